Background: an optimization exercise with open tools, aiming at small area and a short achievable clock period. Do not read the settings as production practice. Only simulation tests tie the RTL to the original design; equivalence was not proved. The runs stand in the order in which they began. Some may have run side by side, so a run need not build on the results above it, and the first need not be the original design. The series may have gaps, and a smaller design here may also do less where the tests do not look.

==> run.sh <==
#!/bin/bash
# synth_recipe.tcl (not shown) runs the flow's synth.tcl, then flattens the netlist and writes it again
# the make line also repeats each setting of config.mk as NAME=value (left out here)
make -C /OpenROAD-flow-scripts/flow DESIGN_CONFIG=/design/flow/config.mk WORK_HOME=/design/flow/orfs CLKGATE_MAP_FILE= SYNTH_SCRIPT=/design/flow/synth_recipe.tcl finish
==> config.mk <==
export PLATFORM = sky130hd
export DESIGN_NAME = risc_v_superscalar
export DESIGN_NICKNAME = risc_v_superscalar
export VERILOG_FILES = /design/flow/design.v
export SDC_FILE = /design/flow/constraint.sdc
export NUM_CORES = 8
export LEC_CHECK = 0
export CAP_MARGIN = 20
export CORE_MARGIN = 2
export CORE_UTILIZATION = 35
export PLACE_DENSITY = 0.6
export SLEW_MARGIN = 20
==> constraint.sdc <==
create_clock -name core_clock -period 95.0 [get_ports {clk}]
set_input_delay 19.0000 -clock core_clock [delete_from_list [all_inputs] [get_ports {clk}]]
set_output_delay 19.0000 -clock core_clock [all_outputs]
set_load 0.01 [all_outputs]
==> design.v <==
package riscv_pkg;
typedef enum bit[6:0]{ 
    R_TYPE = 7'b0110011, 
    I_TYPE = 7'b0010011, 
    S_TYPE = 7'b0100011,
    B_TYPE = 7'b1100011, 
    J_TYPE = 7'b1101111, 
    U_TYPE = 7'b0010111, 
    JALR   = 7'b1100111,
    LW     = 7'b0000011,
    LUI    = 7'b0110111
} Opcode_enum;
typedef struct packed {
   logic [31:0] rs1_data;  
   logic [31:0] rs2_data;  
   logic rs1_data_valid;   
   logic rs2_data_valid;  
   logic [5:0] rs1_tag;    
   logic [5:0] rs2_tag;   
   logic [5:0] rd_tag;     
} queue_data;
typedef struct packed {
   queue_data common_data;
   logic [6:0] opcode;
   logic [2:0] func3;
   logic [6:0] func7;
} int_queue_data;
typedef struct packed {
	queue_data common_data;
	logic [31:0] imm;
	logic load_or_store_signal;
	logic [2:0] func3;
} lw_sw_queue_data;
typedef struct packed {
   logic [31:0]  cdb_data;
   logic [5:0]   cdb_tag;
   logic         cdb_valid;
   logic         cdb_branch;
   logic         cdb_branch_taken;
} cdb_bus;
typedef struct packed {
    logic          issueque_ready;
    logic [31:0]   issueque_rs_data;
    logic [31:0]   issueque_rt_data;
    logic [5:0]    issueque_rd_tag;
    logic [6:0]    issueque_opcode;
    logic [2:0]    func3;
    logic [6:0]    func7;
    logic          issueblk_done;     
} int_issue_data_exec_unit;
typedef struct packed {
    logic          issueque_ready;
    logic [31:0]   issueque_rs_data;
    logic [31:0]   issueque_rt_data;
    logic [5:0]    issueque_rd_tag;
    logic [2:0]    issueque_opcode;
    logic          issueblk_done;     
} int_data_exec_unit;
typedef struct packed {
   logic        valid;
   logic [2:0]  opcode;
   logic [5:0]  rd_tag;
   logic [5:0]  rs_tag;
   logic [31:0] rs_data;
   logic        rs_val;
   logic [5:0]  rt_tag;
   logic [31:0] rt_data;
   logic        rt_val;
} entry_issue_queue_t;
typedef struct packed {
   logic        valid;
   logic [6:0]  opcode;
   logic [2:0]  func3;
   logic [6:0]  func7;
   logic [5:0]  rd_tag;
   logic [5:0]  rs_tag;
   logic [31:0] rs_data;
   logic        rs_val;
   logic [5:0]  rt_tag;
   logic [31:0] rt_data;
   logic        rt_val;
} entry_int_issue_queue_t;
typedef struct packed {
   logic        valid;
   lw_sw_queue_data lw_sw_data;
} entry_issue_mem_queue_t;
typedef struct packed {
    logic          issueque_ready;
    logic [31:0]   issueque_rs_data;
    logic [31:0]   issueque_imm;
    logic [31:0]   issueque_rt_data;
    logic [5:0]    issueque_rd_tag;
    logic     		 issueque_opcode;
    logic          issueblk_done;     
} mem_data_exec_unit;
endpackage
module mux4_1 #(
    parameter int WIDTH = 32
)(
    input  logic [WIDTH-1:0] Data0,  
    input  logic [WIDTH-1:0] Data1,  
    input  logic [WIDTH-1:0] Data2,  
    input  logic [WIDTH-1:0] Data3,  
    input  logic [1:0]       sel,    
    output logic [WIDTH-1:0] Data_o  
);
    always_comb begin
        unique case (sel)
            2'b00:   Data_o = Data0;
            2'b01:   Data_o = Data1;
            2'b10:   Data_o = Data2;
            2'b11:   Data_o = Data3;
            default: Data_o = Data0;  
        endcase
    end
endmodule
module pc #(
    parameter int WIDTH = 32
)(
    input  logic              clk,
    input  logic              rst,
    input  logic              enable,
    input  logic [WIDTH-1:0]  Data_i,
    output logic [WIDTH-1:0]  Data_o
);
    always_ff @(posedge clk or posedge rst) begin
        if (rst)
            Data_o <= 32'h400_000;   
        else if (enable)
            Data_o <= Data_i;
		  else Data_o <= Data_o;
    end
endmodule
module fifo_ifq #(parameter CACHE_LINE_WIDTH=128, FIFO_DEPTH=4)(
input logic 								clk,
input logic 								rst,
input logic [CACHE_LINE_WIDTH-1:0] 	Data_in,
input logic									flush,
input logic [1:0]							Jmp_Branch_Bits_2_3,
input logic 								fifo_write_en,
input logic									read_instruction,
output logic								fifo_full,
output logic								fifo_empty,
output logic [CACHE_LINE_WIDTH-1:0] Data_out,
output logic [4:0]						wp,rp
);
logic [CACHE_LINE_WIDTH-1:0] fifo_mem[FIFO_DEPTH];
always_ff @(posedge clk or posedge rst) begin
   if (rst) begin
      wp <= 'b0;
      for (int i = 0; i < FIFO_DEPTH; i++)
         fifo_mem[i] <= '0;
   end 
	else if (flush) begin
      wp <= 'h4;
      fifo_mem[0] <= Data_in;
      for (int i = 1; i < FIFO_DEPTH; i++)
         fifo_mem[i] <= '0;
   end 
	else if (fifo_write_en && !fifo_full) begin
      fifo_mem[wp[3:2]] <= Data_in;
      wp <= wp + 'h4;
   end
end
always_ff @(posedge clk or posedge rst) begin
   if (rst) begin
		rp <= 'b0;
   end
	else if(flush) begin
		rp[4:2] <= 'b0;
		rp[1:0] <= Jmp_Branch_Bits_2_3;
	 end
	else if(rp[4:2] == 'b0)
		rp <= rp + 1'b1;
	else if (read_instruction && !fifo_empty)
		rp <= rp + 1'b1;
	else if (!read_instruction)
		rp <= rp;	
end
assign fifo_empty = (wp[4:2] == rp[4:2]);
always_comb begin
    if (flush)
        fifo_full = 1'b0;
	 else if (rst)
		  fifo_full = 1'b0;
    else
        fifo_full = (((wp[3:2] + 2'd1) & 2'd3) == rp[3:2]);
end 
assign Data_out = fifo_mem[rp[3:2]];
endmodule
module i_cache #(parameter DATA_WIDTH=32, CACHE_LINE_WIDTH=128, CACHE_DEPTH=64)(
input logic [DATA_WIDTH-1:0] 			PC_in,
input logic [CACHE_LINE_WIDTH-1:0]	line_in,
input logic 								rd_en,
input logic 								abort,
output logic [CACHE_LINE_WIDTH-1:0] D_out,
output logic								d_out_valid
);
always_comb begin
	if (rd_en && !abort)
	begin
		D_out  = line_in;		 
		d_out_valid = 1'b1;
	end
	else
	begin
		D_out = 'b0;
		d_out_valid = 1'b0;
	end
end
endmodule
module ifq #(parameter DATA_WIDTH=32, CACHE_LINE_WIDTH=128, FIFO_DEPTH=4)(
input logic 							clk,
input logic 							rst,
input logic [CACHE_LINE_WIDTH-1:0] 	    D_out,
input logic								d_out_valid,
input logic 							rd_en,
input logic [DATA_WIDTH-1:0]			Jmp_branch_address,
input logic 							jmp_branch_valid,
input logic                             branch_nt_next_inst,
input logic                             branch_signal,
output logic [DATA_WIDTH-1:0]			PC_in, 								
output logic [DATA_WIDTH-1:0]			PC_out, 		
output logic [DATA_WIDTH-1:0]			Instr,
output logic 							rd_en_o,
output logic							abort,
output logic 							empty 		
);
logic [CACHE_LINE_WIDTH-1:0] FIFO_out;		 
logic [4:0]   rp,wp;			 
logic [DATA_WIDTH-1:0] IFQ_mux_2_bypass_mux;  
logic [DATA_WIDTH-1:0] IFQ_mux_1st_instr;  
logic [DATA_WIDTH-1:0] IFQ_mux_1st_or_FIFO_inst; 
logic [DATA_WIDTH-1:0] PC_in_Plus_16;
logic [DATA_WIDTH-1:0] PC_in_reg;
logic 					  fifo_full;
logic [DATA_WIDTH-1:0] PC_out_i_w;
logic [DATA_WIDTH-1:0] IFQ_after_bnt;
logic [DATA_WIDTH-1:0] IFQ_bnt;
assign PC_in = jmp_branch_valid ? Jmp_branch_address : PC_in_reg;
assign PC_in_Plus_16 = PC_in + 'h10;
pc #(.WIDTH(DATA_WIDTH))program_counter_fetch(.clk(clk), .rst(rst), .enable(~fifo_full), .Data_i(PC_in_Plus_16), .Data_o(PC_in_reg));
assign PC_out_i_w = jmp_branch_valid ? Jmp_branch_address : (PC_out + 'h4);
pc #(.WIDTH(DATA_WIDTH))program_counter_out(.clk(clk), .rst(rst), .enable((rd_en | jmp_branch_valid)), .Data_i(PC_out_i_w), .Data_o(PC_out));
fifo_ifq #(.CACHE_LINE_WIDTH(CACHE_LINE_WIDTH), .FIFO_DEPTH(FIFO_DEPTH)) ifq_FIFO(
.clk(clk),
.rst(rst),
.Data_in(D_out),							 
.flush(jmp_branch_valid),
.Jmp_Branch_Bits_2_3(Jmp_branch_address[3:2]),
.fifo_write_en(d_out_valid && rd_en),
.read_instruction(rd_en),
.fifo_full(fifo_full),
.fifo_empty(empty),
.Data_out(FIFO_out),
.rp(rp), .wp(wp)
);
mux4_1 #(.WIDTH(32)) mux_ifq_output (
.Data0(FIFO_out[31:0]), 
.Data1(FIFO_out[63:32]), 
.Data2(FIFO_out[95:64]),
.Data3(FIFO_out[127:96]), 
.sel(rp[1:0]),  
.Data_o(IFQ_mux_2_bypass_mux) 
);
mux4_1 #(.WIDTH(32)) mux_1st_instr (
.Data0(D_out[31:0]), 
.Data1(D_out[63:32]), 
.Data2(D_out[95:64]),
.Data3(D_out[127:96]), 
.sel(rp[1:0]),  
.Data_o(IFQ_mux_1st_instr) 
);
mux4_1 #(.WIDTH(32)) mux_bnt_instr (
.Data0(FIFO_out[31:0]), 
.Data1(FIFO_out[63:32]), 
.Data2(FIFO_out[95:64]),
.Data3(FIFO_out[127:96]), 
.sel(rp[1:0] + 'h1),  
.Data_o(IFQ_bnt) 
);
always_comb begin 
    IFQ_mux_1st_or_FIFO_inst = 'b0;
    if(empty && d_out_valid)
        IFQ_mux_1st_or_FIFO_inst = IFQ_mux_1st_instr;
    else
        IFQ_mux_1st_or_FIFO_inst = IFQ_mux_2_bypass_mux;
end
always_comb begin 
    IFQ_after_bnt = 'b0;
    if(branch_nt_next_inst && jmp_branch_valid == 1'b1)
        IFQ_after_bnt = IFQ_bnt;
    else if(branch_nt_next_inst && jmp_branch_valid == 1'b0)
        IFQ_after_bnt = IFQ_mux_1st_or_FIFO_inst;
    else if(branch_nt_next_inst == 'b0 && jmp_branch_valid == 1'b1)
        IFQ_after_bnt = IFQ_bnt;
    else
        IFQ_after_bnt = IFQ_mux_1st_or_FIFO_inst;
end
assign Instr = IFQ_after_bnt;
assign rd_en_o = ~fifo_full;
assign abort = 1'b0;
endmodule
module decoder(
    input logic [31:0] Instruction,
    output logic [4:0] RS1,
    output logic [4:0] RS2,
    output logic [4:0] RD,
    output logic [6:0] Opcode,
    output logic [2:0] Func3,
    output logic [6:0] Func7,
	output logic rd_en
);
assign Opcode = Instruction[6:0];
assign RD = Instruction[11:7];
assign Func3 = Instruction[14:12];
assign RS1 = Instruction[19:15];
assign RS2 = Instruction[24:20];
assign Func7 = Instruction[31:25];
always_comb begin
	case(Opcode)
		riscv_pkg::R_TYPE, riscv_pkg::I_TYPE, riscv_pkg::U_TYPE, riscv_pkg::J_TYPE, riscv_pkg::LW: rd_en = (RD != 0) ? 1'b1:1'b0;
		default : rd_en = 1'b0;
	endcase
end
endmodule
module imm_gen (
    input  logic [31:0] Instruction_i,
    output logic [31:0] Imm_o
);
    always_comb begin
        unique case (Instruction_i[6:0])
            riscv_pkg::I_TYPE: Imm_o = {{20{Instruction_i[31]}}, Instruction_i[31:20]};
            riscv_pkg::B_TYPE: Imm_o = {{20{Instruction_i[31]}}, Instruction_i[7], Instruction_i[30:25], Instruction_i[11:8], 1'b0};
            riscv_pkg::S_TYPE: Imm_o = {{21{Instruction_i[31]}}, Instruction_i[30:25], Instruction_i[11:7]};
            riscv_pkg::J_TYPE: Imm_o = {{12{Instruction_i[31]}}, Instruction_i[19:12], Instruction_i[20], Instruction_i[30:21], 1'b0};
            riscv_pkg::U_TYPE: Imm_o = {Instruction_i[31:12], 12'b0};
            riscv_pkg::JALR :  Imm_o = {{20{Instruction_i[31]}}, Instruction_i[31:20]};
            riscv_pkg::LW   :  Imm_o = {{20{Instruction_i[31]}}, Instruction_i[31:20]};
            default: Imm_o = 32'h0;
        endcase
    end
endmodule
module addr_calc(
    input logic [31:0] PC,
	input logic [6:0] Opcode,
	input logic [31:0] Imm,
    output logic [31:0] Branch_jump_addr,
	output logic branch,
	output logic jump
);
always_comb begin
Branch_jump_addr = PC + Imm;
branch 			  = 1'b0;
jump 				  = 1'b0;
	case(Opcode)
		riscv_pkg::B_TYPE:
		begin
			branch 			  = 1'b1;
			jump 				  = 1'b0;
		end
		riscv_pkg::J_TYPE:
		begin
			branch 			  = 1'b0;
			jump 				  = 1'b1;
		end
		default:
		begin
			branch 			  = 1'b0;
			jump 				  = 1'b0;
		end
	endcase
end
endmodule
module tag_fifo #(parameter DEPTH=64, DATA_WIDTH=6)(
    input logic 								clk,
    input logic 								rst,
    input logic [DATA_WIDTH-1:0] 		cdb_tag_tf,
    input logic 								cdb_tag_tf_valid,
    input logic 								ren_tf,
    output logic [DATA_WIDTH-1:0] 		tagout_tf,
    output logic 								ff_tf,				 
    output logic 								ef_tf					 
);
logic [DATA_WIDTH-1:0] fifo[DEPTH];
logic [6:0] rp;
logic [6:0] wp;
always_ff @(posedge clk or posedge rst) begin
    if(rst) begin
        rp <= 7'b0000000;
        wp <= 7'b1000000;
        for (int i = 0; i < DEPTH; i++) begin
            fifo[i] <= i[DATA_WIDTH-1:0];
        end
    end
    else begin
        if (ren_tf)
            rp <= rp + 1'b1;
        if (!ff_tf && cdb_tag_tf_valid) begin
            fifo[wp[5:0]] <= cdb_tag_tf;
            wp <= wp + 1'b1;
        end
    end
end
assign tagout_tf = fifo[rp[5:0]];
assign ef_tf = (wp == rp);
assign ff_tf = ((wp[5:0] == rp[5:0]) & (wp[6] != rp[6]));
endmodule
module rst(
    input  logic                clk,
    input  logic                rst,
	 input logic [6:0]			  wdata0_rst,
     input logic [4:0]			  waddr0_rst,
	 input logic 				  wen0_rst,
	 input logic [6:0]			  wdata1_rst,
	 input logic [31:0] 		  wen1_rst,
	 input logic [4:0]			  rsaddr_rst,
	 output logic [5:0]			  rstag_rst,
	 output logic 				  rsvalid_rst,
	 input logic [4:0]			  rtaddr_rst,
	 output logic [5:0]			  rttag_rst,
	 output logic 				  rtvalid_rst,
	 input logic				  cdb_valid,
	 input logic [5:0] 			  cdb_tag_rst,
	 output logic [4:0] 		  rd_regfile_rst
);
logic [6:0] registers [0:31];
logic       cdb_hit;
always_comb begin
	rd_regfile_rst = 'b0;
	cdb_hit        = 1'b0;
	if(cdb_valid) begin
		for (int i = 1; i < 32; i++) begin
			if(registers[i][6] && registers[i][5:0] == cdb_tag_rst) begin
				rd_regfile_rst = i[4:0];
				cdb_hit        = 1'b1;
			end
		end
	end
end
always_ff @(posedge clk or posedge rst) begin
    if (rst) begin
        for (int i = 0; i < 32; i++)
            registers[i] <= 7'h0;
    end
	 else begin
        if (cdb_hit)
            registers[rd_regfile_rst] <= 7'h0;
        if (wen0_rst)
            registers[waddr0_rst] <= wdata0_rst;
    end
end
assign rstag_rst = registers[rsaddr_rst][5:0];
assign rsvalid_rst = registers[rsaddr_rst][6];
assign rttag_rst = registers[rtaddr_rst][5:0];
assign rtvalid_rst = registers[rtaddr_rst][6];
endmodule
module register_file #(
    parameter int ADDR  = 5,
    parameter int WIDTH = 32
)(
    input  logic                clk,
    input  logic                rst,
    input  logic [ADDR-1:0]     Read_reg1,
    input  logic [ADDR-1:0]     Read_reg2,
    input  logic [ADDR-1:0]     Write_reg,
    input  logic [WIDTH-1:0]    Write_Data,
    output logic [WIDTH-1:0]    Read_data1,
    output logic [WIDTH-1:0]    Read_data2
);
    logic [WIDTH-1:0] registers_out [0:(2**ADDR)-1];
    always_ff @(posedge clk or posedge rst) begin
        if (rst) begin
            integer i;
            for (i = 0; i < (2**ADDR); i++) begin
                registers_out[i] <= '0;
            end
            registers_out[2] <= 32'h7fffeffc;  
        end
        else if (Write_reg != 5'h0) begin
            registers_out[Write_reg] <= Write_Data;
        end
    end
assign Read_data1 = registers_out[Read_reg1];
assign Read_data2 = registers_out[Read_reg2];
endmodule
module pkg_dispatch(
    input logic [4:0]               	rs1_decoded, rs2_decoded,
	input logic [31:0]					rs1_data, rs2_data,
	input logic 						rs1_sel_cdb_or_regfile, rs2_sel_cdb_or_regfile,
	input logic [6:0]					Opcode,
	input logic [2:0]					Func3,
	input logic [6:0]					Func7,
	input logic [31:0]					Imm,
	input logic [6:0]					rs1_valid_plus_tag, rs2_valid_plus_tag,
	input logic [5:0]					rd_tag,
	input logic 						stall_branch,
	output riscv_pkg::int_queue_data 				dispatcher_2_int_queue,
	output riscv_pkg::lw_sw_queue_data 			dispatcher_2_lw_sw_queue,
	output riscv_pkg::queue_data					dispatcher_2_mult_or_div,
	output logic						en_div_dispatch,
	output logic 						en_mult_dispatch,
	output logic 						en_store_load_dispatch,
	output logic 					    en_int_dispatch
);
riscv_pkg::queue_data rsv_data_all;
always_comb begin
	rsv_data_all.rs1_data = rs1_data;
    rsv_data_all.rs2_data = rs2_data;
    rsv_data_all.rs1_tag = rs1_valid_plus_tag[5:0];
    rsv_data_all.rs2_tag = rs2_valid_plus_tag[5:0];
    rsv_data_all.rd_tag = rd_tag;
	if(rs1_decoded == 'b0)
		rsv_data_all.rs1_data_valid = 1'b1;
	else if (rs1_sel_cdb_or_regfile)
		rsv_data_all.rs1_data_valid = 1'b1;
	else
		rsv_data_all.rs1_data_valid = ~rs1_valid_plus_tag[6];
	if(rs2_decoded == 'b0)
		rsv_data_all.rs2_data_valid = 1'b1;
	else if (rs2_sel_cdb_or_regfile)
		rsv_data_all.rs2_data_valid = 1'b1;
	else
		rsv_data_all.rs2_data_valid = ~rs2_valid_plus_tag[6];
	if(!stall_branch) begin	
		case(Opcode)
			riscv_pkg::R_TYPE: begin
				if(Func3 == 'h4 && Func7 == 'h1)begin 
					en_div_dispatch 		= 1'b1;
					en_mult_dispatch 		= 1'b0;	 
					en_store_load_dispatch	= 1'b0;
					en_int_dispatch			= 1'b0;	
				end
				else if(Func3 == 'h0 && Func7 == 'h1)begin 
					en_div_dispatch 		= 1'b0;
					en_mult_dispatch 		= 1'b1;	 
					en_store_load_dispatch	= 1'b0;
					en_int_dispatch			= 1'b0;	
				end
				else begin 
					en_div_dispatch 		= 1'b0;
					en_mult_dispatch 		= 1'b0;	 
					en_store_load_dispatch	= 1'b0;
					en_int_dispatch			= 1'b1;	
				end			
			end
			riscv_pkg::I_TYPE, riscv_pkg::LUI: begin
				en_div_dispatch 		= 1'b0;
				en_mult_dispatch 		= 1'b0;	 
				en_store_load_dispatch	= 1'b0;
				en_int_dispatch			= 1'b1;	
				rsv_data_all.rs2_data_valid = 1'b1;
				rsv_data_all.rs2_data = Imm;
			end
			riscv_pkg::LW: begin
				en_div_dispatch 		= 1'b0;
				en_mult_dispatch 		= 1'b0;	 
				en_store_load_dispatch	= 1'b1;
				en_int_dispatch			= 1'b0;	
				rsv_data_all.rs2_data_valid = 1'b1;
			end
			riscv_pkg::S_TYPE: begin
				en_div_dispatch 		= 1'b0;
				en_mult_dispatch 		= 1'b0;	 
				en_store_load_dispatch	= 1'b1;
				en_int_dispatch			= 1'b0;	
			end
			riscv_pkg::J_TYPE: begin
				en_div_dispatch 		= 1'b0;
				en_mult_dispatch 		= 1'b0;	 
				en_store_load_dispatch	= 1'b0;
				en_int_dispatch			= 1'b0;	
			end
			riscv_pkg::JALR, riscv_pkg::B_TYPE, riscv_pkg::U_TYPE: begin    
				en_div_dispatch 		= 1'b0;
				en_mult_dispatch 		= 1'b0;	 
				en_store_load_dispatch	= 1'b0;
				en_int_dispatch			= 1'b1;	
			end
			default: begin   
				en_div_dispatch 		= 1'b0;
				en_mult_dispatch 		= 1'b0;	 
				en_store_load_dispatch	= 1'b0;
				en_int_dispatch			= 1'b0;	
			end
		endcase
	end
	else begin
		en_div_dispatch 		= 1'b0;
		en_mult_dispatch 		= 1'b0;	 
		en_store_load_dispatch	= 1'b0;
		en_int_dispatch			= 1'b0;	
	end
end
assign dispatcher_2_int_queue.common_data 	= rsv_data_all;
assign dispatcher_2_int_queue.opcode 		= Opcode;
assign dispatcher_2_int_queue.func3 		= Func3;
assign dispatcher_2_int_queue.func7		= Func7;
assign dispatcher_2_lw_sw_queue.common_data = rsv_data_all;
assign dispatcher_2_lw_sw_queue.func3		 = Func3;
assign dispatcher_2_lw_sw_queue.imm		 = Imm;
assign dispatcher_2_lw_sw_queue.load_or_store_signal = (Opcode == riscv_pkg::LW) ? 1'b0 : 1'b1;
assign dispatcher_2_mult_or_div = rsv_data_all;
endmodule
module dispatcher(
    input logic                		clk,
	 input logic 					rst,
	 input logic [31:0]			 	ifetch_pc_plus_four,
	 input logic [31:0]			 	ifetch_instruction,
	 input logic 					ifetch_empty_flag,
	 input logic [6:0]			    cdb_tag,
	 input logic 					cdb_valid,
	 input logic [31:0] 			cdb_data,
	 input logic 					cdb_branch,
	 input logic					cdb_branch_taken,  
	 output logic [31:0]			dispatch_jmp_branch_addr,
	 output logic 					dispatch_jump_branch,
	 output logic					dispatch_ren,	 
	 output logic					en_div_dispatch,
	 output logic 					en_mult_dispatch,
	 output logic 					en_store_load_dispatch,
	 output logic 					en_int_dispatch,
	 output riscv_pkg::int_queue_data 			dispatcher_2_int_queue,
	 output riscv_pkg::lw_sw_queue_data 		dispatcher_2_lw_sw_queue,
	 output riscv_pkg::queue_data				dispatcher_2_mult_or_div,
	 output logic 					branch_nt_next_inst,
	 output logic 					branch_signal,
	 input logic 					issueque_int_full,
	 input logic 					issueque_mem_full,
	 input logic 					issueque_mult_full,
	 input logic 					issueque_div_full
);
logic stall_branch;
logic [4:0]  instr_rs1_addr, instr_rs2_addr, instr_rd_addr;
logic [6:0]  instr_opcode;
logic [2:0]  instr_func3;
logic [6:0]  instr_func7;
logic 		 read_enable_w;		 
logic [31:0] Instruction_2_decode; 
logic [5:0]			rs1_tag_W;
logic 				rs1_valid_w;
logic [5:0]			rs2_tag_W;
logic 				rs2_valid_w;
logic [4:0]			rd_regfile_rst_w;
logic [31:0] Imm_o_w;
logic [31:0] Branch_jump_addr_w;
logic branch_signal_W, jump_signal_w;
logic [5:0] Tagout_tf_W;
logic ff_tf_w, et_tf_w;
logic sel_data_rs1, sel_data_rs2;
logic [31:0] rs1_data_dispatcher, rs2_data_dispatcher;
logic [31:0] RS1_regfile, RS2_regfile;
assign Instruction_2_decode = (ifetch_empty_flag || stall_branch) ? 32'b0 : ifetch_instruction;
decoder instruction_decode(
.Instruction(Instruction_2_decode),
.RS1(instr_rs1_addr), .RS2(instr_rs2_addr), .RD(instr_rd_addr),
.Opcode(instr_opcode), .Func3(instr_func3), .Func7(instr_func7),
.rd_en(read_enable_w)
);
imm_gen imm_gen_module (.Instruction_i(Instruction_2_decode), .Imm_o(Imm_o_w));
addr_calc jump_branch_calc(
.PC(ifetch_pc_plus_four), .Opcode(instr_opcode), .Imm(Imm_o_w),
.Branch_jump_addr(Branch_jump_addr_w), .branch(branch_signal_W), .jump(jump_signal_w) 
);
tag_fifo #(.DEPTH(64), .DATA_WIDTH(6))tag_fifo_module(
.clk(clk), .rst(rst),
.cdb_tag_tf(cdb_tag), .cdb_tag_tf_valid(cdb_valid),
.ren_tf(read_enable_w),
.tagout_tf(Tagout_tf_W),
.ff_tf(ff_tf_w), .ef_tf(et_tf_w)				
);
rst rst_module(
.clk(clk),
.rst(rst),
.wdata0_rst({1'b1,Tagout_tf_W}),  
.waddr0_rst(instr_rd_addr),		 
.wen0_rst(read_enable_w),
.wdata1_rst('b0),
.wen1_rst('b0),
.rsaddr_rst(instr_rs1_addr),		 
.rstag_rst(rs1_tag_W),
.rsvalid_rst(rs1_valid_w),
.rtaddr_rst(instr_rs2_addr),		 
.rttag_rst(rs2_tag_W),
.rtvalid_rst(rs2_valid_w),
.cdb_valid(cdb_valid),
.cdb_tag_rst(cdb_tag),
.rd_regfile_rst(rd_regfile_rst_w)
);
register_file #(.ADDR(5), .WIDTH(32))RegFile_module(
.clk(clk),
.rst(rst),
.Read_reg1(instr_rs1_addr),
.Read_reg2(instr_rs2_addr),
.Write_reg(rd_regfile_rst_w),
.Write_Data(cdb_data),
.Read_data1(RS1_regfile),
.Read_data2(RS2_regfile)
);
always_comb begin
    sel_data_rs1 = 1'b0;
    if (cdb_valid) begin
        if ((rs1_valid_w == 1'b1) && (rs1_tag_W == cdb_tag)) begin
            sel_data_rs1 = 1'b1;
        end
    end
end
assign rs1_data_dispatcher = sel_data_rs1 ? cdb_data : RS1_regfile;
always_comb begin
    sel_data_rs2 = 1'b0;
    if (cdb_valid) begin
        if ((rs2_valid_w == 1'b1) && (rs2_tag_W == cdb_tag)) begin
            sel_data_rs2 = 1'b1;
        end
    end
end
assign rs2_data_dispatcher = sel_data_rs2 ? cdb_data : RS2_regfile;
pkg_dispatch pkg_dispatch_module(
	.rs1_decoded(instr_rs1_addr), .rs2_decoded(instr_rs2_addr),
	.rs1_data(rs1_data_dispatcher), .rs2_data(rs2_data_dispatcher),
	.rs1_sel_cdb_or_regfile(sel_data_rs1), .rs2_sel_cdb_or_regfile(sel_data_rs2),
	.Opcode(instr_opcode), .Func3(instr_func3), .Func7(instr_func7), .Imm(Imm_o_w),
	.rs1_valid_plus_tag({rs1_valid_w,rs1_tag_W}), .rs2_valid_plus_tag({rs2_valid_w,rs2_tag_W}),
	.rd_tag(Tagout_tf_W),
	.stall_branch(stall_branch),
	.dispatcher_2_int_queue(dispatcher_2_int_queue),
	.dispatcher_2_lw_sw_queue(dispatcher_2_lw_sw_queue),
	.dispatcher_2_mult_or_div(dispatcher_2_mult_or_div),
	.en_div_dispatch(en_div_dispatch),
	.en_mult_dispatch(en_mult_dispatch),
	.en_store_load_dispatch(en_store_load_dispatch),
	.en_int_dispatch(en_int_dispatch)
);
always_ff @(posedge clk or posedge rst) begin
    if (rst) begin
        stall_branch <= 1'b0;
    end 
    else if (cdb_branch && dispatch_jump_branch) begin
        stall_branch <= 1'b0;
    end 
    else if (branch_signal_W) begin
        stall_branch <= 1'b1;
    end 
	else if (cdb_branch)
		stall_branch <= 1'b0;	
end
assign dispatch_ren = ~stall_branch | ~issueque_int_full | ~issueque_mem_full | ~issueque_mult_full | ~issueque_div_full;
logic [31:0] branch_target_q;
always_ff @(posedge clk or posedge rst) begin
	if(rst)
		branch_target_q <= 'b0;
	else if(branch_signal_W | jump_signal_w)
		branch_target_q <= Branch_jump_addr_w;
end
assign dispatch_jmp_branch_addr = branch_target_q;
always_ff @(posedge clk or posedge rst) begin
	if(rst)
		dispatch_jump_branch <= 1'b0;
	else if(jump_signal_w | cdb_branch_taken)
		dispatch_jump_branch <= 1'b1;
	else 
		dispatch_jump_branch <= 1'b0;
end
always_comb begin 
	branch_nt_next_inst = 'b0;
	if((cdb_branch == 1'b1) && (cdb_branch_taken == 1'b0))
		branch_nt_next_inst = 'b1;
	else 
		branch_nt_next_inst = 'b0;
end
assign branch_signal = branch_signal_W;
endmodule
module queue #(
    parameter DEPTH = 4
) (
    input  logic          clk,
    input  logic          reset,
    input  logic          dispatch_enable,   
    input  logic [31:0]   dispatch_rs_data,
    input  logic [5:0]    dispatch_rs_tag,
    input  logic          dispatch_rs_data_val,
    input  logic [31:0]   dispatch_rt_data,
    input  logic [5:0]    dispatch_rt_tag,
    input  logic          dispatch_rt_data_val,
    input  logic [3:0]    dispatch_opcode,
    input  logic [5:0]    dispatch_rd_tag,
    output logic          issueque_full,
    input  logic [5:0]    cdb_tag,
    input  logic [31:0]   cdb_data,
    input  logic          cdb_valid,
    output logic          issueque_ready,
    output logic [31:0]   issueque_rs_data,
    output logic [31:0]   issueque_rt_data,
    output logic [5:0]    issueque_rd_tag,
    output logic [2:0]    issueque_opcode,
    input  logic          issueblk_done     
);
riscv_pkg::entry_issue_queue_t new_entry;
localparam int EW = 88;     
logic [DEPTH-1:0][EW-1:0] slots;
logic [DEPTH-1:0][EW-1:0] queue_wake;
logic [DEPTH-1:0][EW-1:0] queue_pop;
logic [DEPTH-1:0][EW-1:0] queue_nxt;
riscv_pkg::entry_issue_queue_t wake_tmp;
riscv_pkg::entry_issue_queue_t tmp;
riscv_pkg::entry_issue_queue_t sel_tmp;
logic [DEPTH-1:0] instruction_ready;         
logic [DEPTH-1:0] slot_valid;
logic [2:0] shift_after_issue;
always_comb begin
	for (int i=0; i<DEPTH; i++) begin
		tmp = slots[i];
		slot_valid[i] = tmp.valid;
		instruction_ready[i] = tmp.valid && tmp.rs_val && tmp.rt_val;
	end
end
assign issueque_full = (&slot_valid) & !issueblk_done;
always_comb begin
	for (int i=0; i<DEPTH; i++) begin
		wake_tmp = slots[i];
		if (cdb_valid && wake_tmp.valid) begin    
			if (!wake_tmp.rs_val && wake_tmp.rs_tag == cdb_tag) begin   
				wake_tmp.rs_data = cdb_data;
				wake_tmp.rs_val  = 1'b1;
			end
			if (!wake_tmp.rt_val && wake_tmp.rt_tag == cdb_tag) begin  
				wake_tmp.rt_data = cdb_data;
				wake_tmp.rt_val  = 1'b1;
			end
		end
		queue_wake[i] = wake_tmp;
	end
	queue_pop = queue_wake;
	if (issueblk_done && issueque_ready) begin
		for (int i=0; i<DEPTH-1; i++) begin
			if (i >= shift_after_issue)
				queue_pop[i] = queue_wake[i+1];
		end
		queue_pop[DEPTH-1] = '0;
	end
	new_entry         = '0;
	new_entry.valid   = 1'b1;
	new_entry.rd_tag  = dispatch_rd_tag;
	new_entry.opcode  = dispatch_opcode[2:0];
	new_entry.rs_data = dispatch_rs_data;
	new_entry.rs_tag  = dispatch_rs_tag;
	new_entry.rs_val  = dispatch_rs_data_val;
	new_entry.rt_data = dispatch_rt_data;
	new_entry.rt_tag  = dispatch_rt_tag;
	new_entry.rt_val  = dispatch_rt_data_val;
	queue_nxt = queue_pop;
	if (dispatch_enable && !issueque_full) begin
		queue_nxt = {queue_pop[DEPTH-2:0], new_entry};
	end
end
always_ff @(posedge clk or posedge reset) begin
	if (reset)
		slots <= '0;
	else
		slots <= queue_nxt;
end
always_comb begin
	issueque_rs_data  = 'b0;
	issueque_rt_data  = 'b0;
	issueque_rd_tag   = 'b0;
	issueque_opcode   = 'b0;
	shift_after_issue = 'b0;
	for (int i=0; i<DEPTH; i++) begin
		sel_tmp = slots[i];
		if (instruction_ready[i]) begin
			issueque_rs_data  = sel_tmp.rs_data;
			issueque_rt_data  = sel_tmp.rt_data;
			issueque_rd_tag   = sel_tmp.rd_tag;
			issueque_opcode   = sel_tmp.opcode;
			shift_after_issue = i[2:0];
		end
	end
end
assign issueque_ready    = |instruction_ready;
endmodule
module integer_issue_queue #(
    parameter DEPTH = 4
) (
    input  logic          clk,
    input  logic          reset,
    input  logic          dispatch_enable,   
    input  logic [31:0]   dispatch_rs_data,
    input  logic [5:0]    dispatch_rs_tag,
    input  logic          dispatch_rs_data_val,
    input  logic [31:0]   dispatch_rt_data,
    input  logic [5:0]    dispatch_rt_tag,
    input  logic          dispatch_rt_data_val,
    input  logic [6:0]    dispatch_opcode,
    input  logic [2:0]    dispatch_func3,
    input  logic [6:0]    dispatch_func7,
    input  logic [5:0]    dispatch_rd_tag,
    output logic          issueque_full,
    input  logic [5:0]    cdb_tag,
    input  logic [31:0]   cdb_data,
    input  logic          cdb_valid,
    output logic          issueque_ready,
    output logic [31:0]   issueque_rs_data,
    output logic [31:0]   issueque_rt_data,
    output logic [5:0]    issueque_rd_tag,
    output logic [6:0]    issueque_opcode,
    output logic [2:0]    issueque_funct3,
    output logic [6:0]    issueque_funct7,
    input  logic          issueblk_done     
);
riscv_pkg::entry_int_issue_queue_t new_entry;
localparam int EW = 102;    
logic [DEPTH-1:0][EW-1:0] slots;
logic [DEPTH-1:0][EW-1:0] queue_wake;
logic [DEPTH-1:0][EW-1:0] queue_pop;
logic [DEPTH-1:0][EW-1:0] queue_nxt;
riscv_pkg::entry_int_issue_queue_t wake_tmp;
riscv_pkg::entry_int_issue_queue_t tmp;
riscv_pkg::entry_int_issue_queue_t sel_tmp;
logic [DEPTH-1:0] instruction_ready;         
logic [DEPTH-1:0] slot_valid;
logic [2:0] shift_after_issue;
always_comb begin
	for (int i=0; i<DEPTH; i++) begin
		tmp = slots[i];
		slot_valid[i] = tmp.valid;
		instruction_ready[i] = tmp.valid && tmp.rs_val && tmp.rt_val;
	end
end
assign issueque_full = (&slot_valid) & !issueblk_done;
always_comb begin
	for (int i=0; i<DEPTH; i++) begin
		wake_tmp = slots[i];
		if (cdb_valid && wake_tmp.valid) begin    
			if (!wake_tmp.rs_val && wake_tmp.rs_tag == cdb_tag) begin   
				wake_tmp.rs_data = cdb_data;
				wake_tmp.rs_val  = 1'b1;
			end
			if (!wake_tmp.rt_val && wake_tmp.rt_tag == cdb_tag) begin  
				wake_tmp.rt_data = cdb_data;
				wake_tmp.rt_val  = 1'b1;
			end
		end
		queue_wake[i] = wake_tmp;
	end
	queue_pop = queue_wake;
	if (issueblk_done && issueque_ready) begin
		for (int i=0; i<DEPTH-1; i++) begin
			if (i >= shift_after_issue)
				queue_pop[i] = queue_wake[i+1];
		end
		queue_pop[DEPTH-1] = '0;
	end
	new_entry         = '0;
	new_entry.valid   = 1'b1;
	new_entry.rd_tag  = dispatch_rd_tag;
	new_entry.opcode  = dispatch_opcode;
		new_entry.func3   = dispatch_func3;
		new_entry.func7   = dispatch_func7;
	new_entry.rs_data = dispatch_rs_data;
	new_entry.rs_tag  = dispatch_rs_tag;
	new_entry.rs_val  = dispatch_rs_data_val;
	new_entry.rt_data = dispatch_rt_data;
	new_entry.rt_tag  = dispatch_rt_tag;
	new_entry.rt_val  = dispatch_rt_data_val;
	queue_nxt = queue_pop;
	if (dispatch_enable && !issueque_full) begin
		queue_nxt = {queue_pop[DEPTH-2:0], new_entry};
	end
end
always_ff @(posedge clk or posedge reset) begin
	if (reset)
		slots <= '0;
	else
		slots <= queue_nxt;
end
always_comb begin
	issueque_rs_data  = 'b0;
	issueque_rt_data  = 'b0;
	issueque_rd_tag   = 'b0;
	issueque_opcode   = 'b0;
	issueque_funct3   = 'b0;
	issueque_funct7   = 'b0;
	shift_after_issue = 'b0;
	for (int i=0; i<DEPTH; i++) begin
		sel_tmp = slots[i];
		if (instruction_ready[i]) begin
			issueque_rs_data  = sel_tmp.rs_data;
			issueque_rt_data  = sel_tmp.rt_data;
			issueque_rd_tag   = sel_tmp.rd_tag;
			issueque_opcode   = sel_tmp.opcode;
			issueque_funct3   = sel_tmp.func3;
			issueque_funct7   = sel_tmp.func7;
			shift_after_issue = i[2:0];
		end
	end
end
assign issueque_ready    = |instruction_ready;
endmodule
module mem_issue_queue #(
    parameter DEPTH = 4
) (
    input  logic          clk,
    input  logic          reset,
	 input logic 				dispatch_enable,
	 input riscv_pkg::lw_sw_queue_data	  	  pkg_dispatch_lw_sw,
    output logic          issueque_full,
    input  logic [5:0]    cdb_tag,
    input  logic [31:0]   cdb_data,
    input  logic          cdb_valid,
    output logic          issueque_ready,
    output logic [31:0]   issueque_rs_data,
    output logic [31:0]   issueque_rt_data,
    output logic [31:0]   issueque_imm,
    output logic [5:0]    issueque_rd_tag,
    output logic 		  issueque_opcode,
    input  logic          issueblk_done
);
riscv_pkg::entry_issue_mem_queue_t new_entry;
localparam int EW = 121;    
logic [DEPTH-1:0][EW-1:0] slots;
logic [DEPTH-1:0][EW-1:0] queue_wake;
logic [DEPTH-1:0][EW-1:0] queue_nxt;
riscv_pkg::entry_issue_mem_queue_t oldest;
riscv_pkg::entry_issue_mem_queue_t wake_tmp;
riscv_pkg::entry_issue_mem_queue_t tmp;
logic [DEPTH-1:0] slot_valid;
logic [1:0] oldest_idx;      
always_comb begin
    oldest_idx = 'b0;
    for (int i = 0; i < DEPTH; i++) begin
        tmp = slots[i];
        slot_valid[i] = tmp.valid;
        if (tmp.valid)
            oldest_idx = i[1:0];
    end
end
assign oldest = slots[oldest_idx];
assign issueque_full = (&slot_valid) & !issueblk_done;
always_comb begin
    for (int i = 0; i < DEPTH; i++) begin
        wake_tmp = slots[i];
        if (cdb_valid && wake_tmp.valid) begin
            if (!wake_tmp.lw_sw_data.common_data.rs1_data_valid && wake_tmp.lw_sw_data.common_data.rs1_tag == cdb_tag) begin
                wake_tmp.lw_sw_data.common_data.rs1_data = cdb_data;
                wake_tmp.lw_sw_data.common_data.rs1_data_valid  = 1'b1;
            end
            if (!wake_tmp.lw_sw_data.common_data.rs2_data_valid && wake_tmp.lw_sw_data.common_data.rs2_tag == cdb_tag) begin
                wake_tmp.lw_sw_data.common_data.rs2_data = cdb_data;
                wake_tmp.lw_sw_data.common_data.rs2_data_valid  = 1'b1;
            end
        end
        if (issueblk_done && issueque_ready && i == oldest_idx)
            wake_tmp = '0;
        queue_wake[i] = wake_tmp;
    end
    new_entry.valid       = 1'b1;
    new_entry.lw_sw_data  = pkg_dispatch_lw_sw;
    queue_nxt = queue_wake;
    if (dispatch_enable && !issueque_full) begin
        queue_nxt = {queue_wake[DEPTH-2:0], new_entry};
    end
end
always_ff @(posedge clk or posedge reset) begin
    if (reset)
        slots <= '0;
    else
        slots <= queue_nxt;
end
assign issueque_ready    = oldest.valid && oldest.lw_sw_data.common_data.rs1_data_valid && oldest.lw_sw_data.common_data.rs2_data_valid;
assign issueque_rs_data  = oldest.lw_sw_data.common_data.rs1_data;
assign issueque_rt_data  = oldest.lw_sw_data.common_data.rs2_data;
assign issueque_rd_tag   = oldest.lw_sw_data.common_data.rd_tag;
assign issueque_opcode   = oldest.lw_sw_data.load_or_store_signal;
assign issueque_imm      = oldest.lw_sw_data.imm;
endmodule
module issue_unit(
	input logic clk,
	input logic rst,
    input logic ready_int,
    input logic ready_mult,
    input logic ready_div,
    input logic ready_mem,
    input logic div_exec_ready,
    output logic issue_int,
    output logic issue_mult,
    output logic issue_div,
    output logic issue_mem
);
logic lru;               
logic [6:0] CDB_reservation_reg;
always_ff @(posedge clk or posedge rst) begin
    if(rst)
        lru <= 1'b1;         
    else begin
        if(issue_int)
            lru <= 1'b0;
        else if (issue_mem)
            lru <= 1'b1;
    end
end
always_comb begin
    issue_int    = 1'b0;
    issue_mult  = 1'b0;
    issue_div    = 1'b0;
    issue_mem    = 1'b0;
    if(ready_div && div_exec_ready == 1'b0)
        issue_div = 1'b1;
    else if(ready_mult && !CDB_reservation_reg[4])
        issue_mult = 1'b1;
    else if((ready_int && ready_mem) && !CDB_reservation_reg[0]) begin
        if(lru)
            issue_int = 1'b1;
        else
            issue_mem = 1'b1;
    end
    else if(ready_int && !ready_mem && !CDB_reservation_reg[0])
        issue_int = 1'b1;
    else if(!ready_int && ready_mem && !CDB_reservation_reg[0])
        issue_mem = 1'b1;
end
always_ff @(posedge clk or posedge rst) begin
    if(rst)begin
        CDB_reservation_reg <= 'b0;
    end
    else begin
        CDB_reservation_reg <= {1'b0,CDB_reservation_reg[6:1]};
        if(issue_mult)
            CDB_reservation_reg[3] <= 1'b1;
        if(issue_div)
            CDB_reservation_reg[6] <= 1'b1;
    end
end
endmodule
module ALU #(
    parameter int LENGTH = 32
)(
    input  logic signed [LENGTH-1:0] A_i, 
    input  logic signed [LENGTH-1:0] B_i,
    input  logic [3:0]        ALU_Control,
    output logic              alu_zero,
    output logic signed [LENGTH-1:0] ALU_Result
);
    logic [LENGTH-1:0] temp_result;
    always_comb begin
        unique case (ALU_Control)
            4'h0 : temp_result = A_i + B_i;
            4'h1 : temp_result = A_i + (~B_i + 1'b1);
            4'h2 : temp_result = A_i * B_i;
            4'h3 : temp_result = A_i << B_i;
            4'h4 : temp_result = (A_i < B_i) ? {{LENGTH-1{1'b0}},1'b1} : {LENGTH{1'b0}};
            4'h5 : temp_result = A_i ^ B_i;
            4'h6 : temp_result = A_i >> B_i;
            4'h7 : temp_result = A_i | B_i;
            4'h8 : temp_result = A_i & B_i;
            4'h9 : temp_result = A_i << B_i[4:0];
            4'hA : temp_result = A_i >> B_i[4:0];
            default: temp_result = {LENGTH{1'b0}};
        endcase
    end
    assign alu_zero   = (temp_result == {LENGTH{1'b0}});
    assign ALU_Result = temp_result;
endmodule
module ALU_control (
    input  logic [6:0] Opcode, Funct7,
    input  logic [2:0] Funct3,
    output logic [3:0] ALU_op
);
always_comb begin
case (Opcode)
	riscv_pkg::R_TYPE: begin
	unique case ({Funct3, Funct7})
		 10'b000_0000000: ALU_op = 4'b0000;  
		 10'b000_0100000: ALU_op = 4'b0001;  
		 10'b000_0000001: ALU_op = 4'b0010;  
		 10'b001_0000000: ALU_op = 4'b0011;  
		 10'b010_0000000: ALU_op = 4'b0100;  
		 10'b011_0000000: ALU_op = 4'b0100;  
		 10'b100_0000000: ALU_op = 4'b0101;  
		 10'b101_0100000: ALU_op = 4'b0110;  
		 10'b101_0000000: ALU_op = 4'b0110;  
		 10'b110_0000000: ALU_op = 4'b0111;  
		 10'b111_0000000: ALU_op = 4'b1000;  
		 default:          ALU_op = 4'b0000;
	endcase
end
riscv_pkg::I_TYPE: begin
	unique case (Funct3)
		 3'b000: ALU_op = 4'b0000;  
		 3'b010: ALU_op = 4'b0100;  
		 3'b011: ALU_op = 4'b0100;  
		 3'b100: ALU_op = 4'b0101;  
		 3'b110: ALU_op = 4'b0111;  
		 3'b111: ALU_op = 4'b1000;  
		 3'b001: ALU_op = 4'b1001;  
		 3'b101: ALU_op = 4'b1010;  
		 default: ALU_op = 4'b0000;
	endcase
end
riscv_pkg::B_TYPE: begin
	unique case (Funct3)
		3'b000: ALU_op = 4'b0001;  
		3'b001: ALU_op = 4'b0001;  
		3'b100: ALU_op = 4'b0100;  
		3'b101: ALU_op = 4'b0100;   
		default: ALU_op = 4'b0000;
	endcase
end
default: ALU_op = 4'b0000;
endcase
end
endmodule
module int_exec_unit(
	input logic 		issue_int,
	input logic [6:0] 	Opcode,
	input logic [2:0] 	Funct3,
	input logic [6:0]   Funct7,
	input logic [31:0]	RS1, RS2,
	input logic [5:0]   RD_Tag,
	output riscv_pkg::cdb_bus		cdb_int_unit	
);
logic 			alu_zero_w;
logic [31:0]	ALU_Result_w; 
logic [3:0]		ALU_Opcode_w;
ALU_control alu_control_instance (
	.Opcode(Opcode), .Funct7(Funct7), .Funct3(Funct3),
   .ALU_op(ALU_Opcode_w)
);
ALU #(.LENGTH(32))alu_instance(
.A_i(RS1),	.B_i(RS2), .ALU_Control(ALU_Opcode_w),
.alu_zero(alu_zero_w),
.ALU_Result(ALU_Result_w)
);
always_comb begin
	cdb_int_unit.cdb_data = 'b0;
   	cdb_int_unit.cdb_tag = 'b0;
   	cdb_int_unit.cdb_valid = 'b0;
    cdb_int_unit.cdb_branch = 'b0;
    cdb_int_unit.cdb_branch_taken = 'b0;
	if(issue_int) begin
		cdb_int_unit.cdb_data	= ALU_Result_w;
		cdb_int_unit.cdb_tag	= RD_Tag;
		cdb_int_unit.cdb_valid	= 1'b1;
		cdb_int_unit.cdb_branch = 'b0;
		case (Opcode)
			riscv_pkg::B_TYPE: begin
				cdb_int_unit.cdb_branch = 1'b1;
				cdb_int_unit.cdb_valid	= 1'b0;
				cdb_int_unit.cdb_data	= 'b0;
				cdb_int_unit.cdb_tag	= 'b0;
				if(Funct3 == 'b0)
					cdb_int_unit.cdb_branch_taken = alu_zero_w ? 'b1 : 'b0;
				else if(Funct3 == 'b1)
					cdb_int_unit.cdb_branch_taken = alu_zero_w ? 'b0 : 'b1;
			end
			default: cdb_int_unit.cdb_branch = 'b0;
		endcase
	end
end
endmodule
module memory_master #(
    parameter int LENGTH = 32
)(
    input  logic [LENGTH-1:0] Address,
    input  logic [LENGTH-1:0] Write_Data,
    input  logic              write_en,
    input  logic [LENGTH-1:0] HRData1,
    input  logic [LENGTH-1:0] HRData2, 
    output logic [LENGTH-1:0] HWData,
    output logic [LENGTH-1:0] HAddress,
    output logic [LENGTH-1:0] Mem_Data,
    output logic              write_data_en
);
    logic [1:0] add_decoder, selector;
    always_comb begin
        if (Address >= 32'h10_010_000 && Address < 32'h10_040_000) begin
            if (Address >= 32'h10_010_020 && Address <= 32'h10_010_038) begin
                add_decoder = 2'b10;
            end
            else begin
                add_decoder = 2'b01;
            end
        end 
        else if (Address >= 32'h10_040_000 && Address < 32'h7fff_effc) begin
            add_decoder = 2'b11;
        end 
        else begin
            add_decoder = 2'b01;
        end
    end
    always_comb begin
        unique case (add_decoder)
            2'b01: begin   
                HAddress      = (Address + (~32'h10_010_000 + 1'b1)) >> 2'h2;
                HWData        = Write_Data;
                write_data_en = write_en;
                selector      = 2'b01;
            end	
            2'b10: begin   
                HAddress      = (Address + (~32'h10_010_020 + 1'b1)) >> 2'h2;
                HWData        = Write_Data;
                write_data_en = write_en;
                selector      = 2'b10;
            end	
            2'b11: begin   
                HAddress      = (Address - 32'h7fff_effc + 32'hD4) >> 2'h2; 
                HWData        = Write_Data;
                write_data_en = write_en;
                selector      = 2'b01;
            end			
            default: begin 
                HAddress      = Address;
                HWData        = Write_Data;
                write_data_en = 1'b0;
                selector      = 2'b00;
            end	
        endcase
    end		
    mux4_1 #(.WIDTH(LENGTH)) muxData (
        .Data0 (32'h0),
        .Data1 (HRData1),
        .Data2 (HRData2),      
        .Data3 (32'h0), 
        .sel   (selector),     
        .Data_o(Mem_Data)      
    );
endmodule
module single_port_ram #(
    parameter int DATA_WIDTH = 32,
    parameter int ADDR_WIDTH = 7
)(
    input  logic [DATA_WIDTH-1:0] data,
    input  logic [ADDR_WIDTH-1:0] addr,
    input  logic                  we,
    input  logic                  clk,
    input  logic                  rst,
    output logic [DATA_WIDTH-1:0] q
);
    logic [DATA_WIDTH-1:0] ram [2**ADDR_WIDTH-1:0];
    always_ff @(posedge clk or posedge rst) begin
        if (rst) begin
            for (int i = 0; i < 2**ADDR_WIDTH; i++)
                ram[i] <= '0;
        end
        else if (we) begin
            ram[addr] <= data;
        end
    end
    assign q = ram[addr];
endmodule
module mem_exec_unit(
    input riscv_pkg::mem_data_exec_unit  mem_data_exec_unit,
    input logic clk,
    input logic rst,
    output riscv_pkg::cdb_bus		cdb_mem_unit	
);
logic [31:0] Address_w;              
logic [31:0] Data_from_RAM;          
logic [31:0] HWData_w;               
logic [31:0] HAddress_w;             
logic [31:0] Mem_Data_w;
logic write_en_w;
assign Address_w = mem_data_exec_unit.issueque_rs_data + mem_data_exec_unit.issueque_imm;
memory_master #(.LENGTH(32)) memory_master_instance(
    .Address(Address_w),
    .Write_Data(mem_data_exec_unit.issueque_rt_data),
    .write_en(mem_data_exec_unit.issueque_opcode),  
    .HRData1(Data_from_RAM),
    .HRData2('b0),       
    .HWData(HWData_w),
    .HAddress(HAddress_w),
    .Mem_Data(Mem_Data_w),
    .write_data_en(write_en_w)
);
single_port_ram #(.DATA_WIDTH(32), .ADDR_WIDTH(5)) data_mem_instance (
.data(HWData_w), .addr(HAddress_w),
.we(write_en_w), .clk(clk), .rst(rst),
.q(Data_from_RAM) 
);
always_comb begin 
    cdb_mem_unit.cdb_data = 'b0;
   	cdb_mem_unit.cdb_tag = 'b0;
   	cdb_mem_unit.cdb_valid = 'b0;
    cdb_mem_unit.cdb_branch = 'b0;
    cdb_mem_unit.cdb_branch_taken = 'b0;
    if(mem_data_exec_unit.issueblk_done) begin
        if(mem_data_exec_unit.issueque_opcode == 1'b1) begin
            cdb_mem_unit.cdb_data = 'b0;
            cdb_mem_unit.cdb_tag = 'b0;
            cdb_mem_unit.cdb_valid = 'b0;
            cdb_mem_unit.cdb_branch = 'b0;
            cdb_mem_unit.cdb_branch_taken = 'b0;
        end
        else if(mem_data_exec_unit.issueque_opcode == 1'b0) begin
            cdb_mem_unit.cdb_data = Mem_Data_w;
            cdb_mem_unit.cdb_tag = mem_data_exec_unit.issueque_rd_tag;
            cdb_mem_unit.cdb_valid = 'b1;
            cdb_mem_unit.cdb_branch = 'b0;
            cdb_mem_unit.cdb_branch_taken = 'b0;
        end
    end
    else begin
        cdb_mem_unit.cdb_data = 'b0;
   	    cdb_mem_unit.cdb_tag = 'b0;
   	    cdb_mem_unit.cdb_valid = 'b0;
        cdb_mem_unit.cdb_branch = 'b0;
        cdb_mem_unit.cdb_branch_taken = 'b0;
    end
end
endmodule
module mult_exec_unit(
    input logic clk,
    input logic rst,
    input riscv_pkg::int_data_exec_unit    mult_data_exec_unit,
    output riscv_pkg::cdb_bus		cdb_mult_unit	 
);
riscv_pkg::cdb_bus cdb_mult_aux,cdb_mult_aux1,cdb_mult_aux2,cdb_mult_aux3;
always_comb begin 
    cdb_mult_aux.cdb_data = 'b0;
   	cdb_mult_aux.cdb_tag = 'b0;
   	cdb_mult_aux.cdb_valid = 'b0;
    cdb_mult_aux.cdb_branch = 'b0;
    cdb_mult_aux.cdb_branch_taken = 'b0;
    if(mult_data_exec_unit.issueblk_done) begin
        cdb_mult_aux.cdb_data = mult_data_exec_unit.issueque_rs_data * mult_data_exec_unit.issueque_rt_data;
        cdb_mult_aux.cdb_tag = mult_data_exec_unit.issueque_rd_tag;
        cdb_mult_aux.cdb_valid = 'b1;
        cdb_mult_aux.cdb_branch = 'b0;
        cdb_mult_aux.cdb_branch_taken = 'b0;
    end
    else begin
        cdb_mult_aux.cdb_data = 'b0;
        cdb_mult_aux.cdb_tag = 'b0;
        cdb_mult_aux.cdb_valid = 'b0;
        cdb_mult_aux.cdb_branch = 'b0;
        cdb_mult_aux.cdb_branch_taken = 'b0;
    end
end
always_ff @(posedge clk or posedge rst) begin
    if (rst)
        cdb_mult_aux1 <= 'b0;
    else
        cdb_mult_aux1 <= cdb_mult_aux;
end
always_ff @(posedge clk or posedge rst) begin
    if (rst)
        cdb_mult_aux2 <= 'b0;
    else
        cdb_mult_aux2 <= cdb_mult_aux1;
end
always_ff @(posedge clk or posedge rst) begin
    if (rst)
        cdb_mult_aux3 <= 'b0;
    else
        cdb_mult_aux3 <= cdb_mult_aux2;
end
always_ff @(posedge clk or posedge rst) begin
    if (rst)
        cdb_mult_unit <= 'b0;
    else
        cdb_mult_unit <= cdb_mult_aux3;
end
endmodule
module div_exec_unit(
    input logic clk,
    input logic rst,
    input riscv_pkg::int_data_exec_unit    div_data_exec_unit,
    output riscv_pkg::cdb_bus		cdb_div_unit,
    output logic        div_exec_unit_busy	 
);
riscv_pkg::cdb_bus cdb_div_aux,cdb_div_aux1,cdb_div_aux2,cdb_div_aux3, cdb_div_aux4, cdb_div_aux5, cdb_div_aux6;
logic busy_aux,busy_aux1,busy_aux2,busy_aux3,busy_aux4,busy_aux5,busy_aux6;
always_comb begin 
    cdb_div_aux.cdb_data = 'b0;
   	cdb_div_aux.cdb_tag = 'b0;
   	cdb_div_aux.cdb_valid = 'b0;
    cdb_div_aux.cdb_branch = 'b0;
    cdb_div_aux.cdb_branch_taken = 'b0;
    busy_aux = 1'b0;
    if(div_data_exec_unit.issueblk_done) begin
        cdb_div_aux.cdb_data = (div_data_exec_unit.issueque_rt_data == 32'd0) ? 32'hFFFF_FFFF :
                               div_data_exec_unit.issueque_rs_data / div_data_exec_unit.issueque_rt_data;
        cdb_div_aux.cdb_tag = div_data_exec_unit.issueque_rd_tag;
        cdb_div_aux.cdb_valid = 'b1;
        cdb_div_aux.cdb_branch = 'b0;
        cdb_div_aux.cdb_branch_taken = 'b0;
        busy_aux = 1'b1;
    end
    else begin
        cdb_div_aux.cdb_data = 'b0;
        cdb_div_aux.cdb_tag = 'b0;
        cdb_div_aux.cdb_valid = 'b0;
        cdb_div_aux.cdb_branch = 'b0;
        cdb_div_aux.cdb_branch_taken = 'b0;
        busy_aux = 1'b0;
    end
end
always_ff @(posedge clk or posedge rst) begin
    if (rst) begin
        cdb_div_aux1 <= 'b0;
        busy_aux1 <= 1'b0;
    end
    else begin
        cdb_div_aux1 <= cdb_div_aux;
        busy_aux1 <= busy_aux;
    end
end
always_ff @(posedge clk or posedge rst) begin
    if (rst) begin
        cdb_div_aux2 <= 'b0;
        busy_aux2 <= 1'b0;
    end
    else begin
        cdb_div_aux2 <= cdb_div_aux1;
        busy_aux2 <= busy_aux1;
    end
end
always_ff @(posedge clk or posedge rst) begin
    if (rst) begin
        cdb_div_aux3 <= 'b0;
        busy_aux3 <= 1'b0;
    end
    else begin
        cdb_div_aux3 <= cdb_div_aux2;
        busy_aux3 <= busy_aux2;
    end
end
always_ff @(posedge clk or posedge rst) begin
    if (rst)begin
        cdb_div_aux4 <= 'b0;
        busy_aux4 <= 1'b0;
    end
    else begin
        cdb_div_aux4 <= cdb_div_aux3;
        busy_aux4 <= busy_aux3;
    end
end
always_ff @(posedge clk or posedge rst) begin
    if (rst)begin
        cdb_div_aux5 <= 'b0;
        busy_aux5 <= 1'b0;
    end
    else begin
        cdb_div_aux5 <= cdb_div_aux4;
        busy_aux5 <= busy_aux4;
    end
end
always_ff @(posedge clk or posedge rst) begin
    if (rst)begin
        cdb_div_aux6 <= 'b0;
        busy_aux6 <= 1'b0;
    end
    else begin
        cdb_div_aux6 <= cdb_div_aux5;
        busy_aux6 <= busy_aux5;
    end
end
always_ff @(posedge clk or posedge rst) begin
    if (rst) begin
        cdb_div_unit <= 'b0;
        div_exec_unit_busy <= 1'b0;
    end
    else begin
        cdb_div_unit <= cdb_div_aux6;
        div_exec_unit_busy <= busy_aux6;
    end
end
endmodule
module cdb_logic(
	input logic clk,
	input logic rst,
    input logic issue_int,
    input logic issue_mem,
    input logic issue_div,
    input logic issue_mult,
    input riscv_pkg::cdb_bus     CDB_Int,
    input riscv_pkg::cdb_bus     CDB_Mem,
    input riscv_pkg::cdb_bus     CDB_Mult,
    input riscv_pkg::cdb_bus     CDB_Div,
    output riscv_pkg::cdb_bus    CDB_output  	
);
logic [2:0] cdb_rsv_inst_reg [6:0];
logic [2:0] cdb_sel;
always_ff @(posedge clk or posedge rst) begin
    if (rst) begin
        for (int i = 0; i < 7; i++) begin
            cdb_rsv_inst_reg[i] <= 3'b000;
        end
    end else begin
        for (int i = 0; i < 6; i++) begin
            cdb_rsv_inst_reg[i] <= cdb_rsv_inst_reg[i+1];
        end
        cdb_rsv_inst_reg[6] <= 3'b000;
        if(issue_mult)
            cdb_rsv_inst_reg[3] <= 'h3;
        if(issue_div)
            cdb_rsv_inst_reg[6] <= 'h4;
    end
end
always_comb begin
    if(issue_int)
        cdb_sel = 'h1;
    else if(issue_mem)
        cdb_sel = 'h2;
    else
        cdb_sel = cdb_rsv_inst_reg[0];
end
always_comb begin
    case(cdb_sel)
        'h1:
            CDB_output = CDB_Int;
        'h2:
            CDB_output = CDB_Mem;
        'h3:
            CDB_output = CDB_Mult;
        'h4:
            CDB_output = CDB_Div;
        default: CDB_output = '0;
    endcase
end
endmodule
module risc_v_superscalar(
	input logic clk,
	input logic rst,
	output logic [27:0]  imem_line_addr,	 
	input  logic [127:0] imem_line,		 
	output logic [31:0]  cdb_data,
	output logic [5:0]   cdb_tag,
	output logic         cdb_valid,
	output logic         cdb_branch,
	output logic         cdb_branch_taken
);
logic [31:0]       PC_in;			 
logic              rd_en_o;		 
logic 				 abort;			 
logic [127:0] 		 D_out;			 
logic              d_out_valid;	 
logic [31:0]       PC_out;			 
logic              rd_en;			 
logic [31:0]       Jmp_branch_address;		 
logic              jmp_branch_valid;		 
logic [31:0]       Instr;			 
logic              empty;			 
logic              branch_nt_next_inst;
logic              branch_signal;
logic					 en_div_dispatch;		 
logic 				 en_mult_dispatch;	 
logic 				 en_store_load_dispatch; 		 
logic 				 en_int_dispatch;		 
riscv_pkg::int_queue_data 	 dispatcher_2_int_queue;		 
riscv_pkg::lw_sw_queue_data 	 dispatcher_2_lw_sw_queue;		 
riscv_pkg::queue_data			 dispatcher_2_mult_or_div;		 
logic 				 int_queue_full;					 
logic 				 mult_queue_full;					 
logic 				 div_queue_full;	             
logic              mem_queue_full;               
riscv_pkg::cdb_bus 				CDB_Bus_w;		 
riscv_pkg::cdb_bus           CDB_Int_exec_w; 
riscv_pkg::cdb_bus           CDB_Mem_exec_w; 
riscv_pkg::cdb_bus           CDB_Mult_exec_w; 
riscv_pkg::cdb_bus           CDB_div_exec_w;  
logic [3:0]			ALU_Opcode;
riscv_pkg::int_issue_data_exec_unit int_data_queue_2_exec_unit;
riscv_pkg::int_data_exec_unit mult_data_queue_2_exec_unit;
riscv_pkg::int_data_exec_unit div_data_queue_2_exec_unit;
riscv_pkg::mem_data_exec_unit mem_data_queue_2_exec_unit;
logic             div_exec_unit_busy_w;
i_cache #(.DATA_WIDTH(32), .CACHE_LINE_WIDTH(128), .CACHE_DEPTH(64)) i_cache_instance (
	.PC_in({PC_in[31:4],4'b0}), 
   .line_in(imem_line),
   .rd_en(rd_en_o),
   .abort(abort),
   .D_out(D_out),
   .d_out_valid(d_out_valid)
);
ifq #(.DATA_WIDTH(32), .CACHE_LINE_WIDTH(128), .FIFO_DEPTH(4)) ifq_instance (
	.clk(clk),
   .rst(rst),
   .D_out(D_out),
   .d_out_valid(d_out_valid),
   .rd_en(rd_en),
   .Jmp_branch_address(Jmp_branch_address),
   .jmp_branch_valid(jmp_branch_valid),
   .branch_nt_next_inst(branch_nt_next_inst),
	.branch_signal(branch_signal),
   .PC_in(PC_in),
	.PC_out(PC_out),
   .Instr(Instr),
   .rd_en_o(rd_en_o),
   .abort(abort),
   .empty(empty)
);
dispatcher dispatcher_instance(
	.clk(clk),
	.rst(rst),
	.ifetch_pc_plus_four(PC_out),
	.ifetch_instruction(Instr),
	.ifetch_empty_flag(empty),
	.dispatch_jmp_branch_addr(Jmp_branch_address),
	.dispatch_jump_branch(jmp_branch_valid),
	.dispatch_ren(rd_en),	 
	.cdb_tag(CDB_Bus_w.cdb_tag),
	.cdb_valid(CDB_Bus_w.cdb_valid),
	.cdb_data(CDB_Bus_w.cdb_data),
	.cdb_branch(CDB_Bus_w.cdb_branch),
	.cdb_branch_taken(CDB_Bus_w.cdb_branch_taken),  
	.en_div_dispatch(en_div_dispatch),
	.en_mult_dispatch(en_mult_dispatch),
	.en_store_load_dispatch(en_store_load_dispatch),
	.en_int_dispatch(en_int_dispatch),
	.dispatcher_2_int_queue(dispatcher_2_int_queue),
	.dispatcher_2_lw_sw_queue(dispatcher_2_lw_sw_queue),
	.dispatcher_2_mult_or_div(dispatcher_2_mult_or_div),
   .branch_nt_next_inst(branch_nt_next_inst),	
   .branch_signal(branch_signal),
	.issueque_int_full(int_queue_full),
	.issueque_mem_full(mem_queue_full),
	.issueque_mult_full(mult_queue_full),
	.issueque_div_full(div_queue_full)
);
integer_issue_queue #(.DEPTH(4)) integer_queue_instance (
	.clk(clk),
	.reset(rst),
   .dispatch_enable(en_int_dispatch),   
   .dispatch_rs_data(dispatcher_2_int_queue.common_data.rs1_data),
   .dispatch_rs_tag(dispatcher_2_int_queue.common_data.rs1_tag),
   .dispatch_rs_data_val(dispatcher_2_int_queue.common_data.rs1_data_valid),
   .dispatch_rt_data(dispatcher_2_int_queue.common_data.rs2_data),
   .dispatch_rt_tag(dispatcher_2_int_queue.common_data.rs2_tag),
   .dispatch_rt_data_val(dispatcher_2_int_queue.common_data.rs2_data_valid),
   .dispatch_opcode(dispatcher_2_int_queue.opcode),
   .dispatch_func3(dispatcher_2_int_queue.func3),
   .dispatch_func7(dispatcher_2_int_queue.func7),
   .dispatch_rd_tag(dispatcher_2_int_queue.common_data.rd_tag),
   .issueque_full(int_queue_full),
   .cdb_tag(CDB_Bus_w.cdb_tag),
   .cdb_data(CDB_Bus_w.cdb_data),
   .cdb_valid(CDB_Bus_w.cdb_valid),
   .issueque_ready(int_data_queue_2_exec_unit.issueque_ready),
   .issueque_rs_data(int_data_queue_2_exec_unit.issueque_rs_data),
   .issueque_rt_data(int_data_queue_2_exec_unit.issueque_rt_data),
   .issueque_rd_tag(int_data_queue_2_exec_unit.issueque_rd_tag),
   .issueque_opcode(int_data_queue_2_exec_unit.issueque_opcode),
   .issueque_funct3(int_data_queue_2_exec_unit.func3),
   .issueque_funct7(int_data_queue_2_exec_unit.func7),
   .issueblk_done(int_data_queue_2_exec_unit.issueblk_done)     
);
queue #(.DEPTH(4)) mult_queue_instance (
	.clk(clk),
	.reset(rst),
   .dispatch_enable(en_mult_dispatch),   
   .dispatch_rs_data(dispatcher_2_mult_or_div.rs1_data),
   .dispatch_rs_tag(dispatcher_2_mult_or_div.rs1_tag),
   .dispatch_rs_data_val(dispatcher_2_mult_or_div.rs1_data_valid),
   .dispatch_rt_data(dispatcher_2_mult_or_div.rs2_data),
   .dispatch_rt_tag(dispatcher_2_mult_or_div.rs2_tag),
   .dispatch_rt_data_val(dispatcher_2_mult_or_div.rs2_data_valid),
   .dispatch_opcode('b0),
   .dispatch_rd_tag(dispatcher_2_mult_or_div.rd_tag),
   .issueque_full(mult_queue_full),
   .cdb_tag(CDB_Bus_w.cdb_tag),
   .cdb_data(CDB_Bus_w.cdb_data),
   .cdb_valid(CDB_Bus_w.cdb_valid),
   .issueque_ready(mult_data_queue_2_exec_unit.issueque_ready),
   .issueque_rs_data(mult_data_queue_2_exec_unit.issueque_rs_data),
   .issueque_rt_data(mult_data_queue_2_exec_unit.issueque_rt_data),
   .issueque_rd_tag(mult_data_queue_2_exec_unit.issueque_rd_tag),
   .issueque_opcode(mult_data_queue_2_exec_unit.issueque_opcode),
   .issueblk_done(mult_data_queue_2_exec_unit.issueblk_done)     
);
queue #(.DEPTH(4)) div_queue_instance (
	.clk(clk),
	.reset(rst),
   .dispatch_enable(en_div_dispatch),   
   .dispatch_rs_data(dispatcher_2_mult_or_div.rs1_data),
   .dispatch_rs_tag(dispatcher_2_mult_or_div.rs1_tag),
   .dispatch_rs_data_val(dispatcher_2_mult_or_div.rs1_data_valid),
   .dispatch_rt_data(dispatcher_2_mult_or_div.rs2_data),
   .dispatch_rt_tag(dispatcher_2_mult_or_div.rs2_tag),
   .dispatch_rt_data_val(dispatcher_2_mult_or_div.rs2_data_valid),
   .dispatch_opcode('b0),
   .dispatch_rd_tag(dispatcher_2_mult_or_div.rd_tag),
   .issueque_full(div_queue_full),
   .cdb_tag(CDB_Bus_w.cdb_tag),
   .cdb_data(CDB_Bus_w.cdb_data),
   .cdb_valid(CDB_Bus_w.cdb_valid),
   .issueque_ready(div_data_queue_2_exec_unit.issueque_ready),
   .issueque_rs_data(div_data_queue_2_exec_unit.issueque_rs_data),
   .issueque_rt_data(div_data_queue_2_exec_unit.issueque_rt_data),
   .issueque_rd_tag(div_data_queue_2_exec_unit.issueque_rd_tag),
   .issueque_opcode(div_data_queue_2_exec_unit.issueque_opcode),
   .issueblk_done(div_data_queue_2_exec_unit.issueblk_done)     
);
mem_issue_queue #(.DEPTH(4)) mem_queue_instance (
   .clk(clk),
   .reset(rst),
    .dispatch_enable(en_store_load_dispatch),
	 .pkg_dispatch_lw_sw(dispatcher_2_lw_sw_queue),
    .issueque_full(mem_queue_full),
   .cdb_tag(CDB_Bus_w.cdb_tag),
   .cdb_data(CDB_Bus_w.cdb_data),
   .cdb_valid(CDB_Bus_w.cdb_valid),
   .issueque_ready(mem_data_queue_2_exec_unit.issueque_ready),
   .issueque_rs_data(mem_data_queue_2_exec_unit.issueque_rs_data),
   .issueque_rt_data(mem_data_queue_2_exec_unit.issueque_rt_data),
   .issueque_imm(mem_data_queue_2_exec_unit.issueque_imm),
   .issueque_rd_tag(mem_data_queue_2_exec_unit.issueque_rd_tag),
   .issueque_opcode(mem_data_queue_2_exec_unit.issueque_opcode),
   .issueblk_done(mem_data_queue_2_exec_unit.issueblk_done)     
);
issue_unit issue_unit_instance(
   .clk(clk),
   .rst(rst),
    .ready_int(int_data_queue_2_exec_unit.issueque_ready),
    .ready_mult(mult_data_queue_2_exec_unit.issueque_ready),
    .ready_div(div_data_queue_2_exec_unit.issueque_ready),
    .ready_mem(mem_data_queue_2_exec_unit.issueque_ready),
    .div_exec_ready(div_exec_unit_busy_w),
    .issue_int(int_data_queue_2_exec_unit.issueblk_done),
    .issue_mult(mult_data_queue_2_exec_unit.issueblk_done),
    .issue_div(div_data_queue_2_exec_unit.issueblk_done),
    .issue_mem(mem_data_queue_2_exec_unit.issueblk_done)
);
int_exec_unit int_exec_unit_instance(
   .issue_int(int_data_queue_2_exec_unit.issueblk_done),
	.Opcode(int_data_queue_2_exec_unit.issueque_opcode),
	.Funct3(int_data_queue_2_exec_unit.func3),
   .Funct7(int_data_queue_2_exec_unit.func7),
	.RS1(int_data_queue_2_exec_unit.issueque_rs_data), 
   .RS2(int_data_queue_2_exec_unit.issueque_rt_data),
	.RD_Tag(int_data_queue_2_exec_unit.issueque_rd_tag),
	.cdb_int_unit(CDB_Int_exec_w)	
);	 
mem_exec_unit mem_exec_unit_instance(
   .mem_data_exec_unit(mem_data_queue_2_exec_unit),
   .clk(clk),
   .rst(rst),
   .cdb_mem_unit(CDB_Mem_exec_w)	
);
mult_exec_unit mult_exec_unit_instance(
   .clk(clk),
   .rst(rst),
   .mult_data_exec_unit(mult_data_queue_2_exec_unit),
   .cdb_mult_unit(CDB_Mult_exec_w)	 
);
div_exec_unit div_exec_unit_instance(
   .clk(clk),
   .rst(rst),
   .div_data_exec_unit(div_data_queue_2_exec_unit),
   .cdb_div_unit(CDB_div_exec_w),
   .div_exec_unit_busy(div_exec_unit_busy_w)	 
);
cdb_logic cdb_logic_feedback_instance(
   .clk(clk),
	.rst(rst),
   .issue_int(int_data_queue_2_exec_unit.issueblk_done),
   .issue_mult(mult_data_queue_2_exec_unit.issueblk_done),
   .issue_div(div_data_queue_2_exec_unit.issueblk_done),
   .issue_mem(mem_data_queue_2_exec_unit.issueblk_done),
   .CDB_Int(CDB_Int_exec_w),
   .CDB_Mem(CDB_Mem_exec_w),
   .CDB_Mult(CDB_Mult_exec_w),
   .CDB_Div(CDB_div_exec_w),
   .CDB_output(CDB_Bus_w)  	
);
assign imem_line_addr   = PC_in[31:4];
assign cdb_data         = CDB_Bus_w.cdb_data;
assign cdb_tag          = CDB_Bus_w.cdb_tag;
assign cdb_valid        = CDB_Bus_w.cdb_valid;
assign cdb_branch       = CDB_Bus_w.cdb_branch;
assign cdb_branch_taken = CDB_Bus_w.cdb_branch_taken;
endmodule
==> key figures, run 1 <==
Clocking
  • Clock latency on the worst-skew pair: 1.29 ns
  • Root buffer cell: clkbuf_16
  • Cts hold-fix bufs: 0
  • CTS tree: yes
  • H-tree depth: 6
  • Clock Path Buffers: 4
  • CTS Sinks: 5,250
  • Clock Pin Slew Worst Setup and Hold Paths: 0.06 ns
  • Total CTS buffers: 591

Critical path
  • Delay-heaviest family, CP: compound AO/OA/AOI/OAI gates
  • Arr. time, crit path: 88.86 ns
  • Crit-path max FO: 21
  • Crit path launch type: flip-flop
  • Setup crit end kind: flip-flop
  • Worst path bufs/invs: 21
  • Max incr delay on CP: 0.66 ns
  • Crit-path most repeated cell: o21a_1
  • Slowest CP cell: or4_1
  • Setup CP Type: flip-flop to flip-flop
  • Critical Path RT: 96.06 ns
  • Reg2reg setup slack: 7.20 ns

Cells and area
  • Largest register FFs: 1,024
  • Fin nets: 37,500
  • Layout cell share with drive strength beyond 1: 0.120
  • Area delta synth->final: 14.2%
  • Core Util, Final: 0.400
  • Largest Register: mem_exec_unit_instance.data_mem_instance.ram
  • Commonest non-fill, non-tap cell in the layout: dfrtp_1
  • Most frequent cells in the layout: dfrtp_1 (5,020), nand2_1 (4,536), nor2_1 (3,733)
  • Biggest regs: mem_exec_unit_instance.data_mem_instance.ram: 1024 flops, dispatcher_instance.RegFile_module.registers_out: 992 flops, ifq_instance.ifq_FIFO.fifo_mem: 512 flops

Die
  • Initial Util: 0.351
  • Die Area: 917,000 um^2
  • Num rows: 350
  • Core area: 907,000 um^2
  • Die width: 958 um
  • Die height: 958 um
  • # IOs: 199

Timing
  • Slew HR: 0.0737
  • Unrepaired setup endpoints after global routing: no
  • Final Hold Viols: 0
  • Slew @ Worst Pin: 1.38 ns
  • Layout Skew: 0.128 ns
  • Fin crit period: 87.80 ns
  • Final setup TNS: 0 ns
  • Final period util: 0.924
  • Final Max Tran Viols: 0
  • Final setup violation count: 0
  • Fmax: 11.4 MHz

Logic synthesis
  • Post-synthesis sequential area ratio: 0.414
  • YS warnings: 36
  • Top post-synthesis cells by area: dfrtp_1 (40%), nand2_1 (5.4%), o21ai_0 (5.2%)
  • Compound-Gate Fraction of Synth Area: 0.218
  • Syn Area/Cell: 8.86 um^2
  • Area share of the largest cell type after synthesis: 0.395
  • Synth area leader: dfrtp_1
  • Main combinational cell family by area after synthesis: compound AO/OA/AOI/OAI gates
  • Synthesized area: 318,000 um^2
  • Top_reg_cell synth: dfrtp_1
  • #FFs+latches synth: 5,250
  • Post-Synth XOR/XNOR Area: 0.0263
  • Mux contribution to synthesized area: 0.0389
  • Cells after synthesis: 35,900
  • Number of flops mapped to enable cells by yosys: 0
  • Post-synthesis adder-cell area fraction: 0.0903
  • Post-Synth Simple-Gate Area: 0.161
  • Post-synthesis async set-or-reset flop share: 1.00
  • Distinct cell type count after synthesis: 113
  • Net count after synthesis: 37,900

GRT
  • Met3 Use GR: 0.121
  • Number of global-route vias before repair: 292,000
  • GRT met2 Usage: 0.462
  • Initial antenna violation count: 193
  • Largest net degree at the start of global routing: 184
  • First-pass GRT wire length: 2,200,000 um
  • Global-route track usage on met1: 0.414
  • Grt total ovfl: 0
  • GR Util All Layers: 0.328
  • Gr busiest metal: met2

Routing
  • Via count: 306,000
  • DRT iter0 DRCs: 43,600
  • Drc violations: 0
  • Post-Route WL: 1,560,000 um
  • Detail Route Antenna Nets: 0
  • Via density per instance: 6.31
  • Drt wl/cell: 32.2 um
  • Drt first pass iters: 13

Place
  • GPL Wtd Cong: 0.999
  • Post-DP HPWL: 1,040,000 um
  • Port buffer count: 198

Run status
  • Outcome: complete, no violations

Hold path
  • HP Class: flip-flop to flip-flop

Job
  • Max-cap violations: 0
cells by family (layout without fill, tap and decap cells):
logic type	count (synthesis)	in the layout
AND/OR/NAND/NOR	11800	11800
multiplexers	1008	1008
flip-flops	5250	5250
XOR/XNOR	952	952
AO/OA/AOI/OAI	10800	10800
buffers and inverters	4289	4454
other	0	191
adder cells (fa/ha/maj)	1805	1805
layer usage:
layer	wire (um)	vias up
li1	-	127000
met1	585000	151000
met2	632000	20900
met3	206000	5760
met4	135000	135
met5	2130	-
worst register-to-register path: cells and delay by family (launching register included):
kind                     cells  cell delay, ns
adder cells (fa/ha/maj)     31            9.31
buffers and inverters       21            4.19
AND/OR/NAND/NOR             62           12.98
AO/OA/AOI/OAI              250           56.89
multiplexers                12            3.83
flip-flops                   1            0.39
cell type report:
type	instances	area, um^2
Fill cell	89800	544000
Multi-Input combinational cell	26400	175000
Sequential cell	5250	132000
Clock buffer	861	17300
Timing Repair Buffer	1940	15600
Tap cell	12100	15200
Inverter	1435	5390
Clock inverter	218	3140
Antenna cell	191	478
worst paths after layout:
check	from	end	cells after the start
worst max-delay path	div_queue_instance.slots[175]$_DFF_PP0_	div_exec_unit_instance.cdb_div_aux1[9]$_DFF_PP0_	376
worst min-delay path	mult_exec_unit_instance.cdb_mult_aux1[8]$_DFF_PP0_	mult_exec_unit_instance.cdb_mult_aux2[8]$_DFF_PP0_	0
worst max register to register	div_queue_instance.slots[175]$_DFF_PP0_	div_exec_unit_instance.cdb_div_aux1[9]$_DFF_PP0_	376
worst min register to register	mult_exec_unit_instance.cdb_mult_aux1[8]$_DFF_PP0_	mult_exec_unit_instance.cdb_mult_aux2[8]$_DFF_PP0_	0
max in group asynchronous	rst	mult_queue_instance.slots[333]$_DFF_PP0_	11
min in group asynchronous	rst	ifq_instance.ifq_FIFO.fifo_mem[2][20]$_DFFE_PP0P_	3
synthesized netlist by cell type (61+ instances only):
cell and number:
a31oi_1 169, mux2_2 501, and4_1 66, nor2b_1 158, a311oi_1 67, nor4_1 157
buf_1 319, and2_1 159, a2111oi_0 64, clkbuf_1 2259, o221ai_1 125, a211o_1 61
o211ai_1 124, a221o_1 112, nand3_1 992, a22o_1 601, fa_1 820, a221oi_1 541
and3_1 275, ha_1 985, a211oi_1 227, xor2_1 257, inv_1 1409, a21oi_1 2445
dfrtp_1 5026, nand2_1 4585, a222oi_1 278, mux4_2 131, o22ai_1 622, a22oi_1 853
dfstp_2 224, nand2b_1 131, or2_2 76, o21ai_0 3285, nor2_1 3856, xnor2_1 693
o31ai_1 115, or3_1 118, o21a_1 278, a21o_1 266, mux2i_1 373, nand4_1 439
nor3_1 565, buf_2 260
per-stage QoR:
stage	cells	instance area [um^2]	setup slack, ns	hold WS (ns)
after detailed placement	47100	342000	3.39	0.335
after floorplan	35900	318000	2.96	0.331
after global routing	48300	363000	0.0224	0.347
final	48400	363000	7.20	0.327
after global placement	47100	342000	3.31	0.331
after CTS	48200	362000	2.88	0.328
what timing repair did:
action,4_1_cts,5_1_grt
buffers inserted,0,1
resized for setup,0,34
endpoints found under the setup margin,0,2
Power of run 1 is not shown: the default activity estimate is doubtful for this run.
==> inputs of run 2 (changes only) <==
==> design.v (replaced) <==
package riscv_pkg;
typedef enum bit[6:0]{ 
    R_TYPE = 7'b0110011, 
    I_TYPE = 7'b0010011, 
    S_TYPE = 7'b0100011,
    B_TYPE = 7'b1100011, 
    J_TYPE = 7'b1101111, 
    U_TYPE = 7'b0010111, 
    JALR   = 7'b1100111,
    LW     = 7'b0000011,
    LUI    = 7'b0110111
} Opcode_enum;
typedef struct packed {
   logic [31:0] rs1_data;  
   logic [31:0] rs2_data;  
   logic rs1_data_valid;   
   logic rs2_data_valid;  
   logic [5:0] rs1_tag;    
   logic [5:0] rs2_tag;   
   logic [5:0] rd_tag;     
} queue_data;
typedef struct packed {
   queue_data common_data;
   logic [6:0] opcode;
   logic [2:0] func3;
   logic [6:0] func7;
} int_queue_data;
typedef struct packed {
	queue_data common_data;
	logic [31:0] imm;
	logic load_or_store_signal;
	logic [2:0] func3;
} lw_sw_queue_data;
typedef struct packed {
   logic [31:0]  cdb_data;
   logic [5:0]   cdb_tag;
   logic         cdb_valid;
   logic         cdb_branch;
   logic         cdb_branch_taken;
} cdb_bus;
typedef struct packed {
    logic          issueque_ready;
    logic [31:0]   issueque_rs_data;
    logic [31:0]   issueque_rt_data;
    logic [5:0]    issueque_rd_tag;
    logic [6:0]    issueque_opcode;
    logic [2:0]    func3;
    logic [6:0]    func7;
    logic          issueblk_done;     
} int_issue_data_exec_unit;
typedef struct packed {
    logic          issueque_ready;
    logic [31:0]   issueque_rs_data;
    logic [31:0]   issueque_rt_data;
    logic [5:0]    issueque_rd_tag;
    logic [2:0]    issueque_opcode;
    logic          issueblk_done;     
} int_data_exec_unit;
typedef struct packed {
   logic        valid;
   logic [2:0]  opcode;
   logic [5:0]  rd_tag;
   logic [5:0]  rs_tag;
   logic [31:0] rs_data;
   logic        rs_val;
   logic [5:0]  rt_tag;
   logic [31:0] rt_data;
   logic        rt_val;
} entry_issue_queue_t;
typedef struct packed {
   logic        valid;
   logic [6:0]  opcode;
   logic [2:0]  func3;
   logic [6:0]  func7;
   logic [5:0]  rd_tag;
   logic [5:0]  rs_tag;
   logic [31:0] rs_data;
   logic        rs_val;
   logic [5:0]  rt_tag;
   logic [31:0] rt_data;
   logic        rt_val;
} entry_int_issue_queue_t;
typedef struct packed {
   logic        valid;
   lw_sw_queue_data lw_sw_data;
} entry_issue_mem_queue_t;
typedef struct packed {
    logic          issueque_ready;
    logic [31:0]   issueque_rs_data;
    logic [31:0]   issueque_imm;
    logic [31:0]   issueque_rt_data;
    logic [5:0]    issueque_rd_tag;
    logic     		 issueque_opcode;
    logic          issueblk_done;     
} mem_data_exec_unit;
endpackage
module sq #(
    parameter int OPW = 4
) (
    input  logic           clk,
    input  logic           rst_q,       
    input  logic           ins,         
    input  logic [OPW-1:0] n_op,
    input  logic [5:0]     n_rd,
    input  logic           n_v1,
    input  logic [31:0]    n_d1,
    input  logic           n_v2,
    input  logic [31:0]    n_d2,
    input  logic           cdb_valid,
    input  logic [5:0]     cdb_tag,
    input  logic [31:0]    cdb_data,
    input  logic           issue,       
    output logic           ready_c,
    output logic           full,
    output logic           ready_n,
    output logic [OPW-1:0] op_n,
    output logic [5:0]     rd_n,
    output logic [31:0]    a_n,
    output logic [31:0]    b_n
);
logic [3:0]            v, ve, vw, vp, vn;
logic [3:0][OPW-1:0]   op, opp, opn;
logic [3:0][5:0]       rd, rdp, rdn;
logic [3:0]            v1, v2, v1w, v2w, v1p, v2p, v1n, v2n;
logic [3:0][31:0]      d1, d2, d1w, d2w, d1p, d2p, d1n, d2n;
logic [3:0]            rdy, rdyn;
logic [1:0]            sel, seln;
assign ve = rst_q ? 4'b0 : v;
always_comb begin
    for (int i = 0; i < 4; i++)
        rdy[i] = ve[i] & v1[i] & v2[i];
    sel = 2'd0;
    for (int i = 0; i < 4; i++)
        if (rdy[i]) sel = i[1:0];
end
assign ready_c = |rdy;
assign full    = (&ve) & ~issue;
always_comb begin
    for (int i = 0; i < 4; i++) begin
        v1w[i] = v1[i];
        d1w[i] = d1[i];
        v2w[i] = v2[i];
        d2w[i] = d2[i];
        if (cdb_valid && !v1[i] && d1[i][5:0] == cdb_tag) begin
            v1w[i] = 1'b1;
            d1w[i] = cdb_data;
        end
        if (cdb_valid && !v2[i] && d2[i][5:0] == cdb_tag) begin
            v2w[i] = 1'b1;
            d2w[i] = cdb_data;
        end
    end
    vw = ve;
    vp = vw; opp = op; rdp = rd; v1p = v1w; v2p = v2w; d1p = d1w; d2p = d2w;
    if (issue) begin
        for (int i = 0; i < 3; i++) begin
            if (i >= sel) begin
                vp[i] = vw[i+1]; opp[i] = op[i+1]; rdp[i] = rd[i+1];
                v1p[i] = v1w[i+1]; v2p[i] = v2w[i+1]; d1p[i] = d1w[i+1]; d2p[i] = d2w[i+1];
            end
        end
        vp[3] = 1'b0;
    end
    vn = vp; opn = opp; rdn = rdp; v1n = v1p; v2n = v2p; d1n = d1p; d2n = d2p;
    if (ins && !full) begin
        for (int i = 1; i < 4; i++) begin
            vn[i] = vp[i-1]; opn[i] = opp[i-1]; rdn[i] = rdp[i-1];
            v1n[i] = v1p[i-1]; v2n[i] = v2p[i-1]; d1n[i] = d1p[i-1]; d2n[i] = d2p[i-1];
        end
        vn[0] = 1'b1; opn[0] = n_op; rdn[0] = n_rd;
        v1n[0] = n_v1; v2n[0] = n_v2; d1n[0] = n_d1; d2n[0] = n_d2;
    end
end
always_ff @(posedge clk) begin
    v <= vn; op <= opn; rd <= rdn; v1 <= v1n; v2 <= v2n; d1 <= d1n; d2 <= d2n;
end
always_comb begin
    for (int i = 0; i < 4; i++)
        rdyn[i] = vn[i] & v1n[i] & v2n[i];
    seln = 2'd0;
    for (int i = 0; i < 4; i++)
        if (rdyn[i]) seln = i[1:0];
end
assign ready_n = |rdyn;
assign op_n    = opn[seln];
assign rd_n    = rdn[seln];
assign a_n     = d1n[seln];
assign b_n     = d2n[seln];
endmodule
module mq (
    input  logic        clk,
    input  logic        rst_q,
    input  logic        ins,
    input  logic        n_st,
    input  logic [5:0]  n_rd,
    input  logic        n_v1,
    input  logic [5:0]  n_t1,
    input  logic [31:0] n_d1,
    input  logic        n_v2,
    input  logic [5:0]  n_t2,
    input  logic [31:0] n_d2,
    input  logic [11:0] n_imm,
    input  logic        cdb_valid,
    input  logic [5:0]  cdb_tag,
    input  logic [31:0] cdb_data,
    input  logic        issue,
    output logic        ready_c,
    output logic        full,
    output logic        ready_n,
    output logic        valid_n,     
    output logic        st_n,
    output logic [5:0]  rd_n,
    output logic [31:0] rs_n,
    output logic [31:0] rt_n,
    output logic [11:0] imm_n
);
logic [3:0]        v, ve, vw, vn, st, stn;
logic [3:0][5:0]   rd, rdn, t1, t1n, t2, t2n;
logic [3:0]        v1, v2, v1w, v2w, v1n, v2n;
logic [3:0][31:0]  d1, d2, d1w, d2w, d1n, d2n;
logic [3:0][11:0]  imm, immn;
logic [1:0]        old, oldn;
assign ve = rst_q ? 4'b0 : v;
always_comb begin
    old = 2'd0;
    for (int i = 0; i < 4; i++)
        if (ve[i]) old = i[1:0];
end
assign ready_c = ve[old] & v1[old] & v2[old];
assign full    = (&ve) & ~issue;
always_comb begin
    for (int i = 0; i < 4; i++) begin
        v1w[i] = v1[i];
        d1w[i] = d1[i];
        v2w[i] = v2[i];
        d2w[i] = d2[i];
        if (cdb_valid && !v1[i] && t1[i] == cdb_tag) begin
            v1w[i] = 1'b1;
            d1w[i] = cdb_data;
        end
        if (cdb_valid && !v2[i] && t2[i] == cdb_tag) begin
            v2w[i] = 1'b1;
            d2w[i] = cdb_data;
        end
    end
    vw = ve;
    if (issue)
        vw[old] = 1'b0;
    vn = vw; stn = st; rdn = rd; t1n = t1; t2n = t2; v1n = v1w; v2n = v2w; d1n = d1w; d2n = d2w; immn = imm;
    if (ins && !full) begin
        for (int i = 1; i < 4; i++) begin
            vn[i] = vw[i-1]; stn[i] = st[i-1]; rdn[i] = rd[i-1]; t1n[i] = t1[i-1]; t2n[i] = t2[i-1];
            v1n[i] = v1w[i-1]; v2n[i] = v2w[i-1]; d1n[i] = d1w[i-1]; d2n[i] = d2w[i-1]; immn[i] = imm[i-1];
        end
        vn[0] = 1'b1; stn[0] = n_st; rdn[0] = n_rd; t1n[0] = n_t1; t2n[0] = n_t2;
        v1n[0] = n_v1; v2n[0] = n_v2; d1n[0] = n_d1; d2n[0] = n_d2; immn[0] = n_imm;
    end
end
always_ff @(posedge clk) begin
    v <= vn; st <= stn; rd <= rdn; t1 <= t1n; t2 <= t2n;
    v1 <= v1n; v2 <= v2n; d1 <= d1n; d2 <= d2n; imm <= immn;
end
always_comb begin
    oldn = 2'd0;
    for (int i = 0; i < 4; i++)
        if (vn[i]) oldn = i[1:0];
end
assign valid_n = |vn;
assign ready_n = vn[oldn] & v1n[oldn] & v2n[oldn];
assign st_n    = stn[oldn];
assign rd_n    = rdn[oldn];
assign rs_n    = d1n[oldn];
assign rt_n    = d2n[oldn];
assign imm_n   = immn[oldn];
endmodule
module mulp (
    input  logic        clk,
    input  logic [31:0] a,
    input  logic [31:0] b,
    input  logic [5:0]  tag,
    output logic [31:0] p,
    output logic [5:0]  pt
);
logic [31:0] ma, mb, p1, p2;
logic [5:0]  mt, t1, t2;
always_ff @(posedge clk) begin
    ma <= a;
    mb <= b;
    mt <= tag;
    p1 <= ma * mb;
    t1 <= mt;
    p2 <= p1;
    t2 <= t1;
    p  <= p2;
    pt <= t2;
end
endmodule
module divp #(
    parameter logic [31:0] BND = (32'd1 << 5) | (32'd1 << 10) | (32'd1 << 15) |
                                 (32'd1 << 19) | (32'd1 << 23) | (32'd1 << 27)
) (
    input  logic        clk,
    input  logic [31:0] a,       
    input  logic [31:0] b,       
    input  logic [5:0]  tag,
    output logic [31:0] q,
    output logic [5:0]  qt
);
logic [31:0] n0, d0;
logic [5:0]  t0;
always_ff @(posedge clk) begin
    n0 <= a;
    d0 <= b;
    t0 <= tag;
end
for (genvar j = 1; j <= 32; j++) begin : st
    logic [j-1:0] rc, ro;        
    logic [31:0]  nqc, nqo;      
    logic [31:0]  dd;            
    logic [31:0]  dout;
    logic [5:0]   tin, tout;
    logic [j-1:0] tt;
    logic         hz, ge;
    logic [31:0]  nqi;
    if (j == 1) begin : first
        assign nqi = n0;
        assign dd  = d0;
        assign tin = t0;
        assign tt  = nqi[31];
    end else begin : next
        assign nqi = st[j-1].nqo;
        assign dd  = st[j-1].dout;
        assign tin = st[j-1].tout;
        assign tt  = {st[j-1].ro, nqi[31]};
    end
    if (j < 32) begin : hzc
        assign hz = ~|dd[31:j];
    end else begin : hzl
        assign hz = 1'b1;
    end
    assign ge  = hz & (tt >= dd[j-1:0]);
    assign rc  = ge ? (tt - dd[j-1:0]) : tt;
    assign nqc = {nqi[30:0], ge};
    if (BND[j-1]) begin : rg
        always_ff @(posedge clk) begin
            ro   <= rc;
            nqo  <= nqc;
            dout <= dd;
            tout <= tin;
        end
    end else begin : cb
        assign ro   = rc;
        assign nqo  = nqc;
        assign dout = dd;
        assign tout = tin;
    end
end
assign q  = st[32].nqo;
assign qt = st[32].tout;
endmodule
module risc_v_superscalar(
	input logic clk,
	input logic rst,
	output logic [27:0]  imem_line_addr,	 
	input  logic [127:0] imem_line,		 
	output logic [31:0]  cdb_data,
	output logic [5:0]   cdb_tag,
	output logic         cdb_valid,
	output logic         cdb_branch,
	output logic         cdb_branch_taken
);
localparam logic [6:0] OP_R    = 7'b0110011;
localparam logic [6:0] OP_I    = 7'b0010011;
localparam logic [6:0] OP_S    = 7'b0100011;
localparam logic [6:0] OP_B    = 7'b1100011;
localparam logic [6:0] OP_J    = 7'b1101111;
localparam logic [6:0] OP_U    = 7'b0010111;
localparam logic [6:0] OP_JALR = 7'b1100111;
localparam logic [6:0] OP_LW   = 7'b0000011;
localparam logic [6:0] OP_LUI  = 7'b0110111;
localparam logic [3:0] A_ADD  = 4'd0;
localparam logic [3:0] A_SUB  = 4'd1;
localparam logic [3:0] A_SLT  = 4'd2;
localparam logic [3:0] A_XOR  = 4'd3;
localparam logic [3:0] A_OR   = 4'd4;
localparam logic [3:0] A_AND  = 4'd5;
localparam logic [3:0] A_SLL  = 4'd6;    
localparam logic [3:0] A_SRL  = 4'd7;
localparam logic [3:0] A_SLLI = 4'd8;    
localparam logic [3:0] A_SRLI = 4'd9;
localparam logic [3:0] A_BEQ  = 4'd10;
localparam logic [3:0] A_BNE  = 4'd11;
localparam logic [3:0] A_BNO  = 4'd12;   
logic rst_q;    
always_ff @(posedge clk)
	rst_q <= rst;
logic [31:0] cq_data, cn_data;
logic [5:0]  cq_tag, cn_tag;
logic        cq_valid, cn_valid, cq_branch, cn_branch, cq_taken, cn_taken;
logic [31:0] pcq, pcq_n;    
always_ff @(posedge clk or posedge rst) begin
	if (rst) begin
		cq_data  <= '0;
		cq_tag   <= '0;
		cq_valid <= 1'b0;
		cq_branch <= 1'b0;
		cq_taken <= 1'b0;
		pcq      <= 32'h400000;
	end else begin
		cq_data  <= cn_data;
		cq_tag   <= cn_tag;
		cq_valid <= cn_valid;
		cq_branch <= cn_branch;
		cq_taken <= cn_taken;
		pcq      <= pcq_n;
	end
end
assign imem_line_addr   = pcq[31:4];
assign cdb_data         = cq_data;
assign cdb_tag          = cq_tag;
assign cdb_valid        = cq_valid;
assign cdb_branch       = cq_branch;
assign cdb_branch_taken = cq_taken;
logic [31:0] pco, pco_e, pco_n;           
logic [2:0]  wpl, wpl_e, wpl_n;           
logic [4:0]  rp, rp_e, rp_n;              
logic [3:0]  fz, fz_e, fz_n;              
logic [3:0][127:0] fm;                    
logic        jmp, jmp_e, jmp_n;           
logic        stall, stall_e, stall_n;     
logic [31:0] tgt, tgt_n;                  
logic [6:0]  tf_rp, tf_rp_e, tf_rp_n, tf_wp, tf_wp_e, tf_wp_n;
logic        tf_aw, tf_aw_e, tf_aw_n;     
logic [63:0][5:0] tf_mem;
logic [31:1] rv, rv_e, rv_n;              
logic [31:1][5:0] rt;
logic [31:1] rfw, rfw_e, rfw_n;           
logic [31:1][31:0] rf;
logic        lru, lru_e, lru_n;
logic [4:1]  mv, mv_e, mv_n;              
logic [7:1]  dv, dv_e, dv_n;              
logic [31:0] ramw, ramw_e, ramw_n;        
logic [31:0][31:0] ram;
logic        we_q, we_e, we_n;            
logic [4:0]  wa_q, wa_n;
logic [31:0] wd_q, wd_n;
assign pco_e   = rst_q ? 32'h400000 : pco;
assign wpl_e   = rst_q ? 3'd0 : wpl;
assign rp_e    = rst_q ? 5'd0 : rp;
assign fz_e    = rst_q ? 4'hf : fz;
assign jmp_e   = ~rst_q & jmp;
assign stall_e = ~rst_q & stall;
assign tf_rp_e = rst_q ? 7'd0 : tf_rp;
assign tf_wp_e = rst_q ? 7'd64 : tf_wp;
assign tf_aw_e = ~rst_q & tf_aw;
assign rv_e    = rst_q ? '0 : rv;
assign rfw_e   = rst_q ? '0 : rfw;
assign lru_e   = rst_q | lru;
assign mv_e    = rst_q ? '0 : mv;
assign dv_e    = rst_q ? '0 : dv;
assign ramw_e  = rst_q ? '0 : ramw;
assign we_e    = ~rst_q & we_q;
always_ff @(posedge clk) begin
	pco   <= pco_n;
	wpl   <= wpl_n;
	rp    <= rp_n;
	fz    <= fz_n;
	jmp   <= jmp_n;
	stall <= stall_n;
	tgt   <= tgt_n;
	tf_rp <= tf_rp_n;
	tf_wp <= tf_wp_n;
	tf_aw <= tf_aw_n;
	rv    <= rv_n;
	rfw   <= rfw_n;
	lru   <= lru_n;
	mv    <= mv_n;
	dv    <= dv_n;
	ramw  <= ramw_n;
	we_q  <= we_n;
	wa_q  <= wa_n;
	wd_q  <= wd_n;
end
logic iq_ins, xq_ins, dq_ins, mq_ins;
logic iq_rc, xq_rc, dq_rc, mq_rc;        
logic iq_full, xq_full, dq_full, mq_full;
logic iq_rn, xq_rn, dq_rn, mq_rn;        
logic is_int, is_mem, is_mult, is_div;   
logic in_int, in_mem, in_mult, in_div;   
logic        full, empty, rd_en, wr;
logic [127:0] line;
logic [1:0]  widx;
logic [31:0] instr, i2d;
assign full  = jmp_e ? 1'b0 : ((wpl_e[1:0] + 2'd1) == rp_e[3:2]);
assign empty = (wpl_e == rp_e[4:2]);
assign rd_en = ~stall_e | ~iq_full | ~mq_full | ~xq_full | ~dq_full;
assign wr    = ~full & rd_en;
assign line  = fz_e[rp_e[3:2]] ? 128'b0 : fm[rp_e[3:2]];
assign widx  = jmp_e ? (rp_e[1:0] + 2'd1) : rp_e[1:0];
assign instr = line[widx*32 +: 32];
assign i2d   = (empty | stall_e) ? 32'b0 : instr;
always_comb begin
	wpl_n = wpl_e;
	fz_n  = fz_e;
	if (jmp_e) begin
		wpl_n = 3'd1;
		fz_n  = 4'b1110;
	end else if (wr) begin
		wpl_n = wpl_e + 3'd1;
		fz_n[wpl_e[1:0]] = 1'b0;
	end
	if (jmp_e)
		rp_n = {3'b000, tgt[3:2]};
	else if (rp_e[4:2] == 3'd0 || (rd_en && !empty))
		rp_n = rp_e + 5'd1;
	else
		rp_n = rp_e;
	pco_n = jmp_e ? tgt : (rd_en ? pco_e + 32'd4 : pco_e);
end
always_ff @(posedge clk) begin
	for (int k = 0; k < 4; k++)
		if (jmp_e ? (k == 0) : (wr && wpl_e[1:0] == k[1:0]))
			fm[k] <= imem_line;
end
logic [6:0]  opc, f7;
logic [4:0]  rd, rs1, rs2;
logic [2:0]  f3;
logic        o_r, o_i, o_s, o_b, o_j, o_u, o_jalr, o_lw, o_lui;
logic        rd_en_dec;
logic [31:0] imm, bj;
assign opc = i2d[6:0];
assign rd  = i2d[11:7];
assign f3  = i2d[14:12];
assign rs1 = i2d[19:15];
assign rs2 = i2d[24:20];
assign f7  = i2d[31:25];
assign o_r    = opc == OP_R;
assign o_i    = opc == OP_I;
assign o_s    = opc == OP_S;
assign o_b    = opc == OP_B;
assign o_j    = opc == OP_J;
assign o_u    = opc == OP_U;
assign o_jalr = opc == OP_JALR;
assign o_lw   = opc == OP_LW;
assign o_lui  = opc == OP_LUI;
assign rd_en_dec = (o_r | o_i | o_u | o_j | o_lw) & (rd != 5'd0);
always_comb begin
	if (o_i | o_jalr | o_lw) imm = {{20{i2d[31]}}, i2d[31:20]};
	else if (o_b)            imm = {{20{i2d[31]}}, i2d[7], i2d[30:25], i2d[11:8], 1'b0};
	else if (o_s)            imm = {{21{i2d[31]}}, i2d[30:25], i2d[11:7]};
	else if (o_j)            imm = {{12{i2d[31]}}, i2d[19:12], i2d[20], i2d[30:21], 1'b0};
	else if (o_u)            imm = {i2d[31:12], 12'b0};
	else                     imm = 32'b0;
end
assign bj = pco_e + imm;
assign jmp_n   = o_j | cq_taken;
assign tgt_n   = (o_b | o_j) ? bj : tgt;
always_comb begin
	if (cq_branch && jmp_e) stall_n = 1'b0;
	else if (o_b)           stall_n = 1'b1;
	else if (cq_branch)     stall_n = 1'b0;
	else                    stall_n = stall_e;
end
assign pcq_n = jmp_n ? tgt_n : (pcq + (full ? 32'd0 : 32'd16));
logic [5:0] tagout;
logic       tf_ow, tf_ff, tf_we;
assign tf_ow  = tf_aw_e | (tf_rp_e[5:0] < tf_wp_e[5:0]);
assign tagout = tf_ow ? tf_mem[tf_rp_e[5:0]] : tf_rp_e[5:0];
assign tf_ff  = (tf_wp_e[5:0] == tf_rp_e[5:0]) & (tf_wp_e[6] ^ tf_rp_e[6]);
assign tf_we  = ~tf_ff & cq_valid;
assign tf_rp_n = tf_rp_e + {6'd0, rd_en_dec};
assign tf_wp_n = tf_wp_e + {6'd0, tf_we};
assign tf_aw_n = tf_aw_e | (tf_we & (tf_wp_e[5:0] == 6'd63));
always_ff @(posedge clk)
	if (tf_we)
		tf_mem[tf_wp_e[5:0]] <= cq_tag;
logic [31:1] hit, hp;
logic        v1, v2;
logic [5:0]  t1, t2;
logic [31:0] r1, r2;
logic        sel1, sel2, val1, val2;
logic [31:0] d1, d2;
always_comb begin
	for (int i = 1; i < 32; i++)
		hit[i] = cq_valid & rv_e[i] & (rt[i] == cq_tag);
	hp = '0;
	for (int i = 1; i < 32; i++)
		if (hit[i]) hp = 31'd1 << (i - 1);
	for (int i = 1; i < 32; i++) begin
		rv_n[i]  = (rd_en_dec && rd == i[4:0]) | (rv_e[i] & ~hp[i]);
		rfw_n[i] = rfw_e[i] | hp[i];
	end
end
always_ff @(posedge clk) begin
	for (int i = 1; i < 32; i++) begin
		if (rd_en_dec && rd == i[4:0])
			rt[i] <= tagout;
		if (hp[i])
			rf[i] <= cq_data;
	end
end
logic [31:0]       rv_x, rfw_x;
logic [31:0][5:0]  rt_x;
logic [31:0][31:0] rf_x;
assign rv_x  = {rv_e, 1'b0};
assign rfw_x = {rfw_e, 1'b0};
assign rt_x  = {rt, 6'd0};
assign rf_x  = {rf, 32'd0};
assign v1 = rv_x[rs1];
assign v2 = rv_x[rs2];
assign t1 = rt_x[rs1];
assign t2 = rt_x[rs2];
assign r1 = rfw_x[rs1] ? rf_x[rs1] : ((rs1 == 5'd2) ? 32'h7fffeffc : 32'd0);
assign r2 = rfw_x[rs2] ? rf_x[rs2] : ((rs2 == 5'd2) ? 32'h7fffeffc : 32'd0);
assign sel1 = cq_valid & v1 & (t1 == cq_tag);
assign sel2 = cq_valid & v2 & (t2 == cq_tag);
assign d1   = sel1 ? cq_data : r1;
assign d2   = sel2 ? cq_data : r2;
assign val1 = ~v1 | sel1;
assign val2 = ~v2 | sel2;
logic [3:0]  aop;
logic [31:0] q1, q2;       
logic        iv2;
logic [31:0] id2;
always_comb begin
	aop = A_ADD;
	if (o_r) begin
		case ({f3, f7})
			10'b000_0100000: aop = A_SUB;
			10'b001_0000000: aop = A_SLL;
			10'b010_0000000: aop = A_SLT;
			10'b011_0000000: aop = A_SLT;
			10'b100_0000000: aop = A_XOR;
			10'b101_0100000: aop = A_SRL;
			10'b101_0000000: aop = A_SRL;
			10'b110_0000000: aop = A_OR;
			10'b111_0000000: aop = A_AND;
			default:         aop = A_ADD;
		endcase
	end else if (o_i) begin
		case (f3)
			3'b010, 3'b011: aop = A_SLT;
			3'b100:         aop = A_XOR;
			3'b110:         aop = A_OR;
			3'b111:         aop = A_AND;
			3'b001:         aop = A_SLLI;
			3'b101:         aop = A_SRLI;
			default:        aop = A_ADD;
		endcase
	end else if (o_b) begin
		case (f3)
			3'b000:  aop = A_BEQ;
			3'b001:  aop = A_BNE;
			default: aop = A_BNO;
		endcase
	end
end
assign q1  = val1 ? d1 : {26'd0, t1};
assign q2  = val2 ? d2 : {26'd0, t2};
assign iv2 = (o_i | o_lui) ? 1'b1 : val2;
assign id2 = (o_i | o_lui) ? imm : q2;
assign iq_ins = o_r ? !((f3 == 3'd4 || f3 == 3'd0) && f7 == 7'd1) : (o_i | o_lui | o_jalr | o_b | o_u);
assign xq_ins = o_r & (f3 == 3'd0) & (f7 == 7'd1);
assign dq_ins = o_r & (f3 == 3'd4) & (f7 == 7'd1);
assign mq_ins = o_lw | o_s;
logic [3:0]  iq_op;
logic [5:0]  iq_rd, xq_rd, dq_rd, mq_rd;
logic [31:0] iq_a, iq_b, xq_a, xq_b, dq_a, dq_b, mq_rs, mq_rt;
logic [11:0] mq_imm;
logic        mq_vn, mq_st;
logic        xq_op_unused, dq_op_unused;
sq #(.OPW(4)) int_q (
	.clk(clk), .rst_q(rst_q), .ins(iq_ins),
	.n_op(aop), .n_rd(tagout), .n_v1(val1), .n_d1(q1), .n_v2(iv2), .n_d2(id2),
	.cdb_valid(cq_valid), .cdb_tag(cq_tag), .cdb_data(cq_data),
	.issue(is_int), .ready_c(iq_rc), .full(iq_full),
	.ready_n(iq_rn), .op_n(iq_op), .rd_n(iq_rd), .a_n(iq_a), .b_n(iq_b)
);
sq #(.OPW(1)) mult_q (
	.clk(clk), .rst_q(rst_q), .ins(xq_ins),
	.n_op(1'b0), .n_rd(tagout), .n_v1(val1), .n_d1(q1), .n_v2(val2), .n_d2(q2),
	.cdb_valid(cq_valid), .cdb_tag(cq_tag), .cdb_data(cq_data),
	.issue(is_mult), .ready_c(xq_rc), .full(xq_full),
	.ready_n(xq_rn), .op_n(xq_op_unused), .rd_n(xq_rd), .a_n(xq_a), .b_n(xq_b)
);
sq #(.OPW(1)) div_queue (
	.clk(clk), .rst_q(rst_q), .ins(dq_ins),
	.n_op(1'b0), .n_rd(tagout), .n_v1(val1), .n_d1(q1), .n_v2(val2), .n_d2(q2),
	.cdb_valid(cq_valid), .cdb_tag(cq_tag), .cdb_data(cq_data),
	.issue(is_div), .ready_c(dq_rc), .full(dq_full),
	.ready_n(dq_rn), .op_n(dq_op_unused), .rd_n(dq_rd), .a_n(dq_a), .b_n(dq_b)
);
mq mem_q (
	.clk(clk), .rst_q(rst_q), .ins(mq_ins),
	.n_st(~o_lw), .n_rd(tagout), .n_v1(val1), .n_t1(t1), .n_d1(d1),
	.n_v2(o_lw | val2), .n_t2(t2), .n_d2(d2), .n_imm(imm[11:0]),
	.cdb_valid(cq_valid), .cdb_tag(cq_tag), .cdb_data(cq_data),
	.issue(is_mem), .ready_c(mq_rc), .full(mq_full),
	.ready_n(mq_rn), .valid_n(mq_vn), .st_n(mq_st), .rd_n(mq_rd),
	.rs_n(mq_rs), .rt_n(mq_rt), .imm_n(mq_imm)
);
always_comb begin
	is_int = 1'b0; is_mem = 1'b0; is_mult = 1'b0; is_div = 1'b0;
	if (dq_rc && !dv_e[7])
		is_div = 1'b1;
	else if (xq_rc && !dv_e[3])
		is_mult = 1'b1;
	else if (!(mv_e[4] | dv_e[7])) begin
		if (iq_rc && (lru_e || !mq_rc))
			is_int = 1'b1;
		else if (mq_rc)
			is_mem = 1'b1;
	end
end
assign lru_n = is_int ? 1'b0 : (is_mem ? 1'b1 : lru_e);
assign mv_n  = {mv_e[3:1], is_mult};
assign dv_n  = {dv_e[6:1], is_div};
always_comb begin
	in_int = 1'b0; in_mem = 1'b0; in_mult = 1'b0; in_div = 1'b0;
	if (dq_rn && !dv_e[6])
		in_div = 1'b1;
	else if (xq_rn && !dv_e[2])
		in_mult = 1'b1;
	else if (!(mv_e[3] | dv_e[6])) begin
		if (iq_rn && (lru_n || !mq_rn))
			in_int = 1'b1;
		else if (mq_rn)
			in_mem = 1'b1;
	end
end
logic [31:0] alu;
logic        beq, btaken;
always_comb begin
	case (iq_op)
		A_SUB:   alu = iq_a - iq_b;
		A_SLT:   alu = {31'd0, (iq_a[31] != iq_b[31]) ? iq_a[31] : (iq_a < iq_b)};
		A_XOR:   alu = iq_a ^ iq_b;
		A_OR:    alu = iq_a | iq_b;
		A_AND:   alu = iq_a & iq_b;
		A_SLL:   alu = (|iq_b[31:5]) ? 32'd0 : (iq_a << iq_b[4:0]);
		A_SRL:   alu = (|iq_b[31:5]) ? 32'd0 : (iq_a >> iq_b[4:0]);
		A_SLLI:  alu = iq_a << iq_b[4:0];
		A_SRLI:  alu = iq_a >> iq_b[4:0];
		default: alu = iq_a + iq_b;
	endcase
end
assign beq    = (iq_a == iq_b);
assign btaken = (iq_op == A_BEQ) ? beq : ((iq_op == A_BNE) ? ~beq : 1'b0);
wire   ibr    = (iq_op == A_BEQ) | (iq_op == A_BNE) | (iq_op == A_BNO);
logic [31:0] maddr;
logic        m_in1, m_gpio, m_stack;
logic [4:0]  ma;
logic [31:0] mdata;
assign maddr   = mq_rs + {{20{mq_imm[11]}}, mq_imm};
assign m_in1   = (maddr >= 32'h10010000) && (maddr < 32'h10040000);
assign m_gpio  = m_in1 && (maddr >= 32'h10010020) && (maddr <= 32'h10010038);
assign m_stack = !m_in1 && (maddr >= 32'h10040000) && (maddr < 32'h7fffeffc);
assign ma      = maddr[6:2] - (m_gpio ? 5'd8 : (m_stack ? 5'd10 : 5'd0));
always_ff @(posedge clk)
	if (we_e)
		ram[wa_q] <= wd_q;
always_comb begin
	ramw_n = ramw_e;
	if (we_e)
		ramw_n[wa_q] = 1'b1;
end
assign we_n = mq_vn & mq_st;
assign wa_n = ma;
assign wd_n = mq_rt;
always_comb begin
	if (we_e && wa_q == ma)
		mdata = wd_q;
	else if (ramw_e[ma])
		mdata = ram[ma];
	else
		mdata = 32'd0;
	if (m_gpio)
		mdata = 32'd0;
end
logic [31:0] mul_res, div_res;
logic [5:0]  mul_t, div_t;
mulp mul_unit (.clk(clk), .a(xq_a), .b(xq_b), .tag(xq_rd), .p(mul_res), .pt(mul_t));
divp div_unit (.clk(clk), .a(dq_a), .b(dq_b), .tag(dq_rd), .q(div_res), .qt(div_t));
always_comb begin
	cn_data = 32'd0; cn_tag = 6'd0; cn_valid = 1'b0; cn_branch = 1'b0; cn_taken = 1'b0;
	if (in_int) begin
		if (ibr) begin
			cn_branch = 1'b1;
			cn_taken  = btaken;
		end else begin
			cn_data  = alu;
			cn_tag   = iq_rd;
			cn_valid = 1'b1;
		end
	end else if (in_mem) begin
		if (!mq_st) begin
			cn_data  = mdata;
			cn_tag   = mq_rd;
			cn_valid = 1'b1;
		end
	end else if (mv_e[3]) begin
		cn_data  = mul_res;
		cn_tag   = mul_t;
		cn_valid = 1'b1;
	end else if (dv_e[6]) begin
		cn_data  = div_res;
		cn_tag   = div_t;
		cn_valid = 1'b1;
	end
end
endmodule
==> key figures, run 2 <==
GRT
  • First-pass GRT wire length: 1,860,000 um (-15%)
  • GR Util All Layers: 0.288 (-0.0397)
  • Largest net degree at the start of global routing: 197 (+7.1%)
  • Grt total ovfl: 0 (unchanged)
  • Number of global-route vias before repair: 248,000 (-15%)
  • Initial antenna violation count: 221 (+15%)

Critical path
  • CP Launch Point: cq_data[4]$_DFF_PP0_
  • Worst r2r dst: cq_data[0]$_DFF_PP0_
  • Crit-path max FO: 14 (-33%)
  • Setup crit end kind: output port
  • Reg2reg setup slack: 74.47 ns (+67.27 ns)
  • Setup CP Type: flip-flop to output port
  • Slowest CP cell: clkdlybuf4s50_1
  • Max incr delay on CP: 0.95 ns (+0.29 ns)
  • Cells along the critical path: buf_4 > clkdlybuf4s50_1
  • WP depth: 2 (-99%)
  • Length in cells of the worst reg-to-reg path: 78 (-79%)
  • Crit path launch type: flip-flop
  • Critical Path RT: 76.00 ns (-20.06 ns)
  • Arr. time, crit path: 3.18 ns (-85.68 ns)
  • Delay-heaviest family, CP: buffers and inverters
  • Worst path bufs/invs: 2 (-90%)
  • RR Startpoint: div_unit.st[28].dout[1]$_DFF_P_
  • Critical Path End: cdb_data[4]

Logic synthesis
  • YS warnings: 6 (-83%)
  • Distinct cell type count after synthesis: 149 (+32%)
  • Area share of the largest cell type after synthesis: 0.309 (-0.0863)
  • Synthesized area: 306,000 um^2 (-3.8%)
  • Syn Area/Cell: 10.3 um^2 (+16%)
  • Top post-synthesis cells by area: edfxtp_1 (31%), dfxtp_1 (15%), mux2_2 (5.3%)
  • Post-synthesis async set-or-reset flop share: 0.0126 (-0.987)
  • Cell with the most instances after synthesis: nand2_1
  • Top_reg_cell synth: edfxtp_1
  • Number of flops mapped to enable cells by yosys: 3,150 (+3,150)
  • #FFs+latches synth: 5,468 (+4.2%)
  • Net count after synthesis: 31,200 (-18%)
  • Post-synthesis sequential area ratio: 0.462 (+0.0479)
  • Cells after synthesis: 29,800 (-17%)
  • Synth area leader: edfxtp_1
  • Commonest cells in the netlist: nand2_1 (3,254), edfxtp_1 (3,150), dfxtp_1 (2,249)

Routing
  • Post-Route WL: 1,340,000 um (-14%)
  • Via density per instance: 6.30 (-0.21%)
  • Drc violations: 0 (unchanged)
  • DRT iter0 DRCs: 38,600 (-11%)
  • Via count: 262,000 (-14%)
  • Drt first pass iters: 10 (-3)
  • Drt wl/cell: 32.3 um (+0.26%)
  • Detail Route Antenna Nets: 0 (unchanged)

Timing
  • Layout Skew: 0.108 ns (-0.0200 ns)
  • Final Max Tran Viols: 0 (unchanged)
  • Final Hold Viols: 0 (unchanged)
  • Slew @ Worst Pin: 1.38 ns (+0.00726 ns)
  • Fin crit period: 22.18 ns (-65.62 ns)
  • Final setup TNS: 0 ns (unchanged)
  • Final period util: 0.233 (-0.691)
  • Final setup violation count: 0 (unchanged)
  • Slew HR: 0.0773 (+0.00362)
  • Unrepaired setup endpoints after global routing: no
  • Fmax: 45.1 MHz (+300%)

Clocking
  • Clock Pin Slew Worst Setup and Hold Paths: 0.06 ns (about the same)
  • CTS Sinks: 5,468 (+4.2%)
  • Clock Path Buffers: 4 (unchanged)
  • Cts hold-fix bufs: 0 (unchanged)
  • Total CTS buffers: 603 (+2.0%)
  • Root buffer cell: clkbuf_16
  • Clock latency on the worst-skew pair: 1.26 ns (-0.03 ns)
  • Post-CTS Setup Bufs: 0 (unchanged)
  • CTS-repair resized insts: 0 (unchanged)
  • CTS tree: yes
  • H-tree depth: 6 (unchanged)

Cells and area
  • Commonest non-fill, non-tap cell in the layout: nand2_1
  • Post-Layout Cell Count: 41,600 (-14%)
  • Fin nets: 30,700 (-18%)
  • Largest register FFs: 1,024 (unchanged)
  • Area delta synth->final: 12.1%
  • Cell area after layout: 343,000 um^2 (-5.5%)
  • Largest Register: ram
  • Most frequent cells in the layout: nand2_1 (3,218), edfxtp_1 (3,150), dfxtp_1 (2,219)
  • Biggest regs: ram: 1024 flops, rf: 992 flops, fm: 512 flops
  • Core Util, Final: 0.394 (-0.00674)
  • Layout cell share with drive strength beyond 1: 0.146 (+0.0263)

Die
  • Die width: 939 um (-1.9%)
  • Die height: 939 um (-1.9%)
  • # IOs: 199 (unchanged)
  • Initial Util: 0.351 (+0.000385)
  • Die Area: 882,000 um^2 (-3.8%)
  • Core area: 872,000 um^2 (-3.9%)
  • Num rows: 343 (-2.0%)

Place
  • Placed insts: 40,200 (-15%)
  • Placed Area: 322,000 um^2 (-5.8%)
  • Port buffer count: 198 (unchanged)
  • GPL Wtd Cong: 1.04 (+4.0%)
  • Post-DP HPWL: 892,000 um (-14%)

Run status
  • Outcome: complete, no violations

Hold path
  • HP Class: flip-flop to flip-flop

Job
  • Max-cap violations: 0 (unchanged)
-- run 2: area by class of cell --
| type | count | area (um^2) |
|---|---|---|
| fill | 83800 | 529000 |
| multi-input combinational | 20800 | 153000 |
| sequential | 5468 | 142000 |
| clock buffer | 784 | 16500 |
| tap | 11600 | 14500 |
| timing repair buffer | 1095 | 9120 |
| inverter | 1283 | 4840 |
| clock inverter | 312 | 3590 |
| antenna | 246 | 616 |
-- run 2: worst min-delay path by stage --
stage	start	cells past startpoint	to	slack, ns
floorplan	div_unit.st[6].nqo[5]$_DFF_P_	0	div_unit.st[11].nqo[10]$_DFF_P_	0.31
global placement	div_unit.st[24].nqo[14]$_DFF_P_	0	div_unit.st[28].nqo[18]$_DFF_P_	0.31
detailed placement	div_unit.st[20].nqo[17]$_DFF_P_	0	div_unit.st[24].nqo[21]$_DFF_P_	0.31
CTS	div_unit.t0[3]$_DFF_P_	0	div_unit.st[6].tout[3]$_DFF_P_	0.31
global route	div_unit.st[20].nqo[25]$_DFF_P_	0	div_unit.st[24].nqo[29]$_DFF_P_	0.30
finish	mul_unit.p2[25]$_DFF_P_	0	mul_unit.p[25]$_DFF_P_	0.30
-- run 2: cells by family after synthesis --
kind of cell	after synthesis	synth area share
AND/OR/NAND/NOR	7967	0.116
AO/OA/AOI/OAI	8064	0.179
flip-flops	5468	0.462
adder cells (fa/ha/maj)	1291	0.0636
multiplexers	2504	0.105
buffers and inverters	3507	0.0467
XOR/XNOR	988	0.0284
-- run 2: per-stage QoR --
stage	hold WS [ns]	worst slack [ns]
floorplan	0.310	58.76
global placement	0.310	73.64
detailed placement	0.312	73.60
CTS	0.306	72.92
global route	0.301	72.67
finish	0.300	72.82
-- run 2: routing by layer --
layer | global-route usage | part of all wire | up-vias
li1 | - | - | 110000
met3 | 0.105 | 0.13 | 5049
met4 | 0.217 | 0.090 | 164
met5 | 0.00349 | 0.0014 | -
met1 | 0.349 | 0.37 | 129000
met2 | 0.418 | 0.41 | 17900
-- run 2: worst reg2reg max path, delay by kind of cell (launching register included) --
kind | cells | cell delay, ns
flops | 1 | 0.40
buf+inv | 4 | 1.14
compound gates | 62 | 15.79
mux | 2 | 0.67
fa+ha+maj | 4 | 1.22
simple gates | 6 | 1.15
Power of run 2 is not shown: the default activity estimate is doubtful for this run.
==> inputs of run 3 (changes only) <==
--- a/design.v
+++ b/design.v
@@ -94,6 +94,138 @@
     logic          issueblk_done;     
 } mem_data_exec_unit;
 endpackage
+module fetchq (
+	input  logic         clk,
+	input  logic         rst_q,       
+	input  logic         flush,       
+	input  logic         wr,          
+	input  logic [127:0] din,
+	input  logic         nl,          
+	input  logic [1:0]   rw,          
+	output logic [31:0]  instr
+);
+logic [1:0]        pw, pr;
+logic [2:0][127:0] fm;
+logic [2:0]        wen;
+logic [127:0]      line;
+for (genvar k = 0; k < 3; k++) begin : ent
+	assign wen[k] = (rst_q | flush) ? (k == 0) : (wr && pw == k);
+	always_ff @(posedge clk)
+		if (wen[k])
+			fm[k] <= din;
+end
+always_ff @(posedge clk) begin
+	pw <= (rst_q | flush) ? 2'd1 : (wr ? ((pw == 2'd2) ? 2'd0 : pw + 2'd1) : pw);
+	pr <= (rst_q | flush) ? 2'd0 : (nl ? ((pr == 2'd2) ? 2'd0 : pr + 2'd1) : pr);
+end
+assign line  = (pr == 2'd0) ? fm[0] : ((pr == 2'd1) ? fm[1] : fm[2]);
+assign instr = line[rw*32 +: 32];
+endmodule
+module tagf (
+	input  logic       clk,
+	input  logic       rst_q,       
+	input  logic       rd,          
+	input  logic       wv,          
+	input  logic [5:0] wtag,
+	output logic [5:0] tagout
+);
+logic [6:0] rp, wp;
+logic       aw;                     
+logic [63:0][5:0] mem;
+logic [63:0] wen, oh;
+logic       ow, ff, we;
+assign ff = (wp[5:0] == rp[5:0]) & (wp[6] ^ rp[6]);
+assign we = ~ff & wv;
+for (genvar i = 0; i < 64; i++) begin : slot
+	assign wen[i] = we & (wp[5:0] == i);
+	always_ff @(posedge clk)
+		if (wen[i])
+			mem[i] <= wtag;
+	assign oh[i] = (rp[5:0] == i);
+end
+assign ow = aw | (rp[5:0] < wp[5:0]);
+always_comb begin
+	tagout = 6'd0;
+	for (int i = 0; i < 64; i++)
+		tagout = tagout | (mem[i] & {6{oh[i]}});
+	if (!ow)
+		tagout = rp[5:0];
+end
+always_ff @(posedge clk) begin
+	rp <= rst_q ? 7'd0  : rp + {6'd0, rd};
+	wp <= rst_q ? 7'd64 : wp + {6'd0, we};
+	aw <= ~rst_q & (aw | (we & (wp[5:0] == 6'd63)));
+end
+endmodule
+module rstab (
+	input  logic        clk,
+	input  logic        rst_q,
+	input  logic [4:0]  rs1, rs2,
+	input  logic        ren,         
+	input  logic [4:0]  rd,
+	input  logic [5:0]  ntag,
+	input  logic        cv,
+	input  logic [5:0]  ctag,
+	output logic        v1, v2,
+	output logic [5:0]  t1, t2,
+	output logic [31:1] hp           
+);
+logic [31:1]       rv;
+logic [31:1][5:0]  rt;
+logic [31:1]       hit, wen;
+logic [31:0]       rv_x;
+logic [31:0][5:0]  rt_x;
+always_comb begin
+	for (int i = 1; i < 32; i++)
+		hit[i] = cv & rv[i] & (rt[i] == ctag);
+	hp = '0;
+	for (int i = 1; i < 32; i++)
+		if (hit[i]) hp = 31'd1 << (i - 1);
+end
+for (genvar i = 1; i < 32; i++) begin : reg_
+	assign wen[i] = ren & (rd == i);
+	always_ff @(posedge clk) begin
+		rv[i] <= ~rst_q & (wen[i] | (rv[i] & ~hp[i]));
+		if (wen[i])
+			rt[i] <= ntag;
+	end
+end
+assign rv_x = {rv, 1'b0};
+assign rt_x = {rt, 6'd0};
+assign v1 = rv_x[rs1];
+assign v2 = rv_x[rs2];
+assign t1 = rt_x[rs1];
+assign t2 = rt_x[rs2];
+endmodule
+module regf (
+	input  logic        clk,
+	input  logic        rst_q,
+	input  logic [4:0]  rs1, rs2,
+	input  logic [31:1] we,
+	input  logic [31:0] wd,
+	output logic [31:0] r1, r2
+);
+logic [31:1]       w;
+logic [31:1][31:0] rf;
+logic [31:1]       o1, o2;
+for (genvar i = 1; i < 32; i++) begin : word
+	always_ff @(posedge clk) begin
+		w[i] <= ~rst_q & (w[i] | we[i]);
+		if (we[i])
+			rf[i] <= wd;
+	end
+	assign o1[i] = (rs1 == i) & w[i];
+	assign o2[i] = (rs2 == i) & w[i];
+end
+always_comb begin
+	r1 = ((rs1 == 5'd2) && !w[2]) ? 32'h7fffeffc : 32'd0;
+	r2 = ((rs2 == 5'd2) && !w[2]) ? 32'h7fffeffc : 32'd0;
+	for (int i = 1; i < 32; i++) begin
+		r1 = r1 | (rf[i] & {32{o1[i]}});
+		r2 = r2 | (rf[i] & {32{o2[i]}});
+	end
+end
+endmodule
 module sq #(
     parameter int OPW = 4
 ) (
@@ -118,23 +250,22 @@
     output logic [31:0]    a_n,
     output logic [31:0]    b_n
 );
-logic [3:0]            v, ve, vw, vp, vn;
+logic [3:0]            v, vw, vp, vn;
 logic [3:0][OPW-1:0]   op, opp, opn;
 logic [3:0][5:0]       rd, rdp, rdn;
 logic [3:0]            v1, v2, v1w, v2w, v1p, v2p, v1n, v2n;
 logic [3:0][31:0]      d1, d2, d1w, d2w, d1p, d2p, d1n, d2n;
 logic [3:0]            rdy, rdyn;
 logic [1:0]            sel, seln;
-assign ve = rst_q ? 4'b0 : v;
 always_comb begin
     for (int i = 0; i < 4; i++)
-        rdy[i] = ve[i] & v1[i] & v2[i];
+        rdy[i] = v[i] & v1[i] & v2[i];
     sel = 2'd0;
     for (int i = 0; i < 4; i++)
         if (rdy[i]) sel = i[1:0];
 end
 assign ready_c = |rdy;
-assign full    = (&ve) & ~issue;
+assign full    = (&v) & ~issue;
 always_comb begin
     for (int i = 0; i < 4; i++) begin
         v1w[i] = v1[i];
@@ -150,7 +281,7 @@
             d2w[i] = cdb_data;
         end
     end
-    vw = ve;
+    vw = v;
     vp = vw; opp = op; rdp = rd; v1p = v1w; v2p = v2w; d1p = d1w; d2p = d2w;
     if (issue) begin
         for (int i = 0; i < 3; i++) begin
@@ -172,7 +303,7 @@
     end
 end
 always_ff @(posedge clk) begin
-    v <= vn; op <= opn; rd <= rdn; v1 <= v1n; v2 <= v2n; d1 <= d1n; d2 <= d2n;
+    v <= rst_q ? 4'b0 : vn; op <= opn; rd <= rdn; v1 <= v1n; v2 <= v2n; d1 <= d1n; d2 <= d2n;
 end
 always_comb begin
     for (int i = 0; i < 4; i++)
@@ -214,20 +345,19 @@
     output logic [31:0] rt_n,
     output logic [11:0] imm_n
 );
-logic [3:0]        v, ve, vw, vn, st, stn;
+logic [3:0]        v, vw, vn, st, stn;
 logic [3:0][5:0]   rd, rdn, t1, t1n, t2, t2n;
 logic [3:0]        v1, v2, v1w, v2w, v1n, v2n;
 logic [3:0][31:0]  d1, d2, d1w, d2w, d1n, d2n;
 logic [3:0][11:0]  imm, immn;
 logic [1:0]        old, oldn;
-assign ve = rst_q ? 4'b0 : v;
 always_comb begin
     old = 2'd0;
     for (int i = 0; i < 4; i++)
-        if (ve[i]) old = i[1:0];
+        if (v[i]) old = i[1:0];
 end
-assign ready_c = ve[old] & v1[old] & v2[old];
-assign full    = (&ve) & ~issue;
+assign ready_c = v[old] & v1[old] & v2[old];
+assign full    = (&v) & ~issue;
 always_comb begin
     for (int i = 0; i < 4; i++) begin
         v1w[i] = v1[i];
@@ -243,7 +373,7 @@
             d2w[i] = cdb_data;
         end
     end
-    vw = ve;
+    vw = v;
     if (issue)
         vw[old] = 1'b0;
     vn = vw; stn = st; rdn = rd; t1n = t1; t2n = t2; v1n = v1w; v2n = v2w; d1n = d1w; d2n = d2w; immn = imm;
@@ -257,7 +387,7 @@
     end
 end
 always_ff @(posedge clk) begin
-    v <= vn; st <= stn; rd <= rdn; t1 <= t1n; t2 <= t2n;
+    v <= rst_q ? 4'b0 : vn; st <= stn; rd <= rdn; t1 <= t1n; t2 <= t2n;
     v1 <= v1n; v2 <= v2n; d1 <= d1n; d2 <= d2n; imm <= immn;
 end
 always_comb begin
@@ -273,6 +403,78 @@
 assign rt_n    = d2n[oldn];
 assign imm_n   = immn[oldn];
 endmodule
+module alu (
+	input  logic [3:0]  op,
+	input  logic [31:0] a, b,
+	output logic [31:0] y,
+	output logic        br,
+	output logic        taken
+);
+localparam logic [3:0] A_SUB  = 4'd1;
+localparam logic [3:0] A_SLT  = 4'd2;
+localparam logic [3:0] A_XOR  = 4'd3;
+localparam logic [3:0] A_OR   = 4'd4;
+localparam logic [3:0] A_AND  = 4'd5;
+localparam logic [3:0] A_SLL  = 4'd6;
+localparam logic [3:0] A_SRL  = 4'd7;
+localparam logic [3:0] A_SLLI = 4'd8;
+localparam logic [3:0] A_SRLI = 4'd9;
+localparam logic [3:0] A_BEQ  = 4'd10;
+localparam logic [3:0] A_BNE  = 4'd11;
+localparam logic [3:0] A_BNO  = 4'd12;
+logic        sub, left, zero_sh;
+logic [31:0] s, sa, sr, sl;
+logic        lt;
+assign sub  = (op == A_SUB) | (op == A_SLT);
+assign s    = a + (sub ? ~b : b) + {31'd0, sub};
+assign lt   = (a[31] != b[31]) ? a[31] : s[31];
+assign left = (op == A_SLL) | (op == A_SLLI);
+assign zero_sh = ((op == A_SLL) | (op == A_SRL)) & (|b[31:5]);
+always_comb begin
+	for (int i = 0; i < 32; i++) sa[i] = left ? a[31-i] : a[i];
+	sr = sa >> b[4:0];
+	for (int i = 0; i < 32; i++) sl[i] = left ? sr[31-i] : sr[i];
+	case (op)
+		A_SLT:   y = {31'd0, lt};
+		A_XOR:   y = a ^ b;
+		A_OR:    y = a | b;
+		A_AND:   y = a & b;
+		A_SLL, A_SRL, A_SLLI, A_SRLI: y = zero_sh ? 32'd0 : sl;
+		default: y = s;
+	endcase
+end
+assign br    = (op == A_BEQ) | (op == A_BNE) | (op == A_BNO);
+assign taken = (op == A_BEQ) ? (a == b) : ((op == A_BNE) ? (a != b) : 1'b0);
+endmodule
+module dmem (
+	input  logic        clk,
+	input  logic        rst_q,
+	input  logic        we,
+	input  logic [4:0]  wa,
+	input  logic [31:0] wd,
+	input  logic [4:0]  ra,
+	output logic [31:0] rdata
+);
+logic [31:0]       w, wen, oh;
+logic [31:0][31:0] ram;
+for (genvar i = 0; i < 32; i++) begin : word
+	assign wen[i] = we & (wa == i);
+	always_ff @(posedge clk) begin
+		w[i] <= ~rst_q & (w[i] | wen[i]);
+		if (wen[i])
+			ram[i] <= wd;
+	end
+end
+always_comb begin
+	for (int i = 0; i < 32; i++)
+		oh[i] = (ra == i[4:0]) & w[i];
+	rdata = 32'd0;
+	for (int i = 0; i < 32; i++)
+		rdata = rdata | (ram[i] & {32{oh[i]}});
+	if (we && wa == ra)
+		rdata = wd;
+end
+endmodule
 module mulp (
     input  logic        clk,
     input  logic [31:0] a,
@@ -283,11 +485,13 @@
 );
 logic [31:0] ma, mb, p1, p2;
 logic [5:0]  mt, t1, t2;
+logic [31:0] prod;
+mulc core (.a(ma), .b(mb), .p(prod));
 always_ff @(posedge clk) begin
     ma <= a;
     mb <= b;
     mt <= tag;
-    p1 <= ma * mb;
+    p1 <= prod;
     t1 <= mt;
     p2 <= p1;
     t2 <= t1;
@@ -295,9 +499,30 @@
     pt <= t2;
 end
 endmodule
+module mulc (input logic [31:0] a, b, output logic [31:0] p);
+logic [15:0] one, two, neg;
+logic [15:0][31:0] row;
+always_comb begin
+	for (int i = 0; i < 16; i++) begin
+		logic bm1, b0, b1;
+		bm1 = (i == 0) ? 1'b0 : b[2*i-1];
+		b0  = b[2*i];
+		b1  = b[2*i+1];
+		one[i] = b0 ^ bm1;
+		two[i] = (b1 & ~b0 & ~bm1) | (~b1 & b0 & bm1);
+		neg[i] = b1 & ~(b0 & bm1);
+		row[i] = '0;
+		for (int j = 0; j < 32 - 2*i; j++)
+			row[i][j + 2*i] = ((one[i] & a[j]) | (two[i] & ((j == 0) ? 1'b0 : a[j-1]))) ^ neg[i];
+	end
+	p = 32'd0;
+	for (int i = 0; i < 16; i++)
+		p = p + row[i] + ({31'd0, neg[i]} << (2*i));
+end
+endmodule
 module divp #(
-    parameter logic [31:0] BND = (32'd1 << 5) | (32'd1 << 10) | (32'd1 << 15) |
-                                 (32'd1 << 19) | (32'd1 << 23) | (32'd1 << 27)
+    parameter logic [31:0] BND = (32'd1 << 2)  | (32'd1 << 9)  | (32'd1 << 14) | (32'd1 << 18) |
+                                 (32'd1 << 22) | (32'd1 << 25) | (32'd1 << 28)
 ) (
     input  logic        clk,
     input  logic [31:0] a,       
@@ -306,13 +531,6 @@
     output logic [31:0] q,
     output logic [5:0]  qt
 );
-logic [31:0] n0, d0;
-logic [5:0]  t0;
-always_ff @(posedge clk) begin
-    n0 <= a;
-    d0 <= b;
-    t0 <= tag;
-end
 for (genvar j = 1; j <= 32; j++) begin : st
     logic [j-1:0] rc, ro;        
     logic [31:0]  nqc, nqo;      
@@ -320,12 +538,13 @@
     logic [31:0]  dout;
     logic [5:0]   tin, tout;
     logic [j-1:0] tt;
+    logic [j:0]   sb;
     logic         hz, ge;
     logic [31:0]  nqi;
     if (j == 1) begin : first
-        assign nqi = n0;
-        assign dd  = d0;
-        assign tin = t0;
+        assign nqi = a;
+        assign dd  = b;
+        assign tin = tag;
         assign tt  = nqi[31];
     end else begin : next
         assign nqi = st[j-1].nqo;
@@ -338,8 +557,9 @@
     end else begin : hzl
         assign hz = 1'b1;
     end
-    assign ge  = hz & (tt >= dd[j-1:0]);
-    assign rc  = ge ? (tt - dd[j-1:0]) : tt;
+    assign sb  = {1'b0, tt} - {1'b0, dd[j-1:0]};
+    assign ge  = hz & ~sb[j];
+    assign rc  = ge ? sb[j-1:0] : tt;
     assign nqc = {nqi[30:0], ge};
     if (BND[j-1]) begin : rg
         always_ff @(posedge clk) begin
@@ -394,90 +614,63 @@
 logic rst_q;    
 always_ff @(posedge clk)
 	rst_q <= rst;
-logic [31:0] cq_data, cn_data;
-logic [5:0]  cq_tag, cn_tag;
-logic        cq_valid, cn_valid, cq_branch, cn_branch, cq_taken, cn_taken;
+logic [31:0] cp_data, cq_data, cn_data;
+logic [5:0]  cp_tag, cq_tag, cn_tag;
+logic        cp_valid, cq_valid, cn_valid, cp_branch, cq_branch, cn_branch, cp_taken, cq_taken, cn_taken;
 logic [31:0] pcq, pcq_n;    
 always_ff @(posedge clk or posedge rst) begin
 	if (rst) begin
-		cq_data  <= '0;
-		cq_tag   <= '0;
-		cq_valid <= 1'b0;
-		cq_branch <= 1'b0;
-		cq_taken <= 1'b0;
-		pcq      <= 32'h400000;
+		cp_data   <= '0;
+		cp_tag    <= '0;
+		cp_valid  <= 1'b0;
+		cp_branch <= 1'b0;
+		cp_taken  <= 1'b0;
+		pcq       <= 32'h400000;
 	end else begin
-		cq_data  <= cn_data;
-		cq_tag   <= cn_tag;
-		cq_valid <= cn_valid;
-		cq_branch <= cn_branch;
-		cq_taken <= cn_taken;
-		pcq      <= pcq_n;
+		cp_data   <= rst_q ? 32'd0 : cn_data;
+		cp_tag    <= rst_q ? 6'd0 : cn_tag;
+		cp_valid  <= ~rst_q & cn_valid;
+		cp_branch <= ~rst_q & cn_branch;
+		cp_taken  <= ~rst_q & cn_taken;
+		pcq       <= rst_q ? 32'h400010 : pcq_n;
 	end
 end
+always_ff @(posedge clk) begin
+	cq_data   <= rst_q ? 32'd0 : cn_data;
+	cq_tag    <= rst_q ? 6'd0 : cn_tag;
+	cq_valid  <= ~rst_q & cn_valid;
+	cq_branch <= ~rst_q & cn_branch;
+	cq_taken  <= ~rst_q & cn_taken;
+end
 assign imem_line_addr   = pcq[31:4];
-assign cdb_data         = cq_data;
-assign cdb_tag          = cq_tag;
-assign cdb_valid        = cq_valid;
-assign cdb_branch       = cq_branch;
-assign cdb_branch_taken = cq_taken;
-logic [31:0] pco, pco_e, pco_n;           
-logic [2:0]  wpl, wpl_e, wpl_n;           
-logic [4:0]  rp, rp_e, rp_n;              
-logic [3:0]  fz, fz_e, fz_n;              
-logic [3:0][127:0] fm;                    
-logic        jmp, jmp_e, jmp_n;           
-logic        stall, stall_e, stall_n;     
+assign cdb_data         = cp_data;
+assign cdb_tag          = cp_tag;
+assign cdb_valid        = cp_valid;
+assign cdb_branch       = cp_branch;
+assign cdb_branch_taken = cp_taken;
+logic [31:0] pco, pco_n;                  
+logic [2:0]  wpl, wpl_n;                  
+logic [4:0]  rp, rp_n;                    
+logic        jmp, jmp_n;                  
+logic        stall, stall_n;              
 logic [31:0] tgt, tgt_n;                  
-logic [6:0]  tf_rp, tf_rp_e, tf_rp_n, tf_wp, tf_wp_e, tf_wp_n;
-logic        tf_aw, tf_aw_e, tf_aw_n;     
-logic [63:0][5:0] tf_mem;
-logic [31:1] rv, rv_e, rv_n;              
-logic [31:1][5:0] rt;
-logic [31:1] rfw, rfw_e, rfw_n;           
-logic [31:1][31:0] rf;
-logic        lru, lru_e, lru_n;
-logic [4:1]  mv, mv_e, mv_n;              
-logic [7:1]  dv, dv_e, dv_n;              
-logic [31:0] ramw, ramw_e, ramw_n;        
-logic [31:0][31:0] ram;
-logic        we_q, we_e, we_n;            
+logic        lru, lru_n;
+logic [4:1]  mv, mv_n;                    
+logic [7:1]  dv, dv_n;                    
+logic        we_q, we_n;                  
 logic [4:0]  wa_q, wa_n;
 logic [31:0] wd_q, wd_n;
-assign pco_e   = rst_q ? 32'h400000 : pco;
-assign wpl_e   = rst_q ? 3'd0 : wpl;
-assign rp_e    = rst_q ? 5'd0 : rp;
-assign fz_e    = rst_q ? 4'hf : fz;
-assign jmp_e   = ~rst_q & jmp;
-assign stall_e = ~rst_q & stall;
-assign tf_rp_e = rst_q ? 7'd0 : tf_rp;
-assign tf_wp_e = rst_q ? 7'd64 : tf_wp;
-assign tf_aw_e = ~rst_q & tf_aw;
-assign rv_e    = rst_q ? '0 : rv;
-assign rfw_e   = rst_q ? '0 : rfw;
-assign lru_e   = rst_q | lru;
-assign mv_e    = rst_q ? '0 : mv;
-assign dv_e    = rst_q ? '0 : dv;
-assign ramw_e  = rst_q ? '0 : ramw;
-assign we_e    = ~rst_q & we_q;
 always_ff @(posedge clk) begin
-	pco   <= pco_n;
-	wpl   <= wpl_n;
-	rp    <= rp_n;
-	fz    <= fz_n;
-	jmp   <= jmp_n;
-	stall <= stall_n;
+	pco   <= rst_q ? 32'h400004 : pco_n;
+	wpl   <= rst_q ? 3'd1 : wpl_n;
+	rp    <= rst_q ? 5'd1 : rp_n;
+	jmp   <= ~rst_q & jmp_n;
+	stall <= ~rst_q & stall_n;
 	tgt   <= tgt_n;
-	tf_rp <= tf_rp_n;
-	tf_wp <= tf_wp_n;
-	tf_aw <= tf_aw_n;
-	rv    <= rv_n;
-	rfw   <= rfw_n;
-	lru   <= lru_n;
-	mv    <= mv_n;
-	dv    <= dv_n;
-	ramw  <= ramw_n;
-	we_q  <= we_n;
+	lru   <= rst_q | lru_n;
+	mv    <= rst_q ? 4'd0 : mv_n;
+	dv    <= rst_q ? 7'd0 : dv_n;
+	we_q  <= ~rst_q & we_n;
 	wa_q  <= wa_n;
 	wd_q  <= wd_n;
 end
@@ -488,39 +681,31 @@
 logic is_int, is_mem, is_mult, is_div;   
 logic in_int, in_mem, in_mult, in_div;   
 logic        full, empty, rd_en, wr;
-logic [127:0] line;
 logic [1:0]  widx;
 logic [31:0] instr, i2d;
-assign full  = jmp_e ? 1'b0 : ((wpl_e[1:0] + 2'd1) == rp_e[3:2]);
-assign empty = (wpl_e == rp_e[4:2]);
-assign rd_en = ~stall_e | ~iq_full | ~mq_full | ~xq_full | ~dq_full;
+assign full  = jmp ? 1'b0 : ((wpl[1:0] + 2'd1) == rp[3:2]);
+assign empty = (wpl == rp[4:2]);
+assign rd_en = ~stall | ~iq_full | ~mq_full | ~xq_full | ~dq_full;
 assign wr    = ~full & rd_en;
-assign line  = fz_e[rp_e[3:2]] ? 128'b0 : fm[rp_e[3:2]];
-assign widx  = jmp_e ? (rp_e[1:0] + 2'd1) : rp_e[1:0];
-assign instr = line[widx*32 +: 32];
-assign i2d   = (empty | stall_e) ? 32'b0 : instr;
-always_comb begin
-	wpl_n = wpl_e;
-	fz_n  = fz_e;
-	if (jmp_e) begin
+assign widx  = jmp ? (rp[1:0] + 2'd1) : rp[1:0];
+fetchq fetch_lines (
+	.clk(clk), .rst_q(rst_q), .flush(jmp), .wr(wr), .din(imem_line),
+	.nl(rp_n[4:2] != rp[4:2]), .rw(widx), .instr(instr)
+);
+assign i2d   = (empty | stall) ? 32'b0 : instr;
+always_comb begin
+	wpl_n = wpl;
+	if (jmp)
 		wpl_n = 3'd1;
-		fz_n  = 4'b1110;
-	end else if (wr) begin
-		wpl_n = wpl_e + 3'd1;
-		fz_n[wpl_e[1:0]] = 1'b0;
-	end
-	if (jmp_e)
+	else if (wr)
+		wpl_n = wpl + 3'd1;
+	if (jmp)
 		rp_n = {3'b000, tgt[3:2]};
-	else if (rp_e[4:2] == 3'd0 || (rd_en && !empty))
-		rp_n = rp_e + 5'd1;
+	else if (rp[4:2] == 3'd0 || (rd_en && !empty))
+		rp_n = rp + 5'd1;
 	else
-		rp_n = rp_e;
-	pco_n = jmp_e ? tgt : (rd_en ? pco_e + 32'd4 : pco_e);
-end
-always_ff @(posedge clk) begin
-	for (int k = 0; k < 4; k++)
-		if (jmp_e ? (k == 0) : (wr && wpl_e[1:0] == k[1:0]))
-			fm[k] <= imem_line;
+		rp_n = rp;
+	pco_n = jmp ? tgt : (rd_en ? pco + 32'd4 : pco);
 end
 logic [6:0]  opc, f7;
 logic [4:0]  rd, rs1, rs2;
@@ -552,66 +737,29 @@
 	else if (o_u)            imm = {i2d[31:12], 12'b0};
 	else                     imm = 32'b0;
 end
-assign bj = pco_e + imm;
+assign bj = pco + imm;
 assign jmp_n   = o_j | cq_taken;
 assign tgt_n   = (o_b | o_j) ? bj : tgt;
 always_comb begin
-	if (cq_branch && jmp_e) stall_n = 1'b0;
+	if (cq_branch && jmp) stall_n = 1'b0;
 	else if (o_b)           stall_n = 1'b1;
 	else if (cq_branch)     stall_n = 1'b0;
-	else                    stall_n = stall_e;
+	else                    stall_n = stall;
 end
 assign pcq_n = jmp_n ? tgt_n : (pcq + (full ? 32'd0 : 32'd16));
 logic [5:0] tagout;
-logic       tf_ow, tf_ff, tf_we;
-assign tf_ow  = tf_aw_e | (tf_rp_e[5:0] < tf_wp_e[5:0]);
-assign tagout = tf_ow ? tf_mem[tf_rp_e[5:0]] : tf_rp_e[5:0];
-assign tf_ff  = (tf_wp_e[5:0] == tf_rp_e[5:0]) & (tf_wp_e[6] ^ tf_rp_e[6]);
-assign tf_we  = ~tf_ff & cq_valid;
-assign tf_rp_n = tf_rp_e + {6'd0, rd_en_dec};
-assign tf_wp_n = tf_wp_e + {6'd0, tf_we};
-assign tf_aw_n = tf_aw_e | (tf_we & (tf_wp_e[5:0] == 6'd63));
-always_ff @(posedge clk)
-	if (tf_we)
-		tf_mem[tf_wp_e[5:0]] <= cq_tag;
-logic [31:1] hit, hp;
+tagf tag_fifo (.clk(clk), .rst_q(rst_q), .rd(rd_en_dec), .wv(cq_valid), .wtag(cq_tag), .tagout(tagout));
 logic        v1, v2;
 logic [5:0]  t1, t2;
 logic [31:0] r1, r2;
+logic [31:1] hp;
 logic        sel1, sel2, val1, val2;
 logic [31:0] d1, d2;
-always_comb begin
-	for (int i = 1; i < 32; i++)
-		hit[i] = cq_valid & rv_e[i] & (rt[i] == cq_tag);
-	hp = '0;
-	for (int i = 1; i < 32; i++)
-		if (hit[i]) hp = 31'd1 << (i - 1);
-	for (int i = 1; i < 32; i++) begin
-		rv_n[i]  = (rd_en_dec && rd == i[4:0]) | (rv_e[i] & ~hp[i]);
-		rfw_n[i] = rfw_e[i] | hp[i];
-	end
-end
-always_ff @(posedge clk) begin
-	for (int i = 1; i < 32; i++) begin
-		if (rd_en_dec && rd == i[4:0])
-			rt[i] <= tagout;
-		if (hp[i])
-			rf[i] <= cq_data;
-	end
-end
-logic [31:0]       rv_x, rfw_x;
-logic [31:0][5:0]  rt_x;
-logic [31:0][31:0] rf_x;
-assign rv_x  = {rv_e, 1'b0};
-assign rfw_x = {rfw_e, 1'b0};
-assign rt_x  = {rt, 6'd0};
-assign rf_x  = {rf, 32'd0};
-assign v1 = rv_x[rs1];
-assign v2 = rv_x[rs2];
-assign t1 = rt_x[rs1];
-assign t2 = rt_x[rs2];
-assign r1 = rfw_x[rs1] ? rf_x[rs1] : ((rs1 == 5'd2) ? 32'h7fffeffc : 32'd0);
-assign r2 = rfw_x[rs2] ? rf_x[rs2] : ((rs2 == 5'd2) ? 32'h7fffeffc : 32'd0);
+rstab status_table (
+	.clk(clk), .rst_q(rst_q), .rs1(rs1), .rs2(rs2), .ren(rd_en_dec), .rd(rd), .ntag(tagout),
+	.cv(cq_valid), .ctag(cq_tag), .v1(v1), .v2(v2), .t1(t1), .t2(t2), .hp(hp)
+);
+regf reg_file (.clk(clk), .rst_q(rst_q), .rs1(rs1), .rs2(rs2), .we(hp), .wd(cq_data), .r1(r1), .r2(r2));
 assign sel1 = cq_valid & v1 & (t1 == cq_tag);
 assign sel2 = cq_valid & v2 & (t2 == cq_tag);
 assign d1   = sel1 ? cq_data : r1;
@@ -701,52 +849,36 @@
 );
 always_comb begin
 	is_int = 1'b0; is_mem = 1'b0; is_mult = 1'b0; is_div = 1'b0;
-	if (dq_rc && !dv_e[7])
+	if (dq_rc && !dv[7])
 		is_div = 1'b1;
-	else if (xq_rc && !dv_e[3])
+	else if (xq_rc && !dv[3])
 		is_mult = 1'b1;
-	else if (!(mv_e[4] | dv_e[7])) begin
-		if (iq_rc && (lru_e || !mq_rc))
+	else if (!(mv[4] | dv[7])) begin
+		if (iq_rc && (lru || !mq_rc))
 			is_int = 1'b1;
 		else if (mq_rc)
 			is_mem = 1'b1;
 	end
 end
-assign lru_n = is_int ? 1'b0 : (is_mem ? 1'b1 : lru_e);
-assign mv_n  = {mv_e[3:1], is_mult};
-assign dv_n  = {dv_e[6:1], is_div};
+assign lru_n = is_int ? 1'b0 : (is_mem ? 1'b1 : lru);
+assign mv_n  = {mv[3:1], is_mult};
+assign dv_n  = {dv[6:1], is_div};
 always_comb begin
 	in_int = 1'b0; in_mem = 1'b0; in_mult = 1'b0; in_div = 1'b0;
-	if (dq_rn && !dv_e[6])
+	if (dq_rn && !dv[6])
 		in_div = 1'b1;
-	else if (xq_rn && !dv_e[2])
+	else if (xq_rn && !dv[2])
 		in_mult = 1'b1;
-	else if (!(mv_e[3] | dv_e[6])) begin
+	else if (!(mv[3] | dv[6])) begin
 		if (iq_rn && (lru_n || !mq_rn))
 			in_int = 1'b1;
 		else if (mq_rn)
 			in_mem = 1'b1;
 	end
 end
-logic [31:0] alu;
-logic        beq, btaken;
-always_comb begin
-	case (iq_op)
-		A_SUB:   alu = iq_a - iq_b;
-		A_SLT:   alu = {31'd0, (iq_a[31] != iq_b[31]) ? iq_a[31] : (iq_a < iq_b)};
-		A_XOR:   alu = iq_a ^ iq_b;
-		A_OR:    alu = iq_a | iq_b;
-		A_AND:   alu = iq_a & iq_b;
-		A_SLL:   alu = (|iq_b[31:5]) ? 32'd0 : (iq_a << iq_b[4:0]);
-		A_SRL:   alu = (|iq_b[31:5]) ? 32'd0 : (iq_a >> iq_b[4:0]);
-		A_SLLI:  alu = iq_a << iq_b[4:0];
-		A_SRLI:  alu = iq_a >> iq_b[4:0];
-		default: alu = iq_a + iq_b;
-	endcase
-end
-assign beq    = (iq_a == iq_b);
-assign btaken = (iq_op == A_BEQ) ? beq : ((iq_op == A_BNE) ? ~beq : 1'b0);
-wire   ibr    = (iq_op == A_BEQ) | (iq_op == A_BNE) | (iq_op == A_BNO);
+logic [31:0] alu_y;
+logic        ibr, btaken;
+alu int_alu (.op(iq_op), .a(iq_a), .b(iq_b), .y(alu_y), .br(ibr), .taken(btaken));
 logic [31:0] maddr;
 logic        m_in1, m_gpio, m_stack;
 logic [4:0]  ma;
@@ -756,27 +888,12 @@
 assign m_gpio  = m_in1 && (maddr >= 32'h10010020) && (maddr <= 32'h10010038);
 assign m_stack = !m_in1 && (maddr >= 32'h10040000) && (maddr < 32'h7fffeffc);
 assign ma      = maddr[6:2] - (m_gpio ? 5'd8 : (m_stack ? 5'd10 : 5'd0));
-always_ff @(posedge clk)
-	if (we_e)
-		ram[wa_q] <= wd_q;
-always_comb begin
-	ramw_n = ramw_e;
-	if (we_e)
-		ramw_n[wa_q] = 1'b1;
-end
-assign we_n = mq_vn & mq_st;
-assign wa_n = ma;
-assign wd_n = mq_rt;
-always_comb begin
-	if (we_e && wa_q == ma)
-		mdata = wd_q;
-	else if (ramw_e[ma])
-		mdata = ram[ma];
-	else
-		mdata = 32'd0;
-	if (m_gpio)
-		mdata = 32'd0;
-end
+logic [31:0] ram_q;
+dmem data_mem (.clk(clk), .rst_q(rst_q), .we(we_q), .wa(wa_q), .wd(wd_q), .ra(ma), .rdata(ram_q));
+assign we_n  = mq_vn & mq_st;
+assign wa_n  = ma;
+assign wd_n  = mq_rt;
+assign mdata = m_gpio ? 32'd0 : ram_q;
 logic [31:0] mul_res, div_res;
 logic [5:0]  mul_t, div_t;
 mulp mul_unit (.clk(clk), .a(xq_a), .b(xq_b), .tag(xq_rd), .p(mul_res), .pt(mul_t));
@@ -788,7 +905,7 @@
 			cn_branch = 1'b1;
 			cn_taken  = btaken;
 		end else begin
-			cn_data  = alu;
+			cn_data  = alu_y;
 			cn_tag   = iq_rd;
 			cn_valid = 1'b1;
 		end
@@ -798,11 +915,11 @@
 			cn_tag   = mq_rd;
 			cn_valid = 1'b1;
 		end
-	end else if (mv_e[3]) begin
+	end else if (mv[3]) begin
 		cn_data  = mul_res;
 		cn_tag   = mul_t;
 		cn_valid = 1'b1;
-	end else if (dv_e[6]) begin
+	end else if (dv[6]) begin
 		cn_data  = div_res;
 		cn_tag   = div_t;
 		cn_valid = 1'b1;
--- a/config.mk
+++ b/config.mk
@@ -7,6 +7,8 @@
 export LEC_CHECK = 0
 export CAP_MARGIN = 20
 export CORE_MARGIN = 2
-export CORE_UTILIZATION = 35
-export PLACE_DENSITY = 0.6
+export CORE_UTILIZATION = 45
+export CTS_CLUSTER_DIAMETER = 150
+export CTS_CLUSTER_SIZE = 25
+export PLACE_DENSITY = 0.65
 export SLEW_MARGIN = 20
==> key figures, run 3 <==
Routing
  • Drt wl/cell: 33.7 um (+4.4%)
  • Via count: 227,000 (-13%)
  • Post-Route WL: 1,120,000 um (-16%)
  • Drt first pass iters: 17 (+7)
  • Detail Route Antenna Nets: 0 (unchanged)
  • Drc violations: 0 (unchanged)
  • Via density per instance: 6.80 (+7.9%)
  • DRT iter0 DRCs: 38,200 (-1.1%)

Timing
  • Fin crit period: 21.20 ns (-0.980 ns)
  • Final setup TNS: 0 ns (unchanged)
  • Fmax: 47.2 MHz (+4.6%)
  • Slew HR: 0.0754 (-0.00194)
  • Final setup violation count: 0 (unchanged)
  • Layout Skew: 0.156 ns (+0.0485 ns)
  • Final Max Tran Viols: 0 (unchanged)
  • Unrepaired setup endpoints after global routing: no
  • Slew @ Worst Pin: 1.38 ns (-0.00743 ns)
  • Final Hold Viols: 0 (unchanged)
  • Final period util: 0.223 (-0.0103)

Die
  • Die Area: 599,000 um^2 (-32%)
  • Initial Util: 0.452 (+0.101)
  • Die height: 774 um (-18%)
  • Core area: 590,000 um^2 (-32%)
  • Num rows: 282 (-18%)
  • Die width: 774 um (-18%)
  • # IOs: 199 (unchanged)

Cells and area
  • Most frequent cells in the layout: edfxtp_1 (3,022), nor2_1 (2,690), dfxtp_1 (2,259)
  • Fillcell total: 53,200 (-37%)
  • Commonest non-fill, non-tap cell in the layout: edfxtp_1
  • Largest Register: data_mem.ram
  • Layout cell share with drive strength beyond 1: 0.0848 (-0.0615)
  • Area delta synth->final: 7.74%
  • Biggest regs: data_mem.ram: 1024 flops, reg_file.rf: 992 flops
  • Largest register FFs: 1,024 (unchanged)
  • Fin nets: 26,400 (-14%)

Logic synthesis
  • Number of flops mapped to enable cells by yosys: 3,022 (-4.1%)
  • Syn Area/Cell: 10.4 um^2 (+1.3%)
  • YS warnings: 13 (+7)
  • Synth area leader: edfxtp_1
  • Net count after synthesis: 26,800 (-14%)
  • #FFs+latches synth: 5,401 (-1.2%)
  • Cells after synthesis: 25,600 (-14%)
  • Area share of the largest cell type after synthesis: 0.340 (+0.0311)
  • Commonest cells in the netlist: edfxtp_1 (3,022), nor2_1 (2,749), dfxtp_1 (2,310)
  • Top_reg_cell synth: edfxtp_1
  • Post-synthesis sequential area ratio: 0.520 (+0.0582)
  • Post-synthesis async set-or-reset flop share: 0.0128 (+0.000157)
  • Synthesized area: 267,000 um^2 (-13%)
  • Cell with the most instances after synthesis: edfxtp_1
  • Top post-synthesis cells by area: edfxtp_1 (34%), dfxtp_1 (17%), nor2_1 (3.9%)
  • Distinct cell type count after synthesis: 133 (-11%)

Critical path
  • Worst r2r dst: div_unit.st[23].ro[5]$_DFF_P_
  • Setup CP Type: flip-flop to output port
  • Critical Path End: imem_line_addr[18]
  • CP Launch Point: pcq[22]$_DFF_PP1_
  • WP depth: 1 (-1)
  • Arr. time, crit path: 2.20 ns (-0.98 ns)
  • Slowest CP cell: dfstp_2
  • Length in cells of the worst reg-to-reg path: 95 (+22%)
  • RR Startpoint: div_unit.st[19].dout[1]$_DFF_P_
  • Crit-path max FO: 4 (-10)
  • Delay-heaviest family, CP: flip-flops
  • Crit path launch type: flip-flop
  • Setup crit end kind: output port
  • Reg2reg setup slack: 75.36 ns (+0.89 ns)
  • Cells along the critical path: clkdlybuf4s50_1
  • Worst path bufs/invs: 1 (-1)
  • Max incr delay on CP: 0.57 ns (-0.38 ns)
  • Critical Path RT: 76.00 ns (about the same)

GRT
  • Grt total ovfl: 0 (unchanged)
  • Number of global-route vias before repair: 208,000 (-16%)
  • Initial antenna violation count: 149 (-33%)
  • First-pass GRT wire length: 1,560,000 um (-16%)
  • GR Util All Layers: 0.358 (+0.0693)
  • Largest net degree at the start of global routing: 155 (-21%)

Hold path
  • Hold-critical path depth: 0 (unchanged)
  • HP Class: flip-flop to flip-flop

Job
  • Max-cap violations: 0 (unchanged)

Place
  • GPL Wtd Cong: 1.06 (+1.9%)
  • Post-DP HPWL: 733,000 um (-18%)
  • Port buffer count: 198 (unchanged)

Run status
  • Outcome: complete, no violations

Clocking
  • CTS tree: yes
  • CTS Sinks: 5,401 (-1.2%)
  • Clock latency on the worst-skew pair: 1.13 ns (-0.13 ns)
  • Clock Pin Slew Worst Setup and Hold Paths: 0.10 ns (+0.04 ns)
  • Root buffer cell: clkbuf_16
  • Total CTS buffers: 240 (-60%)
  • CTS-repair resized insts: 0 (unchanged)
  • Cts hold-fix bufs: 0 (unchanged)
  • Post-CTS Setup Bufs: 0 (unchanged)
  • Clock Path Buffers: 4 (unchanged)
  • H-tree depth: 4 (-2)
[run 3: routing by layer]
| layer | GRT usage | share of wire | vias to the layer above |
|---|---|---|---|
| met3 | 0.136 | 0.15 | 4668 |
| met4 | 0.245 | 0.088 | 94 |
| li1 | - | - | 94000 |
| met1 | 0.446 | 0.35 | 110000 |
| met5 | 0.0203 | 0.0013 | - |
| met2 | 0.510 | 0.41 | 18100 |
[run 3: how the worst min path moves through the flow]
stage	from	end	slack, ns
after floorplan	div_unit.st[3].nqo[3]$_DFF_P_	div_unit.st[10].nqo[10]$_DFF_P_	0.31
after global placement	div_unit.st[23].nqo[20]$_DFF_P_	div_unit.st[26].nqo[23]$_DFF_P_	0.31
after detailed placement	div_unit.st[10].nqo[3]$_DFF_P_	div_unit.st[15].nqo[8]$_DFF_P_	0.31
after CTS	div_unit.st[23].nqo[21]$_DFF_P_	div_unit.st[26].nqo[24]$_DFF_P_	0.24
after global routing	div_unit.st[23].nqo[21]$_DFF_P_	div_unit.st[26].nqo[24]$_DFF_P_	0.24
final	div_unit.st[23].nqo[21]$_DFF_P_	div_unit.st[26].nqo[24]$_DFF_P_	0.24
[run 3: kinds of logic after synthesis]
family,Yosys count,share of synthesized area
AOI/OAI and AO/OA,7112,0.182
xor gates and xnor gates,1174,0.0386
adders and majority gates,1051,0.0558
buffers and inverters,2678,0.0396
DFF,5401,0.520
muxes,1037,0.0431
and+or+nand+nor,7178,0.121
[run 3: stage by stage]
step	hold slack [ns]	std cells	worst slack, ns	utilization	instance area [um^2]
after global placement	0.310	32800	74.36	0.475	280000
after detailed placement	0.312	32800	74.40	0.475	280000
after floorplan	0.310	25600	74.26	-	267000
after CTS	0.243	33200	73.74	0.486	287000
after global routing	0.242	33200	72.74	0.487	287000
final	0.243	33300	73.80	0.487	288000
[run 3: area by class of cell]
type                    count  area, um^2  area share
flip-flops and latches   5401      139000       0.483
multi-input cells       17600      120000       0.416
well taps                7810        9770      0.0340
repair buffers           1045        8450      0.0294
clock buffers             390        6610      0.0230
inverters                 973        3680      0.0128
diodes                    148         370     0.00129
clock inverters            13         275    0.000957
Power of run 3 is left out: the tool's default activity adds up to more than one toggle a clock period on the data nets, which glitch-free logic cannot reach.
==> inputs of run 4 (changes only) <==
--- a/design.v
+++ b/design.v
@@ -250,12 +250,12 @@
     output logic [31:0]    a_n,
     output logic [31:0]    b_n
 );
-logic [3:0]            v, vw, vp, vn;
-logic [3:0][OPW-1:0]   op, opp, opn;
-logic [3:0][5:0]       rd, rdp, rdn;
-logic [3:0]            v1, v2, v1w, v2w, v1p, v2p, v1n, v2n;
-logic [3:0][31:0]      d1, d2, d1w, d2w, d1p, d2p, d1n, d2n;
-logic [3:0]            rdy, rdyn;
+logic [3:0]            v, vp, vn;
+logic [3:0][OPW-1:0]   op, opn;
+logic [3:0][5:0]       rd, rdn;
+logic [3:0]            v1, v2, v1w, v2w, v1n, v2n;
+logic [3:0][31:0]      d1, d2, d1w, d2w, d1n, d2n;
+logic [3:0]            rdy, rdyn, sh;
 logic [1:0]            sel, seln;
 always_comb begin
     for (int i = 0; i < 4; i++)
@@ -281,23 +281,22 @@
             d2w[i] = cdb_data;
         end
     end
-    vw = v;
-    vp = vw; opp = op; rdp = rd; v1p = v1w; v2p = v2w; d1p = d1w; d2p = d2w;
-    if (issue) begin
-        for (int i = 0; i < 3; i++) begin
-            if (i >= sel) begin
-                vp[i] = vw[i+1]; opp[i] = op[i+1]; rdp[i] = rd[i+1];
-                v1p[i] = v1w[i+1]; v2p[i] = v2w[i+1]; d1p[i] = d1w[i+1]; d2p[i] = d2w[i+1];
-            end
-        end
-        vp[3] = 1'b0;
-    end
-    vn = vp; opn = opp; rdn = rdp; v1n = v1p; v2n = v2p; d1n = d1p; d2n = d2p;
+    vp = v;
+    if (issue)
+        vp[sel] = 1'b0;
+    sh = 4'b0;
     if (ins && !full) begin
-        for (int i = 1; i < 4; i++) begin
-            vn[i] = vp[i-1]; opn[i] = opp[i-1]; rdn[i] = rdp[i-1];
-            v1n[i] = v1p[i-1]; v2n[i] = v2p[i-1]; d1n[i] = d1p[i-1]; d2n[i] = d2p[i-1];
+        sh[0] = 1'b1;
+        for (int i = 1; i < 4; i++)
+            sh[i] = sh[i-1] & vp[i-1];
+    end
+    vn = vp; opn = op; rdn = rd; v1n = v1w; v2n = v2w; d1n = d1w; d2n = d2w;
+    for (int i = 1; i < 4; i++)
+        if (sh[i]) begin
+            vn[i] = vp[i-1]; opn[i] = op[i-1]; rdn[i] = rd[i-1];
+            v1n[i] = v1w[i-1]; v2n[i] = v2w[i-1]; d1n[i] = d1w[i-1]; d2n[i] = d2w[i-1];
         end
+    if (sh[0]) begin
         vn[0] = 1'b1; opn[0] = n_op; rdn[0] = n_rd;
         v1n[0] = n_v1; v2n[0] = n_v2; d1n[0] = n_d1; d2n[0] = n_d2;
     end
@@ -521,7 +520,7 @@
 end
 endmodule
 module divp #(
-    parameter logic [31:0] BND = (32'd1 << 2)  | (32'd1 << 9)  | (32'd1 << 14) | (32'd1 << 18) |
+    parameter logic [31:0] BND = (32'd1 << 5)  | (32'd1 << 11) | (32'd1 << 15) | (32'd1 << 19) |
                                  (32'd1 << 22) | (32'd1 << 25) | (32'd1 << 28)
 ) (
     input  logic        clk,
@@ -618,6 +617,7 @@
 logic [5:0]  cp_tag, cq_tag, cn_tag;
 logic        cp_valid, cq_valid, cn_valid, cp_branch, cq_branch, cn_branch, cp_taken, cq_taken, cn_taken;
 logic [31:0] pcq, pcq_n;    
+logic [31:0] pcx;           
 always_ff @(posedge clk or posedge rst) begin
 	if (rst) begin
 		cp_data   <= '0;
@@ -625,14 +625,14 @@
 		cp_valid  <= 1'b0;
 		cp_branch <= 1'b0;
 		cp_taken  <= 1'b0;
-		pcq       <= 32'h400000;
+		pcx       <= 32'd0;
 	end else begin
 		cp_data   <= rst_q ? 32'd0 : cn_data;
 		cp_tag    <= rst_q ? 6'd0 : cn_tag;
 		cp_valid  <= ~rst_q & cn_valid;
 		cp_branch <= ~rst_q & cn_branch;
 		cp_taken  <= ~rst_q & cn_taken;
-		pcq       <= rst_q ? 32'h400010 : pcq_n;
+		pcx       <= rst_q ? 32'h000010 : (pcq_n ^ 32'h400000);
 	end
 end
 always_ff @(posedge clk) begin
@@ -642,6 +642,7 @@
 	cq_branch <= ~rst_q & cn_branch;
 	cq_taken  <= ~rst_q & cn_taken;
 end
+assign pcq              = pcx ^ 32'h400000;
 assign imem_line_addr   = pcq[31:4];
 assign cdb_data         = cp_data;
 assign cdb_tag          = cp_tag;
==> flow/run.sh (new file) <==
#!/bin/bash
# Layout flow: the standard flow (standard.sh runs the standard synthesis,
# floorplan, power grid, placement, CTS, routing and finish) with two ORFS
# variables set on its make command line:
#  - BUFFER_PORTS_ARGS: the port buffers are buf_4 cells (buffer_ports picks a
#    clkdlybuf4s50 delay cell otherwise, about 0.8 ns on every output path);
#  - SETUP_SLACK_MARGIN: timing repair (after CTS and after global routing)
#    works on every path longer than 20 ns. The constraints stay the design's
#    (95 ns clock, the same input and output delays).
# make's output goes to standard.log; each ORFS step keeps its own log under
# orfs/logs.
set -euo pipefail
bash standard.sh "BUFFER_PORTS_ARGS=-buffer_cell sky130_fd_sc_hd__buf_4" SETUP_SLACK_MARGIN=75 finish > standard.log 2>&1
==> standard.sh (new file) <==
#!/bin/bash
# synth_recipe.tcl (not shown) runs the flow's synth.tcl, then flattens the netlist and writes it again
# the make line also repeats each setting of config.mk as NAME=value (left out here)
make -C /OpenROAD-flow-scripts/flow DESIGN_CONFIG=/design/flow/config.mk WORK_HOME=/design/flow/orfs CLKGATE_MAP_FILE= SYNTH_SCRIPT=/design/flow/synth_recipe.tcl "${@:-finish}"
==> config.mk (replaced) <==
export PLATFORM = sky130hd
export DESIGN_NAME = risc_v_superscalar
export DESIGN_NICKNAME = risc_v_superscalar
export VERILOG_FILES = /design/flow/design.v
export SDC_FILE = /design/flow/constraint.sdc
export NUM_CORES = 8
export LEC_CHECK = 0
export CAP_MARGIN = 30
export CORE_MARGIN = 2
export CORE_UTILIZATION = 45
export CTS_CLUSTER_DIAMETER = 100
export CTS_CLUSTER_SIZE = 20
export PLACE_DENSITY = 0.65
export SLEW_MARGIN = 30
removed: run.sh
==> key figures, run 4 <==
Critical path
  • Max incr delay on CP: 0.40 ns (-0.17 ns)
  • Setup CP Type: flip-flop to output port
  • Setup crit end kind: output port
  • Cells along the critical path: inv_2 > buf_6
  • Crit-path max FO: 2 (-2)
  • RR Startpoint: div_unit.st[16].dout[1]$_DFF_P_
  • Arr. time, crit path: 1.63 ns (-0.57 ns)
  • Worst r2r dst: div_unit.st[20].ro[13]$_DFF_P_
  • Critical Path RT: 76.00 ns (about the same)
  • Slowest CP cell: dfrtp_1
  • Reg2reg setup slack: 77.27 ns (+1.91 ns)
  • Length in cells of the worst reg-to-reg path: 85 (-11%)
  • Crit path launch type: flip-flop

Logic synthesis
  • Post-synthesis sequential area ratio: 0.531 (+0.0108)
  • Net count after synthesis: 26,000 (-2.9%)
  • Top post-synthesis cells by area: edfxtp_1 (35%), dfxtp_1 (18%), ha_1 (3.9%)
  • Area share of the largest cell type after synthesis: 0.347 (+0.00670)
  • #FFs+latches synth: 5,408 (+0.13%)
  • Syn Area/Cell: 10.5 um^2 (+1.1%)
  • Post-synthesis async set-or-reset flop share: 0.0128 (-0.0000165)
  • Top_reg_cell synth: edfxtp_1
  • Distinct cell type count after synthesis: 141 (+6.0%)
  • Cell with the most instances after synthesis: edfxtp_1
  • Number of flops mapped to enable cells by yosys: 3,022 (unchanged)
  • Synthesized area: 262,000 um^2 (-1.9%)
  • Cells after synthesis: 24,900 (-3.0%)
  • YS warnings: 13 (unchanged)
  • Synth area leader: edfxtp_1
  • Commonest cells in the netlist: edfxtp_1 (3,022), nor2_1 (2,694), dfxtp_1 (2,317)

Routing
  • Drt wl/cell: 36.2 um (+7.5%)
  • Via density per instance: 6.81 (+0.24%)
  • Detail Route Antenna Nets: 0 (unchanged)
  • Drc violations: 0 (unchanged)
  • Post-Route WL: 1,190,000 um (+6.1%)
  • Via count: 224,000 (-1.1%)
  • Drt first pass iters: 14 (-3)
  • DRT iter0 DRCs: 39,700 (+4.0%)

Clocking
  • H-tree depth: 5 (+1)
  • Clock Pin Slew Worst Setup and Hold Paths: 0.09 ns (about the same)
  • Root buffer cell: clkbuf_16
  • Cts hold-fix bufs: 0 (unchanged)
  • CTS Sinks: 5,408 (+0.13%)
  • Total CTS buffers: 315 (+31%)
  • CTS tree: yes
  • Clock Path Buffers: 4 (unchanged)
  • Clock latency on the worst-skew pair: 1.13 ns (about the same)

Timing
  • Slew @ Worst Pin: 1.24 ns (-0.139 ns)
  • Final setup TNS: 0 ns (unchanged)
  • Layout Skew: 0.151 ns (-0.00549 ns)
  • Final period util: 0.217 (-0.00600)
  • Final setup violation count: 0 (unchanged)
  • Unrepaired setup endpoints after global routing: yes
  • Final Hold Viols: 0 (unchanged)
  • Final Max Tran Viols: 0 (unchanged)
  • Final Hold Slack: 0.230 ns (-0.0130 ns)
  • Fmax: 48.5 MHz (+2.8%)
  • Slew HR: 0.175 (+0.0997)
  • Fin crit period: 20.63 ns (-0.570 ns)

Hold path
  • HP Class: flip-flop to flip-flop
  • Hold-critical path depth: 0 (unchanged)
  • Worst min-delay path startpoint: mul_unit.p2[0]$_DFF_P_
  • Hold path endpoint: mul_unit.p[0]$_DFF_P_

Run status
  • Outcome: complete, no violations

Place
  • Placed Area: 276,000 um^2 (-1.7%)
  • GPL Wtd Cong: 1.10 (+3.4%)
  • Post-DP HPWL: 800,000 um (+9.1%)
  • Port buffer count: 198 (unchanged)

GRT
  • GR Util All Layers: 0.389 (+0.0316)
  • Initial antenna violation count: 174 (+17%)
  • Largest net degree at the start of global routing: 126 (-19%)
  • Grt total ovfl: 0 (unchanged)
  • First-pass GRT wire length: 1,630,000 um (+4.6%)
  • Number of global-route vias before repair: 207,000 (-0.55%)

Die
  • Die height: 767 um (-0.97%)
  • Initial Util: 0.451 (-0.00125)
  • Die width: 767 um (-0.97%)
  • Core area: 581,000 um^2 (-1.7%)
  • Num rows: 280 (-0.71%)
  • Die Area: 588,000 um^2 (-1.9%)
  • # IOs: 199 (unchanged)

Cells and area
  • Commonest non-fill, non-tap cell in the layout: edfxtp_1
  • Layout cell share with drive strength beyond 1: 0.110 (+0.0250)
  • Most frequent cells in the layout: edfxtp_1 (3,022), nor2_1 (2,607), dfxtp_1 (2,236)
  • Fin nets: 25,900 (-1.7%)
  • Largest Register: data_mem.ram
  • Fillcell total: 52,300 (-1.8%)
  • Biggest regs: data_mem.ram: 1024 flops, reg_file.rf: 992 flops
  • Cell area after layout: 286,000 um^2 (-0.42%)
  • Area delta synth->final: 9.40%
  • Largest register FFs: 1,024 (unchanged)

Job
  • Max-cap violations: 0 (unchanged)
run 4: changes by cell type in the layout (fill, tap and decap cells not counted), sizes merged, moves of 89 or more:
cell and delta:
a221oi -103, a21oi -311, o22a -157, nand2 +89
clkdlybuf4s50 -198, a22oi +158, mux2i -145, o22ai +146
buf +328, a22o -236, a211oi -134
run 4: cells by family after synthesis:
kind of cell / after synthesis / synth area share
AND/OR/NAND/NOR: 7198 / 0.123
flip-flops: 5408 / 0.531
adder cells (fa/ha/maj): 1050 / 0.0569
multiplexers: 910 / 0.0394
XOR/XNOR: 1130 / 0.0378
AO/OA/AOI/OAI: 6620 / 0.173
buffers and inverters: 2550 / 0.0389
run 4: how the worst max path moves through the flow:
stage / depth (start not counted) / to / slack, ns / from
detailed placement: 3 / cp_data[11]$_DFF_PP0_ / 75.15 / rst
global placement: 3 / cp_data[11]$_DFF_PP0_ / 74.87 / rst
finish: 2 / imem_line_addr[18] / 74.37 / pcx[22]$_DFF_PP0_
floorplan: 1 / cp_branch$_DFF_PP0_ / 75.24 / rst
CTS: 1 / imem_line_addr[16] / 74.31 / pcx[20]$_DFF_PP0_
global route: 2 / imem_line_addr[18] / 74.33 / pcx[22]$_DFF_PP0_
run 4: final cells by class:
class	instances	area (um^2)	area share
Clock inverter	43	768	0.00268
Inverter	958	3640	0.0127
Timing Repair Buffer	1177	9450	0.0330
Clock buffer	469	8580	0.0299
Sequential cell	5408	139000	0.486
Tap cell	7755	9700	0.0339
Antenna cell	182	455	0.00159
Multi-Input combinational cell	16900	115000	0.401
run 4: through the flow:
step,cells,util,setup slack [ns]
floorplan,24900,-,75.24
global placement,32100,0.474,74.87
detailed placement,32200,0.475,75.15
CTS,32700,0.491,74.31
global route,32800,0.493,74.33
finish,32900,0.493,74.37
run 4: layer usage:
layer | part of all wire | up-vias | track usage
met1 | 0.35 | 109000 | 0.464
met3 | 0.14 | 5004 | 0.147
met4 | 0.099 | 102 | 0.304
met2 | 0.41 | 17800 | 0.563
met5 | 0.0015 | - | 0.0201
li1 | - | 91900 | -
run 4: what timing repair did:
action                     4_1_cts  5_1_grt
setup buffers                   25        8
pin swaps                        0        0
setup endpoints to repair       69       84
resized for setup               69        3
run 4: critical path: cells and delay by family, from the launching register on:
family,cells,cell delay (ns)
buffers and inverters,2,0.18
flip-flops,1,0.40
Power of run 4 is not shown: the default activity estimate is doubtful for this run.
==> inputs of run 5 (changes only) <==
--- a/design.v
+++ b/design.v
@@ -667,7 +667,6 @@
 	rp    <= rst_q ? 5'd1 : rp_n;
 	jmp   <= ~rst_q & jmp_n;
 	stall <= ~rst_q & stall_n;
-	tgt   <= tgt_n;
 	lru   <= rst_q | lru_n;
 	mv    <= rst_q ? 4'd0 : mv_n;
 	dv    <= rst_q ? 7'd0 : dv_n;
@@ -741,6 +740,9 @@
 assign bj = pco + imm;
 assign jmp_n   = o_j | cq_taken;
 assign tgt_n   = (o_b | o_j) ? bj : tgt;
+always_ff @(posedge clk)
+	if (o_b | o_j)
+		tgt <= bj;
 always_comb begin
 	if (cq_branch && jmp) stall_n = 1'b0;
 	else if (o_b)           stall_n = 1'b1;
==> flow/run.sh (replaced) <==
#!/bin/bash
# Layout flow. Every step is the standard flow (standard.sh), with these changes:
#  1. Synthesis: the standard synthesis runs first (synth_standard.log). Then the same
#     synthesis runs again in orfs_area/ with one file changed in a copy of ORFS's scripts:
#     abc_speed.script is replaced by abc_map.script, which maps the logic for area, without
#     ABC's buffering and gate sizing towards a delay target (timing repair in the layout sizes
#     the gates that need it). match_regs.py checks that both netlists have the same registers
#     (the same Q nets, each in the same cell type) and names them as the standard synthesis
#     does; only then does this netlist replace the standard one. Otherwise the standard netlist
#     is kept.
#  2. Layout (standard.log): the port buffers are buf_4 cells (buffer_ports picks a clkdlybuf4s50
#     delay cell otherwise), and timing repair (after CTS and after global routing) works on every
#     path longer than 20 ns. The constraints stay the design's (95 ns clock, same I/O delays).
# Each tool's output goes to the logs named above and ORFS's own logs under orfs*/logs.
set -euo pipefail
W=$PWD
R=$W/orfs/results/$FLOW_PLATFORM/risc_v_superscalar/base
RA=$W/orfs_area/results/$FLOW_PLATFORM/risc_v_superscalar/base

bash standard.sh synth > synth_standard.log 2>&1
cp "$R/1_2_yosys.v" netlist_standard.v

rm -rf scripts_area
cp -r "$FLOW_HOME/scripts" scripts_area
cp flow/abc_map.script scripts_area/abc_speed.script
sed -e "s#WORK_HOME=[^ ]*#WORK_HOME=$W/orfs_area SCRIPTS_DIR=$W/scripts_area#" standard.sh > synth_area.sh
if bash synth_area.sh synth > synth_area.log 2>&1 &&
   python3 flow/match_regs.py netlist_standard.v "$RA/1_2_yosys.v" netlist_area.v > match_regs.log 2>&1; then
  cp netlist_area.v "$R/1_2_yosys.v"
  rm -f "$R/1_synth.odb" "$R/1_synth.sdc"
  echo "area netlist used" >> match_regs.log
else
  echo "standard netlist kept" >> match_regs.log
fi

bash standard.sh "BUFFER_PORTS_ARGS=-buffer_cell sky130_fd_sc_hd__buf_4" SETUP_SLACK_MARGIN=75 finish > standard.log 2>&1
==> flow/abc_map.script (new file) <==
strash
&get -n
&fraig -x
&put
scorr
dc2
strash
&get -n
&dch -f
&nf
&put
==> flow/match_regs.py (new file) <==
#!/usr/bin/env python3
"""Name the registers of a second synthesis of the same design as the standard synthesis names them.

usage: match_regs.py STANDARD.v OTHER.v OUT.v

Both netlists are Yosys-written, flattened, mapped to sky130 cells. A register is an instance of a
flip-flop cell (sky130_fd_sc_hd__df*, edf*, sdf*); it is identified by the net on its Q pin. The
script exits with status 1, writing nothing, unless both netlists have the same registers: the same
Q nets, each in the same cell type, and nothing but Q as a register output. Otherwise it writes
OTHER.v to OUT.v with each register instance renamed to the standard netlist's name for it (any
other instance that would clash with such a name gets a new name).
"""
import re
import sys

INST = re.compile(r'^(\s*)(sky130_fd_sc_hd__\w+)\s+(\\\S+|[A-Za-z_][\w$]*)\s*\(\s*$')
PIN = re.compile(r'\.(\w+)\(\s*(.*?)\s*\)')
FLOP = re.compile(r'^sky130_fd_sc_hd__(e?df|sdf)\w*$')


def parse(path):
    lines = open(path).read().split('\n')
    insts = []   # (line index, cell, name, {pin: net})
    i = 0
    while i < len(lines):
        m = INST.match(lines[i])
        if m:
            cell, name = m.group(2), m.group(3)
            j = i
            body = []
            while not lines[j].rstrip().endswith(');'):
                j += 1
                body.append(lines[j])
            pins = dict(PIN.findall(' '.join(body)))
            insts.append((i, cell, name, pins))
            i = j + 1
        else:
            i += 1
    return lines, insts


def regs(insts, path):
    out = {}
    for _, cell, name, pins in insts:
        if FLOP.match(cell):
            outs = [p for p in pins if p in ('Q', 'Q_N')]
            if outs != ['Q']:
                sys.exit(f'{path}: register {name} ({cell}) does not drive exactly its Q pin')
            q = pins['Q']
            if q in out:
                sys.exit(f'{path}: two registers on net {q}')
            out[q] = (name, cell)
    return out


def main():
    std_path, oth_path, out_path = sys.argv[1:4]
    _, std_insts = parse(std_path)
    oth_lines, oth_insts = parse(oth_path)
    std = regs(std_insts, std_path)
    oth = regs(oth_insts, oth_path)
    if set(std) != set(oth):
        sys.exit(f'register Q nets differ: {len(std)} vs {len(oth)}, '
                 f'{sorted(set(std) ^ set(oth))[:10]}')
    for q in std:
        if std[q][1] != oth[q][1]:
            sys.exit(f'register on {q}: cell {std[q][1]} vs {oth[q][1]}')
    wanted = {oth[q][0]: std[q][0] for q in std}          # other name -> standard name
    reg_names = set(wanted.values())
    used = {name for _, _, name, _ in oth_insts}
    renames = {}
    for _, cell, name, _ in oth_insts:
        if name in wanted:
            renames[name] = wanted[name]
        elif name in reg_names:
            k = 0
            while f'{name}_m{k}' in used or f'{name}_m{k}' in reg_names:
                k += 1
            renames[name] = f'{name}_m{k}'
            used.add(renames[name])
    if len(set(renames.values())) != len(renames):
        sys.exit('renaming would give two instances one name')

    def fmt(n):
        return n + ' ' if n.startswith('\\') else n

    for idx, cell, name, _ in oth_insts:
        if name in renames:
            ind = INST.match(oth_lines[idx]).group(1)
            oth_lines[idx] = f'{ind}{cell} {fmt(renames[name])} ('
    open(out_path, 'w').write('\n'.join(oth_lines))
    print(f'{len(std)} registers matched, {sum(1 for n in renames if n in wanted and renames[n] != n)} '
          f'renamed, {sum(1 for n in renames if n not in wanted)} other instances renamed')


main()
--- a/config.mk
+++ b/config.mk
@@ -7,8 +7,8 @@
 export LEC_CHECK = 0
 export CAP_MARGIN = 30
 export CORE_MARGIN = 2
-export CORE_UTILIZATION = 45
+export CORE_UTILIZATION = 40
 export CTS_CLUSTER_DIAMETER = 100
 export CTS_CLUSTER_SIZE = 20
-export PLACE_DENSITY = 0.65
+export PLACE_DENSITY = 0.6
 export SLEW_MARGIN = 30
==> key figures, run 5 <==
Cells and area
  • Fin nets: 23,600 (-8.9%)
  • Area delta synth->final: 11.7%
  • Fillcell total: 56,900 (+8.8%)
  • Largest register FFs: 1,024 (unchanged)
  • Most frequent cells in the layout: edfxtp_1 (3,022), dfxtp_1 (2,242), nand2_1 (1,697)
  • Commonest non-fill, non-tap cell in the layout: edfxtp_1
  • Largest Register: data_mem.ram
  • Layout cell share with drive strength beyond 1: 0.0784 (-0.0314)
  • Biggest regs: data_mem.ram: 1024 flops, reg_file.rf: 992 flops

Timing
  • Final Hold Viols: 0 (unchanged)
  • Slew @ Worst Pin: 1.13 ns (-0.108 ns)
  • Final Max Tran Viols: 0 (unchanged)
  • Unrepaired setup endpoints after global routing: yes
  • Final period util: 0.217 (-0.000412)
  • Slew HR: 0.239 (+0.0644)
  • Final setup violation count: 0 (unchanged)
  • Final setup TNS: 0 ns (unchanged)
  • Fmax: 48.6 MHz (+0.19%)
  • Layout Skew: 0.140 ns (-0.0112 ns)
  • Fin crit period: 20.59 ns (-0.0391 ns)

Clocking
  • H-tree depth: 5 (unchanged)
  • Root buffer cell: clkbuf_16
  • Total CTS buffers: 315 (unchanged)
  • Cts hold-fix bufs: 0 (unchanged)
  • Clock latency on the worst-skew pair: 1.10 ns (-0.03 ns)
  • CTS tree: yes
  • Clock Path Buffers: 4 (unchanged)
  • CTS Sinks: 5,408 (unchanged)
  • Clock Pin Slew Worst Setup and Hold Paths: 0.09 ns (about the same)

GRT
  • Largest net degree at the start of global routing: 130 (+3.2%)
  • Initial antenna violation count: 135 (-22%)
  • Number of global-route vias before repair: 187,000 (-9.6%)
  • First-pass GRT wire length: 1,370,000 um (-16%)
  • Grt total ovfl: 0 (unchanged)
  • GR Util All Layers: 0.299 (-0.0906)

Routing
  • Detail Route Antenna Nets: 0 (unchanged)
  • Via count: 199,000 (-11%)
  • Drc violations: 0 (unchanged)
  • Via density per instance: 6.44 (-5.4%)
  • Drt wl/cell: 31.6 um (-13%)
  • Post-Route WL: 976,000 um (-18%)
  • Drt first pass iters: 13 (-1)
  • DRT iter0 DRCs: 32,800 (-17%)

Critical path
  • Max incr delay on CP: 0.44 ns (+0.04 ns)
  • Cells along the critical path: buf_6
  • Delay-heaviest family, CP: flip-flops
  • Crit path launch type: flip-flop
  • Arr. time, crit path: 1.59 ns (-0.04 ns)
  • Slowest CP cell: dfrtp_2
  • Worst path bufs/invs: 1 (-1)
  • Critical Path RT: 76.00 ns (about the same)
  • Setup CP Type: flip-flop to output port
  • Crit-path max FO: 4 (+2)
  • Setup crit end kind: output port

Die
  • Initial Util: 0.401 (-0.0503)
  • Die Area: 626,000 um^2 (+6.4%)
  • Die width: 791 um (+3.2%)
  • Num rows: 289 (+3.2%)
  • # IOs: 199 (unchanged)
  • Core area: 618,000 um^2 (+6.5%)
  • Die height: 791 um (+3.2%)

Logic synthesis
  • Syn Area/Cell: 11.7 um^2 (+11%)
  • Synthesized area: 248,000 um^2 (-5.4%)
  • Net count after synthesis: 22,400 (-14%)
  • YS warnings: 13 (unchanged)
  • Cells after synthesis: 21,300 (-15%)

Job
  • Max-cap violations: 0 (unchanged)

Place
  • Port buffer count: 198 (unchanged)
  • Post-DP HPWL: 618,000 um (-23%)
  • GPL Wtd Cong: 0.947 (-14%)

Hold path
  • HP Class: flip-flop to flip-flop

Run status
  • Outcome: complete, no violations
## run 5: final cells by class
type	count	area [um^2]	share of cell area
antenna	86	215	0.000778
clock buffer	448	8470	0.0306
clock inverter	45	708	0.00256
inverter	780	2970	0.0107
multi-input combinational	15000	108000	0.389
sequential	5408	139000	0.503
tap	8148	10200	0.0368
timing repair buffer	924	7340	0.0265
## run 5: stage by stage
stage	hold slack (ns)	setup WS [ns]	utilization	std cells	cell area (um^2)
finish	0.277	74.41	0.447	30900	277000
global route	0.284	74.35	0.447	30800	276000
CTS	0.282	74.32	0.447	30800	276000
detailed placement	0.312	74.65	0.431	30300	266000
global placement	0.310	74.61	0.431	30300	266000
floorplan	0.310	69.62	-	21300	248000
## run 5: per-layer routing
layer	up-vias	wire [um]	global-route usage
met1	97400	377000	0.395
met3	3036	123000	0.0844
met2	13400	405000	0.440
met4	98	69200	0.168
li1	85000	-	-
met5	-	771	0.00160
## run 5: worst reg2reg max path: cells and delay by family (launching register included)
kind,cells,cell delay (ns)
AOI/OAI and AO/OA,15,3.04
adders and majority gates,6,2.03
buffers and inverters,11,3.58
DFF,1,0.59
muxes,6,1.85
and+or+nand+nor,32,7.46
## run 5: path summary, 6_finish.rpt
path                                                      from                               to  slack, ns  depth (start not counted)
worst max-delay path                          pcx[6]$_DFF_PP0_                imem_line_addr[2]      74.41                          1
worst min-delay path            div_unit.st[20].nqo[9]$_DFF_P_  div_unit.st[23].nqo[12]$_DFF_P_       0.28                          0
worst max register to register              rp[0]$_SDFFE_PP1P_     div_unit.st[6].ro[1]$_DFF_P_      76.29                         70
worst min register to register  div_unit.st[20].nqo[9]$_DFF_P_  div_unit.st[23].nqo[12]$_DFF_P_       0.28                          0
max in group asynchronous                                  rst                pcx[23]$_DFF_PP0_      75.69                          3
min in group asynchronous                                  rst            cp_data[15]$_DFF_PP0_      18.06                          2
## run 5: repair_timing
action / CTS / global route
setup buffers: 24 / 15
resized for setup: 72 / 15
setup endpoints to repair: 69 / 106
pin swaps: 0 / 1
Power of run 5 is not shown: the default activity estimate is doubtful for this run.
==> inputs of run 6 (changes only) <==
--- a/design.v
+++ b/design.v
@@ -613,42 +613,35 @@
 logic rst_q;    
 always_ff @(posedge clk)
 	rst_q <= rst;
-logic [31:0] cp_data, cq_data, cn_data;
-logic [5:0]  cp_tag, cq_tag, cn_tag;
-logic        cp_valid, cq_valid, cn_valid, cp_branch, cq_branch, cn_branch, cp_taken, cq_taken, cn_taken;
+logic [31:0] cq_data, cn_data;
+logic [5:0]  cq_tag, cn_tag;
+logic        cq_valid, cn_valid, cq_branch, cn_branch, cq_taken, cn_taken;
 logic [31:0] pcq, pcq_n;    
 logic [31:0] pcx;           
 always_ff @(posedge clk or posedge rst) begin
 	if (rst) begin
-		cp_data   <= '0;
-		cp_tag    <= '0;
-		cp_valid  <= 1'b0;
-		cp_branch <= 1'b0;
-		cp_taken  <= 1'b0;
+		cq_data   <= '0;
+		cq_tag    <= '0;
+		cq_valid  <= 1'b0;
+		cq_branch <= 1'b0;
+		cq_taken  <= 1'b0;
 		pcx       <= 32'd0;
 	end else begin
-		cp_data   <= rst_q ? 32'd0 : cn_data;
-		cp_tag    <= rst_q ? 6'd0 : cn_tag;
-		cp_valid  <= ~rst_q & cn_valid;
-		cp_branch <= ~rst_q & cn_branch;
-		cp_taken  <= ~rst_q & cn_taken;
+		cq_data   <= rst_q ? 32'd0 : cn_data;
+		cq_tag    <= rst_q ? 6'd0 : cn_tag;
+		cq_valid  <= ~rst_q & cn_valid;
+		cq_branch <= ~rst_q & cn_branch;
+		cq_taken  <= ~rst_q & cn_taken;
 		pcx       <= rst_q ? 32'h000010 : (pcq_n ^ 32'h400000);
 	end
 end
-always_ff @(posedge clk) begin
-	cq_data   <= rst_q ? 32'd0 : cn_data;
-	cq_tag    <= rst_q ? 6'd0 : cn_tag;
-	cq_valid  <= ~rst_q & cn_valid;
-	cq_branch <= ~rst_q & cn_branch;
-	cq_taken  <= ~rst_q & cn_taken;
-end
 assign pcq              = pcx ^ 32'h400000;
 assign imem_line_addr   = pcq[31:4];
-assign cdb_data         = cp_data;
-assign cdb_tag          = cp_tag;
-assign cdb_valid        = cp_valid;
-assign cdb_branch       = cp_branch;
-assign cdb_branch_taken = cp_taken;
+assign cdb_data         = cq_data;
+assign cdb_tag          = cq_tag;
+assign cdb_valid        = cq_valid;
+assign cdb_branch       = cq_branch;
+assign cdb_branch_taken = cq_taken;
 logic [31:0] pco, pco_n;                  
 logic [2:0]  wpl, wpl_n;                  
 logic [4:0]  rp, rp_n;                    
--- a/flow/run.sh
+++ b/flow/run.sh
@@ -2,12 +2,12 @@
 # Layout flow. Every step is the standard flow (standard.sh), with these changes:
 #  1. Synthesis: the standard synthesis runs first (synth_standard.log). Then the same
 #     synthesis runs again in orfs_area/ with one file changed in a copy of ORFS's scripts:
-#     abc_speed.script is replaced by abc_map.script, which maps the logic for area, without
-#     ABC's buffering and gate sizing towards a delay target (timing repair in the layout sizes
-#     the gates that need it). match_regs.py checks that both netlists have the same registers
-#     (the same Q nets, each in the same cell type) and names them as the standard synthesis
-#     does; only then does this netlist replace the standard one. Otherwise the standard netlist
-#     is kept.
+#     abc_speed.script is replaced by abc_map.script, which is the same ABC script without its
+#     last steps (buffering and gate sizing towards ABC's delay target) and with area recovery
+#     in its last mapping; the layout's timing repair sizes the gates that need it.
+#     match_regs.py checks that both netlists have the same registers (the same Q nets, each in
+#     the same cell type) and names them as the standard synthesis does; only then does this
+#     netlist replace the standard one. Otherwise the standard netlist is kept.
 #  2. Layout (standard.log): the port buffers are buf_4 cells (buffer_ports picks a clkdlybuf4s50
 #     delay cell otherwise), and timing repair (after CTS and after global routing) works on every
 #     path longer than 20 ns. The constraints stay the design's (95 ns clock, same I/O delays).
==> flow/abc_map.script (replaced) <==
&get -n
&st
&dch
&nf
&st
&syn2
&if -g -K 6
&synch2
&nf
&st
&syn2
&if -g -K 6
&synch2
&nf
&st
&syn2
&if -g -K 6
&synch2
&nf
&st
&syn2
&if -g -K 6
&synch2
&nf
&st
&syn2
&if -g -K 6
&synch2
&nf -R 1000
&put
==> key figures, run 6 <==
Place
  • Placed Area: 269,000 um^2 (+0.96%)
  • Port buffer count: 198 (unchanged)
  • GPL Wtd Cong: 1.01 (+6.9%)
  • Post-DP HPWL: 709,000 um (+15%)

Clocking
  • Root buffer cell: clkbuf_16
  • H-tree depth: 5 (unchanged)
  • Cts hold-fix bufs: 0 (unchanged)
  • CTS tree: yes
  • CTS Sinks: 5,367 (-0.76%)
  • Clock latency on the worst-skew pair: 1.15 ns (+0.05 ns)
  • Total CTS buffers: 316 (+0.32%)
  • Clock Pin Slew Worst Setup and Hold Paths: 0.09 ns (about the same)
  • Clock Path Buffers: 4 (unchanged)

Die
  • Initial Util: 0.401 (+0.000664)
  • Die Area: 627,000 um^2 (+0.28%)
  • # IOs: 199 (unchanged)
  • Die height: 792 um (+0.14%)
  • Die width: 792 um (+0.14%)
  • Num rows: 289 (unchanged)
  • Core area: 619,000 um^2 (+0.12%)

Critical path
  • Critical Path RT: 76.00 ns (about the same)
  • Reg2reg setup slack: 76.06 ns (-0.23 ns)
  • Arr. time, crit path: 1.89 ns (+0.30 ns)
  • WP depth: 1 (unchanged)
  • Length in cells of the worst reg-to-reg path: 77 (+10%)
  • Max incr delay on CP: 0.59 ns (+0.15 ns)
  • Crit path launch type: flip-flop
  • Crit-path max FO: 3 (-1)
  • Cells along the critical path: buf_6
  • Setup CP Type: flip-flop to output port
  • Slowest CP cell: dfrtp_4
  • Delay-heaviest family, CP: flip-flops
  • RR Startpoint: jmp$_DFF_P_
  • Setup crit end kind: output port
  • Worst r2r dst: cq_data[23]$_DFF_PP0_
  • Worst path bufs/invs: 1 (unchanged)

Hold path
  • Worst min-delay path startpoint: div_unit.st[12].nqo[4]$_DFF_P_
  • Hold path endpoint: div_unit.st[16].nqo[8]$_DFF_P_
  • Hold-critical path depth: 0 (unchanged)
  • HP Class: flip-flop to flip-flop

Cells and area
  • Most frequent cells in the layout: edfxtp_1 (3,022), nor2_1 (2,816), dfxtp_1 (2,244)
  • Cell area after layout: 281,000 um^2 (+1.4%)
  • Layout cell share with drive strength beyond 1: 0.0871 (+0.00871)
  • Area delta synth->final: 13.0%
  • Commonest non-fill, non-tap cell in the layout: edfxtp_1
  • Core Util, Final: 0.453 (+0.00584)
  • Fin nets: 25,100 (+6.3%)
  • Largest register FFs: 1,024 (unchanged)
  • Largest Register: data_mem.ram
  • Biggest regs: data_mem.ram: 1024 flops, reg_file.rf: 992 flops

Logic synthesis
  • Net count after synthesis: 23,700 (+5.6%)
  • Synthesized area: 248,000 um^2 (+0.28%)
  • Cells after synthesis: 22,500 (+5.9%)
  • YS warnings: 13 (unchanged)
  • Syn Area/Cell: 11.0 um^2 (-5.3%)

Timing
  • Slew @ Worst Pin: 1.26 ns (+0.135 ns)
  • Layout Skew: 0.183 ns (+0.0428 ns)
  • Fmax: 47.9 MHz (-1.4%)
  • Final Hold Viols: 0 (unchanged)
  • Final period util: 0.220 (+0.00317)
  • Final Max Tran Viols: 0 (unchanged)
  • Slew HR: 0.152 (-0.0879)
  • Final Hold Slack: 0.286 ns (+0.00850 ns)
  • Fin crit period: 20.89 ns (+0.301 ns)
  • Unrepaired setup endpoints after global routing: yes
  • Final setup violation count: 0 (unchanged)
  • Final setup TNS: 0 ns (unchanged)

Routing
  • Drt wl/cell: 33.7 um (+6.5%)
  • Drc violations: 0 (unchanged)
  • Via density per instance: 6.48 (+0.58%)
  • Detail Route Antenna Nets: 0 (unchanged)
  • Via count: 211,000 (+6.2%)
  • Drt first pass iters: 14 (+1)
  • DRT iter0 DRCs: 35,600 (+8.5%)
  • Post-Route WL: 1,100,000 um (+13%)

GRT
  • First-pass GRT wire length: 1,510,000 um (+10%)
  • Number of global-route vias before repair: 195,000 (+4.3%)
  • Largest net degree at the start of global routing: 112 (-14%)
  • Initial antenna violation count: 148 (+9.6%)
  • Grt total ovfl: 0 (unchanged)
  • GR Util All Layers: 0.336 (+0.0372)

Run status
  • Outcome: complete, no violations

Job
  • Max-cap violations: 0 (unchanged)
-- run 6: final cells by class --
type / count / area, um^2
clock buffers: 428 / 8420
inverters: 830 / 3150
clock inverters: 48 / 851
flip-flops and latches: 5367 / 138000
repair buffers: 1167 / 9620
fillers: 57600 / 338000
diodes: 202 / 505
multi-input cells: 16300 / 109000
well taps: 8293 / 10400
-- run 6: worst max-delay path by stage --
| stage | from | endpoint |
|---|---|---|
| 6_report | cq_tag[0]$_DFF_PP0_ | cdb_tag[0] |
| 5_1_grt | cq_tag[4]$_DFF_PP0_ | cdb_tag[4] |
| 4_1_cts | cq_tag[4]$_DFF_PP0_ | cdb_tag[4] |
| 3_5_place_dp | rst | cq_data[0]$_DFF_PP0_ |
| 3_3_place_gp | rst | cq_data[15]$_DFF_PP0_ |
| 2_1_floorplan | cq_tag[5]$_DFF_PP0_ | cdb_tag[5] |
-- run 6: layer usage --
metal  wire (um)  track usage  up-vias  part of all wire
met3      162000        0.130     3770              0.15
met5         722      0.00628        -           0.00066
met2      447000        0.481    15800              0.41
met1      408000        0.430   103000              0.37
met4       81400        0.195       76             0.074
li1            -            -    88500                 -
-- run 6: timing repair --
item | CTS | global route
gates resized for setup | 69 | 13
setup endpoints to repair | 69 | 120
setup buffers | 97 | 5
cloned | 0 | 2
pin swaps | 0 | 2
-- run 6: stage by stage --
step           setup WS [ns]  instances
6_report               74.11      32600
5_1_grt                74.12      32500
4_1_cts                74.07      32400
3_5_place_dp           74.32      31800
3_3_place_gp           74.29      31800
2_1_floorplan          74.29      22500
Power of run 6 is left out: the tool's default activity adds up to more than one toggle a clock period on the data nets, which glitch-free logic cannot reach.
==> inputs of run 7 (changes only) <==
--- a/design.v
+++ b/design.v
@@ -613,35 +613,42 @@
 logic rst_q;    
 always_ff @(posedge clk)
 	rst_q <= rst;
-logic [31:0] cq_data, cn_data;
-logic [5:0]  cq_tag, cn_tag;
-logic        cq_valid, cn_valid, cq_branch, cn_branch, cq_taken, cn_taken;
+logic [31:0] cp_data, cq_data, cn_data;
+logic [5:0]  cp_tag, cq_tag, cn_tag;
+logic        cp_valid, cq_valid, cn_valid, cp_branch, cq_branch, cn_branch, cp_taken, cq_taken, cn_taken;
 logic [31:0] pcq, pcq_n;    
 logic [31:0] pcx;           
 always_ff @(posedge clk or posedge rst) begin
 	if (rst) begin
-		cq_data   <= '0;
-		cq_tag    <= '0;
-		cq_valid  <= 1'b0;
-		cq_branch <= 1'b0;
-		cq_taken  <= 1'b0;
+		cp_data   <= '0;
+		cp_tag    <= '0;
+		cp_valid  <= 1'b0;
+		cp_branch <= 1'b0;
+		cp_taken  <= 1'b0;
 		pcx       <= 32'd0;
 	end else begin
-		cq_data   <= rst_q ? 32'd0 : cn_data;
-		cq_tag    <= rst_q ? 6'd0 : cn_tag;
-		cq_valid  <= ~rst_q & cn_valid;
-		cq_branch <= ~rst_q & cn_branch;
-		cq_taken  <= ~rst_q & cn_taken;
+		cp_data   <= rst_q ? 32'd0 : cn_data;
+		cp_tag    <= rst_q ? 6'd0 : cn_tag;
+		cp_valid  <= ~rst_q & cn_valid;
+		cp_branch <= ~rst_q & cn_branch;
+		cp_taken  <= ~rst_q & cn_taken;
 		pcx       <= rst_q ? 32'h000010 : (pcq_n ^ 32'h400000);
 	end
 end
+always_ff @(posedge clk) begin
+	cq_data   <= rst_q ? 32'd0 : cn_data;
+	cq_tag    <= rst_q ? 6'd0 : cn_tag;
+	cq_valid  <= ~rst_q & cn_valid;
+	cq_branch <= ~rst_q & cn_branch;
+	cq_taken  <= ~rst_q & cn_taken;
+end
 assign pcq              = pcx ^ 32'h400000;
 assign imem_line_addr   = pcq[31:4];
-assign cdb_data         = cq_data;
-assign cdb_tag          = cq_tag;
-assign cdb_valid        = cq_valid;
-assign cdb_branch       = cq_branch;
-assign cdb_branch_taken = cq_taken;
+assign cdb_data         = cp_data;
+assign cdb_tag          = cp_tag;
+assign cdb_valid        = cp_valid;
+assign cdb_branch       = cp_branch;
+assign cdb_branch_taken = cp_taken;
 logic [31:0] pco, pco_n;                  
 logic [2:0]  wpl, wpl_n;                  
 logic [4:0]  rp, rp_n;                    
==> key figures, run 7 <==
Timing
  • Final Hold Slack: 0.306 ns (+0.0207 ns)
  • Slew @ Worst Pin: 1.17 ns (-0.0897 ns)
  • Final WS setup: 74.30 ns (+0.190 ns)
  • Unrepaired setup endpoints after global routing: yes
  • Final setup TNS: 0 ns (unchanged)
  • Final setup violation count: 0 (unchanged)
  • Final Hold Viols: 0 (unchanged)
  • Fmax: 48.3 MHz (+0.92%)
  • Slew HR: 0.195 (+0.0430)
  • Layout Skew: 0.0986 ns (-0.0840 ns)
  • Final Max Tran Viols: 0 (unchanged)
  • Final period util: 0.218 (-0.00200)
  • Fin crit period: 20.70 ns (-0.190 ns)

Logic synthesis
  • Net count after synthesis: 23,700 (+0.11%)
  • Syn Area/Cell: 11.0 um^2 (+0.11%)
  • Synthesized area: 249,000 um^2 (+0.23%)
  • YS warnings: 13 (unchanged)
  • Cells after synthesis: 22,500 (+0.12%)

Place
  • GPL Wtd Cong: 1.01 (-0.52%)
  • Port buffer count: 198 (unchanged)
  • Dpl ws: 74.57 ns (+0.246 ns)
  • Post-DP HPWL: 738,000 um (+4.2%)

Die
  • Core area: 620,000 um^2 (+0.12%)
  • # IOs: 199 (unchanged)
  • Die height: 793 um (+0.11%)
  • Die Area: 629,000 um^2 (+0.23%)
  • Die width: 793 um (+0.11%)
  • Num rows: 289 (unchanged)
  • Initial Util: 0.402 (+0.000446)

Routing
  • Drt first pass iters: 17 (+3)
  • DR top layer: met5
  • DRT iter0 DRCs: 36,000 (+1.1%)
  • Drt wl/cell: 34.5 um (+2.4%)
  • Via density per instance: 6.51 (+0.46%)
  • Via count: 212,000 (+0.14%)
  • Post-Route WL: 1,120,000 um (+2.1%)
  • Drc violations: 0 (unchanged)
  • Metal-1 WL: 414,000 um (+1.6%)
  • Detail Route Antenna Nets: 2 (+2)
  • Met3 WL: 151,000 um (-6.3%)
  • Met2 wire len: 462,000 um (+3.5%)

GRT
  • Number of global-route vias before repair: 195,000 (-0.12%)
  • GR Util All Layers: 0.342 (+0.00635)
  • Initial antenna violation count: 152 (+2.7%)
  • Grt total ovfl: 0 (unchanged)
  • Largest net degree at the start of global routing: 130 (+16%)
  • First-pass GRT wire length: 1,540,000 um (+1.8%)

Cells and area
  • Reg area: 139,000 um^2 (+0.59%)
  • Fillcell total: 57,700 (+0.097%)
  • Fin nets: 25,100 (-0.29%)
  • Most frequent cells in the layout: edfxtp_1 (3,022), nor2_1 (2,441), nand2_1 (2,244)
  • Largest Register: data_mem.ram
  • Biggest regs: data_mem.ram: 1024 flops, reg_file.rf: 992 flops
  • Commonest non-fill, non-tap cell in the layout: edfxtp_1
  • Multi-input logic area: 109,000 um^2 (-0.70%)
  • Largest register FFs: 1,024 (unchanged)
  • Area delta synth->final: 12.2%
  • Layout cell share with drive strength beyond 1: 0.0804 (-0.00669)

Clocking
  • CTS tree: yes
  • Clock latency on the worst-skew pair: 1.11 ns (-0.04 ns)
  • Clock Path Buffers: 4 (unchanged)
  • Root buffer cell: clkbuf_16
  • Clock Pin Slew Worst Setup and Hold Paths: 0.09 ns (about the same)
  • H-tree depth: 5 (unchanged)
  • Cts hold-fix bufs: 0 (unchanged)
  • CTS Sinks: 5,408 (+0.76%)
  • Total CTS buffers: 317 (+0.32%)

Critical path
  • Crit-path max FO: 1 (-2)
  • Crit path launch type: flip-flop
  • Slowest CP cell: dfrtp_2
  • Arr. time, crit path: 1.70 ns (-0.19 ns)
  • Max incr delay on CP: 0.50 ns (-0.09 ns)
  • Worst r2r dst: cp_data[9]$_DFF_PP0_
  • Setup CP Type: flip-flop to output port
  • RR Startpoint: jmp$_DFF_P_
  • Length in cells of the worst reg-to-reg path: 70 (-9.1%)
  • Worst path bufs/invs: 1 (unchanged)
  • Reg2reg setup slack: 75.93 ns (-0.13 ns)
  • Cells along the critical path: buf_6
  • Critical Path RT: 76.00 ns (about the same)
  • Delay-heaviest family, CP: flip-flops
  • Setup crit end kind: output port

Hold path
  • HP Class: flip-flop to flip-flop
  • Hold path endpoint: mul_unit.t1[3]$_DFF_P_
  • Worst min-delay path startpoint: mul_unit.mt[3]$_DFF_P_
  • Hold-critical path depth: 0 (unchanged)

Job
  • Max-cap violations: 0 (unchanged)

Run status
  • Failing layout criteria: antenna violations
  • Outcome: complete, but fails checks
-- run 7: how the worst max path moves through the flow --
stage	from	to	slack [ns]	depth (start not counted)
2_1_floorplan	div_unit.st[26].dout[1]$_DFF_P_	div_unit.st[29].ro[22]$_DFF_P_	75.19	106
3_5_place_dp	rst	cp_data[5]$_DFF_PP0_	74.57	3
6_report	cp_data[8]$_DFF_PP0_	cdb_data[8]	74.30	1
3_3_place_gp	rst	cp_data[1]$_DFF_PP0_	74.63	3
4_1_cts	cp_data[8]$_DFF_PP0_	cdb_data[8]	74.24	1
5_1_grt	cp_data[8]$_DFF_PP0_	cdb_data[8]	74.27	1
-- run 7: stage by stage --
step           std cells  area [um^2]   util
2_1_floorplan      22500       249000      -
3_3_place_gp       31800       268000  0.433
3_5_place_dp       31800       269000  0.434
4_1_cts            32400       279000  0.450
5_1_grt            32400       279000  0.450
6_report           32500       279000  0.451
-- run 7: metal layers --
layer  GRT usage  vias to the layer above
li1            -                    88300
met1       0.435                   103000
met2       0.498                    15900
met3       0.118                     4207
met4       0.216                       80
met5     0.00613                        -
-- run 7: repair_timing --
| action | 4_1_cts | 5_1_grt |
|---|---|---|
| setup buffers | 23 | 8 |
| setup endpoints to repair | 69 | 113 |
| gates cloned | 0 | 2 |
| pin swaps | 0 | 1 |
| gates resized for setup | 72 | 18 |
-- run 7: cell type report --
class | instances | area share
Clock inverter | 49 | 0.00266
Antenna cell | 132 | 0.00118
Multi-Input combinational cell | 16300 | 0.389
Inverter | 787 | 0.0108
Tap cell | 8293 | 0.0371
Timing Repair Buffer | 1068 | 0.0308
Sequential cell | 5408 | 0.498
Clock buffer | 468 | 0.0307
Power of run 7 is not shown: the default activity estimate is doubtful for this run.
==> inputs of run 8 (changes only) <==
==> flow/run.sh (replaced) <==
#!/bin/bash
# Layout flow. Every step is the standard flow (standard.sh), with these changes:
#  1. Synthesis: the standard synthesis runs first (synth_standard.log). Then the design is
#     synthesized again in orfs_area/ with ORFS's synthesis, each module on its own
#     (SYNTH_HIERARCHICAL 1, flattened at the end by synth_recipe.tcl), and with one file changed
#     in a copy of ORFS's scripts: abc_speed.script is replaced by abc_map.script, an ABC script
#     that maps for area (no buffering or gate sizing towards ABC's delay target; the layout's
#     timing repair sizes the gates that need it). match_regs.py checks that both netlists have
#     the same registers (the same names up to Yosys's cell-type tag, each in the same cell type)
#     and gives them the standard synthesis's names; only then does this netlist replace the
#     standard one. Otherwise the standard netlist is kept.
#  2. Layout (standard.log): the port buffers are buf_4 cells (buffer_ports picks a clkdlybuf4s50
#     delay cell otherwise), and timing repair (after CTS and after global routing) works on every
#     path longer than 20 ns. The constraints stay the design's (95 ns clock, same I/O delays).
# Each tool's output goes to the logs named above and ORFS's own logs under orfs*/logs.
set -euo pipefail
W=$PWD
R=$W/orfs/results/$FLOW_PLATFORM/risc_v_superscalar/base
RA=$W/orfs_area/results/$FLOW_PLATFORM/risc_v_superscalar/base

bash standard.sh synth > synth_standard.log 2>&1
cp "$R/1_2_yosys.v" netlist_standard.v

rm -rf scripts_area
cp -r "$FLOW_HOME/scripts" scripts_area
cp flow/abc_map.script scripts_area/abc_speed.script
sed -e "s#WORK_HOME=[^ ]*#WORK_HOME=$W/orfs_area SCRIPTS_DIR=$W/scripts_area SYNTH_HIERARCHICAL=1#" standard.sh > synth_area.sh
if bash synth_area.sh synth > synth_area.log 2>&1 &&
   python3 flow/match_regs.py netlist_standard.v "$RA/1_2_yosys.v" netlist_area.v > match_regs.log 2>&1; then
  cp netlist_area.v "$R/1_2_yosys.v"
  rm -f "$R/1_synth.odb" "$R/1_synth.sdc"
  echo "area netlist used" >> match_regs.log
else
  echo "standard netlist kept" >> match_regs.log
fi

bash standard.sh "BUFFER_PORTS_ARGS=-buffer_cell sky130_fd_sc_hd__buf_4" SETUP_SLACK_MARGIN=75 finish > standard.log 2>&1
==> flow/abc_map.script (replaced) <==
strash
&get -n
&fraig -x
&put
scorr
dc2
strash
&get -n
&syn4
&dch -f
&nf -R 1000 -p
&put
--- a/flow/match_regs.py
+++ b/flow/match_regs.py
@@ -4,9 +4,10 @@
 usage: match_regs.py STANDARD.v OTHER.v OUT.v
 
 Both netlists are Yosys-written, flattened, mapped to sky130 cells. A register is an instance of a
-flip-flop cell (sky130_fd_sc_hd__df*, edf*, sdf*); it is identified by the net on its Q pin. The
+flip-flop cell (sky130_fd_sc_hd__df*, edf*, sdf*); it is identified by its instance name without
+Yosys's cell-type tag ($_..._), or by the net on its Q pin when Yosys named it by number. The
 script exits with status 1, writing nothing, unless both netlists have the same registers: the same
-Q nets, each in the same cell type, and nothing but Q as a register output. Otherwise it writes
+identities, each in the same cell type, and nothing but Q as a register output. Otherwise it writes
 OTHER.v to OUT.v with each register instance renamed to the standard netlist's name for it (any
 other instance that would clash with such a name gets a new name).
 """
@@ -39,6 +40,14 @@
     return lines, insts
 
 
+def key(name, q):
+    """A register's identity: its instance name without Yosys's cell-type tag ($_..._), or, for an
+    instance Yosys named by number, its Q net."""
+    if name.startswith('_'):
+        return 'Q:' + q
+    return re.sub(r'\$_[A-Z0-9_]+_\s*$', '', name.rstrip())
+
+
 def regs(insts, path):
     out = {}
     for _, cell, name, pins in insts:
@@ -46,10 +55,10 @@
             outs = [p for p in pins if p in ('Q', 'Q_N')]
             if outs != ['Q']:
                 sys.exit(f'{path}: register {name} ({cell}) does not drive exactly its Q pin')
-            q = pins['Q']
-            if q in out:
-                sys.exit(f'{path}: two registers on net {q}')
-            out[q] = (name, cell)
+            k = key(name, pins['Q'])
+            if k in out:
+                sys.exit(f'{path}: two registers with key {k}')
+            out[k] = (name, cell)
     return out
 
 
@@ -60,11 +69,11 @@
     std = regs(std_insts, std_path)
     oth = regs(oth_insts, oth_path)
     if set(std) != set(oth):
-        sys.exit(f'register Q nets differ: {len(std)} vs {len(oth)}, '
+        sys.exit(f'register names differ: {len(std)} vs {len(oth)}, '
                  f'{sorted(set(std) ^ set(oth))[:10]}')
     for q in std:
         if std[q][1] != oth[q][1]:
-            sys.exit(f'register on {q}: cell {std[q][1]} vs {oth[q][1]}')
+            sys.exit(f'register {q}: cell {std[q][1]} vs {oth[q][1]}')
     wanted = {oth[q][0]: std[q][0] for q in std}          # other name -> standard name
     reg_names = set(wanted.values())
     used = {name for _, _, name, _ in oth_insts}
==> key figures, run 8 <==
Run status
  • Outcome: complete, no violations

Clocking
  • Clock Pin Slew Worst Setup and Hold Paths: 0.09 ns (about the same)
  • H-tree depth: 5 (unchanged)
  • Cts hold-fix bufs: 0 (unchanged)
  • Clock latency on the worst-skew pair: 1.08 ns (-0.03 ns)
  • CTS tree: yes
  • CTS Sinks: 5,408 (unchanged)
  • Clock Path Buffers: 4 (unchanged)
  • Total CTS buffers: 315 (-0.63%)
  • Root buffer cell: clkbuf_16

Critical path
  • Length in cells of the worst reg-to-reg path: 73 (+4.3%)
  • Arr. time, crit path: 1.75 ns (+0.05 ns)
  • Crit path launch type: flip-flop
  • Setup crit end kind: output port
  • Max incr delay on CP: 0.60 ns (+0.10 ns)
  • Delay-heaviest family, CP: flip-flops
  • WP depth: 1 (unchanged)
  • Critical Path RT: 76.00 ns (about the same)
  • Cells along the critical path: buf_6
  • Slowest CP cell: dfrtp_2
  • Worst path bufs/invs: 1 (unchanged)
  • Crit-path max FO: 1 (unchanged)
  • Setup CP Type: flip-flop to output port

Die
  • # IOs: 199 (unchanged)
  • Core area: 605,000 um^2 (-2.3%)
  • Die height: 783 um (-1.3%)
  • Die width: 783 um (-1.3%)
  • Num rows: 286 (-1.0%)
  • Die Area: 613,000 um^2 (-2.5%)
  • Initial Util: 0.401 (-0.00101)

Place
  • Port buffer count: 198 (unchanged)
  • Post-DP HPWL: 631,000 um (-14%)
  • GPL Wtd Cong: 0.967 (-4.0%)

Routing
  • Detail Route Antenna Nets: 0 (-2)
  • Drt wl/cell: 32.1 um (-7.0%)
  • Via count: 199,000 (-5.9%)
  • Drc violations: 0 (unchanged)
  • Drt first pass iters: 17 (unchanged)
  • Post-Route WL: 986,000 um (-12%)
  • Via density per instance: 6.47 (-0.56%)
  • DRT iter0 DRCs: 33,200 (-7.8%)

Cells and area
  • Layout cell share with drive strength beyond 1: 0.0743 (-0.00615)
  • Fin nets: 23,600 (-5.8%)
  • Fillcell total: 55,900 (-3.0%)
  • Largest register FFs: 1,024 (unchanged)
  • Largest Register: data_mem.ram
  • Area delta synth->final: 11.4%
  • Most frequent cells in the layout: edfxtp_1 (3,022), nand2_1 (2,305), dfxtp_1 (2,245)
  • Biggest regs: data_mem.ram: 1024 flops, reg_file.rf: 992 flops
  • Commonest non-fill, non-tap cell in the layout: edfxtp_1

Logic synthesis
  • Cells after synthesis: 21,300 (-5.6%)
  • Net count after synthesis: 22,500 (-5.3%)
  • Syn Area/Cell: 11.4 um^2 (+3.2%)
  • YS warnings: 13 (unchanged)
  • Synthesized area: 243,000 um^2 (-2.6%)

Timing
  • Final Max Tran Viols: 0 (unchanged)
  • Slew @ Worst Pin: 1.20 ns (+0.0259 ns)
  • Final Hold Viols: 0 (unchanged)
  • Fmax: 48.2 MHz (-0.22%)
  • Final period util: 0.218 (+0.000482)
  • Final setup violation count: 0 (unchanged)
  • Layout Skew: 0.145 ns (+0.0462 ns)
  • Unrepaired setup endpoints after global routing: yes
  • Fin crit period: 20.75 ns (+0.0458 ns)
  • Final setup TNS: 0 ns (unchanged)
  • Slew HR: 0.197 (+0.00215)

GRT
  • Number of global-route vias before repair: 187,000 (-4.2%)
  • Largest net degree at the start of global routing: 178 (+37%)
  • Initial antenna violation count: 137 (-9.9%)
  • GR Util All Layers: 0.308 (-0.0345)
  • Grt total ovfl: 0 (unchanged)
  • First-pass GRT wire length: 1,380,000 um (-10%)

Job
  • Max-cap violations: 0 (unchanged)

Hold path
  • Hold-critical path depth: 0 (unchanged)
  • HP Class: flip-flop to flip-flop
[run 8: cell type report]
| cell class | count | area [um^2] | area share |
|---|---|---|---|
| sequential | 5408 | 139000 | 0.514 |
| multi-input combinational | 15000 | 101000 | 0.375 |
| tap | 8064 | 10100 | 0.0373 |
| clock buffer | 457 | 8510 | 0.0315 |
| timing repair buffer | 899 | 7250 | 0.0268 |
| inverter | 858 | 3260 | 0.0121 |
| clock inverter | 39 | 586 | 0.00217 |
| antenna | 79 | 198 | 0.000731 |
[run 8: final timing paths]
check	from	to	slack (ns)
worst min register to register	div_unit.st[23].nqo[5]$_DFF_P_	div_unit.st[26].nqo[8]$_DFF_P_	0.31
worst min-delay path	div_unit.st[23].nqo[5]$_DFF_P_	div_unit.st[26].nqo[8]$_DFF_P_	0.31
worst max register to register	jmp$_DFF_P_	cp_data[14]$_DFF_PP0_	76.30
max in group asynchronous	rst	cp_data[9]$_DFF_PP0_	75.59
min in group asynchronous	rst	cp_branch$_DFF_PP0_	18.07
worst max-delay path	cp_data[6]$_DFF_PP0_	cdb_data[6]	74.25
[run 8: through the flow]
step	instances	setup WS [ns]	cell area [um^2]	hold WS [ns]	util
2_1_floorplan	21300	75.21	243000	0.310	-
3_3_place_gp	30100	74.62	260000	0.310	0.429
3_5_place_dp	30100	74.56	260000	0.312	0.430
4_1_cts	30700	74.21	270000	0.319	0.446
5_1_grt	30700	74.24	270000	0.328	0.446
6_report	30800	74.25	270000	0.306	0.446
[run 8: timing repair]
item / in CTS / in global routing
pin swaps: 0 / 2
buffers inserted: 27 / 6
gates resized for setup: 71 / 10
endpoints found under the setup margin: 69 / 107
gates cloned: 0 / 0
[run 8: routing by layer]
layer,GRT usage,vias up,part of all wire
li1,-,84600,-
met1,0.405,97200,0.38
met2,0.455,14300,0.42
met3,0.0997,2928,0.14
met4,0.154,98,0.062
met5,0.00102,-,0.00075
Power of run 8 is not shown: the default activity estimate is doubtful for this run.
==> inputs of run 9 (changes only) <==
--- a/flow/run.sh
+++ b/flow/run.sh
@@ -11,7 +11,8 @@
 #     standard one. Otherwise the standard netlist is kept.
 #  2. Layout (standard.log): the port buffers are buf_4 cells (buffer_ports picks a clkdlybuf4s50
 #     delay cell otherwise), and timing repair (after CTS and after global routing) works on every
-#     path longer than 20 ns. The constraints stay the design's (95 ns clock, same I/O delays).
+#     path longer than 20 ns, and antenna repair after detailed routing may take up to 10 rounds
+#     (ORFS's default is 5). The constraints stay the design's (95 ns clock, same I/O delays).
 # Each tool's output goes to the logs named above and ORFS's own logs under orfs*/logs.
 set -euo pipefail
 W=$PWD
@@ -34,4 +35,4 @@
   echo "standard netlist kept" >> match_regs.log
 fi
 
-bash standard.sh "BUFFER_PORTS_ARGS=-buffer_cell sky130_fd_sc_hd__buf_4" SETUP_SLACK_MARGIN=75 finish > standard.log 2>&1
+bash standard.sh "BUFFER_PORTS_ARGS=-buffer_cell sky130_fd_sc_hd__buf_4" SETUP_SLACK_MARGIN=75 MAX_REPAIR_ANTENNAS_ITER_DRT=10 finish > standard.log 2>&1
--- a/config.mk
+++ b/config.mk
@@ -8,7 +8,7 @@
 export CAP_MARGIN = 30
 export CORE_MARGIN = 2
 export CORE_UTILIZATION = 40
-export CTS_CLUSTER_DIAMETER = 100
-export CTS_CLUSTER_SIZE = 20
+export CTS_CLUSTER_DIAMETER = 120
+export CTS_CLUSTER_SIZE = 22
 export PLACE_DENSITY = 0.6
 export SLEW_MARGIN = 30
==> key figures, run 9 <==
Run status
  • Outcome: complete, no violations

Routing
  • Post-Route WL: 986,000 um (about the same)
  • Drt wl/cell: 32.1 um (+0.12%)
  • Via count: 199,000 (-0.28%)
  • Drt first pass iters: 13 (-4)
  • Via density per instance: 6.46 (-0.14%)
  • Detail Route Antenna Nets: 0 (unchanged)
  • Drc violations: 0 (unchanged)
  • DRT iter0 DRCs: 32,700 (-1.4%)

Critical path
  • Setup crit end kind: output port
  • Slowest CP cell: dfrtp_2
  • Max incr delay on CP: 0.60 ns (about the same)
  • Reg2reg setup slack: 76.21 ns (-0.09 ns)
  • Worst r2r dst: cp_data[14]$_DFF_PP0_
  • Setup CP Type: flip-flop to output port
  • RR Startpoint: jmp$_DFF_P_
  • Crit path launch type: flip-flop
  • Arr. time, crit path: 1.74 ns (about the same)
  • Worst path bufs/invs: 1 (unchanged)
  • Critical Path RT: 76.00 ns (about the same)
  • Delay-heaviest family, CP: flip-flops
  • Length in cells of the worst reg-to-reg path: 73 (unchanged)
  • Crit-path max FO: 1 (unchanged)
  • Cells along the critical path: buf_6

Logic synthesis
  • Net count after synthesis: 22,500 (unchanged)
  • Syn Area/Cell: 11.4 um^2 (unchanged)
  • YS warnings: 13 (unchanged)
  • Synthesized area: 243,000 um^2 (unchanged)
  • Cells after synthesis: 21,300 (unchanged)

Timing
  • Unrepaired setup endpoints after global routing: yes
  • Final setup violation count: 0 (unchanged)
  • Final Max Tran Viols: 0 (unchanged)
  • Slew @ Worst Pin: 1.22 ns (+0.0221 ns)
  • Fin crit period: 20.74 ns (-0.00370 ns)
  • Fmax: 48.2 MHz (about the same)
  • Slew HR: 0.180 (-0.0172)
  • Final setup TNS: 0 ns (unchanged)
  • Final period util: 0.218 (about the same)
  • Final Hold Slack: 0.273 ns (-0.0339 ns)
  • Final Hold Viols: 0 (unchanged)
  • Layout Skew: 0.119 ns (-0.0258 ns)

Place
  • Post-DP HPWL: 631,000 um (unchanged)
  • GPL Wtd Cong: 0.967 (unchanged)
  • Port buffer count: 198 (unchanged)

Cells and area
  • Largest register FFs: 1,024 (unchanged)
  • Largest Register: data_mem.ram
  • Area delta synth->final: 11.1%
  • Fin nets: 23,600 (-0.11%)
  • Biggest regs: data_mem.ram: 1024 flops, reg_file.rf: 992 flops
  • Most frequent cells in the layout: edfxtp_1 (3,022), nand2_1 (2,305), dfxtp_1 (2,244)
  • Layout cell share with drive strength beyond 1: 0.0733 (-0.000986)
  • Commonest non-fill, non-tap cell in the layout: edfxtp_1

Clocking
  • CTS tree: yes
  • Clock Pin Slew Worst Setup and Hold Paths: 0.10 ns (about the same)
  • CTS Sinks: 5,408 (unchanged)
  • H-tree depth: 5 (unchanged)
  • Root buffer cell: clkbuf_16
  • Clock latency on the worst-skew pair: 1.05 ns (-0.03 ns)
  • Clock Path Buffers: 4 (unchanged)
  • Total CTS buffers: 288 (-8.6%)

GRT
  • Number of global-route vias before repair: 187,000 (-0.13%)
  • Grt total ovfl: 0 (unchanged)
  • GR Util All Layers: 0.308 (about the same)
  • Largest net degree at the start of global routing: 178 (unchanged)
  • First-pass GRT wire length: 1,380,000 um (about the same)
  • Initial antenna violation count: 121 (-12%)

Die
  • Core area: 605,000 um^2 (unchanged)
  • Initial Util: 0.401 (unchanged)
  • Die width: 783 um (unchanged)
  • Num rows: 286 (unchanged)
  • Die Area: 613,000 um^2 (unchanged)
  • Die height: 783 um (unchanged)
  • # IOs: 199 (unchanged)

Hold path
  • Hold-critical path depth: 0 (unchanged)
  • HP Class: flip-flop to flip-flop
  • Worst min-delay path startpoint: div_unit.st[20].nqo[4]$_DFF_P_
  • Hold path endpoint: div_unit.st[23].nqo[7]$_DFF_P_

Job
  • Max-cap violations: 0 (unchanged)
run 9: repair_timing:
action / CTS / global route
gates resized for setup: 71 / 8
hold buffers: 0 / 0
setup buffers: 27 / 6
endpoints found under the setup margin: 69 / 106
pin swaps: 0 / 2
run 9: per-layer routing:
layer / vias up / GRT usage / wire, um
met2: 14000 / 0.453 / 412000
li1: 84600 / - / -
met1: 96800 / 0.406 / 374000
met3: 3011 / 0.0993 / 136000
met4: 92 / 0.156 / 62900
met5: - / 0.000862 / 761
run 9: cell type report:
| type | count | area (um^2) |
|---|---|---|
| Antenna cell | 74 | 185 |
| Clock buffer | 423 | 7840 |
| Clock inverter | 35 | 557 |
| Fill cell | 56000 | 336000 |
| Inverter | 858 | 3260 |
| Multi-Input combinational cell | 15000 | 101000 |
| Sequential cell | 5408 | 139000 |
| Tap cell | 8064 | 10100 |
| Timing Repair Buffer | 900 | 7240 |
run 9: worst max-delay path by stage:
stage,to,start,cells after the start
3_3_place_gp,cp_data[3]$_DFF_PP0_,rst,3
4_1_cts,cdb_data[6],cp_data[6]$_DFF_PP0_,1
6_report,cdb_data[6],cp_data[6]$_DFF_PP0_,1
5_1_grt,cdb_data[6],cp_data[6]$_DFF_PP0_,1
3_5_place_dp,cp_data[18]$_DFF_PP0_,rst,3
2_1_floorplan,cp_data[30]$_DFF_PP0_,jmp$_DFF_P_,60
run 9: metrics by stage:
stage	cell area, um^2	utilization	setup WS (ns)	std cells
2_1_floorplan	243000	-	75.21	21300
3_3_place_gp	260000	0.429	74.62	30100
3_5_place_dp	260000	0.430	74.56	30100
4_1_cts	269000	0.445	74.23	30600
5_1_grt	270000	0.445	74.23	30700
6_report	270000	0.445	74.26	30700
Power of run 9 is not shown: the default activity estimate is doubtful for this run.
==> inputs of run 10 (changes only) <==
--- a/config.mk
+++ b/config.mk
@@ -7,8 +7,8 @@
 export LEC_CHECK = 0
 export CAP_MARGIN = 30
 export CORE_MARGIN = 2
-export CORE_UTILIZATION = 40
+export CORE_UTILIZATION = 50
 export CTS_CLUSTER_DIAMETER = 120
 export CTS_CLUSTER_SIZE = 22
-export PLACE_DENSITY = 0.6
+export PLACE_DENSITY = 0.66
 export SLEW_MARGIN = 30
==> key figures, run 10 <==
Timing
  • Slew HR: 0.197 (+0.0173)
  • Final WS setup: 74.43 ns (+0.174 ns)
  • Final period util: 0.217 (-0.00183)
  • Final setup TNS: 0 ns (unchanged)
  • Layout Skew: 0.124 ns (+0.00532 ns)
  • Fin crit period: 20.57 ns (-0.174 ns)
  • Fmax: 48.6 MHz (+0.84%)
  • Slew @ Worst Pin: 1.20 ns (-0.0177 ns)
  • Final Hold Viols: 0 (unchanged)
  • Unrepaired setup endpoints after global routing: yes
  • Final setup violation count: 0 (unchanged)
  • Final Max Tran Viols: 0 (unchanged)

Clocking
  • Cts hold-fix bufs: 0 (unchanged)
  • Clock Path Buffers: 4 (unchanged)
  • Total CTS buffers: 289 (+0.35%)
  • Clock Pin Slew Worst Setup and Hold Paths: 0.09 ns (about the same)
  • CTS tree: yes
  • H-tree depth: 5 (unchanged)
  • Root buffer cell: clkbuf_16
  • Clock latency on the worst-skew pair: 1.07 ns (+0.02 ns)
  • CTS Sinks: 5,408 (unchanged)

Critical path
  • Cells along the critical path: clkinv_2 > buf_6
  • Setup crit end kind: output port
  • Setup CP Type: flip-flop to output port
  • Crit path launch type: flip-flop
  • Slowest CP cell: dfrtp_1
  • Critical Path RT: 76.00 ns (about the same)
  • Delay-heaviest family, CP: flip-flops
  • Worst path bufs/invs: 2 (+1)
  • Max incr delay on CP: 0.38 ns (-0.22 ns)
  • Arr. time, crit path: 1.57 ns (-0.17 ns)
  • Crit-path max FO: 2 (+1)

Routing
  • Via count: 199,000 (+0.31%)
  • DRT iter0 DRCs: 35,500 (+8.4%)
  • Post-Route WL: 950,000 um (-3.7%)
  • DR top layer: met5
  • Met3 WL: 137,000 um (+0.89%)
  • Drt first pass iters: 14 (+1)
  • Drc violations: 0 (unchanged)
  • Metal-1 WL: 351,000 um (-6.1%)
  • Drt wl/cell: 32.7 um (+1.8%)
  • Detail Route Antenna Nets: 0 (unchanged)
  • Via density per instance: 6.85 (+6.0%)
  • Met2 wire len: 391,000 um (-5.2%)

Logic synthesis
  • Syn Area/Cell: 11.4 um^2 (unchanged)
  • Cells after synthesis: 21,300 (unchanged)
  • Synthesized area: 243,000 um^2 (unchanged)
  • Net count after synthesis: 22,500 (unchanged)
  • YS warnings: 13 (unchanged)

Cells and area
  • Post-Layout Cell Count: 29,100 (-5.3%)
  • Layout cell share with drive strength beyond 1: 0.0715 (-0.00177)
  • Fillcell total: 40,900 (-27%)
  • Area delta synth->final: 10.2%
  • Largest register FFs: 1,024 (unchanged)
  • Fin nets: 23,600 (-0.10%)
  • Largest Register: data_mem.ram
  • Biggest regs: data_mem.ram: 1024 flops, reg_file.rf: 992 flops
  • Commonest non-fill, non-tap cell in the layout: edfxtp_1
  • Most frequent cells in the layout: edfxtp_1 (3,022), nand2_1 (2,304), dfxtp_1 (2,242)

GRT
  • Initial antenna violation count: 99 (-18%)
  • GR Util All Layers: 0.372 (+0.0645)
  • Number of global-route vias before repair: 185,000 (-0.76%)
  • Largest net degree at the start of global routing: 108 (-39%)
  • Grt total ovfl: 0 (unchanged)
  • First-pass GRT wire length: 1,340,000 um (-3.3%)

Die
  • Die width: 701 um (-11%)
  • Num rows: 255 (-11%)
  • Core area: 483,000 um^2 (-20%)
  • Die height: 701 um (-11%)
  • Initial Util: 0.503 (+0.102)
  • # IOs: 199 (unchanged)
  • Die Area: 491,000 um^2 (-20%)

Hold path
  • HP Class: flip-flop to flip-flop

Place
  • GPL Wtd Cong: 1.01 (+4.1%)
  • Placed insts: 28,500 (-5.6%)
  • Post-DP HPWL: 602,000 um (-4.7%)
  • Port buffer count: 198 (unchanged)
  • Dpl ws: 74.66 ns (+0.0925 ns)

Job
  • Max-cap violations: 0 (unchanged)

Run status
  • Outcome: complete, no violations
[run 10: final timing paths]
path	start	end	slack (ns)	cells after the start
setup / recovery	pcx[22]$_DFF_PP0_	imem_line_addr[18]	74.43	2
hold / removal	div_unit.st[16].nqo[0]$_DFF_P_	div_unit.st[20].nqo[4]$_DFF_P_	0.29	0
setup reg to reg	jmp$_DFF_P_	cq_data[31]$_DFF_P_	75.86	68
hold reg to reg	div_unit.st[16].nqo[0]$_DFF_P_	div_unit.st[20].nqo[4]$_DFF_P_	0.29	0
max in group asynchronous	rst	cp_data[1]$_DFF_PP0_	75.68	3
min in group asynchronous	rst	cp_valid$_DFF_PP0_	18.09	2
[run 10: metrics by stage]
stage	utilization	cell area (um^2)	hold WS, ns
4_1_cts	0.553	267000	0.303
2_1_floorplan	-	243000	0.310
5_1_grt	0.554	267000	0.299
3_5_place_dp	0.534	258000	0.312
3_3_place_gp	0.534	258000	0.311
6_report	0.554	267000	0.294
[run 10: area by class of cell]
type | count | area [um^2] | area share
sequential | 5408 | 139000 | 0.520
multi-input combinational | 15000 | 101000 | 0.379
tap | 6425 | 8040 | 0.0301
clock buffer | 433 | 7830 | 0.0293
timing repair buffer | 875 | 7030 | 0.0263
inverter | 858 | 3260 | 0.0122
clock inverter | 35 | 693 | 0.00259
antenna | 88 | 220 | 0.000823
[run 10: layer usage]
layer	vias up	global-route usage
li1	84600	-
met1	96400	0.492
met2	14900	0.538
met3	3196	0.122
met4	95	0.210
met5	-	0.00137
[run 10: what timing repair did]
action                     4_1_cts  5_1_grt
setup endpoints to repair       69      133
pin swaps                        0        3
resized for setup               69       19
setup buffers                   29       11
Power of run 10 is not shown: the default activity estimate is doubtful for this run.
==> inputs of run 11 (changes only) <==
--- a/flow/run.sh
+++ b/flow/run.sh
@@ -9,10 +9,12 @@
 #     the same registers (the same names up to Yosys's cell-type tag, each in the same cell type)
 #     and gives them the standard synthesis's names; only then does this netlist replace the
 #     standard one. Otherwise the standard netlist is kept.
-#  2. Layout (standard.log): the port buffers are buf_4 cells (buffer_ports picks a clkdlybuf4s50
+#  2. Layout (standard_place.log up to placement, standard.log after it): the port buffers are buf_4 cells (buffer_ports picks a clkdlybuf4s50
 #     delay cell otherwise), and timing repair (after CTS and after global routing) works on every
 #     path longer than 20 ns, and antenna repair after detailed routing may take up to 10 rounds
 #     (ORFS's default is 5). The constraints stay the design's (95 ns clock, same I/O delays).
+#  3. After placement, place_outputs.tcl (place_outputs.log) moves each CDB port register, which
+#     drives only its port's buffer, next to that buffer and legalizes the placement again.
 # Each tool's output goes to the logs named above and ORFS's own logs under orfs*/logs.
 set -euo pipefail
 W=$PWD
@@ -35,4 +37,7 @@
   echo "standard netlist kept" >> match_regs.log
 fi
 
-bash standard.sh "BUFFER_PORTS_ARGS=-buffer_cell sky130_fd_sc_hd__buf_4" SETUP_SLACK_MARGIN=75 MAX_REPAIR_ANTENNAS_ITER_DRT=10 finish > standard.log 2>&1
+ARGS=("BUFFER_PORTS_ARGS=-buffer_cell sky130_fd_sc_hd__buf_4" SETUP_SLACK_MARGIN=75 MAX_REPAIR_ANTENNAS_ITER_DRT=10)
+bash standard.sh "${ARGS[@]}" place > standard_place.log 2>&1
+PLACE_ODB="$R/3_place.odb" openroad -no_init -exit flow/place_outputs.tcl > place_outputs.log 2>&1
+bash standard.sh "${ARGS[@]}" finish > standard.log 2>&1
==> flow/place_outputs.tcl (new file) <==
# Moves each register that drives only an output port's buffer (the CDB port registers cp_*)
# next to that buffer, then legalizes the placement. Reads and writes the ODB named by
# $::env(PLACE_ODB).
read_db $::env(PLACE_ODB)
set block [ord::get_db_block]
set n 0
foreach inst [$block getInsts] {
  if {![string match "cp_*" [$inst getName]]} continue
  set loads {}
  foreach it [$inst getITerms] {
    if {[[$it getMTerm] getName] ne "Q"} continue
    foreach it2 [[$it getNet] getITerms] {
      if {[$it2 isInputSignal]} { lappend loads [$it2 getInst] }
    }
  }
  if {[llength $loads] != 1 || ![string match "output*" [[lindex $loads 0] getName]]} continue
  set loc [[lindex $loads 0] getLocation]
  $inst setLocation [lindex $loc 0] [lindex $loc 1]
  incr n
}
puts "moved $n port registers"
detailed_placement
check_placement
write_db $::env(PLACE_ODB)
--- a/config.mk
+++ b/config.mk
@@ -7,8 +7,8 @@
 export LEC_CHECK = 0
 export CAP_MARGIN = 30
 export CORE_MARGIN = 2
-export CORE_UTILIZATION = 50
+export CORE_UTILIZATION = 40
 export CTS_CLUSTER_DIAMETER = 120
 export CTS_CLUSTER_SIZE = 22
-export PLACE_DENSITY = 0.66
+export PLACE_DENSITY = 0.6
 export SLEW_MARGIN = 30
==> key figures, run 11 <==
Routing
  • DR top layer: met5
  • DRT iter0 DRCs: 31,900 (-10%)
  • Via count: 199,000 (-0.094%)
  • Metal-1 WL: 375,000 um (+6.6%)
  • Drt wl/cell: 32.1 um (-1.7%)
  • Met2 wire len: 411,000 um (+5.2%)
  • Via density per instance: 6.48 (-5.5%)
  • Drc violations: 0 (unchanged)
  • Detail Route Antenna Nets: 0 (unchanged)
  • Met3 WL: 137,000 um (-0.16%)
  • Drt first pass iters: 16 (+2)
  • Post-Route WL: 986,000 um (+3.8%)

Timing
  • Fmax: 48.6 MHz (about the same)
  • Final WS setup: 74.42 ns (-0.0145 ns)
  • Final Hold Viols: 0 (unchanged)
  • Final setup TNS: 0 ns (unchanged)
  • Final setup violation count: 0 (unchanged)
  • Slew @ Worst Pin: 1.19 ns (-0.0185 ns)
  • Final period util: 0.217 (about the same)
  • Final Max Tran Viols: 0 (unchanged)
  • Fin crit period: 20.58 ns (+0.0145 ns)
  • Layout Skew: 0.100 ns (-0.0239 ns)
  • Slew HR: 0.209 (+0.0123)
  • Unrepaired setup endpoints after global routing: yes

Clocking
  • Total CTS buffers: 287 (-0.69%)
  • Cts hold-fix bufs: 0 (unchanged)
  • CTS Sinks: 5,408 (unchanged)
  • Clock Path Buffers: 4 (unchanged)
  • H-tree depth: 5 (unchanged)
  • Clock Pin Slew Worst Setup and Hold Paths: 0.08 ns (about the same)
  • Root buffer cell: clkbuf_16
  • CTS tree: yes
  • Clock latency on the worst-skew pair: 1.07 ns (about the same)

GRT
  • GR Util All Layers: 0.308 (-0.0646)
  • Largest net degree at the start of global routing: 178 (+65%)
  • First-pass GRT wire length: 1,380,000 um (+3.4%)
  • Initial antenna violation count: 111 (+12%)
  • Grt total ovfl: 0 (unchanged)
  • Number of global-route vias before repair: 187,000 (+0.77%)

Critical path
  • Worst r2r dst: cq_data[6]$_DFF_P_
  • Max incr delay on CP: 0.43 ns (+0.05 ns)
  • Crit path launch type: flip-flop
  • Cells along the critical path: buf_6
  • Worst path bufs/invs: 1 (-1)
  • Slowest CP cell: dfrtp_2
  • Delay-heaviest family, CP: flip-flops
  • Length in cells of the worst reg-to-reg path: 73 (+7.4%)
  • CP Launch Point: pcx[27]$_DFF_PP0_
  • Critical Path End: imem_line_addr[23]
  • Setup CP Type: flip-flop to output port
  • Critical Path RT: 76.00 ns (about the same)
  • Setup crit end kind: output port
  • Crit-path max FO: 2 (unchanged)
  • WP depth: 1 (-1)
  • Reg2reg setup slack: 76.05 ns (+0.19 ns)
  • Arr. time, crit path: 1.58 ns (about the same)
  • RR Startpoint: jmp$_DFF_P_

Place
  • Port buffer count: 198 (unchanged)
  • Post-DP HPWL: 631,000 um (+4.9%)
  • GPL Wtd Cong: 0.967 (-3.9%)
  • Dpl ws: 74.56 ns (-0.0925 ns)
  • Placed Area: 260,000 um^2 (+0.95%)

Job
  • Max-cap violations: 0 (unchanged)

Cells and area
  • Commonest non-fill, non-tap cell in the layout: edfxtp_1
  • Fin nets: 23,600 (+0.081%)
  • Biggest regs: data_mem.ram: 1024 flops, reg_file.rf: 992 flops
  • Largest register FFs: 1,024 (unchanged)
  • Largest Register: data_mem.ram
  • Multi-input logic area: 101,000 um^2 (about the same)
  • Most frequent cells in the layout: edfxtp_1 (3,022), nand2_1 (2,305), dfxtp_1 (2,244)
  • Layout cell share with drive strength beyond 1: 0.0727 (+0.00121)
  • Area delta synth->final: 11.0%
  • Reg area: 139,000 um^2 (about the same)
  • Cell area after layout: 269,000 um^2 (+0.73%)
  • Fillcell total: 56,000 (+37%)

Die
  • Core area: 605,000 um^2 (+25%)
  • Die width: 783 um (+12%)
  • # IOs: 199 (unchanged)
  • Num rows: 286 (+12%)
  • Die Area: 613,000 um^2 (+25%)
  • Die height: 783 um (+12%)
  • Initial Util: 0.401 (-0.102)

Run status
  • Outcome: complete, no violations

Hold path
  • HP Class: flip-flop to flip-flop
  • Worst min-delay path startpoint: div_unit.st[23].nqo[14]$_DFF_P_

Logic synthesis
  • YS warnings: 13 (unchanged)
  • Net count after synthesis: 22,500 (unchanged)
  • Synthesized area: 243,000 um^2 (unchanged)
  • Syn Area/Cell: 11.4 um^2 (unchanged)
  • Cells after synthesis: 21,300 (unchanged)
[run 11: layer usage]
layer / vias to the layer above / global-route usage
met1: 97200 / 0.405
met4: 100 / 0.154
met3: 3002 / 0.101
li1: 84600 / -
met5: - / 0
met2: 14100 / 0.453
[run 11: layout make-up]
class,instances,share of cell area
clock inverter,30,0.00155
sequential,5408,0.516
inverter,858,0.0121
antenna,77,0.000715
multi-input combinational,15000,0.376
clock buffer,440,0.0291
timing repair buffer,896,0.0266
tap,8064,0.0374
[run 11: worst register-to-register path, delay by kind of cell, from the launching register on]
| family | cells | cell delay (ns) |
|---|---|---|
| mux | 1 | 0.47 |
| xor+xnor | 4 | 1.01 |
| buf+inv | 8 | 2.75 |
| simple gates | 21 | 6.44 |
| flops | 1 | 0.53 |
| fa+ha+maj | 2 | 0.67 |
| compound gates | 37 | 6.84 |
[run 11: how the worst min path moves through the flow]
stage / endpoint / slack (ns) / depth (start not counted)
after global routing: mul_unit.p2[27]$_DFF_P_ / 0.28 / 0
after global placement: div_unit.st[23].nqo[22]$_DFF_P_ / 0.31 / 0
final: div_unit.st[26].nqo[17]$_DFF_P_ / 0.28 / 0
after detailed placement: div_unit.st[29].nqo[25]$_DFF_P_ / 0.31 / 0
after floorplan: div_unit.st[12].nqo[10]$_DFF_P_ / 0.31 / 0
after CTS: div_unit.st[26].nqo[17]$_DFF_P_ / 0.25 / 0
[run 11: per-stage QoR]
| stage | std cells | utilization | hold WS, ns |
|---|---|---|---|
| global placement | 30100 | 0.429 | 0.310 |
| CTS | 30600 | 0.444 | 0.253 |
| floorplan | 21300 | - | 0.310 |
| detailed placement | 30100 | 0.430 | 0.312 |
| finish | 30700 | 0.445 | 0.277 |
| global route | 30700 | 0.445 | 0.279 |
[run 11: timing repair]
item	CTS	global route
endpoints found under the hold margin	0	0
setup buffers	27	5
resized for setup	70	9
setup endpoints to repair	69	107
gates cloned	0	0
pin swaps	0	2
Power of run 11 is not shown: the default activity estimate is doubtful for this run.
==> inputs of run 12 (changes only) <==
--- a/config.mk
+++ b/config.mk
@@ -7,8 +7,8 @@
 export LEC_CHECK = 0
 export CAP_MARGIN = 30
 export CORE_MARGIN = 2
-export CORE_UTILIZATION = 40
+export CORE_UTILIZATION = 50
 export CTS_CLUSTER_DIAMETER = 120
 export CTS_CLUSTER_SIZE = 22
-export PLACE_DENSITY = 0.6
+export PLACE_DENSITY = 0.66
 export SLEW_MARGIN = 30
==> key figures, run 12 <==
GRT
  • Grt total ovfl: 0 (unchanged)
  • Number of global-route vias before repair: 186,000 (-0.62%)
  • GR Util All Layers: 0.373 (+0.0652)
  • Initial antenna violation count: 109 (-1.8%)
  • Largest net degree at the start of global routing: 108 (-39%)
  • First-pass GRT wire length: 1,340,000 um (-3.2%)

Routing
  • Detail Route Antenna Nets: 0 (unchanged)
  • Drt wl/cell: 32.7 um (+2.0%)
  • Via count: 199,000 (+0.048%)
  • Post-Route WL: 952,000 um (-3.5%)
  • Via density per instance: 6.85 (+5.7%)
  • Drt first pass iters: 14 (-2)
  • Drc violations: 0 (unchanged)
  • DRT iter0 DRCs: 36,100 (+13%)

Critical path
  • Crit path launch type: flip-flop
  • Worst path bufs/invs: 1 (unchanged)
  • Slowest CP cell: dfrtp_1
  • Max incr delay on CP: 0.40 ns (-0.03 ns)
  • Delay-heaviest family, CP: flip-flops
  • Critical Path RT: 76.00 ns (about the same)
  • Setup CP Type: flip-flop to output port
  • Setup crit end kind: output port
  • Arr. time, crit path: 1.57 ns (about the same)
  • Crit-path max FO: 1 (-1)
  • Cells along the critical path: buf_6

Place
  • Placed Area: 258,000 um^2 (-0.95%)
  • Port buffer count: 198 (unchanged)
  • GPL Wtd Cong: 1.01 (+4.1%)
  • Dpl ws: 74.66 ns (+0.0925 ns)
  • Post-DP HPWL: 602,000 um (-4.7%)

Timing
  • Final setup violation count: 0 (unchanged)
  • Slew @ Worst Pin: 1.18 ns (-0.00894 ns)
  • Fmax: 48.6 MHz (about the same)
  • Layout Skew: 0.139 ns (+0.0384 ns)
  • Slew HR: 0.215 (+0.00596)
  • Final WS setup: 74.43 ns (+0.0180 ns)
  • Final period util: 0.216 (about the same)
  • Final Hold Viols: 0 (unchanged)
  • Unrepaired setup endpoints after global routing: yes
  • Final Max Tran Viols: 0 (unchanged)
  • Fin crit period: 20.57 ns (-0.0180 ns)
  • Final setup TNS: 0 ns (unchanged)

Die
  • Die Area: 491,000 um^2 (-20%)
  • Die height: 701 um (-11%)
  • Num rows: 255 (-11%)
  • Die width: 701 um (-11%)
  • Core area: 483,000 um^2 (-20%)
  • # IOs: 199 (unchanged)
  • Initial Util: 0.503 (+0.102)

Cells and area
  • Area delta synth->final: 10.3%
  • Most frequent cells in the layout: edfxtp_1 (3,022), nand2_1 (2,304), dfxtp_1 (2,242)
  • Layout cell share with drive strength beyond 1: 0.0718 (-0.000901)
  • Cell area after layout: 268,000 um^2 (-0.69%)
  • Largest Register: data_mem.ram
  • Fin nets: 23,600 (-0.059%)
  • Largest register FFs: 1,024 (unchanged)
  • Commonest non-fill, non-tap cell in the layout: edfxtp_1
  • Core Util, Final: 0.554 (+0.109)
  • Biggest regs: data_mem.ram: 1024 flops, reg_file.rf: 992 flops

Job
  • Max-cap violations: 0 (unchanged)

Logic synthesis
  • YS warnings: 13 (unchanged)
  • Net count after synthesis: 22,500 (unchanged)
  • Syn Area/Cell: 11.4 um^2 (unchanged)
  • Synthesized area: 243,000 um^2 (unchanged)
  • Cells after synthesis: 21,300 (unchanged)

Clocking
  • CTS Sinks: 5,408 (unchanged)
  • Clock Path Buffers: 4 (unchanged)
  • CTS tree: yes
  • Cts hold-fix bufs: 0 (unchanged)
  • Total CTS buffers: 289 (+0.70%)
  • H-tree depth: 5 (unchanged)
  • Clock Pin Slew Worst Setup and Hold Paths: 0.09 ns (about the same)
  • Root buffer cell: clkbuf_16
  • Clock latency on the worst-skew pair: 1.08 ns (about the same)

Hold path
  • HP Class: flip-flop to flip-flop

Run status
  • Outcome: complete, no violations
[run 12: cell type report]
class                      instances  area [um^2]
sequential                      5408       139000
tap                             6425         8040
antenna                           87          218
fill                           40800       215000
multi-input combinational      15000       101000
timing repair buffer             880         7080
clock inverter                    36          702
clock buffer                     427         7880
inverter                         858         3260
[run 12: through the flow]
step / hold WS (ns) / std cells
finish: 0.260 / 29100
global route: 0.303 / 29000
CTS: 0.293 / 29000
detailed placement: 0.312 / 28500
global placement: 0.311 / 28500
floorplan: 0.310 / 21300
[run 12: path summary, 6_finish.rpt]
path                            slack (ns)                              to                            from  cells after the start
worst min-delay path                  0.26  div_unit.st[29].nqo[4]$_DFF_P_  div_unit.st[26].nqo[1]$_DFF_P_                      0
max in group asynchronous            75.69               pcx[14]$_DFF_PP0_                             rst                      3
min in group asynchronous            18.08           cp_data[28]$_DFF_PP0_                             rst                      2
worst max-delay path                 74.43                    cdb_data[19]           cp_data[19]$_DFF_PP0_                      1
worst min register to register        0.26  div_unit.st[29].nqo[4]$_DFF_P_  div_unit.st[26].nqo[1]$_DFF_P_                      0
worst max register to register       75.77             cq_data[31]$_DFF_P_                     jmp$_DFF_P_                     68
[run 12: repair_timing]
item / 4_1_cts / 5_1_grt
setup buffers: 28 / 14
pin swaps: 0 / 3
setup endpoints to repair: 69 / 132
resized for setup: 69 / 15
gates cloned: 0 / 0
[run 12: worst reg2reg max path, delay by kind of cell (launching register included)]
family,cells,cell delay [ns]
buffers and inverters,7,3.21
DFF,1,0.54
adders and majority gates,1,0.35
and+or+nand+nor,23,5.92
muxes,1,0.47
AOI/OAI and AO/OA,32,7.26
xor gates and xnor gates,4,1.03
[run 12: per-layer routing]
metal,vias to the layer above,share of wire,track usage
li1,84500,-,-
met1,96400,0.37,0.492
met2,14800,0.41,0.538
met3,3240,0.14,0.121
met4,92,0.072,0.215
met5,-,0.00074,0.000784
Power of run 12 is not shown: the default activity estimate is doubtful for this run.

what the ideal ports hide:
How much do the figures lean on ideal ports? The routed layouts below were timed once more, with nothing changed but the port constraints.
Step 1 assumes that a clkbuf_16 drives the clock port and a buf_2 every other input.
Step 2 moves the port delays by t, midway between the first and last clock arrival at a register: inputs arrive t later, outputs are due t later. That takes back most of the time a late clock gives input paths.
Three values: ideal ports, drivers, drivers and shift; two values: the first two.
run	t, ns	setup slack, ns	worst setup path after step 2	latest minus earliest clock arrival (ns)	worst register clock-pin slew, ns
run 1	1.335	7.200 / 7.200 / 7.200	register to register	0.129 / 0.129	0.07 / 0.07
run 2	1.320	72.821 / 72.713 / 73.526	input, reset recovery	0.123 / 0.123	0.08 / 0.08
run 3	1.184	73.801 / 73.668 / 74.460	input, reset recovery	0.162 / 0.162	0.12 / 0.12
run 4	1.189	74.371 / 74.234 / 75.170	input, reset recovery	0.153 / 0.154	0.11 / 0.11
run 5	1.177	74.410 / 74.265 / 74.635	input, reset recovery	0.145 / 0.145	0.10 / 0.10
run 6	1.218	74.109 / 73.951 / 74.220	input, reset recovery	0.189 / 0.188	0.10 / 0.10
run 7	1.197	74.299 / 74.160 / 74.785	input, reset recovery	0.103 / 0.104	0.10 / 0.10
run 8	1.163	74.253 / 74.099 / 74.557	input, reset recovery	0.157 / 0.157	0.10 / 0.10
run 9	1.131	74.257 / 74.119 / 74.563	input, reset recovery	0.134 / 0.135	0.11 / 0.11
run 10	1.130	74.431 / 74.307 / 74.647	input, reset recovery	0.132 / 0.132	0.10 / 0.10
run 11	1.164	74.416 / 74.272 / 74.488	input, reset recovery	0.101 / 0.102	0.11 / 0.11
run 12	1.134	74.434 / 74.309 / 74.660	input, reset recovery	0.147 / 0.148	0.11 / 0.11
Setup slack includes reset recovery checks.
